From an optimization exercise on the open Yosys and OpenROAD flow, aimed at small area; shortcuts taken in it are not production practice.
Function was checked by simulation only, so behaviour that the tests miss may differ from the original.
Order is by start time. A run may have started before the one above it ended, and the first run may already hold edits.
Not every run is shown, and edits may drop behaviour that the tests do not exercise.

==> flow/design.v <==
`default_nettype none
`timescale 1ns/1ps
module dffe_nbit_t #( parameter 
		      W=6,      
		      PU=6'b0   
		      ) 
    (
     input  wire         rstb,    
     input  wire         clk,     
     input  wire         ena,     
     input  wire [W-1:0] d,       
     output wire [W-1:0] q,       
     output wire         serOut   
     ); 
    reg [W-1:0] SRa;   
    reg [W-1:0] SRb;   
    reg [W-1:0] SRc;   
    assign q = (SRa & SRb) | (SRa & SRc) | (SRb & SRc);
    assign serOut = |((SRa ^ SRb) | (SRa ^ SRc) | (SRb ^ SRc));
    always @(posedge clk, negedge rstb) begin
	if (!rstb) begin
	    SRa <= PU;
	    SRb <= PU;
	    SRc <= PU;
	end else if (ena) begin
            SRa <= d;
            SRb <= d;
            SRc <= d;
	end else begin
	    SRa <= q;   
	    SRb <= q;   
	    SRc <= q;   
	end
    end
endmodule  
`default_nettype none
`timescale 1ns/1ps
module endeavour 
  (
   input  wire         hardrstb,       
   input  wire         softrstb,       
   input  wire         clk,            
   input  wire [4:0]   chipid_pads,    
   input  wire [19:0]  efuse_chipid,   
   output wire         do_efuse_load,  
   input  wire         serialin,       
   output wire         serialout,      
   output wire         serialout_en,   
   output wire         wstrobe,        
   output wire         rstrobe,        
   output wire         rshift,         
   output wire [7:0]   addr,           
   output wire [31:0]  wdata,          
   input  wire [255:0] rdata           
   );
    wire rstb = softrstb && hardrstb;
    wire [4:0] commid;          
    wire       commid_known;    
    wire [4:0] commid_d;
    reg        do_set_commid;   
    wire       commid_frozen;   
    dffe_nbit_t #(.W(6), .PU(6'b011111)) 
    commid_reg_t   
      ( .rstb(hardrstb), .clk(clk),
	.ena(do_set_commid && !commid_frozen),
	.d({1'b1,commid_d}),
	.q({commid_known,commid}),
	.serOut()   
	);
    reg commid_frozen_ena;   
    reg commid_frozen_d;     
    dffe_nbit_t #(.W(1), .PU(1'b0)) 
    commid_frozen_t   
      ( .rstb(hardrstb), .clk(clk),
	.ena(commid_frozen_ena),
	.d(commid_frozen_d),
	.q(commid_frozen),
	.serOut()   
	);
    reg [4:0] din_sync;
    reg       din;
    always @ (posedge clk or negedge rstb) begin
	if (!rstb) begin
	    din_sync <= 5'b0;
	    din      <= 1'b0;
	end else begin
	    din_sync[0] <= serialin;
	    din_sync[1] <= din_sync[0];
	    din_sync[2] <= din_sync[1];
	    din_sync[3] <= din_sync[2];
	    din_sync[4] <= din_sync[3];
	    din         <= (din_sync[4] && din_sync[2]) || 
			   (din_sync[4] && din_sync[3]) ||
			   (din_sync[3] && din_sync[2]) ;
	end
    end
    reg [63:0] sreg;
    reg sreg_clear, sreg_in, sreg_shift;   
    always @ (posedge clk or negedge rstb) begin
	if (!rstb) begin
	    sreg <= 64'b0;
	end else if (sreg_clear) begin
	    sreg <= 64'b0;
	end else if (sreg_shift) begin
	    sreg <= {sreg[62:0], sreg_in};
	end
    end
    localparam TICKS_QUIESCENT = 256;   
    localparam TICKS_BLIP = 4;      
    localparam TICKS_DIT = 16;      
    localparam TICKS_DMZ = 4;       
    localparam TICKS_DAH = 96;      
    localparam TICKS_QUIET = 96;    
    localparam TICKS_BITGAP = 8;    
    localparam TICKS_NEXTBIT = 64;  
    localparam TICKS_TXDIT = 8;     
    localparam TICKS_TXDAH = 48;    
    localparam TICKS_TXGAP = 16;    
    localparam TICKS_RBITS = 32;    
    localparam BITCOUNT_MAX = 56;
    localparam CMD_RD     = 3'b101;
    localparam CMD_RDNEXT = 3'b100;
    localparam CMD_SETID  = 3'b110;
    localparam CMD_WR     = 3'b111;
    localparam SHORT_REPLY_NBITS = 6'd8;   
    localparam LONG_REPLY_NBITS = 6'd48;   
    localparam WRCMD_NBITS     = 6'd56;    
    localparam RDCMD_NBITS     = 6'd16;    
    localparam RDNEXTCMD_NBITS = 6'd8;     
    wire [2:0]  sreg_cmd     = sreg[55:53];
    wire [4:0]  sreg_id      = sreg[52:48];
    wire [7:0]  sreg_addr    = sreg[47:40];
    wire [31:0] sreg_data    = sreg[39:8];
    wire [7:0]  sreg_crc     = sreg[7:0];
    assign commid_d = sreg[44:40];   
    wire [19:0] sreg_efuseid = sreg[35:16];
    wire [4:0]  sreg_padid   = sreg[12:8];
    wire id_match = commid_known && (sreg_id == commid);
    wire setid_match =
	 (!commid_frozen) &&
	 ((sreg_efuseid==efuse_chipid && sreg_padid==5'b11111) ||
	  (sreg_efuseid==20'hfffff    && sreg_padid==chipid_pads));
    wire efuseload_match = 
         sreg_efuseid==20'hfffff &&
         commid_d==5'b11111 &&
         sreg_padid==5'b11111;
    reg [7:0] rdaddr;
    reg [7:0] rdaddr_d;     
    reg       rdaddr_ena;   
    always @ (posedge clk or negedge rstb) begin
	if (!rstb) begin
	    rdaddr <= 8'b0;
	end else if (rdaddr_ena) begin
	    rdaddr <= rdaddr_d;
	end
    end
    wire [7:0] sreg_calccrc =
	       sreg[55:48] ^ sreg[47:40] ^ sreg[39:32] ^ 
	       sreg[31:24] ^ sreg[23:16] ^ sreg[15: 8];
    wire crcok = (sreg_calccrc == sreg_crc);
    reg        rstrobe_ff, rshift_ff;
    reg        wstrobe_ff, wstrobe_ff1;
    reg        wstrobe_d, rstrobe_d, rshift_d;   
    reg        addr_clear;   
    reg [7:0]  addr_ff;
    reg [31:0] wdata_ff;
    always @ (posedge clk or negedge rstb) begin
	if (!rstb) begin
	    addr_ff  <= 8'b0;
	    wdata_ff <= 32'b0;
	end else if (addr_clear) begin
	    addr_ff  <= 8'b0;
	    wdata_ff <= 32'b0;
	end else if (rstrobe_d) begin
	    addr_ff  <= rdaddr;
	end else if (wstrobe_d) begin
	    addr_ff  <= sreg_addr;
	    wdata_ff <= sreg_data;
	end
    end
    always @ (posedge clk or negedge rstb) begin
	if (!rstb) begin
	    wstrobe_ff  <= 1'b0;
	    wstrobe_ff1 <= 1'b0;
	    rstrobe_ff  <= 1'b0;
	    rshift_ff   <= 1'b0;
	end else begin
	    wstrobe_ff  <= wstrobe_d;
	    wstrobe_ff1 <= wstrobe_ff;
	    rstrobe_ff  <= rstrobe_d;
	    rshift_ff   <= rshift_d;
	end
    end
    assign wstrobe = wstrobe_ff1;   
    assign rstrobe = rstrobe_ff;
    assign rshift  = rshift_ff;
    assign addr    = addr_ff;
    assign wdata   = wdata_ff;
    wire rdat;   
    reg [1:0] rdat_ff;   
    reg [31:0] srin;
    always @ (posedge clk or negedge rstb) begin
	if (!rstb) begin
	    rdat_ff <= 2'b0;
	    srin    <= 32'b0;
	end else if (rshift_ff) begin
	    rdat_ff <= {rdat_ff[0], rdat};
	    srin    <= {srin[30:0], rdat_ff[1]};
	end
    end
    reg [47:0] srout;
    reg [5:0]  srout_bitcount;
    reg [5:0]  srout_bitcount_d;   
    wire [2:0] seqnum;
    reg srout_load, srout_shift, seqnum_inc;   
    always @ (posedge clk or negedge rstb) begin
	if (!rstb) begin
	    srout <= 48'b0;
	    srout_bitcount <= 6'b0;
	end else if (srout_load) begin
	    srout_bitcount <= srout_bitcount_d;
	    srout[47:43] <= commid;
	    srout[42:40] <= seqnum;
	    srout[39:32] <= rdaddr;
	    srout[31:0]  <= srin;   
	end else if (srout_shift) begin
	    srout_bitcount <= (srout_bitcount==6'b0 ? 
			       6'b0 : srout_bitcount - 1'b1);
	    srout <= {srout[46:0], 1'b0};
	end
    end
    dffe_nbit_t #(.W(3), .PU(3'b000))
    seqnum_reg_t   
      ( .rstb(rstb), .clk(clk), .ena(seqnum_inc), 
	.d(seqnum + 1'b1), .q(seqnum), 
	.serOut()   
	);
    reg [5:0] bitcount;
    reg bitcount_clear, bitcount_inc;   
    always @ (posedge clk or negedge rstb) begin
	if (!rstb) begin
	    bitcount <= 6'b0;
	end else if (bitcount_clear) begin
	    bitcount <= 6'b0;
	end else if (bitcount_inc) begin
	    bitcount <= bitcount + 1'b1;
	end
    end
    reg [5:0] bitcountnp;
    reg bitcountnp_ena;   
    always @ (posedge clk or negedge rstb) begin
	if (!rstb) begin
	    bitcountnp <= 6'b0;
	end else if (bitcount_clear) begin
	    bitcountnp <= 6'b0;
	end else if (bitcountnp_ena) begin
	    bitcountnp <= bitcount;
	end
    end
    reg [11:0] ticks;
    reg ticks_clear;   
    always @ (posedge clk or negedge rstb) begin
	if (!rstb) begin
	    ticks <= 12'b0;
	end else if (ticks_clear) begin
	    ticks <= 12'b0;
	end else if (ticks != 12'hfff) begin
	    ticks <= ticks + 1'b1;
	end
    end
    reg do_efuse_load_ff;
    reg do_do_efuse_load;   
    always @ (posedge clk or negedge rstb) begin
        if (!rstb) begin
            do_efuse_load_ff <= 1'b0;
        end else begin
            do_efuse_load_ff <= do_do_efuse_load;
        end
    end
    assign do_efuse_load = do_efuse_load_ff;   
    reg dout_ff, douten_ff;
    reg dout, douten;   
    always @ (posedge clk or negedge rstb) begin
	if (!rstb) begin
	    dout_ff    <= 1'b0;
	    douten_ff <= 1'b0;
	end else begin
	    dout_ff <= dout;
	    douten_ff <= douten;
	end
    end
    assign serialout    = dout_ff;
    assign serialout_en = douten_ff;
    localparam   
      START=7'd0, QUIESCENT=7'd1, WAIT_FIRSTBIT=7'd2, HIGH_BLIP=7'd3,
      HIGH_DIT=7'd4, HIGH_DMZ=7'd5, HIGH_DAH=7'd6, GOT_BIT=7'd7, BITGAP=7'd8,
      WAIT_NEXTBIT=7'd9, REALIGN=7'd10, EOT=7'd11, WRCMD=7'd126,
      SETIDCMD=7'd13, SETIDCMD1=7'd14, RDNEXTCMD=7'd15, RDCMD=7'd16,
      RDCMD1=7'd17, RDCMD2=7'd18, RDCMD3=7'd19, RDCMD4=7'd20, RDCMD5=7'd21,
      RDCMD9=7'd22, REPLY=7'd23, REPLYLOOP=7'd24, SEND_DIT=7'd25,
      SEND_DAH=7'd26, SEND_BITGAP=7'd27, EFUSECMD=7'd28, EOFQUIET=7'd29,
      ERROR=7'd31;
    wire [6:0] fsm;
    reg [6:0] fsm_prev;   
    reg [6:0] fsm_d;   
    dffe_nbit_t #(.W(7), .PU(7'd0))
    fsm_reg_t   
      ( .rstb(rstb), .clk(clk), .ena(1'b1),
        .d(fsm_d), .q(fsm), .serOut());   
    always @ (posedge clk or negedge rstb) begin
	if (!rstb) begin
	    fsm_prev <= START;
	end else begin
	    fsm_prev <= fsm;   
	end
    end
    always @ (*) begin
	fsm_d             = START;
	sreg_clear        = 1'b0;
	sreg_in           = 1'b0;
	sreg_shift        = 1'b0;
	ticks_clear       = 1'b0;
	bitcount_clear    = 1'b0;
	bitcount_inc      = 1'b0;
	bitcountnp_ena    = 1'b0;
	wstrobe_d         = 1'b0;
	rstrobe_d         = 1'b0;
	rshift_d          = 1'b0;
	douten            = 1'b0;
	dout              = 1'b0;
	srout_load        = 1'b0;
	srout_shift       = 1'b0;
	srout_bitcount_d  = 6'b0;
	seqnum_inc        = 1'b0;
	do_set_commid     = 1'b0;
        do_do_efuse_load  = 1'b0;
	rdaddr_ena        = 1'b0;
	rdaddr_d          = 8'b0;
	addr_clear        = 1'b0;
        commid_frozen_ena = 1'b0;
        commid_frozen_d   = 1'b1;
	case (fsm)
	    START:
	      begin
		  sreg_clear = 1'b1;    
		  ticks_clear = 1'b1;   
		  addr_clear = 1'b1;    
		  fsm_d = din ? START : QUIESCENT;
	      end
	    QUIESCENT:
	      begin
		  sreg_clear = 1'b1;
		  ticks_clear = 1'b0;
		  addr_clear = 1'b1;
		  if (din) begin
		      fsm_d = START;
		  end else if (ticks >= TICKS_QUIESCENT) begin
		      fsm_d = WAIT_FIRSTBIT;
		  end else begin
		      fsm_d = QUIESCENT;
		  end
	      end
	    WAIT_FIRSTBIT:
	      begin
		  sreg_clear = 1'b1;
		  ticks_clear = 1'b1;
		  bitcount_clear = 1'b1;
		  addr_clear = 1'b1;
		  fsm_d = din ? HIGH_BLIP : WAIT_FIRSTBIT;
	      end
	    HIGH_BLIP:
	      begin
		  sreg_clear = 1'b0;
		  ticks_clear = 1'b0;
		  if (!din) begin
		      fsm_d = ERROR;
		  end else if (ticks >= TICKS_BLIP) begin
		      ticks_clear = 1'b1;
		      fsm_d = HIGH_DIT;
		  end else begin
		      fsm_d = HIGH_BLIP;
		  end
	      end
	    HIGH_DIT:
	      begin
		  sreg_clear = 1'b0;
		  ticks_clear = 1'b0;
		  if (!din) begin
		      fsm_d = GOT_BIT;
		  end else if (ticks >= TICKS_DIT) begin
		      ticks_clear = 1'b1;
		      fsm_d = HIGH_DMZ;
		  end else begin
		      fsm_d = HIGH_DIT;
		  end
	      end
	    HIGH_DMZ:
	      begin
		  sreg_clear = 1'b0;
		  ticks_clear = 1'b0;
		  if (!din) begin
		      fsm_d = ERROR;
		  end else if (ticks >= TICKS_DMZ) begin
		      ticks_clear = 1'b1;
		      fsm_d = HIGH_DAH;
		  end else begin
		      fsm_d = HIGH_DMZ;
		  end
	      end
	    HIGH_DAH:
	      begin
		  sreg_clear = 1'b0;
		  ticks_clear = 1'b0;
		  if (!din) begin
		      fsm_d = GOT_BIT;
		  end else if (ticks >= TICKS_DAH) begin
		      fsm_d = ERROR;
		  end else begin
		      fsm_d = HIGH_DAH;
		  end
	      end
	    GOT_BIT:
	      begin
		  if ((fsm_prev==HIGH_DAH || fsm_prev==HIGH_DIT) && !din)
		  begin
		      sreg_in = (fsm_prev==HIGH_DAH);
		      sreg_shift = 1'b1;
		      sreg_clear = 1'b0;
		      ticks_clear = 1'b1;
		      bitcount_inc = 1'b1;
		      fsm_d = BITGAP;
		  end else begin
		      fsm_d = ERROR;
		  end
	      end
	    BITGAP:
	      begin
		  if (din) begin
		      fsm_d = ERROR;
		  end else if (ticks >= TICKS_BITGAP) begin
		      ticks_clear = 1'b1;
		      fsm_d = WAIT_NEXTBIT;
		  end else begin
		      fsm_d = BITGAP;
		  end
	      end
	    WAIT_NEXTBIT:
	      begin
		  if (bitcount > BITCOUNT_MAX) begin
		      fsm_d = ERROR;
		  end else if (din) begin
		      ticks_clear = 1'b1;
		      fsm_d = HIGH_BLIP;
		  end else if (ticks >= TICKS_NEXTBIT) begin
		      fsm_d = REALIGN;
		      bitcountnp_ena = 1'b1;
		  end else begin
		      fsm_d = WAIT_NEXTBIT;
		  end
	      end
	    REALIGN:
	      begin
		  if (bitcount >= BITCOUNT_MAX) begin
		      fsm_d = EOT;
		  end else begin
		      bitcount_inc = 1'b1;
		      sreg_in = 1'b0;
		      sreg_shift = 1'b1;
		      fsm_d = REALIGN;
		  end
	      end
	    EOT:
	      begin
                  if (sreg_cmd==CMD_SETID &&
                      bitcountnp==WRCMD_NBITS &&
                      efuseload_match && crcok)
                  begin
		      seqnum_inc = 1'b1;
		      fsm_d = EFUSECMD;
		  end else if (sreg_cmd==CMD_SETID && 
		      bitcountnp==WRCMD_NBITS &&
		      setid_match && crcok)
		  begin
		      seqnum_inc = 1'b1;
		      fsm_d = SETIDCMD;
		  end else if (sreg_cmd==CMD_WR &&
			       bitcountnp==WRCMD_NBITS &&
			       id_match && crcok)
		  begin
		      seqnum_inc = 1'b1;
		      fsm_d = WRCMD;
		  end else if (sreg_cmd==CMD_RD &&
			       bitcountnp==RDCMD_NBITS &&
			       id_match) begin
		      seqnum_inc = 1'b1;
		      fsm_d = RDCMD;
		  end else if (sreg_cmd==CMD_RDNEXT &&
			       bitcountnp==RDNEXTCMD_NBITS &&
			       id_match) begin
		      seqnum_inc = 1'b1;
		      fsm_d = RDNEXTCMD;
		  end else begin
		      fsm_d = ERROR;
		  end
	      end
	    WRCMD:
	      begin
		  if (fsm_prev==EOT) begin
		      wstrobe_d = 1'b1;
		      srout_bitcount_d = SHORT_REPLY_NBITS;
		      srout_load = 1'b1;
		      fsm_d = REPLY;
		  end else begin
		      fsm_d = ERROR;
		  end
	      end
	    SETIDCMD:
	      begin
		  if (sreg[55:48]==8'b11011111 &&
		      sreg[47:45]==3'b111 &&
		      sreg[39:36]==4'b1111 &&
		      sreg[15:13]==3'b111)
		  begin
		      do_set_commid = 1'b1;
                      commid_frozen_d = 1'b1;
                      commid_frozen_ena = 1'b1;
		      fsm_d = SETIDCMD1;
		  end else begin
		      fsm_d = ERROR;
		  end
	      end
	    SETIDCMD1:
	      begin
		  srout_bitcount_d = SHORT_REPLY_NBITS;
		  srout_load = 1'b1;
		  fsm_d = REPLY;
	      end
	    RDNEXTCMD:
	      begin
		  fsm_d = RDCMD1;
		  rdaddr_d = rdaddr + 8'h01;
		  rdaddr_ena = 1'b1;
	      end
	    RDCMD:
	      begin
		  fsm_d = RDCMD1;
		  rdaddr_d = sreg_addr;
		  rdaddr_ena = 1'b1;
	      end
	    RDCMD1:
	      begin
		  fsm_d = RDCMD2;
	      end
	    RDCMD2:
	      begin
		  rstrobe_d = 1'b1;
		  ticks_clear = 1'b1;
		  fsm_d = RDCMD3;
	      end
	    RDCMD3:
	      begin
		  rshift_d = 1'b1;
		  ticks_clear = 1'b1;
		  fsm_d = RDCMD4;
	      end
	    RDCMD4:
	      begin
		  rshift_d = 1'b1;
		  if (ticks < TICKS_RBITS) begin
		      fsm_d = RDCMD4;
		  end else begin
		      fsm_d = RDCMD5;
		  end
	      end
	    RDCMD5:
	      begin
		  fsm_d = RDCMD9;
	      end
	    RDCMD9:
	      begin
		  srout_bitcount_d = LONG_REPLY_NBITS;
		  srout_load = 1'b1;
		  fsm_d = REPLY;
	      end
	    REPLY:
	      begin
		  douten = 1'b1;
		  ticks_clear = 1'b1;
		  fsm_d = SEND_BITGAP;
	      end
	    REPLYLOOP:
	      begin
		  srout_shift = 1'b1;
		  ticks_clear = 1'b1;
		  addr_clear = 1'b1;
		  douten = 1'b1;
		  if (srout_bitcount==6'b0) begin
		      fsm_d = EOFQUIET;
		  end else if (srout[47]) begin
		      fsm_d = SEND_DAH;
		  end else begin
		      fsm_d = SEND_DIT;
		  end
	      end
            EOFQUIET:
              begin
                  douten = 1'b1;
                  dout = 1'b0;
                  if (ticks < TICKS_QUIET) begin
                      fsm_d = EOFQUIET;
                  end else begin
                      ticks_clear = 1'b1;
                      fsm_d = START;
                  end
              end
	    SEND_DIT:
	      begin
		  douten = 1'b1;
		  dout = 1'b1;
		  if (ticks < TICKS_TXDIT) begin
		      fsm_d = SEND_DIT;
		  end else begin
		      ticks_clear = 1'b1;
		      fsm_d = SEND_BITGAP;
		  end
	      end
	    SEND_DAH:
	      begin
		  douten = 1'b1;
		  dout = 1'b1;
		  if (ticks < TICKS_TXDAH) begin
		      fsm_d = SEND_DAH;
		  end else begin
		      ticks_clear = 1'b1;
		      fsm_d = SEND_BITGAP;
		  end
	      end
	    SEND_BITGAP:
	      begin
		  douten = 1'b1;
		  dout = 1'b0;
		  if (ticks < TICKS_TXGAP) begin
		      fsm_d = SEND_BITGAP;
		  end else begin
		      fsm_d = REPLYLOOP;
		  end
	      end
	    EFUSECMD:
	      begin
		  if (sreg[55:48]==8'b11011111 &&
		      sreg[47:40]==8'b11111111 &&
		      sreg[39:36]==4'b1111 &&
		      sreg[15:13]==3'b111)
		  begin
		      do_do_efuse_load = 1'b1;
                      commid_frozen_d = 1'b0;
                      commid_frozen_ena = 1'b1;
		  end
		  fsm_d = ERROR;
	      end
	    ERROR:
	      begin
		  addr_clear = 1'b1;
		  fsm_d = START;
	      end
	    default:
	      begin
		  addr_clear = 1'b1;
		  fsm_d = START;
	      end
	endcase
    end
    wire [7:0]   a = addr_ff; 
    wire [255:0] d = rdata; 
    assign rdat = d[a];
endmodule  
`default_nettype wire
==> flow/run.sh <==
#!/bin/bash
# synth_recipe.tcl (not shown) runs the flow's synth.tcl, then flattens the netlist and writes it again
# the make line also repeats each setting of config.mk as NAME=value (left out here)
make -C /OpenROAD-flow-scripts/flow DESIGN_CONFIG=/design/flow/config.mk WORK_HOME=/design/flow/orfs CLKGATE_MAP_FILE= SYNTH_SCRIPT=/design/flow/synth_recipe.tcl finish
==> flow/config.mk <==
export PLATFORM = sky130hd
export DESIGN_NAME = endeavour
export DESIGN_NICKNAME = endeavour
export VERILOG_FILES = /design/flow/design.v
export SDC_FILE = /design/flow/constraint.sdc
export NUM_CORES = 4
export LEC_CHECK = 0
export CAP_MARGIN = 20
export CORE_MARGIN = 2
export CORE_UTILIZATION = 40
export SLEW_MARGIN = 20
==> flow/constraint.sdc <==
create_clock -name core_clock -period 10.0 [get_ports {clk}]
set_input_delay 2.0000 -clock core_clock [delete_from_list [all_inputs] [get_ports {clk}]]
set_output_delay 2.0000 -clock core_clock [all_outputs]
set_load 0.01 [all_outputs]
==> results.ini, run 1 <==
[run]
cap_violations=0

[clock_tree]
cts_tree=done
ctsHtreeMaxLevel=1
clock_tree.buffer_depth=3
cts.sinks=251
cts_buffers=28
cts_hold_repair.buffers=0
cts_resized=0
ctsRootBufferMaster=sky130_fd_sc_hd__clkbuf_16
clock_latency_ns=0.55
postCtsSetupBuffers=0
clk_pin_slew_worst_paths_ns=0.06

[logic_synthesis]
mappedNetlistArea_um2=14200
ys_seq_elements=251
synth_sequential_area_ratio_pct=44.2
mappedNetlistNets=1687
synth_top_cells_by_area=sky130_fd_sc_hd__dfrtp_1, sky130_fd_sc_hd__mux4_2, sky130_fd_sc_hd__nand2_1
post_synth.cell_area_avg_um2=10.2
synthDominantAreaCellType=sky130_fd_sc_hd__dfrtp_1
syn_inst=1394
synth_warnings=5
synth-edff-count=0
synthDominantCellAreaShare_pct=43.3
postSynth.asyncResetShare_pct=100
netlist-cell-type-count=68
synth_ff_type=sky130_fd_sc_hd__dfrtp_1

[grt]
grt_antenna_before_repair=1
grt_max_degree=80
first_global_vias=12300
grt_pass1_wl_um=70600
grt_use_total_pct=24.4
grt.overflow.total=0

[layout]
layout.cell_area.non_filler_um2=18700
mostFrequentLayoutCell=sky130_fd_sc_hd__clkdlybuf4s50_1
ff_latch_area_um2=6290
multi_input_area_um2=7410
antenna-diode-count=0
area.growth.synth_to_final_pct=31.6
post_layout_nets=1946
nFillCells=3197
highest_count_cells_in_the_layout_ignoring_fill_and_taps=sky130_fd_sc_hd__clkdlybuf4s50_1, sky130_fd_sc_hd__dfrtp_1, sky130_fd_sc_hd__nand2_1, sky130_fd_sc_hd__nor2_1, sky130_fd_sc_hd__a21oi_1
drive_above_1_share_pct=11.0
finalNonFillerCells=2132

[floorplanning]
top_level_pins=331
start_util_pct=40.3
floorplan.core_area_um2=35300
row_count=69
die_area_um2=37100
dieWidth_um=193
die_height_um=193

[place]
placed_cells_incl_taps=2084
dpl_cell_area_um2=17800
buffer_ports.inserted=330
hpwlAfterDp_um=33100
place.gp.congestion=0.910

[worst_setup_path]
critical_path_arrival_ns=4.88
timing.critical_path.from_type=input port
reg2reg_from=fsm_reg_t.SRa[0]
worst_setup_end_kind=async pin
regToRegEndpoint=srout[10]
worst_r2r_path_depth=10
req_time_crit_path_ns=10.55
reg2reg_setup_slack_ns=6.25
critPathMaxFanout=68
criticalPathCategory=in2async

[timing]
slew_headroom_pct=41.2
timing_max_transition_violations_final=0
fin_skew_ns=0.0172
grt_setup_unrepaired=no
post-route-period-util_pct=43.3
finalCriticalPeriod_ns=4.33
setup_viol=0
setup_total_negative_slack_ns=0
final-hold-violation-count=0
worst_slew_pin_slew_ns=0.882
max_freq_mhz=231

[route]
drt_drc_violations_left=0
drt_iter0_drc=618
drt_pre_antenna_iters=5
postRouteAntennaNets=0
routedWlPerCell_um=21.3
avgViaCountPerCell=5.71
drt-total-wl_um=45400
via_total_after_detailed_routing=12200

[outcome]
run_status=timing/DRC/antenna clean

[hold_path]
worst_hold_path_type=reg2reg
hold_path.startpoint=wstrobe_ff
hold_end=wstrobe_ff1
hold_path_depth=0

layout make-up:
cell class              instances  area share (%)
clock inverters                 6           0.214
repair buffers                348            18.4
inverters                      25           0.501
multi-input cells             999            39.6
flip-flops and latches        251            33.6
clock buffers                  42            4.62
well taps                     461            3.08
critical path, cell delays in order:
cell                              delay [ns]
sky130_fd_sc_hd__clkdlybuf4s50_1        0.69
sky130_fd_sc_hd__and2_4                 0.57
sky130_fd_sc_hd__buf_4                  0.71
sky130_fd_sc_hd__buf_4                  0.81
per-stage QoR:
step / hold slack, ns / setup slack (ns) / util [%]
floorplan: 0.331 / 0.104 / -
global placement: 0.333 / 5.05 / 50.4
detailed placement: 0.337 / 4.98 / 50.4
CTS: 0.351 / 5.57 / 53.0
global route: 0.367 / 5.21 / 53.0
finish: 0.350 / 5.67 / 53.0
Yosys cell counts, types with 8 or more instances:
master,count
sky130_fd_sc_hd__o21ai_0,34
sky130_fd_sc_hd__dfrtp_1,246
sky130_fd_sc_hd__xnor3_1,12
sky130_fd_sc_hd__o221ai_1,11
sky130_fd_sc_hd__nand3_1,30
sky130_fd_sc_hd__nor2_2,10
sky130_fd_sc_hd__nand2_1,233
sky130_fd_sc_hd__and3_1,10
sky130_fd_sc_hd__inv_1,24
sky130_fd_sc_hd__mux4_2,51
sky130_fd_sc_hd__a22oi_1,52
sky130_fd_sc_hd__xor2_1,43
sky130_fd_sc_hd__nand2b_1,13
sky130_fd_sc_hd__ha_1,8
sky130_fd_sc_hd__a21oi_1,64
sky130_fd_sc_hd__nor4_1,17
sky130_fd_sc_hd__o22ai_1,8
sky130_fd_sc_hd__mux2i_1,39
sky130_fd_sc_hd__clkbuf_1,102
sky130_fd_sc_hd__nand4_1,23
sky130_fd_sc_hd__nor2_1,66
sky130_fd_sc_hd__mux2_2,40
sky130_fd_sc_hd__xnor2_1,29
sky130_fd_sc_hd__a311oi_1,11
sky130_fd_sc_hd__nor3_1,28
sky130_fd_sc_hd__a22o_1,56
logic make-up after synthesis:
| family | after synthesis | synth area share (%) |
|---|---|---|
| AO/OA/AOI/OAI | 294 | 14.8 |
| XOR/XNOR | 84 | 6.33 |
| adder cells (fa/ha/maj) | 9 | 0.774 |
| buffers and inverters | 144 | 4.00 |
| flip-flops | 251 | 44.2 |
| multiplexers | 130 | 14.0 |
| AND/OR/NAND/NOR | 482 | 15.9 |
layer usage:
layer,GRT usage (%),share of wire [%],vias up
li1,-,-,5624
met1,32.5,44,6129
met2,41.4,48,347
met3,3.51,5.6,77
met4,6.58,2.4,2
met5,0,0.040,-
how the worst max path moves through the flow:
stage / start / end / slack (ns) / depth (start not counted)
final: hardrstb / srout[14] / 5.67 / 4
after global placement: hardrstb / srout[18] / 5.05 / 4
after floorplan: hardrstb / addr_ff[0] / 0.10 / 1
after detailed placement: hardrstb / srout[18] / 4.98 / 4
after CTS: hardrstb / srin[10] / 5.57 / 4
after global routing: hardrstb / srin[17] / 5.21 / 4
state kept, by name, indices dropped and copies added, names as in the netlist, 2 cells and up:
signal            cells
wdata_ff             32
rdat_ff               2
srout                48
din_sync              5
commid_reg_t.SRa      6
fsm_reg_t.SRa         6
addr_ff               8
seqnum_reg_t.SRb      3
ticks                12
sreg                 56
fsm_prev              6
srin                 32
srout_bitcount        6
rdaddr                8
bitcountnp            6
bitcount              6
Power of run 1 is not shown: the default activity estimate is doubtful for this run.
==> run 2, diff against run 1 <==
==> flow/design.v (replaced) <==
`default_nettype none
`timescale 1ns/1ps
module dffe_nbit_t #( parameter 
		      W=6,      
		      PU=6'b0   
		      ) 
    (
     input  wire         rstb,    
     input  wire         clk,     
     input  wire         ena,     
     input  wire [W-1:0] d,       
     output wire [W-1:0] q,       
     output wire         serOut   
     ); 
    reg [W-1:0] SRa;   
    reg [W-1:0] SRb;   
    reg [W-1:0] SRc;   
    assign q = (SRa & SRb) | (SRa & SRc) | (SRb & SRc);
    assign serOut = |((SRa ^ SRb) | (SRa ^ SRc) | (SRb ^ SRc));
    always @(posedge clk, negedge rstb) begin
	if (!rstb) begin
	    SRa <= PU;
	    SRb <= PU;
	    SRc <= PU;
	end else if (ena) begin
            SRa <= d;
            SRb <= d;
            SRc <= d;
	end else begin
	    SRa <= q;   
	    SRb <= q;   
	    SRc <= q;   
	end
    end
endmodule  
`default_nettype none
`timescale 1ns/1ps
module endeavour
  (
   input  wire         hardrstb,
   input  wire         softrstb,
   input  wire         clk,
   input  wire [4:0]   chipid_pads,
   input  wire [19:0]  efuse_chipid,
   output wire         do_efuse_load,
   input  wire         serialin,
   output wire         serialout,
   output wire         serialout_en,
   output wire         wstrobe,
   output wire         rstrobe,
   output wire         rshift,
   output wire [7:0]   addr,
   output wire [31:0]  wdata,
   input  wire [255:0] rdata
   );
    wire rstb = softrstb && hardrstb;
    localparam [4:0]
      START=5'd0, QUIESCENT=5'd1, WAIT_FIRSTBIT=5'd2, HIGH_BLIP=5'd3,
      HIGH_DIT=5'd4, HIGH_DMZ=5'd5, HIGH_DAH=5'd6, GOT_BIT=5'd7,
      BITGAP=5'd8, WAIT_NEXTBIT=5'd9, REALIGN=5'd10, EOT=5'd11,
      WRCMD=5'd12, SETIDCMD=5'd13, SETIDCMD1=5'd14, RDCMD=5'd15,
      RDCMD1=5'd16, RDCMD2=5'd17, RDCMD3=5'd18, RDCMD4=5'd19,
      RDCMD5=5'd20, RDCMD9=5'd21, REPLY=5'd22, REPLYLOOP=5'd23,
      SEND_DIT=5'd24, SEND_DAH=5'd25, SEND_BITGAP=5'd26, EFUSECMD=5'd27,
      EOFQUIET=5'd28, ERROR=5'd29, ERROR_EFL=5'd30;
    reg [4:0] fsm, fsm_d;
    reg [4:0] commid;
    reg       commid_known, commid_frozen;
    reg [4:0] din_sync;
    reg       din;
    always @(posedge clk or negedge rstb) begin
        if (!rstb) begin
            din_sync <= 5'b0;
            din      <= 1'b0;
        end else begin
            din_sync <= {din_sync[3:0], serialin};
            din      <= (din_sync[4] & din_sync[2]) |
                        (din_sync[4] & din_sync[3]) |
                        (din_sync[3] & din_sync[2]);
        end
    end
    wire st_dit   = (fsm == HIGH_DIT);
    wire st_dah   = (fsm == HIGH_DAH);
    wire got      = (st_dit | st_dah) & !din;    
    wire st_real  = (fsm == REALIGN);
    wire st_rd4   = (fsm == RDCMD4);
    wire st_rloop = (fsm == REPLYLOOP);
    reg [8:0] ticks;
    reg       ticks_keep;
    always @(posedge clk) begin
        if (ticks_keep) ticks <= ticks + 1'b1;
        else            ticks <= 9'd0;
    end
    reg  [5:0] bitcount;
    wire bc56 = bitcount[5] & bitcount[4] & bitcount[3];        
    wire bc57 = bc56 & bitcount[0];                             
    always @(posedge clk) begin
        if (fsm == WAIT_FIRSTBIT || fsm == REPLY)
            bitcount <= 6'd0;
        else if (got || st_real || st_rloop)
            bitcount <= bitcount + 1'b1;
    end
    reg [7:0] rdaddr;
    wire rdat = rdata[rdaddr];
    reg  [55:0] sreg;
    wire sreg_shift = got | (st_real & !bc56) | (st_rd4 & !ticks[5]) |
                      st_rloop;
    wire sreg_in = (st_rd4 & rdat) | st_dah;
    always @(posedge clk) begin
        if (sreg_shift) sreg <= {sreg[54:0], sreg_in};
    end
    wire [2:0]  cmd     = sreg[55:53];
    wire [4:0]  id      = sreg[52:48];
    wire [19:0] efuseid = sreg[35:16];
    wire [4:0]  padid   = sreg[12:8];
    wire crcok = ((sreg[55:48] ^ sreg[47:40] ^ sreg[39:32] ^ sreg[31:24] ^
                   sreg[23:16] ^ sreg[15:8] ^ sreg[7:0]) == 8'd0);
    wire id_match = commid_known && (id == commid);
    wire efid_ones = (efuseid == 20'hfffff);
    wire pad_ones  = (padid == 5'b11111);
    wire setid_match = !commid_frozen &&
         ((efuseid == efuse_chipid && pad_ones) ||
          (efid_ones && padid == chipid_pads));
    wire efuseload_match = efid_ones && sreg[44:40] == 5'b11111 && pad_ones;
    wire setid_fixed = sreg[55:45] == 11'b11011111111 &&
                       sreg[39:36] == 4'b1111 && sreg[15:13] == 3'b111;
    wire len56 = (ticks[6:0] == 7'd66);
    wire len16 = (ticks[6:0] == 7'd106);
    wire len8  = (ticks[6:0] == 7'd114);
    wire acc_efuse = cmd == 3'b110 && len56 && efuseload_match && crcok;
    wire acc_setid = cmd == 3'b110 && len56 && setid_match && crcok;
    wire acc_wr    = cmd == 3'b111 && len56 && id_match && crcok;
    wire acc_rd    = cmd[2:1] == 2'b10 && (cmd[0] ? len16 : len8) && id_match;
    reg rlong;
    always @(posedge clk) begin
        if (fsm == EOT) rlong <= !sreg[54];
    end
    reg [2:0] seqnum;
    always @(posedge clk or negedge rstb) begin
        if (!rstb)
            seqnum <= 3'd0;
        else if (fsm == EOT && (acc_efuse | acc_setid | acc_wr | acc_rd))
            seqnum <= seqnum + 1'b1;
    end
    always @(posedge clk or negedge rstb) begin
        if (!rstb)
            rdaddr <= 8'd0;
        else if (fsm == RDCMD)
            rdaddr <= sreg[53] ? sreg[47:40] : rdaddr + 8'd1;
    end
    always @(posedge clk or negedge hardrstb) begin
        if (!hardrstb) begin
            commid        <= 5'b11111;
            commid_known  <= 1'b0;
            commid_frozen <= 1'b0;
        end else if (fsm == SETIDCMD && setid_fixed) begin
            commid        <= sreg[44:40];
            commid_known  <= 1'b1;
            commid_frozen <= 1'b1;
        end else if (fsm == EFUSECMD && setid_fixed && sreg[44:40] == 5'b11111)
        begin
            commid_frozen <= 1'b0;
        end
    end
    reg rd_mode, wr_mode;
    always @(posedge clk or negedge rstb) begin
        if (!rstb) begin
            rd_mode <= 1'b0;
            wr_mode <= 1'b0;
        end else begin
            if (fsm == RDCMD2)   rd_mode <= 1'b1;
            else if (st_rloop)   rd_mode <= 1'b0;
            if (fsm == WRCMD)    wr_mode <= 1'b1;
            else if (st_rloop)   wr_mode <= 1'b0;
        end
    end
    assign addr  = rd_mode ? rdaddr : (wr_mode ? sreg[47:40] : 8'd0);
    assign wdata = wr_mode ? sreg[39:8] : 32'd0;
    assign wstrobe = wr_mode && fsm == SEND_BITGAP && ticks[4:0] == 5'd0;
    assign rstrobe = (fsm == RDCMD3);
    assign rshift  = (fsm == RDCMD4) || (fsm == RDCMD5);
    assign do_efuse_load = (fsm == ERROR_EFL);
    wire [15:0] hdr = {commid, seqnum, rdaddr};
    wire hdr_phase = !bitcount[5] && !bitcount[4];
    wire rbit = hdr_phase ? hdr[~bitcount[3:0]] : sreg[47];
    wire rdone = rlong ? (bitcount[5] & bitcount[4]) : bitcount[3];
    reg dout, douten;
    always @(posedge clk or negedge rstb) begin
        if (!rstb) begin
            dout   <= 1'b0;
            douten <= 1'b0;
        end else begin
            dout   <= (fsm == SEND_DIT) || (fsm == SEND_DAH);
            douten <= (fsm == REPLY) || (fsm == REPLYLOOP) ||
                      (fsm == EOFQUIET) || (fsm == SEND_DIT) ||
                      (fsm == SEND_DAH) || (fsm == SEND_BITGAP);
        end
    end
    assign serialout    = dout;
    assign serialout_en = douten;
    always @(posedge clk or negedge rstb) begin
        if (!rstb) fsm <= START;
        else       fsm <= fsm_d;
    end
    always @(*) begin
        fsm_d = START;
        ticks_keep = 1'b0;
        case (fsm)
          START:         fsm_d = din ? START : QUIESCENT;
          QUIESCENT: begin
              ticks_keep = 1'b1;
              if (din)            fsm_d = START;
              else if (ticks[8])  fsm_d = WAIT_FIRSTBIT;
              else                fsm_d = QUIESCENT;
          end
          WAIT_FIRSTBIT: fsm_d = din ? HIGH_BLIP : WAIT_FIRSTBIT;
          HIGH_BLIP: begin
              ticks_keep = !ticks[2];
              if (!din)           fsm_d = ERROR;
              else if (ticks[2])  fsm_d = HIGH_DIT;
              else                fsm_d = HIGH_BLIP;
          end
          HIGH_DIT: begin
              ticks_keep = !ticks[4];
              if (!din)           fsm_d = GOT_BIT;
              else if (ticks[4])  fsm_d = HIGH_DMZ;
              else                fsm_d = HIGH_DIT;
          end
          HIGH_DMZ: begin
              ticks_keep = !ticks[2];
              if (!din)           fsm_d = ERROR;
              else if (ticks[2])  fsm_d = HIGH_DAH;
              else                fsm_d = HIGH_DMZ;
          end
          HIGH_DAH: begin
              ticks_keep = 1'b1;
              if (!din)                     fsm_d = GOT_BIT;
              else if (ticks[6] & ticks[5]) fsm_d = ERROR;
              else                          fsm_d = HIGH_DAH;
          end
          GOT_BIT:       fsm_d = din ? ERROR : BITGAP;
          BITGAP: begin
              ticks_keep = !ticks[3];
              if (din)            fsm_d = ERROR;
              else if (ticks[3])  fsm_d = WAIT_NEXTBIT;
              else                fsm_d = BITGAP;
          end
          WAIT_NEXTBIT: begin
              ticks_keep = !din;
              if (bc57)           fsm_d = ERROR;
              else if (din)       fsm_d = HIGH_BLIP;
              else if (ticks[6])  fsm_d = REALIGN;
              else                fsm_d = WAIT_NEXTBIT;
          end
          REALIGN: begin
              ticks_keep = 1'b1;
              fsm_d = bc56 ? EOT : REALIGN;
          end
          EOT: begin
              if (acc_efuse)      fsm_d = EFUSECMD;
              else if (acc_setid) fsm_d = SETIDCMD;
              else if (acc_wr)    fsm_d = WRCMD;
              else if (acc_rd)    fsm_d = RDCMD;
              else                fsm_d = ERROR;
          end
          WRCMD:         fsm_d = REPLY;
          SETIDCMD:      fsm_d = setid_fixed ? SETIDCMD1 : ERROR;
          SETIDCMD1:     fsm_d = REPLY;
          RDCMD:         fsm_d = RDCMD1;
          RDCMD1:        fsm_d = RDCMD2;
          RDCMD2:        fsm_d = RDCMD3;
          RDCMD3:        fsm_d = RDCMD4;
          RDCMD4: begin
              ticks_keep = 1'b1;
              fsm_d = ticks[5] ? RDCMD5 : RDCMD4;
          end
          RDCMD5:        fsm_d = RDCMD9;
          RDCMD9:        fsm_d = REPLY;
          REPLY:         fsm_d = SEND_BITGAP;
          REPLYLOOP: begin
              if (rdone)          fsm_d = EOFQUIET;
              else if (rbit)      fsm_d = SEND_DAH;
              else                fsm_d = SEND_DIT;
          end
          EOFQUIET: begin
              ticks_keep = 1'b1;
              fsm_d = (ticks[6] & ticks[5]) ? START : EOFQUIET;
          end
          SEND_DIT: begin
              ticks_keep = !ticks[3];
              fsm_d = ticks[3] ? SEND_BITGAP : SEND_DIT;
          end
          SEND_DAH: begin
              ticks_keep = !(ticks[5] & ticks[4]);
              fsm_d = (ticks[5] & ticks[4]) ? SEND_BITGAP : SEND_DAH;
          end
          SEND_BITGAP: begin
              ticks_keep = 1'b1;
              fsm_d = ticks[4] ? REPLYLOOP : SEND_BITGAP;
          end
          EFUSECMD:
              fsm_d = (setid_fixed && sreg[44:40] == 5'b11111) ?
                      ERROR_EFL : ERROR;
          default:       fsm_d = START;
        endcase
    end
endmodule
`default_nettype wire
==> run 2 against run 1 <==
Effect of this change: clock-buffer cell count shrank 32; global-route usage is 3.3 points higher; synthesized cell count is 43% lower; core utilization grew 6.5 points; via count is 37% lower; sequential share of layout area down 9.9 points; area after synthesis shrank 42%; register-to-register slack better by 0.12 ns; critical endpoint is now wstrobe.
==> results.ini, run 2 <==
[logic_synthesis]
mappedNetlistNets=1079  ; -36%
synth_ff_type=sky130_fd_sc_hd__edfxtp_1
post_synth.cell_area_avg_um2=10.4  ; +2.0%
ys_seq_elements=105  ; -58%
mappedNetlistArea_um2=8200  ; -42%
synthMostInstantiatedCell=sky130_fd_sc_hd__nand2_1
synthDominantAreaCellType=sky130_fd_sc_hd__edfxtp_1
synth_top_cells_by_area=sky130_fd_sc_hd__edfxtp_1, sky130_fd_sc_hd__mux4_2, sky130_fd_sc_hd__dfrtp_1
postSynth.asyncResetShare_pct=31.4  ; -69 points
syn_inst=788  ; -43%
synthTopCellsByCount=sky130_fd_sc_hd__nand2_1, sky130_fd_sc_hd__edfxtp_1, sky130_fd_sc_hd__mux4_2, sky130_fd_sc_hd__nor2_1, sky130_fd_sc_hd__mux2i_1
synth_warnings=1  ; -4
netlist-cell-type-count=66  ; -2.9%
synth_sequential_area_ratio_pct=34.7  ; -9.5 points
synthDominantCellAreaShare_pct=20.9  ; -22 points
synth-edff-count=57  ; +57

[clock_tree]
ctsHtreeMaxLevel=3  ; +2
postCtsSetupBuffers=0  ; unchanged
ctsRootBufferMaster=sky130_fd_sc_hd__clkbuf_16
cts_tree=done
clock_tree.buffer_depth=2  ; -1
cts_resized=0  ; unchanged
clk_pin_slew_worst_paths_ns=0.07  ; about the same
cts_hold_repair.buffers=0  ; unchanged
clock_latency_ns=0.36  ; -0.19 ns
cts.sinks=105  ; -58%
cts_buffers=9  ; -68%

[worst_setup_path]
critPathMaxFanout=21  ; -69%
req_time_crit_path_ns=8.00  ; -2.55 ns
worst_setup_end_kind=output pin
timing.critical_path.from_type=flop
criticalPathCategory=reg2out
critical_path_arrival_ns=2.55  ; -2.33 ns

[route]
avgViaCountPerCell=5.67  ; -0.68%
drt-total-wl_um=30300  ; -33%
drt_pre_antenna_iters=5  ; unchanged
routedWlPerCell_um=22.3  ; +4.6%
drt_iter0_drc=590  ; -4.5%
via_total_after_detailed_routing=7705  ; -37%
drt_drc_violations_left=0  ; unchanged
postRouteAntennaNets=0  ; unchanged

[timing]
worst_slew_pin_slew_ns=1.02  ; +0.135 ns
setup_total_negative_slack_ns=0  ; unchanged
fin_skew_ns=0.0146  ; -0.00259 ns
max_freq_mhz=220  ; -4.9%
setup_viol=0  ; unchanged
final-hold-violation-count=0  ; unchanged
post-route-period-util_pct=45.5  ; +2.2 points
slew_headroom_pct=32.0  ; -9.2 points
grt_setup_unrepaired=no
finalCriticalPeriod_ns=4.55  ; +0.221 ns
timing_max_transition_violations_final=0  ; unchanged

[layout]
max_flop_register=sreg
mostFrequentLayoutCell=sky130_fd_sc_hd__clkdlybuf4s50_1
area.growth.synth_to_final_pct=46.3
post_layout_nets=1372  ; -29%
number_of_flip_flops_in_the_largest_register=56  ; unchanged
highest_count_cells_in_the_layout_ignoring_fill_and_taps=sky130_fd_sc_hd__clkdlybuf4s50_1, sky130_fd_sc_hd__nand2_1, sky130_fd_sc_hd__edfxtp_1, sky130_fd_sc_hd__mux4_2, sky130_fd_sc_hd__nor2_1
drive_above_1_share_pct=8.84  ; -2.2 points
postLayoutCoreUtil_pct=59.5  ; +6.5 points
layout_top_registers=sreg: 56 flops, ticks: 9 flops, rdaddr: 8 flops

[grt]
global_route.peak_usage_layer=met2
grt_pass1_wl_um=45600  ; -35%
groute.layer.met2.usage_pct=44.7  ; +3.4 points
grt_max_degree=57  ; -29%
first_global_vias=7702  ; -37%
groute.layer.met1.usage_pct=36.7  ; +4.2 points
met3_track_utilization_from_global_routing_pct=7.14  ; +3.6 points
grt_antenna_before_repair=6  ; +5
grt.overflow.total=0  ; unchanged
grt_use_total_pct=27.7  ; +3.3 points

[floorplanning]
row_count=52  ; -25%
die_area_um2=21700  ; -42%
die_height_um=147  ; -24%
start_util_pct=40.7  ; +0.37 points
top_level_pins=331  ; unchanged
dieWidth_um=147  ; -24%
floorplan.core_area_um2=20200  ; -43%

[outcome]
run_status=timing/DRC/antenna clean

[place]
hpwlAfterDp_um=23700  ; -28%
place.gp.congestion=0.889  ; -2.3%
buffer_ports.inserted=330  ; unchanged

[run]
cap_violations=0  ; unchanged

[hold_path]
worst_hold_path_type=reg2reg

-- run 2: changes by cell type in the layout (fill, tap and decap cells not counted), moves of 53 or more --
cell,previous run,this run
sky130_fd_sc_hd__a22o_1,56,3
sky130_fd_sc_hd__dfrtp_1,244,26
sky130_fd_sc_hd__edfxtp_1,0,57
sky130_fd_sc_hd__nand2_1,233,61
-- run 2: per-stage QoR --
| step | instances | setup slack (ns) | cell area, µm² | hold WS [ns] |
|---|---|---|---|---|
| floorplan | 788 | 6.26 | 8200 | 0.331 |
| global placement | 1340 | 5.76 | 11700 | 0.334 |
| detailed placement | 1340 | 5.72 | 11700 | 0.335 |
| CTS | 1356 | 5.52 | 12000 | 0.352 |
| global route | 1358 | 5.32 | 12000 | 0.376 |
| finish | 1358 | 5.45 | 12000 | 0.350 |
-- run 2: routing by layer --
metal,routed length (µm),vias up
met5,20,-
met4,700,4
met3,2400,42
met2,14600,335
met1,12500,3736
li1,-,3588
-- run 2: worst paths after layout --
path | from | end | slack [ns] | cells past startpoint
max in group asynchronous | hardrstb | rdaddr[0] | 7.23 | 3
worst min register to register | din_sync[0] | din_sync[1] | 0.35 | 0
worst min-delay path | din_sync[0] | din_sync[1] | 0.35 | 0
min in group asynchronous | hardrstb | commid_known | 1.93 | 1
worst max-delay path | fsm[3] | wstrobe | 5.45 | 3
worst max register to register | rdaddr[0] | sreg[0] | 6.37 | 7
-- run 2: layout make-up --
class                      instances  area [µm²]
fill                            1777        8170
multi-input combinational        611        5060
timing repair buffer             339        3370
sequential                       105        2850
tap                              270         338
clock buffer                      10         250
clock inverter                     6        68.8
inverter                          15        56.3
antenna                            2        5.00
-- run 2: critical path: stages, from the launching register on --
cell	delay, ns
sky130_fd_sc_hd__dfrtp_1	0.76
sky130_fd_sc_hd__nand2b_1	0.28
sky130_fd_sc_hd__nor4_1	0.52
sky130_fd_sc_hd__clkdlybuf4s50_1	0.63
-- run 2: kinds of logic (layout without fill, tap and decap cells) --
family	after synthesis	in the layout	share of synthesized area (%)
fa+ha+maj	7	7	1.04
xor+xnor	79	79	10.8
other cells	0	2	0
compound gates	156	156	12.7
flops	105	105	34.7
simple gates	267	267	16.9
buf+inv	72	370	3.65
mux	102	102	20.2
Power of run 2 is not shown: the default activity estimate is doubtful for this run.
==> run 3, diff against run 2 <==
==> flow/flow/run.sh (new file) <==
#!/bin/bash
set -o pipefail
export BUFFER_PORTS_ARGS="-buffer_cell sky130_fd_sc_hd__buf_1"
bash standard.sh > standard.log 2>&1
==> flow/standard.sh (new file) <==
#!/bin/bash
# synth_recipe.tcl (not shown) runs the flow's synth.tcl, then flattens the netlist and writes it again
# the make line also repeats each setting of config.mk as NAME=value (left out here)
make -C /OpenROAD-flow-scripts/flow DESIGN_CONFIG=/design/flow/config.mk WORK_HOME=/design/flow/orfs CLKGATE_MAP_FILE= SYNTH_SCRIPT=/design/flow/synth_recipe.tcl "${@:-finish}"
removed: flow/run.sh
==> run 3 against run 2 <==
Effect of this change: largest cell class unchanged; die area did not move; first-iteration DRC count rose by 31%; design area decreased by 17%; via count up 0.61%; still clean on timing, DRC and antenna; cell count unchanged.
==> results.ini, run 3 <==
[outcome]
run_status=timing/DRC/antenna clean

[grt]
grt_max_degree=56  ; -1.8%
grt_pass1_wl_um=43000  ; -5.7%
first_global_vias=7343  ; -4.7%
grt_antenna_before_repair=1  ; -5
grt.overflow.total=0  ; unchanged
grt_use_total_pct=26.0  ; -1.7 points

[hold_path]
worst_hold_path_type=reg2reg

[logic_synthesis]
synth_ff_type=sky130_fd_sc_hd__edfxtp_1
synth-edff-count=57  ; unchanged
synth_sequential_area_ratio_pct=34.7  ; unchanged
synthDominantCellAreaShare_pct=20.9  ; unchanged
synthDominantAreaCellType=sky130_fd_sc_hd__edfxtp_1
mappedNetlistNets=1079  ; unchanged
postSynth.asyncResetShare_pct=31.4  ; unchanged
syn_inst=788  ; unchanged
synthMostInstantiatedCell=sky130_fd_sc_hd__nand2_1
post_synth.cell_area_avg_um2=10.4  ; unchanged
synthTopCellsByCount=sky130_fd_sc_hd__nand2_1, sky130_fd_sc_hd__edfxtp_1, sky130_fd_sc_hd__mux4_2, sky130_fd_sc_hd__nor2_1, sky130_fd_sc_hd__mux2i_1
ys_seq_elements=105  ; unchanged
synth_warnings=1  ; unchanged
mappedNetlistArea_um2=8200  ; unchanged
netlist-cell-type-count=66  ; unchanged
synth_top_cells_by_area=sky130_fd_sc_hd__edfxtp_1, sky130_fd_sc_hd__mux4_2, sky130_fd_sc_hd__dfrtp_1

[worst_setup_path]
timing.critical_path.from_type=flop
crit_path_max_incr_delay_ns=0.78  ; +0.02 ns
worst_setup_end_kind=output pin
criticalPathCategory=reg2out
worstPathCellList=nand2b_1, nor4_1, buf_1
critPathMaxFanout=21  ; unchanged
cp_slowest_cell=sky130_fd_sc_hd__dfrtp_1
req_time_crit_path_ns=8.00  ; about the same
critical_path_arrival_ns=2.14  ; -0.41 ns

[floorplanning]
row_count=52  ; unchanged
start_util_pct=40.7  ; unchanged
dieWidth_um=147  ; unchanged
top_level_pins=331  ; unchanged
floorplan.core_area_um2=20200  ; unchanged
die_area_um2=21700  ; unchanged
die_height_um=147  ; unchanged

[timing]
max_freq_mhz=242  ; +9.9%
setup_viol=0  ; unchanged
worst_slew_pin_slew_ns=0.965  ; -0.0522 ns
fin_skew_ns=0.0133  ; -0.00129 ns
slew_headroom_pct=35.5  ; +3.5 points
grt_setup_unrepaired=no
post-route-period-util_pct=41.4  ; -4.1 points
setup_total_negative_slack_ns=0  ; unchanged
timing_max_transition_violations_final=0  ; unchanged
final-hold-violation-count=0  ; unchanged
finalCriticalPeriod_ns=4.14  ; -0.409 ns

[route]
avgViaCountPerCell=5.71  ; +0.61%
drt-total-wl_um=28900  ; -4.5%
routedWlPerCell_um=21.3  ; -4.5%
drt_drc_violations_left=0  ; unchanged
postRouteAntennaNets=0  ; unchanged
drt_iter0_drc=771  ; +31%
drt_pre_antenna_iters=5  ; unchanged
via_total_after_detailed_routing=7752  ; +0.61%

[layout]
post_layout_nets=1373  ; +0.073%
layout_top_registers=sreg: 56 flops, ticks: 9 flops, rdaddr: 8 flops
max_flop_register=sreg
number_of_flip_flops_in_the_largest_register=56  ; unchanged
highest_count_cells_in_the_layout_ignoring_fill_and_taps=sky130_fd_sc_hd__buf_1, sky130_fd_sc_hd__nand2_1, sky130_fd_sc_hd__edfxtp_1, sky130_fd_sc_hd__mux4_2, sky130_fd_sc_hd__nor2_1
area.growth.synth_to_final_pct=21.1
drive_above_1_share_pct=8.83  ; about the same
mostFrequentLayoutCell=sky130_fd_sc_hd__buf_1

[place]
place.gp.congestion=0.913  ; +2.7%
hpwlAfterDp_um=22400  ; -5.4%
buffer_ports.inserted=330  ; unchanged

[clock_tree]
ctsRootBufferMaster=sky130_fd_sc_hd__clkbuf_16
clock_latency_ns=0.36  ; about the same
cts_tree=done
cts_hold_repair.buffers=0  ; unchanged
clk_pin_slew_worst_paths_ns=0.08  ; about the same
cts_buffers=9  ; unchanged
postCtsSetupBuffers=0  ; unchanged
cts_resized=0  ; unchanged
clock_tree.buffer_depth=2  ; unchanged
cts.sinks=105  ; unchanged
ctsHtreeMaxLevel=3  ; unchanged

[run]
cap_violations=0  ; unchanged

-- run 3: cell count changes in the layout (fill, tap and decap cells not counted), sizes merged --
cell and delta:
buf +331, clkdlybuf4s50 -330, clkinvlp +1, diode -1, clkinv -2, bufinv +1
-- run 3: metrics by stage --
step | hold slack (ns) | cells | worst slack (ns) | util (%) | area (µm²)
after floorplan | 0.331 | 788 | 6.26 | - | 8200
after global placement | 0.336 | 1341 | 6.05 | 47.7 | 9620
after detailed placement | 0.352 | 1341 | 6.05 | 47.7 | 9620
after CTS | 0.362 | 1357 | 5.86 | 49.2 | 9930
after global routing | 0.364 | 1358 | 5.74 | 49.2 | 9930
final | 0.361 | 1358 | 5.86 | 49.2 | 9930
-- run 3: worst paths after layout --
kind | endpoint | from | cells past startpoint | slack (ns)
worst max-delay path | wstrobe | fsm[3] | 3 | 5.86
worst min-delay path | din_sync[2] | din_sync[1] | 0 | 0.36
worst max register to register | sreg[0] | rdaddr[0] | 7 | 6.37
worst min register to register | din_sync[2] | din_sync[1] | 0 | 0.36
max in group asynchronous | rdaddr[0] | hardrstb | 3 | 7.52
min in group asynchronous | commid_frozen | hardrstb | 1 | 1.58
-- run 3: worst max-delay path, delay by kind of cell (launching register included) --
family | cells | cell delay, ns
AND/OR/NAND/NOR | 2 | 0.79
flip-flops | 1 | 0.78
buffers and inverters | 1 | 0.21
-- run 3: cells by family (layout without fill, tap and decap cells) --
logic type / count (synthesis) / after routing / share of synthesized area, %
AND/OR/NAND/NOR: 267 / 267 / 16.9
AO/OA/AOI/OAI: 156 / 156 / 12.7
flip-flops: 105 / 105 / 34.7
multiplexers: 102 / 102 / 20.2
XOR/XNOR: 79 / 79 / 10.8
buffers and inverters: 72 / 371 / 3.65
adder cells (fa/ha/maj): 7 / 7 / 1.04
other: 0 / 1 / 0
-- run 3: layout make-up --
type | count | area (µm²)
fillers | 1981 | 10200
multi-input cells | 611 | 5060
flip-flops and latches | 105 | 2850
repair buffers | 340 | 1310
well taps | 270 | 338
clock buffers | 10 | 239
clock inverters | 6 | 72.6
inverters | 15 | 56.3
diodes | 1 | 2.50
-- run 3: per-layer routing --
layer / vias to the layer above / track usage [%] / share of wire [%]
met5: - / 0 / 0
met4: 0 / 7.45 / 2.2
met3: 38 / 3.57 / 6.9
met2: 354 / 41.9 / 48
met1: 3768 / 36.9 / 43
li1: 3592 / - / -
Power of run 3 is not shown: the default activity estimate is doubtful for this run.
==> run 4, diff against run 3 <==
--- a/flow/design.v
+++ b/flow/design.v
@@ -64,7 +64,8 @@
       SEND_DIT=5'd24, SEND_DAH=5'd25, SEND_BITGAP=5'd26, EFUSECMD=5'd27,
       EOFQUIET=5'd28, ERROR=5'd29, ERROR_EFL=5'd30;
     reg [4:0] fsm, fsm_d;
-    reg [4:0] commid;
+    reg [4:0] commid_n;    
+    wire [4:0] commid = ~commid_n;
     reg       commid_known, commid_frozen;
     reg [4:0] din_sync;
     reg       din;
@@ -101,29 +102,63 @@
             bitcount <= bitcount + 1'b1;
     end
     reg [7:0] rdaddr;
-    wire rdat = rdata[rdaddr];
-    reg  [55:0] sreg;
-    wire sreg_shift = got | (st_real & !bc56) | (st_rd4 & !ticks[5]) |
-                      st_rloop;
-    wire sreg_in = (st_rd4 & rdat) | st_dah;
-    always @(posedge clk) begin
-        if (sreg_shift) sreg <= {sreg[54:0], sreg_in};
-    end
-    wire [2:0]  cmd     = sreg[55:53];
-    wire [4:0]  id      = sreg[52:48];
-    wire [19:0] efuseid = sreg[35:16];
-    wire [4:0]  padid   = sreg[12:8];
-    wire crcok = ((sreg[55:48] ^ sreg[47:40] ^ sreg[39:32] ^ sreg[31:24] ^
-                   sreg[23:16] ^ sreg[15:8] ^ sreg[7:0]) == 8'd0);
-    wire id_match = commid_known && (id == commid);
+    wire [7:0]  rsel1 = 8'd1 << rdaddr[2:0];
+    wire [7:0]  rsel2 = 8'd1 << rdaddr[5:3];
+    wire [31:0] rgrp1;
+    wire [3:0]  rgrp2;
+    genvar gi;
+    generate for (gi = 0; gi < 32; gi = gi + 1) begin : RG1
+        assign rgrp1[gi] = |(rdata[gi*8 +: 8] & rsel1);
+    end endgenerate
+    generate for (gi = 0; gi < 4; gi = gi + 1) begin : RG2
+        assign rgrp2[gi] = |(rgrp1[gi*8 +: 8] & rsel2);
+    end endgenerate
+    wire rdat = rgrp2[rdaddr[7:6]];
+    wire word_shift = got | (st_real & !bc56);
+    wire in_bit = st_dah;
+    wire k_lt3  = (bitcount[5:2] == 4'd0) && !(bitcount[1] && bitcount[0]);
+    wire k_ge8  = |bitcount[5:3];
+    wire k_lt48 = !(bitcount[5] && bitcount[4]);
+    wire k_3    = (bitcount == 6'd3);
+    reg [2:0] cmd;
+    always @(posedge clk) begin
+        if (word_shift && k_lt3) cmd <= {cmd[1:0], in_bit};
+    end
+    reg idm, id1;   
+    wire [2:0] idpos = 3'd7 - bitcount[2:0];    
+    wire commid_bit = commid[idpos];
+    always @(posedge clk) begin
+        if (word_shift && !k_lt3 && !k_ge8) begin
+            idm <= (idm || k_3) && (in_bit == commid_bit);
+            id1 <= (id1 || k_3) && in_bit;
+        end
+    end
+    reg  [39:0] sreg;
+    wire hdr_phase = !bitcount[5] && !bitcount[4];
+    wire sreg_shift = (word_shift && k_ge8 && k_lt48) ||
+                      (st_rd4 && !ticks[5]) || (st_rloop && !hdr_phase);
+    wire sreg_in = (st_rd4 & rdat) | in_bit;
+    always @(posedge clk) begin
+        if (sreg_shift) sreg <= {sreg[38:0], sreg_in};
+    end
+    reg [7:0] crcacc;
+    always @(posedge clk) begin
+        if (word_shift)
+            crcacc <= {crcacc[6:0], (crcacc[7] & k_ge8) ^ in_bit};
+    end
+    wire [19:0] efuseid = sreg[27:8];
+    wire [4:0]  padid   = sreg[4:0];
+    wire crcok = (crcacc == 8'd0);
+    wire id_match = commid_known && idm;
     wire efid_ones = (efuseid == 20'hfffff);
     wire pad_ones  = (padid == 5'b11111);
     wire setid_match = !commid_frozen &&
          ((efuseid == efuse_chipid && pad_ones) ||
           (efid_ones && padid == chipid_pads));
-    wire efuseload_match = efid_ones && sreg[44:40] == 5'b11111 && pad_ones;
-    wire setid_fixed = sreg[55:45] == 11'b11011111111 &&
-                       sreg[39:36] == 4'b1111 && sreg[15:13] == 3'b111;
+    wire newid_ones = (sreg[36:32] == 5'b11111);
+    wire efuseload_match = efid_ones && newid_ones && pad_ones;
+    wire setid_fixed = cmd == 3'b110 && id1 && sreg[39:37] == 3'b111 &&
+                       sreg[31:28] == 4'b1111 && sreg[7:5] == 3'b111;
     wire len56 = (ticks[6:0] == 7'd66);
     wire len16 = (ticks[6:0] == 7'd106);
     wire len8  = (ticks[6:0] == 7'd114);
@@ -131,10 +166,7 @@
     wire acc_setid = cmd == 3'b110 && len56 && setid_match && crcok;
     wire acc_wr    = cmd == 3'b111 && len56 && id_match && crcok;
     wire acc_rd    = cmd[2:1] == 2'b10 && (cmd[0] ? len16 : len8) && id_match;
-    reg rlong;
-    always @(posedge clk) begin
-        if (fsm == EOT) rlong <= !sreg[54];
-    end
+    wire rlong = !cmd[1];
     reg [2:0] seqnum;
     always @(posedge clk or negedge rstb) begin
         if (!rstb)
@@ -146,18 +178,18 @@
         if (!rstb)
             rdaddr <= 8'd0;
         else if (fsm == RDCMD)
-            rdaddr <= sreg[53] ? sreg[47:40] : rdaddr + 8'd1;
+            rdaddr <= cmd[0] ? sreg[39:32] : rdaddr + 8'd1;
     end
     always @(posedge clk or negedge hardrstb) begin
         if (!hardrstb) begin
-            commid        <= 5'b11111;
+            commid_n      <= 5'b00000;
             commid_known  <= 1'b0;
             commid_frozen <= 1'b0;
         end else if (fsm == SETIDCMD && setid_fixed) begin
-            commid        <= sreg[44:40];
+            commid_n      <= ~sreg[36:32];
             commid_known  <= 1'b1;
             commid_frozen <= 1'b1;
-        end else if (fsm == EFUSECMD && setid_fixed && sreg[44:40] == 5'b11111)
+        end else if (fsm == EFUSECMD && setid_fixed && newid_ones)
         begin
             commid_frozen <= 1'b0;
         end
@@ -174,15 +206,14 @@
             else if (st_rloop)   wr_mode <= 1'b0;
         end
     end
-    assign addr  = rd_mode ? rdaddr : (wr_mode ? sreg[47:40] : 8'd0);
-    assign wdata = wr_mode ? sreg[39:8] : 32'd0;
+    assign addr  = rd_mode ? rdaddr : (wr_mode ? sreg[39:32] : 8'd0);
+    assign wdata = wr_mode ? sreg[31:0] : 32'd0;
     assign wstrobe = wr_mode && fsm == SEND_BITGAP && ticks[4:0] == 5'd0;
     assign rstrobe = (fsm == RDCMD3);
     assign rshift  = (fsm == RDCMD4) || (fsm == RDCMD5);
     assign do_efuse_load = (fsm == ERROR_EFL);
     wire [15:0] hdr = {commid, seqnum, rdaddr};
-    wire hdr_phase = !bitcount[5] && !bitcount[4];
-    wire rbit = hdr_phase ? hdr[~bitcount[3:0]] : sreg[47];
+    wire rbit = hdr_phase ? hdr[~bitcount[3:0]] : sreg[31];
     wire rdone = rlong ? (bitcount[5] & bitcount[4]) : bitcount[3];
     reg dout, douten;
     always @(posedge clk or negedge rstb) begin
@@ -299,7 +330,7 @@
               fsm_d = ticks[4] ? REPLYLOOP : SEND_BITGAP;
           end
           EFUSECMD:
-              fsm_d = (setid_fixed && sreg[44:40] == 5'b11111) ?
+              fsm_d = (setid_fixed && newid_ones) ?
                       ERROR_EFL : ERROR;
           default:       fsm_d = START;
         endcase
--- a/flow/config.mk
+++ b/flow/config.mk
@@ -7,5 +7,5 @@
 export LEC_CHECK = 0
 export CAP_MARGIN = 20
 export CORE_MARGIN = 2
-export CORE_UTILIZATION = 40
+export CORE_UTILIZATION = 60
 export SLEW_MARGIN = 20
==> run 4 against run 3 <==
Effect of this change: routed wire length down 0.74%; worst hold slack about the same; setup slack worse by 0.31 ns; design area down 10%; clock skew down 0.0038 ns; global-route usage up 17 points; die area down 39%; maximum frequency down 7.0%; still clean; critical endpoint unchanged; core utilization up 25 points.
==> results.ini, run 4 <==
[outcome]
run_status=timing/DRC/antenna clean

[timing]
setup_viol=0  ; unchanged
grt_setup_unrepaired=no
fin_skew_ns=0.00953  ; -0.00377 ns
finalCriticalPeriod_ns=4.45  ; +0.311 ns
slew_headroom_pct=34.9  ; -0.62 points
post-route-period-util_pct=44.5  ; +3.1 points
timing_max_transition_violations_final=0  ; unchanged
worst_slew_pin_slew_ns=0.976  ; +0.0112 ns
hold_ws_ns=0.361  ; -0.0000670 ns
max_freq_mhz=225  ; -7.0%
final-hold-violation-count=0  ; unchanged
setup_total_negative_slack_ns=0  ; unchanged

[logic_synthesis]
mappedNetlistArea_um2=7400  ; -9.8%
post_synth.cell_area_avg_um2=8.87  ; -15%
synth_ff_type=sky130_fd_sc_hd__edfxtp_1
synth_top_cells_by_area=sky130_fd_sc_hd__edfxtp_1, sky130_fd_sc_hd__dfrtp_1, sky130_fd_sc_hd__a222oi_1
netlist-cell-type-count=68  ; +3.0%
postSynth.asyncResetShare_pct=32.7  ; +1.2 points
syn_inst=834  ; +5.8%
synth_sequential_area_ratio_pct=36.7  ; +2.1 points
synthMostInstantiatedCell=sky130_fd_sc_hd__nand2_1
synthTopCellsByCount=sky130_fd_sc_hd__nand2_1, sky130_fd_sc_hd__nor2_1, sky130_fd_sc_hd__edfxtp_1, sky130_fd_sc_hd__a222oi_1, sky130_fd_sc_hd__clkbuf_1
ys_seq_elements=101  ; -3.8%
synthDominantCellAreaShare_pct=21.5  ; +0.65 points
synth-edff-count=53  ; -7.0%
synthDominantAreaCellType=sky130_fd_sc_hd__edfxtp_1
synth_warnings=1  ; unchanged
mappedNetlistNets=1130  ; +4.7%

[layout]
postLayoutCoreUtil_pct=74.4  ; +25 points
highest_count_cells_in_the_layout_ignoring_fill_and_taps=sky130_fd_sc_hd__buf_1, sky130_fd_sc_hd__nand2_1, sky130_fd_sc_hd__nor2_1, sky130_fd_sc_hd__edfxtp_1, sky130_fd_sc_hd__a222oi_1
mostFrequentLayoutCell=sky130_fd_sc_hd__buf_1
number_of_flip_flops_in_the_largest_register=40  ; -29%
finalNonFillerCells=1269  ; -6.6%
max_flop_register=sreg
layout_top_registers=sreg: 40 flops, ticks: 9 flops
area.growth.synth_to_final_pct=20.8
drive_above_1_share_pct=4.64  ; -4.2 points
post_layout_nets=1412  ; +2.8%

[worst_setup_path]
worst_setup_end_kind=output pin
crit_cells=4  ; +1
req_time_crit_path_ns=8.00  ; about the same
cp.buffers_inverters=1  ; unchanged
timing.critical_path.from_type=flop
critical_path_arrival_ns=2.45  ; +0.31 ns
critical-path-top-delay-family=simple AND/OR/NAND/NOR gates
criticalPathCategory=reg2out
critPathMaxFanout=26  ; +24%
cp_slowest_cell=sky130_fd_sc_hd__dfrtp_1
crit_path_max_incr_delay_ns=0.87  ; +0.09 ns
worst_r2r_path_depth=10  ; +3
worstPathCellList=nor2b_1, nand2_1, nor4_1, buf_1

[floorplanning]
dieWidth_um=115  ; -22%
top_level_pins=331  ; unchanged
die_height_um=115  ; -22%
start_util_pct=61.6  ; +21 points
die_area_um2=13200  ; -39%
row_count=40  ; -23%
floorplan.core_area_um2=12000  ; -40%

[route]
drt-total-wl_um=28700  ; -0.74%
postRouteAntennaNets=0  ; unchanged
drt_pre_antenna_iters=9  ; +4
via_total_after_detailed_routing=8538  ; +10%
drt_iter0_drc=1090  ; +41%
routedWlPerCell_um=22.6  ; +6.2%
avgViaCountPerCell=6.73  ; +18%
drt_drc_violations_left=0  ; unchanged

[clock_tree]
cts_hold_repair.buffers=0  ; unchanged
ctsRootBufferMaster=sky130_fd_sc_hd__clkbuf_16
cts_tree=done
postCtsSetupBuffers=0  ; unchanged
clock_tree.buffer_depth=2  ; unchanged
cts.sinks=101  ; -3.8%
clock_latency_ns=0.35  ; about the same
clk_pin_slew_worst_paths_ns=0.07  ; about the same
cts_buffers=9  ; unchanged
ctsHtreeMaxLevel=3  ; unchanged
cts_resized=0  ; unchanged

[place]
buffer_ports.inserted=330  ; unchanged
place.gp.congestion=1.05  ; +15%
hpwlAfterDp_um=21800  ; -2.5%
placed_cells_incl_taps=1252  ; -6.6%

[grt]
grt_max_degree=63  ; +13%
grt_pass1_wl_um=43000  ; about the same
first_global_vias=7966  ; +8.5%
grt_antenna_before_repair=3  ; +2
grt.overflow.total=0  ; unchanged
grt_use_total_pct=43.1  ; +17 points

[hold_path]
hold_path_depth=0  ; unchanged
worst_hold_path_type=reg2reg

[run]
cap_violations=0  ; unchanged

run 4: changes by cell type in the layout (fill, tap and decap cells not counted), moves of 9 or more:
cell / change
sky130_fd_sc_hd__mux2i_1: -23
sky130_fd_sc_hd__mux4_2: -44
sky130_fd_sc_hd__xnor3_1: -14
sky130_fd_sc_hd__xor2_1: -11
sky130_fd_sc_hd__o22ai_1: +9
sky130_fd_sc_hd__a22oi_1: +10
sky130_fd_sc_hd__nor2_1: +19
sky130_fd_sc_hd__nand2_1: +26
sky130_fd_sc_hd__a222oi_1: +49
sky130_fd_sc_hd__a221o_1: +10
sky130_fd_sc_hd__xnor2_1: -13
run 4: metal layers:
layer  vias up  track usage (%)  share of wire [%]
li1       3805                -                  -
met1      3968             53.5                 36
met2       666             71.2                 47
met3        95             12.8                 13
met4         4             16.8                4.3
met5         -                0              0.091
run 4: path summary, 6_finish.rpt:
check | from | to | slack, ns
setup / recovery | fsm[3] | wstrobe | 5.55
hold / removal | din_sync[0] | din_sync[1] | 0.36
setup reg to reg | rdaddr[2] | sreg[0] | 6.43
hold reg to reg | din_sync[0] | din_sync[1] | 0.36
max in group asynchronous | hardrstb | rdaddr[6] | 7.49
min in group asynchronous | hardrstb | commid_frozen | 1.61
run 4: cell families (layout without fill, tap and decap cells):
logic type	Yosys count	in the layout	synth area share, %
buffers and inverters	87	374	5.13
xor gates and xnor gates	41	41	4.86
and+or+nand+nor	314	314	21.0
DFF	101	101	36.7
other	0	1	0
AOI/OAI and AO/OA	246	246	24.7
muxes	33	33	5.57
adders and majority gates	12	12	2.00
run 4: layout make-up:
class | instances | area, µm²
Multi-Input combinational cell | 646 | 4330
Fill cell | 954 | 3080
Sequential cell | 101 | 2720
Timing Repair Buffer | 343 | 1340
Clock buffer | 10 | 239
Tap cell | 147 | 184
Clock inverter | 6 | 67.6
Inverter | 15 | 58.8
Antenna cell | 1 | 2.50
run 4: through the flow:
stage	cell area [µm²]	setup WS, ns
after global routing	8930	5.50
final	8930	5.55
after floorplan	7400	5.34
after CTS	8930	5.67
after detailed placement	8620	5.85
after global placement	8620	5.85
Power of run 4 is not shown: the default activity estimate is doubtful for this run.
==> run 5, diff against run 4 <==
--- a/flow/design.v
+++ b/flow/design.v
@@ -58,11 +58,11 @@
       START=5'd0, QUIESCENT=5'd1, WAIT_FIRSTBIT=5'd2, HIGH_BLIP=5'd3,
       HIGH_DIT=5'd4, HIGH_DMZ=5'd5, HIGH_DAH=5'd6, GOT_BIT=5'd7,
       BITGAP=5'd8, WAIT_NEXTBIT=5'd9, REALIGN=5'd10, EOT=5'd11,
-      WRCMD=5'd12, SETIDCMD=5'd13, SETIDCMD1=5'd14, RDCMD=5'd15,
+      WRCMD=5'd12, SETIDCMD=5'd13, PRE_REPLY=5'd14, RDCMD=5'd15,
       RDCMD1=5'd16, RDCMD2=5'd17, RDCMD3=5'd18, RDCMD4=5'd19,
-      RDCMD5=5'd20, RDCMD9=5'd21, REPLY=5'd22, REPLYLOOP=5'd23,
+      RDCMD5=5'd20, START2=5'd21, REPLY=5'd22, REPLYLOOP=5'd23,
       SEND_DIT=5'd24, SEND_DAH=5'd25, SEND_BITGAP=5'd26, EFUSECMD=5'd27,
-      EOFQUIET=5'd28, ERROR=5'd29, ERROR_EFL=5'd30;
+      EOFQUIET=5'd28, ERROR=5'd29, ERROR_EFL=5'd30, QUIESCENT2=5'd31;
     reg [4:0] fsm, fsm_d;
     reg [4:0] commid_n;    
     wire [4:0] commid = ~commid_n;
@@ -86,11 +86,11 @@
     wire st_real  = (fsm == REALIGN);
     wire st_rd4   = (fsm == RDCMD4);
     wire st_rloop = (fsm == REPLYLOOP);
-    reg [8:0] ticks;
+    reg [7:0] ticks;
     reg       ticks_keep;
     always @(posedge clk) begin
         if (ticks_keep) ticks <= ticks + 1'b1;
-        else            ticks <= 9'd0;
+        else            ticks <= 8'd0;
     end
     reg  [5:0] bitcount;
     wire bc56 = bitcount[5] & bitcount[4] & bitcount[3];        
@@ -159,13 +159,12 @@
     wire efuseload_match = efid_ones && newid_ones && pad_ones;
     wire setid_fixed = cmd == 3'b110 && id1 && sreg[39:37] == 3'b111 &&
                        sreg[31:28] == 4'b1111 && sreg[7:5] == 3'b111;
-    wire len56 = (ticks[6:0] == 7'd66);
-    wire len16 = (ticks[6:0] == 7'd106);
-    wire len8  = (ticks[6:0] == 7'd114);
-    wire acc_efuse = cmd == 3'b110 && len56 && efuseload_match && crcok;
-    wire acc_setid = cmd == 3'b110 && len56 && setid_match && crcok;
-    wire acc_wr    = cmd == 3'b111 && len56 && id_match && crcok;
-    wire acc_rd    = cmd[2:1] == 2'b10 && (cmd[0] ? len16 : len8) && id_match;
+    wire len_ok = ticks[6:0] == {1'b1, !cmd[1], !cmd[1] & !cmd[0],
+                                 !cmd[1] & cmd[0], 3'b010};
+    wire acc_efuse = cmd == 3'b110 && len_ok && efuseload_match && crcok;
+    wire acc_setid = cmd == 3'b110 && len_ok && setid_match && crcok;
+    wire acc_wr    = cmd == 3'b111 && len_ok && id_match && crcok;
+    wire acc_rd    = cmd[2:1] == 2'b10 && len_ok && id_match;
     wire rlong = !cmd[1];
     reg [2:0] seqnum;
     always @(posedge clk or negedge rstb) begin
@@ -215,20 +214,15 @@
     wire [15:0] hdr = {commid, seqnum, rdaddr};
     wire rbit = hdr_phase ? hdr[~bitcount[3:0]] : sreg[31];
     wire rdone = rlong ? (bitcount[5] & bitcount[4]) : bitcount[3];
-    reg dout, douten;
+    reg dout;
     always @(posedge clk or negedge rstb) begin
-        if (!rstb) begin
-            dout   <= 1'b0;
-            douten <= 1'b0;
-        end else begin
-            dout   <= (fsm == SEND_DIT) || (fsm == SEND_DAH);
-            douten <= (fsm == REPLY) || (fsm == REPLYLOOP) ||
-                      (fsm == EOFQUIET) || (fsm == SEND_DIT) ||
-                      (fsm == SEND_DAH) || (fsm == SEND_BITGAP);
-        end
+        if (!rstb) dout <= 1'b0;
+        else       dout <= (fsm == SEND_DIT) || (fsm == SEND_DAH);
     end
     assign serialout    = dout;
-    assign serialout_en = douten;
+    assign serialout_en = (fsm == SEND_BITGAP) || (fsm == REPLYLOOP) ||
+                          (fsm == SEND_DIT) || (fsm == SEND_DAH) ||
+                          (fsm == EOFQUIET) || (fsm == START2);
     always @(posedge clk or negedge rstb) begin
         if (!rstb) fsm <= START;
         else       fsm <= fsm_d;
@@ -237,13 +231,14 @@
         fsm_d = START;
         ticks_keep = 1'b0;
         case (fsm)
-          START:         fsm_d = din ? START : QUIESCENT;
+          START, START2: fsm_d = din ? START : QUIESCENT;
           QUIESCENT: begin
               ticks_keep = 1'b1;
               if (din)            fsm_d = START;
-              else if (ticks[8])  fsm_d = WAIT_FIRSTBIT;
+              else if (&ticks)    fsm_d = QUIESCENT2;
               else                fsm_d = QUIESCENT;
           end
+          QUIESCENT2:    fsm_d = din ? START : WAIT_FIRSTBIT;
           WAIT_FIRSTBIT: fsm_d = din ? HIGH_BLIP : WAIT_FIRSTBIT;
           HIGH_BLIP: begin
               ticks_keep = !ticks[2];
@@ -295,8 +290,8 @@
               else                fsm_d = ERROR;
           end
           WRCMD:         fsm_d = REPLY;
-          SETIDCMD:      fsm_d = setid_fixed ? SETIDCMD1 : ERROR;
-          SETIDCMD1:     fsm_d = REPLY;
+          SETIDCMD:      fsm_d = setid_fixed ? PRE_REPLY : ERROR;
+          PRE_REPLY:     fsm_d = REPLY;
           RDCMD:         fsm_d = RDCMD1;
           RDCMD1:        fsm_d = RDCMD2;
           RDCMD2:        fsm_d = RDCMD3;
@@ -305,8 +300,7 @@
               ticks_keep = 1'b1;
               fsm_d = ticks[5] ? RDCMD5 : RDCMD4;
           end
-          RDCMD5:        fsm_d = RDCMD9;
-          RDCMD9:        fsm_d = REPLY;
+          RDCMD5:        fsm_d = PRE_REPLY;
           REPLY:         fsm_d = SEND_BITGAP;
           REPLYLOOP: begin
               if (rdone)          fsm_d = EOFQUIET;
@@ -315,7 +309,7 @@
           end
           EOFQUIET: begin
               ticks_keep = 1'b1;
-              fsm_d = (ticks[6] & ticks[5]) ? START : EOFQUIET;
+              fsm_d = (ticks[6] & ticks[5]) ? START2 : EOFQUIET;
           end
           SEND_DIT: begin
               ticks_keep = !ticks[3];
@@ -332,7 +326,6 @@
           EFUSECMD:
               fsm_d = (setid_fixed && newid_ones) ?
                       ERROR_EFL : ERROR;
-          default:       fsm_d = START;
         endcase
     end
 endmodule
==> flow/flow/run.sh (replaced) <==
#!/bin/bash
# Layout flow: the standard flow (standard.sh), with two changes:
#  1. synthesis maps the logic with an area-oriented ABC script
#     (flow/area.script) instead of ORFS's speed script; everything else in
#     synthesis, including the flip-flop mapping, is the standard one;
#  2. the port buffers inserted at global placement use the smallest buffer.
# Each tool's output goes to a log file in this folder and to ORFS's logs.
set -euo pipefail
W=$PWD
# synthesis script = synth_recipe.tcl, with the ABC script swapped
{
  echo "proc abc {args} {"
  echo "  set i [lsearch \$args -script]"
  echo "  if {\$i >= 0} { lset args [expr {\$i + 1}] $W/flow/area.script }"
  echo "  yosys abc {*}\$args"
  echo "}"
  cat "$W/synth_recipe.tcl"
} > "$W/area_synth.tcl"
sed "s#SYNTH_SCRIPT=[^ ]*#SYNTH_SCRIPT=$W/area_synth.tcl#" "$W/standard.sh" > "$W/area_standard.sh"
grep -q "SYNTH_SCRIPT=$W/area_synth.tcl" "$W/area_standard.sh"
export BUFFER_PORTS_ARGS="-buffer_cell sky130_fd_sc_hd__buf_1"
bash "$W/area_standard.sh" > "$W/flow.log" 2>&1
==> flow/flow/area.script (new file) <==
&get -n
&st
&dch -f
&nf -a -p -R 100
&st
&dch -f
&nf -a -p -R 100
&st
&dch -f
&nf -a -p -R 100
&put
topo
dnsize -c
--- a/flow/config.mk
+++ b/flow/config.mk
@@ -7,5 +7,6 @@
 export LEC_CHECK = 0
 export CAP_MARGIN = 20
 export CORE_MARGIN = 2
-export CORE_UTILIZATION = 60
+export CORE_UTILIZATION = 50
+export CTS_BUF_LIST = sky130_fd_sc_hd__clkbuf_8
 export SLEW_MARGIN = 20
==> run 5 against run 4 <==
Effect of this change: clock skew is 0.0066 ns higher; non-clock buffer count down 4; still clean; register-to-register slack worse by 0.41 ns; largest cell class unchanged; area after synthesis is 13% lower.
==> results.ini, run 5 <==
[route]
drt-total-wl_um=30000  ; +4.5%
drt_drc_violations_left=0  ; unchanged
via_total_after_detailed_routing=8163  ; -4.4%
drt_pre_antenna_iters=10  ; +1
drt_iter0_drc=1194  ; +9.5%
routedWlPerCell_um=24.6  ; +8.8%
postRouteAntennaNets=0  ; unchanged
avgViaCountPerCell=6.70  ; -0.47%

[logic_synthesis]
synthTopCellsByCount=sky130_fd_sc_hd__a222oi_1, sky130_fd_sc_hd__nand2_1, sky130_fd_sc_hd__edfxtp_1, sky130_fd_sc_hd__nor2_1
postSynth.asyncResetShare_pct=32.3  ; -0.35 points
post_synth.cell_area_avg_um2=9.30  ; +4.9%
synth_top_cells_by_area=sky130_fd_sc_hd__edfxtp_1, sky130_fd_sc_hd__dfrtp_1, sky130_fd_sc_hd__a222oi_1
ys_seq_elements=99  ; -2.0%
syn_inst=691  ; -17%
netlist-cell-type-count=50  ; -26%
synth-edff-count=53  ; unchanged
mappedNetlistNets=987  ; -13%
synthMostInstantiatedCell=sky130_fd_sc_hd__a222oi_1
synthDominantAreaCellType=sky130_fd_sc_hd__edfxtp_1
mappedNetlistArea_um2=6430  ; -13%
synth_sequential_area_ratio_pct=41.6  ; +4.8 points
synth_ff_type=sky130_fd_sc_hd__edfxtp_1
synth_warnings=1  ; unchanged
synthDominantCellAreaShare_pct=24.8  ; +3.2 points

[layout]
area.growth.synth_to_final_pct=27.4
finalNonFillerCells=1219  ; -3.9%
mostFrequentLayoutCell=sky130_fd_sc_hd__buf_1
layout.cell_area.non_filler_um2=8190  ; -8.3%
number_of_flip_flops_in_the_largest_register=40  ; unchanged
highest_count_cells_in_the_layout_ignoring_fill_and_taps=sky130_fd_sc_hd__buf_1, sky130_fd_sc_hd__a222oi_1, sky130_fd_sc_hd__nand2_1, sky130_fd_sc_hd__edfxtp_1, sky130_fd_sc_hd__nor2_1
max_flop_register=sreg
post_layout_nets=1337  ; -5.3%
drive_above_1_share_pct=2.68  ; -2.0 points

[clock_tree]
ctsHtreeMaxLevel=3  ; unchanged
cts_buffers=9  ; unchanged
cts_hold_repair.buffers=0  ; unchanged
clk_pin_slew_worst_paths_ns=0.10  ; +0.03 ns
cts_resized=0  ; unchanged
postCtsSetupBuffers=0  ; unchanged
cts_tree=done
ctsRootBufferMaster=sky130_fd_sc_hd__clkbuf_8
clock_latency_ns=0.39  ; +0.04 ns
cts.sinks=99  ; -2.0%
clock_tree.buffer_depth=2  ; unchanged

[hold_path]
worst_hold_path_type=reg2reg
hold_end=din_sync[1]
hold_path_depth=0  ; unchanged
hold_path.startpoint=din_sync[0]

[grt]
grt_pass1_wl_um=44800  ; +4.2%
grt.overflow.total=0  ; unchanged
grt_antenna_before_repair=2  ; -1
grt_use_total_pct=42.7  ; -0.42 points
first_global_vias=7762  ; -2.6%
grt_max_degree=35  ; -44%

[place]
hpwlAfterDp_um=22800  ; +4.5%
dpl_cell_area_um2=7990  ; -7.4%
placed_cells_incl_taps=1202  ; -4.0%
buffer_ports.inserted=330  ; unchanged
place.gp.congestion=1.01  ; -3.3%

[worst_setup_path]
critical_path_arrival_ns=2.47  ; +0.02 ns
req_time_crit_path_ns=8.00  ; about the same
reg2reg_setup_slack_ns=6.02  ; -0.41 ns
worst_r2r_path_depth=9  ; -1
reg2reg_from=rdaddr[2]
timing.critical_path.from_type=flop
regToRegEndpoint=sreg[0]
critPathMaxFanout=19  ; -27%
worst_setup_end_kind=output pin
criticalPathCategory=reg2out

[timing]
grt_setup_unrepaired=no
post-route-period-util_pct=44.7  ; +0.16 points
slew_headroom_pct=29.3  ; -5.6 points
finalCriticalPeriod_ns=4.47  ; +0.0158 ns
timing_max_transition_violations_final=0  ; unchanged
worst_slew_pin_slew_ns=1.03  ; +0.0577 ns
setup_total_negative_slack_ns=0  ; unchanged
fin_skew_ns=0.0161  ; +0.00658 ns
final-hold-violation-count=0  ; unchanged
setup_viol=0  ; unchanged
max_freq_mhz=224  ; -0.35%

[floorplanning]
dieWidth_um=117  ; +2.1%
floorplan.core_area_um2=12600  ; +4.6%
row_count=41  ; +2.5%
die_area_um2=13800  ; +4.2%
start_util_pct=51.1  ; -10 points
die_height_um=117  ; +2.1%
top_level_pins=331  ; unchanged

[outcome]
run_status=timing/DRC/antenna clean

[run]
cap_violations=0  ; unchanged

run 5: changes by cell type in the layout (fill, tap and decap cells not counted), sizes merged, moves of 10 or more:
cell	previous run	this run
nand3	29	42
a221o	10	0
clkinv	2	26
nor2	65	51
nand2	87	59
o21ai	46	34
xor2	28	11
mux2i	22	3
a31oi	7	17
inv	18	1
a222oi	49	67
run 5: stage by stage:
| stage | hold slack [ns] | setup slack [ns] | util (%) |
|---|---|---|---|
| 2_1_floorplan | 0.331 | 6.29 | - |
| 3_3_place_gp | 0.334 | 5.80 | 63.5 |
| 3_5_place_dp | 0.336 | 5.65 | 63.5 |
| 4_1_cts | 0.356 | 5.58 | 65.2 |
| 5_1_grt | 0.371 | 5.38 | 65.2 |
| 6_report | 0.354 | 5.53 | 65.2 |
run 5: cells by family after synthesis:
logic type / count (synthesis) / synth area share, %
compound gates: 243 / 28.0
fa+ha+maj: 12 / 2.30
buf+inv: 24 / 1.40
simple gates: 278 / 21.8
mux: 6 / 0.993
flops: 99 / 41.6
xor+xnor: 29 / 3.95
run 5: area by class of cell:
type / count / area, µm²
diodes: 1 / 2.50
inverters: 24 / 90.1
clock buffers: 11 / 151
clock inverters: 5 / 53.8
well taps: 172 / 215
multi-input cells: 568 / 3700
fillers: 1109 / 4380
repair buffers: 339 / 1310
flip-flops and latches: 99 / 2670
run 5: metal layers:
metal / vias to the layer above / part of all wire (%) / wire length, µm / track usage (%)
met5: - / 0.017 / 5 / 0
met4: 2 / 5.6 / 1670 / 22.8
met3: 110 / 12 / 3730 / 11.1
met2: 709 / 45 / 13500 / 67.0
met1: 3787 / 37 / 11100 / 54.0
li1: 3555 / - / - / -
run 5: worst max-delay path by stage:
stage          depth (start not counted)              from        end  slack [ns]
2_1_floorplan                         10  efuse_chipid[11]  seqnum[1]        6.29
3_3_place_gp                           7         rdata[59]    sreg[0]        5.80
3_5_place_dp                           7         rdata[59]    sreg[0]        5.65
4_1_cts                                5            fsm[3]    wstrobe        5.58
5_1_grt                                5            fsm[4]     rshift        5.38
6_report                               5            fsm[4]     rshift        5.53
run 5: worst max-delay path, cell delays in order, from the launching register on:
cell                       delay [ns]
sky130_fd_sc_hd__dfrtp_1         0.76
sky130_fd_sc_hd__clkinv_1        0.30
sky130_fd_sc_hd__nor3_1          0.37
sky130_fd_sc_hd__nand2_1         0.26
sky130_fd_sc_hd__o21ai_0         0.20
sky130_fd_sc_hd__buf_1           0.19
Power of run 5 is not shown: the default activity estimate is doubtful for this run.
==> run 6, diff against run 5 <==
--- a/flow/config.mk
+++ b/flow/config.mk
@@ -8,5 +8,4 @@
 export CAP_MARGIN = 20
 export CORE_MARGIN = 2
 export CORE_UTILIZATION = 50
-export CTS_BUF_LIST = sky130_fd_sc_hd__clkbuf_8
 export SLEW_MARGIN = 20
==> run 6 against run 5 <==
Effect of this change: still clean; synthesized cell count stayed put; clock skew fell by 0.0053 ns; clock-buffer cell count increased by 1; critical endpoint unchanged; highest routed layer unchanged.
==> results.ini, run 6 <==
[clock_tree]
ctsHtreeMaxLevel=3  ; unchanged
clk_pin_slew_worst_paths_ns=0.07  ; -0.03 ns
cts_buffers=9  ; unchanged
postCtsSetupBuffers=0  ; unchanged
clock_latency_ns=0.36  ; -0.03 ns
cts_hold_repair.buffers=0  ; unchanged
cts_resized=0  ; unchanged
clock_tree.buffer_depth=2  ; unchanged
cts_tree=done
cts.sinks=99  ; unchanged
ctsRootBufferMaster=sky130_fd_sc_hd__clkbuf_16

[timing]
setup_total_negative_slack_ns=0  ; unchanged
final-hold-violation-count=0  ; unchanged
worst_slew_pin_slew_ns=1.04  ; +0.00218 ns
slew_headroom_pct=30.5  ; +1.3 points
timing_max_transition_violations_final=0  ; unchanged
grt_setup_unrepaired=no
post-route-period-util_pct=44.2  ; -0.50 points
max_freq_mhz=226  ; +1.1%
fin_skew_ns=0.0108  ; -0.00530 ns
finalCriticalPeriod_ns=4.42  ; -0.0497 ns
setup_viol=0  ; unchanged

[grt]
grt_antenna_before_repair=2  ; unchanged
grt.overflow.total=0  ; unchanged
grt_max_degree=35  ; unchanged
grt_use_total_pct=42.6  ; -0.089 points
grt_pass1_wl_um=44700  ; -0.14%
first_global_vias=7767  ; +0.064%

[floorplanning]
row_count=41  ; unchanged
start_util_pct=51.1  ; unchanged
dieWidth_um=117  ; unchanged
floorplan.core_area_um2=12600  ; unchanged
die_area_um2=13800  ; unchanged
top_level_pins=331  ; unchanged
die_height_um=117  ; unchanged

[worst_setup_path]
req_time_crit_path_ns=8.00  ; about the same
critPathMaxFanout=19  ; unchanged
critical-path-top-delay-family=flip-flops
worstPathCellList=clkinv_1, nor3_1, nand2_1, o21ai_0, buf_1
cp.buffers_inverters=2  ; unchanged
timing.critical_path.from_type=flop
critical_path_arrival_ns=2.42  ; -0.05 ns
worst_setup_end_kind=output pin
criticalPathCategory=reg2out
crit_path_max_incr_delay_ns=0.75  ; about the same
crit_cells=5  ; unchanged
cp_slowest_cell=sky130_fd_sc_hd__dfrtp_1
worst_r2r_path_depth=9  ; unchanged

[logic_synthesis]
synth_warnings=1  ; unchanged
mappedNetlistArea_um2=6430  ; unchanged
synth_top_cells_by_area=sky130_fd_sc_hd__edfxtp_1, sky130_fd_sc_hd__dfrtp_1, sky130_fd_sc_hd__a222oi_1
synth_xor_xnor_area_share_pct=3.95  ; unchanged
synth_compound_area_share_pct=28.0  ; unchanged
netlist-cell-type-count=50  ; unchanged
post_synth_and_or_nand_nor_area_fraction_pct=21.8  ; unchanged
synthMostInstantiatedCell=sky130_fd_sc_hd__a222oi_1
synthTopCellsByCount=sky130_fd_sc_hd__a222oi_1, sky130_fd_sc_hd__nand2_1, sky130_fd_sc_hd__edfxtp_1, sky130_fd_sc_hd__nor2_1
post_synth_mux_area_share_pct=0.993  ; unchanged
syn_inst=691  ; unchanged
postSynth.asyncResetShare_pct=32.3  ; unchanged
ys_seq_elements=99  ; unchanged
synth-edff-count=53  ; unchanged
mappedNetlistNets=987  ; unchanged
synth_ff_type=sky130_fd_sc_hd__edfxtp_1
largest_family_of_logic_cells_by_synthesized_area=compound AO/OA/AOI/OAI gates
synthDominantAreaCellType=sky130_fd_sc_hd__edfxtp_1
synthDominantCellAreaShare_pct=24.8  ; unchanged
post_synth.cell_area_avg_um2=9.30  ; unchanged
synth_area_in_adders_pct=2.30  ; unchanged
synth_sequential_area_ratio_pct=41.6  ; unchanged

[hold_path]
worst_hold_path_type=reg2reg
hold_path_depth=0  ; unchanged

[layout]
mostFrequentLayoutCell=sky130_fd_sc_hd__buf_1
number_of_flip_flops_in_the_largest_register=40  ; unchanged
highest_count_cells_in_the_layout_ignoring_fill_and_taps=sky130_fd_sc_hd__buf_1, sky130_fd_sc_hd__a222oi_1, sky130_fd_sc_hd__nand2_1, sky130_fd_sc_hd__edfxtp_1, sky130_fd_sc_hd__nor2_1
post_layout_nets=1337  ; unchanged
antenna-diode-count=0  ; -1
max_flop_register=sreg
area.growth.synth_to_final_pct=29.0
drive_above_1_share_pct=2.68  ; unchanged

[run]
cap_violations=0  ; unchanged

[route]
drt_iter0_drc=1332  ; +12%
routedWlPerCell_um=24.7  ; +0.35%
drt_drc_violations_left=0  ; unchanged
avgViaCountPerCell=6.74  ; +0.60%
postRouteAntennaNets=0  ; unchanged
drt-total-wl_um=30100  ; +0.27%
via_total_after_detailed_routing=8205  ; +0.51%
drt_pre_antenna_iters=9  ; -1

[place]
hpwlAfterDp_um=22800  ; unchanged
buffer_ports.inserted=330  ; unchanged
place.gp.congestion=1.01  ; unchanged

[outcome]
run_status=timing/DRC/antenna clean

run 6: cell counts after synthesis:
Identical to the previous run, type by type.
run 6: metal layers:
layer	vias up	GRT usage [%]	routed length (µm)
li1	3562	-	-
met1	3826	54.0	11200
met2	694	67.4	13500
met3	119	10.2	3640
met4	4	22.9	1690
met5	-	0	27
run 6: path summary, 6_finish.rpt:
kind | startpoint | to | slack (ns)
min in group asynchronous | hardrstb | commid_frozen | 1.60
worst min register to register | din_sync[0] | din_sync[1] | 0.35
worst max-delay path | fsm[4] | rshift | 5.58
max in group asynchronous | hardrstb | rdaddr[4] | 7.48
worst max register to register | rdaddr[2] | sreg[0] | 6.08
worst min-delay path | din_sync[0] | din_sync[1] | 0.35
run 6: kinds of logic after synthesis:
logic type               count (synthesis)
multiplexers                             6
XOR/XNOR                                29
adder cells (fa/ha/maj)                 12
buffers and inverters                   24
flip-flops                              99
AO/OA/AOI/OAI                          243
AND/OR/NAND/NOR                        278
run 6: per-stage QoR:
stage / instance area [µm²] / std cells / hold WS (ns) / worst slack [ns] / utilization, %
6_report: 8290 / 1218 / 0.349 / 5.58 / 66.0
5_1_grt: 8290 / 1218 / 0.364 / 5.44 / 66.0
4_1_cts: 8290 / 1218 / 0.350 / 5.64 / 66.0
3_5_place_dp: 7990 / 1202 / 0.336 / 5.65 / 63.5
3_3_place_gp: 7990 / 1202 / 0.334 / 5.80 / 63.5
2_1_floorplan: 6430 / 691 / 0.331 / 6.29 / -
run 6: cell type report:
class                   instances  area [µm²]
flip-flops and latches         99        2670
inverters                      24        90.1
well taps                     172         215
fillers                      1093        4280
clock buffers                  12         256
multi-input cells             568        3700
repair buffers                339        1310
clock inverters                 4        50.0
Power of run 6 is not shown: the default activity estimate is doubtful for this run.
==> run 7, diff against run 6 <==
--- a/flow/design.v
+++ b/flow/design.v
@@ -193,18 +193,11 @@
             commid_frozen <= 1'b0;
         end
     end
-    reg rd_mode, wr_mode;
-    always @(posedge clk or negedge rstb) begin
-        if (!rstb) begin
-            rd_mode <= 1'b0;
-            wr_mode <= 1'b0;
-        end else begin
-            if (fsm == RDCMD2)   rd_mode <= 1'b1;
-            else if (st_rloop)   rd_mode <= 1'b0;
-            if (fsm == WRCMD)    wr_mode <= 1'b1;
-            else if (st_rloop)   wr_mode <= 1'b0;
-        end
-    end
+    wire rfirst  = (fsm == REPLY) ||
+                   ((fsm == SEND_BITGAP || fsm == REPLYLOOP) && bitcount == 6'd0);
+    wire rd_mode = (fsm == RDCMD3) || (fsm == RDCMD4) || (fsm == RDCMD5) ||
+                   ((fsm == PRE_REPLY || rfirst) && rlong);
+    wire wr_mode = rfirst && !rlong && cmd[0];
     assign addr  = rd_mode ? rdaddr : (wr_mode ? sreg[39:32] : 8'd0);
     assign wdata = wr_mode ? sreg[31:0] : 32'd0;
     assign wstrobe = wr_mode && fsm == SEND_BITGAP && ticks[4:0] == 5'd0;
==> flow/flow/area.script (replaced) <==
&get -n
&st
&dc2
&dch -f
&nf -a -p -R 100
&st
&dc2
&dch -f
&nf -a -p -R 100
&st
&dc2
&dch -f
&nf -a -p -R 100
&put
topo
dnsize -c
--- a/flow/config.mk
+++ b/flow/config.mk
@@ -8,4 +8,5 @@
 export CAP_MARGIN = 20
 export CORE_MARGIN = 2
 export CORE_UTILIZATION = 50
+export CTS_BUF_LIST = sky130_fd_sc_hd__clkbuf_8
 export SLEW_MARGIN = 20
==> run 7 against run 6 <==
Effect of this change: still clean; routed wire length decreased by 8.1%; die area decreased by 0.47%; setup slack got worse by 1.3 ns; non-clock buffer count increased by 1; clock-buffer cell count decreased by 3; clock skew increased by 0.0099 ns; worst hold slack improved by 0.017 ns; flip-flop and latch count decreased by 2; critical path depth increased by 5; cell count decreased by 0.25%; global-route usage decreased by 2.6 points; critical endpoint is now addr[3].
==> results.ini, run 7 <==
[grt]
grt_use_total_pct=40.0  ; -2.6 points
grt_pass1_wl_um=40300  ; -9.9%
first_global_vias=7338  ; -5.5%
grt_max_degree=42  ; +20%
grt.overflow.total=0  ; unchanged
grt_antenna_before_repair=4  ; +2

[timing]
hold_ws_ns=0.366  ; +0.0172 ns
fin_skew_ns=0.0207  ; +0.00990 ns
final-hold-violation-count=0  ; unchanged
grt_setup_unrepaired=no
finalCriticalPeriod_ns=5.67  ; +1.25 ns
timing_max_transition_violations_final=0  ; unchanged
post-route-period-util_pct=56.7  ; +13 points
setup_viol=0  ; unchanged
setup_total_negative_slack_ns=0  ; unchanged
slew_headroom_pct=27.1  ; -3.5 points
max_freq_mhz=176  ; -22%
worst_slew_pin_slew_ns=1.08  ; +0.0479 ns

[logic_synthesis]
netlist-cell-type-count=49  ; -2.0%
synth_compound_area_share_pct=27.2  ; -0.78 points
synth_top_cells_by_area=sky130_fd_sc_hd__edfxtp_1, sky130_fd_sc_hd__dfrtp_1, sky130_fd_sc_hd__a222oi_1
mappedNetlistArea_um2=6400  ; -0.49%
post_synth.cell_area_avg_um2=9.33  ; +0.24%
post_synth_and_or_nand_nor_area_fraction_pct=22.6  ; +0.75 points
synth_xor_xnor_area_share_pct=4.38  ; +0.43 points
synth_ff_type=sky130_fd_sc_hd__edfxtp_1
ys_seq_elements=97  ; -2.0%
post_synth_mux_area_share_pct=1.13  ; +0.14 points
syn_inst=686  ; -0.72%
synthTopCellsByCount=sky130_fd_sc_hd__a222oi_1, sky130_fd_sc_hd__nor2_1, sky130_fd_sc_hd__edfxtp_1, sky130_fd_sc_hd__nand2_1, sky130_fd_sc_hd__nand3_1
synth-edff-count=53  ; unchanged
synth_sequential_area_ratio_pct=41.0  ; -0.58 points
synthDominantAreaCellType=sky130_fd_sc_hd__edfxtp_1
synthMostInstantiatedCell=sky130_fd_sc_hd__a222oi_1
synthDominantCellAreaShare_pct=24.9  ; +0.12 points
postSynth.asyncResetShare_pct=30.9  ; -1.4 points
synth_area_in_adders_pct=2.50  ; +0.21 points
synth_warnings=1  ; unchanged
mappedNetlistNets=983  ; -0.41%
largest_family_of_logic_cells_by_synthesized_area=compound AO/OA/AOI/OAI gates

[worst_setup_path]
critPathMaxFanout=8  ; -11
reg2reg_from=rdaddr[0]
worst_setup_end_kind=output pin
criticalPathCategory=reg2out
timing.critical_path.from_type=flop
critical_path_arrival_ns=3.67  ; +1.25 ns
startpoint=fsm[2]
req_time_crit_path_ns=8.00  ; about the same

[floorplanning]
die_height_um=117  ; -0.23%
floorplan.core_area_um2=12600  ; unchanged
start_util_pct=50.9  ; -0.25 points
dieWidth_um=117  ; -0.23%
top_level_pins=331  ; unchanged
die_area_um2=13700  ; -0.47%
row_count=41  ; unchanged

[route]
postRouteAntennaNets=0  ; unchanged
drt-total-wl_um=27600  ; -8.1%
via_total_after_detailed_routing=7845  ; -4.4%
drt_drc_violations_left=0  ; unchanged
routedWlPerCell_um=22.7  ; -7.9%
drt_iter0_drc=1076  ; -19%
avgViaCountPerCell=6.46  ; -4.2%
drt_pre_antenna_iters=10  ; +1

[clock_tree]
cts.sinks=97  ; -2.0%
ctsRootBufferMaster=sky130_fd_sc_hd__clkbuf_8
cts_tree=done
postCtsSetupBuffers=0  ; unchanged
cts_hold_repair.buffers=0  ; unchanged
ctsHtreeMaxLevel=3  ; unchanged
cts_resized=0  ; unchanged
clock_latency_ns=0.38  ; +0.02 ns
cts_buffers=9  ; unchanged
clk_pin_slew_worst_paths_ns=0.11  ; +0.04 ns
clock_tree.buffer_depth=2  ; unchanged

[place]
hpwlAfterDp_um=21400  ; -6.2%
buffer_ports.inserted=330  ; unchanged
placed_cells_incl_taps=1198  ; -0.33%
place.gp.congestion=0.993  ; -2.1%
dpl_cell_area_um2=7940  ; -0.63%

[layout]
nFillCells=1134  ; +3.8%
finalNonFillerCells=1215  ; -0.25%
number_of_flip_flops_in_the_largest_register=40  ; unchanged
mostFrequentLayoutCell=sky130_fd_sc_hd__buf_1
post_layout_nets=1334  ; -0.22%
max_flop_register=sreg
area.growth.synth_to_final_pct=27.2
highest_count_cells_in_the_layout_ignoring_fill_and_taps=sky130_fd_sc_hd__buf_1, sky130_fd_sc_hd__a222oi_1, sky130_fd_sc_hd__nor2_1, sky130_fd_sc_hd__edfxtp_1, sky130_fd_sc_hd__nand2_1
layout.cell_area.non_filler_um2=8140  ; -1.9%
drive_above_1_share_pct=2.88  ; +0.20 points

[hold_path]
hold_path.startpoint=din_sync[0]
worst_hold_path_type=reg2reg

[run]
cap_violations=0  ; unchanged

[outcome]
run_status=timing/DRC/antenna clean

[run 7: cell types whose count changed after synthesis, moves of 4 or more]
cell	before	now
sky130_fd_sc_hd__nor4_1	10	14
sky130_fd_sc_hd__o22ai_1	14	5
sky130_fd_sc_hd__a311oi_1	0	4
sky130_fd_sc_hd__a21oi_1	42	34
sky130_fd_sc_hd__xnor2_1	18	13
sky130_fd_sc_hd__nor2_1	51	63
sky130_fd_sc_hd__xor2_1	11	19
sky130_fd_sc_hd__nand2_1	59	52
sky130_fd_sc_hd__a22o_1	2	8
sky130_fd_sc_hd__a221oi_1	6	2
[run 7: cell families (layout without fill, tap and decap cells)]
kind of cell,after synthesis,count (layout)
adders and majority gates,13,13
AOI/OAI and AO/OA,230,230
xor gates and xnor gates,32,32
buffers and inverters,21,377
DFF,97,97
muxes,7,7
and+or+nand+nor,286,286
other,0,1
[run 7: layout make-up]
class | count | area [µm²] | area share [%]
Antenna cell | 1 | 2.50 | 0.0308
Tap cell | 172 | 215 | 2.65
Multi-Input combinational cell | 568 | 3710 | 45.6
Timing Repair Buffer | 340 | 1310 | 16.1
Inverter | 21 | 78.8 | 0.969
Sequential cell | 97 | 2620 | 32.2
Clock buffer | 9 | 124 | 1.52
Clock inverter | 7 | 72.6 | 0.892
[run 7: per-stage QoR]
stage	utilization [%]	setup WS (ns)
finish	64.7	4.33
global route	64.7	4.01
CTS	64.7	4.12
detailed placement	63.1	4.55
global placement	63.1	4.61
floorplan	-	5.32
[run 7: path summary, 6_finish.rpt]
path                            cells past startpoint  slack, ns          end
worst max-delay path                               10       4.33      addr[3]
worst min-delay path                                0       0.37  din_sync[1]
worst max register to register                     11       6.18      sreg[0]
worst min register to register                      0       0.37  din_sync[1]
max in group asynchronous                           3       7.33    rdaddr[6]
min in group asynchronous                           2       1.53         dout
[run 7: routing by layer]
layer / up-vias / GRT usage, % / part of all wire, %
met5: - / 0 / 0.098
met4: 4 / 18.5 / 5.0
met3: 89 / 7.88 / 11
met2: 561 / 67.2 / 47
met1: 3648 / 49.9 / 37
li1: 3543 / - / -
[run 7: critical path: stages, from the launching register on]
cell	delay [ns]
sky130_fd_sc_hd__dfrtp_1	0.48
sky130_fd_sc_hd__clkinv_1	0.14
sky130_fd_sc_hd__nor2_1	0.46
sky130_fd_sc_hd__nand2_1	0.29
sky130_fd_sc_hd__nor2_1	0.32
sky130_fd_sc_hd__nor2_1	0.11
sky130_fd_sc_hd__o22ai_1	0.18
sky130_fd_sc_hd__a21oi_1	0.07
sky130_fd_sc_hd__o21ai_1	0.81
sky130_fd_sc_hd__a22o_1	0.28
sky130_fd_sc_hd__buf_1	0.16
Power of run 7 is not shown: the default activity estimate is doubtful for this run.
==> run 8, diff against run 7 <==
--- a/flow/flow/run.sh
+++ b/flow/flow/run.sh
@@ -3,7 +3,8 @@
 #  1. synthesis maps the logic with an area-oriented ABC script
 #     (flow/area.script) instead of ORFS's speed script; everything else in
 #     synthesis, including the flip-flop mapping, is the standard one;
-#  2. the port buffers inserted at global placement use the smallest buffer.
+#  2. the port buffers inserted at global placement use the smallest buffer;
+#  3. clock tree synthesis inserts no dummy (balancing) loads.
 # Each tool's output goes to a log file in this folder and to ORFS's logs.
 set -euo pipefail
 W=$PWD
@@ -19,4 +20,5 @@
 sed "s#SYNTH_SCRIPT=[^ ]*#SYNTH_SCRIPT=$W/area_synth.tcl#" "$W/standard.sh" > "$W/area_standard.sh"
 grep -q "SYNTH_SCRIPT=$W/area_synth.tcl" "$W/area_standard.sh"
 export BUFFER_PORTS_ARGS="-buffer_cell sky130_fd_sc_hd__buf_1"
+export CTS_ARGS="-sink_clustering_enable -repair_clock_nets -dont_use_dummy_load -buf_list sky130_fd_sc_hd__clkbuf_8"
 bash "$W/area_standard.sh" > "$W/flow.log" 2>&1
--- a/flow/config.mk
+++ b/flow/config.mk
@@ -8,5 +8,4 @@
 export CAP_MARGIN = 20
 export CORE_MARGIN = 2
 export CORE_UTILIZATION = 50
-export CTS_BUF_LIST = sky130_fd_sc_hd__clkbuf_8
 export SLEW_MARGIN = 20
==> run 8 against run 7 <==
Effect of this change: sequential share of layout area is 0.29 points higher; non-clock buffer count stayed put; synthesized cell count stayed put; first-iteration DRC count is 5.6% lower.
==> results.ini, run 8 <==
[worst_setup_path]
critical_path_arrival_ns=3.71  ; +0.04 ns
timing.critical_path.from_type=flop
crit_path_max_incr_delay_ns=0.83  ; +0.02 ns
reg2reg_from=rdaddr[0]
reg2reg_setup_slack_ns=6.08  ; -0.10 ns
req_time_crit_path_ns=8.00  ; about the same
criticalPathCategory=reg2out
worstPathCellList=clkinv_1, nor2_1, nand2_1, nor2_1, nor2_1, o22ai_1, a21oi_1, o21ai_1, a22o_1, buf_1
cp_slowest_cell=sky130_fd_sc_hd__o21ai_1
crit_top_cell=sky130_fd_sc_hd__nor2_1
critPathMaxFanout=8  ; unchanged
worst_r2r_path_depth=11  ; unchanged
regToRegEndpoint=sreg[0]
worst_setup_end_kind=output pin

[clock_tree]
cts_resized=0  ; unchanged
cts_hold_repair.buffers=0  ; unchanged
clk_pin_slew_worst_paths_ns=0.10  ; about the same
cts_tree=done
postCtsSetupBuffers=0  ; unchanged
cts.sinks=97  ; unchanged
ctsRootBufferMaster=sky130_fd_sc_hd__clkbuf_8
ctsHtreeMaxLevel=3  ; unchanged
cts_buffers=9  ; unchanged
clock_latency_ns=0.37  ; about the same
clock_tree.buffer_depth=2  ; unchanged

[floorplanning]
die_height_um=117  ; unchanged
start_util_pct=50.9  ; unchanged
dieWidth_um=117  ; unchanged
row_count=41  ; unchanged
top_level_pins=331  ; unchanged
floorplan.core_area_um2=12600  ; unchanged
die_area_um2=13700  ; unchanged

[timing]
worst_slew_pin_slew_ns=1.07  ; -0.0178 ns
final-hold-violation-count=0  ; unchanged
fin_skew_ns=0.0252  ; +0.00444 ns
setup_total_negative_slack_ns=0  ; unchanged
setup_viol=0  ; unchanged
slew_headroom_pct=28.2  ; +1.2 points
post-route-period-util_pct=57.1  ; +0.40 points
max_freq_mhz=175  ; -0.70%
finalCriticalPeriod_ns=5.71  ; +0.0397 ns
grt_setup_unrepaired=no
timing_max_transition_violations_final=0  ; unchanged

[logic_synthesis]
netlist-cell-type-count=49  ; unchanged
synth_sequential_area_ratio_pct=41.0  ; unchanged
synthDominantCellAreaShare_pct=24.9  ; unchanged
mappedNetlistNets=983  ; unchanged
synth-edff-count=53  ; unchanged
syn_inst=686  ; unchanged
postSynth.asyncResetShare_pct=30.9  ; unchanged
ys_seq_elements=97  ; unchanged
synthMostInstantiatedCell=sky130_fd_sc_hd__a222oi_1
mappedNetlistArea_um2=6400  ; unchanged
synthDominantAreaCellType=sky130_fd_sc_hd__edfxtp_1
synth_warnings=1  ; unchanged
synthTopCellsByCount=sky130_fd_sc_hd__a222oi_1, sky130_fd_sc_hd__nor2_1, sky130_fd_sc_hd__edfxtp_1, sky130_fd_sc_hd__nand2_1, sky130_fd_sc_hd__nand3_1
synth_top_cells_by_area=sky130_fd_sc_hd__edfxtp_1, sky130_fd_sc_hd__dfrtp_1, sky130_fd_sc_hd__a222oi_1
post_synth.cell_area_avg_um2=9.33  ; unchanged
synth_ff_type=sky130_fd_sc_hd__edfxtp_1

[grt]
first_global_vias=7317  ; -0.29%
grt_use_total_pct=40.0  ; about the same
grt_antenna_before_repair=2  ; -2
grt.overflow.total=0  ; unchanged
grt_max_degree=42  ; unchanged
grt_pass1_wl_um=40300  ; about the same

[layout]
multi_input_area_um2=3710  ; unchanged
max_flop_register=sreg
postLayoutCoreUtil_pct=64.2  ; -0.58 points
ff_latch_area_um2=2620  ; unchanged
highest_count_cells_in_the_layout_ignoring_fill_and_taps=sky130_fd_sc_hd__buf_1, sky130_fd_sc_hd__a222oi_1, sky130_fd_sc_hd__nor2_1, sky130_fd_sc_hd__edfxtp_1, sky130_fd_sc_hd__nand2_1
post_layout_nets=1334  ; unchanged
area.growth.synth_to_final_pct=26.0
nFillCells=1146  ; +1.1%
drive_above_1_share_pct=2.32  ; -0.56 points
mostFrequentLayoutCell=sky130_fd_sc_hd__buf_1
number_of_flip_flops_in_the_largest_register=40  ; unchanged

[route]
avgViaCountPerCell=6.48  ; +0.43%
drt_pre_antenna_iters=10  ; unchanged
via_total_after_detailed_routing=7833  ; -0.15%
routedWlPerCell_um=22.8  ; +0.42%
postRouteAntennaNets=0  ; unchanged
drt_drc_violations_left=0  ; unchanged
drt_iter0_drc=1016  ; -5.6%
drt-total-wl_um=27600  ; -0.16%

[outcome]
run_status=timing/DRC/antenna clean

[place]
place.gp.congestion=0.993  ; unchanged
buffer_ports.inserted=330  ; unchanged
hpwlAfterDp_um=21400  ; unchanged

[hold_path]
hold_path_depth=0  ; unchanged
hold_end=din_sync[2]
worst_hold_path_type=reg2reg
hold_path.startpoint=din_sync[1]

[run]
cap_violations=0  ; unchanged

## run 8: cell counts after synthesis
Identical to the previous run, type by type.
## run 8: metrics by stage
| stage | hold slack (ns) | cells | instance area (µm²) | setup WS, ns |
|---|---|---|---|---|
| global route | 0.382 | 1208 | 8060 | 4.03 |
| detailed placement | 0.342 | 1198 | 7940 | 4.55 |
| global placement | 0.335 | 1198 | 7940 | 4.61 |
| CTS | 0.375 | 1207 | 8060 | 4.14 |
| floorplan | 0.331 | 686 | 6400 | 5.32 |
| finish | 0.375 | 1208 | 8060 | 4.29 |
## run 8: kinds of logic (layout without fill, tap and decap cells)
kind of cell / Yosys count / count (layout) / synth area share (%)
AOI/OAI and AO/OA: 230 / 230 / 27.2
buffers and inverters: 21 / 370 / 1.23
and+or+nand+nor: 286 / 286 / 22.6
muxes: 7 / 7 / 1.13
other: 0 / 1 / 0
adders and majority gates: 13 / 13 / 2.50
xor gates and xnor gates: 32 / 32 / 4.38
DFF: 97 / 97 / 41.0
## run 8: final cells by class
class | count | share of cell area, %
inverter | 21 | 0.978
tap | 172 | 2.67
antenna | 1 | 0.0310
clock buffer | 9 | 1.54
multi-input combinational | 568 | 46.0
sequential | 97 | 32.5
timing repair buffer | 340 | 16.3
## run 8: how the worst max path moves through the flow
stage	startpoint	end	slack, ns	depth (start not counted)
2_1_floorplan	fsm[2]	wstrobe	5.32	8
3_3_place_gp	fsm[2]	wstrobe	4.61	9
3_5_place_dp	fsm[2]	wstrobe	4.55	9
4_1_cts	fsm[2]	wstrobe	4.14	9
5_1_grt	fsm[2]	addr[1]	4.03	10
6_report	fsm[2]	addr[6]	4.29	10
## run 8: worst max-delay path: cells and delay by family (launching register included)
kind                   cells  cell delay (ns)
and+or+nand+nor            4             1.21
DFF                        1             0.47
buffers and inverters      2             0.30
AOI/OAI and AO/OA          4             1.36
## run 8: metal layers
metal | vias to the layer above | global-route usage [%] | wire length (µm)
li1 | 3532 | - | -
met1 | 3643 | 50.9 | 10400
met2 | 569 | 67.6 | 13100
met3 | 87 | 6.69 | 2790
met4 | 2 | 17.4 | 1240
met5 | - | 0 | 19
Power of run 8 is not shown: the default activity estimate is doubtful for this run.
==> run 9, diff against run 8 <==
--- a/flow/flow/run.sh
+++ b/flow/flow/run.sh
@@ -1,5 +1,5 @@
 #!/bin/bash
-# Layout flow: the standard flow (standard.sh), with two changes:
+# Layout flow: the standard flow (standard.sh), with three changes:
 #  1. synthesis maps the logic with an area-oriented ABC script
 #     (flow/area.script) instead of ORFS's speed script; everything else in
 #     synthesis, including the flip-flop mapping, is the standard one;
==> run 9 against run 8 <==
Effect of this change: global-route usage is the same; setup slack unchanged; still clean; non-clock buffer count did not move; cell count unchanged; routed wire length unchanged; synthesized cell count did not move; clock skew stayed put; flip-flop and latch count did not move; worst hold slack is the same; core utilization stayed put; highest routed layer unchanged; critical endpoint unchanged.
==> results.ini, run 9 <==
[route]
drt-total-wl_um=27600  ; unchanged
drt_pre_antenna_iters=10  ; unchanged
routedWlPerCell_um=22.8  ; unchanged
avgViaCountPerCell=6.48  ; unchanged
postRouteAntennaNets=0  ; unchanged
via_total_after_detailed_routing=7833  ; unchanged
drt_drc_violations_left=0  ; unchanged
drt_iter0_drc=1016  ; unchanged

[grt]
grt_antenna_before_repair=2  ; unchanged
grt_max_degree=42  ; unchanged
grt_use_total_pct=40.0  ; unchanged
first_global_vias=7317  ; unchanged
grt_pass1_wl_um=40300  ; unchanged
grt.overflow.total=0  ; unchanged

[worst_setup_path]
reg2reg_setup_slack_ns=6.08  ; about the same
critical_path_arrival_ns=3.71  ; about the same
criticalPathCategory=reg2out
regToRegEndpoint=sreg[0]
req_time_crit_path_ns=8.00  ; about the same
critPathMaxFanout=8  ; unchanged
reg2reg_from=rdaddr[0]
worst_r2r_path_depth=11  ; unchanged
worst_setup_end_kind=output pin
timing.critical_path.from_type=flop

[floorplanning]
dieWidth_um=117  ; unchanged
die_area_um2=13700  ; unchanged
top_level_pins=331  ; unchanged
die_height_um=117  ; unchanged
start_util_pct=50.9  ; unchanged
floorplan.core_area_um2=12600  ; unchanged
row_count=41  ; unchanged

[hold_path]
hold_path.startpoint=din_sync[1]
hold_end=din_sync[2]
worst_hold_path_type=reg2reg
hold_path_depth=0  ; unchanged

[place]
hpwlAfterDp_um=21400  ; unchanged
buffer_ports.inserted=330  ; unchanged
place.gp.congestion=0.993  ; unchanged
dpl_cell_area_um2=7940  ; unchanged
placed_cells_incl_taps=1198  ; unchanged

[layout]
layout.cell_area.non_filler_um2=8060  ; unchanged
finalNonFillerCells=1208  ; unchanged
drive_above_1_share_pct=2.32  ; unchanged
mostFrequentLayoutCell=sky130_fd_sc_hd__buf_1
highest_count_cells_in_the_layout_ignoring_fill_and_taps=sky130_fd_sc_hd__buf_1, sky130_fd_sc_hd__a222oi_1, sky130_fd_sc_hd__nor2_1, sky130_fd_sc_hd__edfxtp_1, sky130_fd_sc_hd__nand2_1
max_flop_register=sreg
number_of_flip_flops_in_the_largest_register=40  ; unchanged
area.growth.synth_to_final_pct=26.0  ; unchanged
post_layout_nets=1334  ; unchanged

[logic_synthesis]
mappedNetlistArea_um2=6400  ; unchanged
ys_seq_elements=97  ; unchanged
synthMostInstantiatedCell=sky130_fd_sc_hd__a222oi_1
synth_sequential_area_ratio_pct=41.0  ; unchanged
synthDominantCellAreaShare_pct=24.9  ; unchanged
post_synth.cell_area_avg_um2=9.33  ; unchanged
postSynth.asyncResetShare_pct=30.9  ; unchanged
synth_top_cells_by_area=sky130_fd_sc_hd__edfxtp_1, sky130_fd_sc_hd__dfrtp_1, sky130_fd_sc_hd__a222oi_1
synth_warnings=1  ; unchanged
mappedNetlistNets=983  ; unchanged
synth-edff-count=53  ; unchanged
netlist-cell-type-count=49  ; unchanged
syn_inst=686  ; unchanged
synthTopCellsByCount=sky130_fd_sc_hd__a222oi_1, sky130_fd_sc_hd__nor2_1, sky130_fd_sc_hd__edfxtp_1, sky130_fd_sc_hd__nand2_1, sky130_fd_sc_hd__nand3_1
synthDominantAreaCellType=sky130_fd_sc_hd__edfxtp_1
synth_ff_type=sky130_fd_sc_hd__edfxtp_1

[clock_tree]
clock_tree.buffer_depth=2  ; unchanged
cts_tree=done
postCtsSetupBuffers=0  ; unchanged
clock_latency_ns=0.37  ; about the same
ctsRootBufferMaster=sky130_fd_sc_hd__clkbuf_8
cts_buffers=9  ; unchanged
cts_resized=0  ; unchanged
cts_hold_repair.buffers=0  ; unchanged
clk_pin_slew_worst_paths_ns=0.10  ; about the same
ctsHtreeMaxLevel=3  ; unchanged
cts.sinks=97  ; unchanged

[timing]
post-route-period-util_pct=57.1  ; unchanged
slew_headroom_pct=28.2  ; unchanged
fin_skew_ns=0.0252  ; unchanged
setup_total_negative_slack_ns=0  ; unchanged
worst_slew_pin_slew_ns=1.07  ; unchanged
setup_viol=0  ; unchanged
finalCriticalPeriod_ns=5.71  ; unchanged
grt_setup_unrepaired=no
max_freq_mhz=175  ; unchanged
final-hold-violation-count=0  ; unchanged
timing_max_transition_violations_final=0  ; unchanged

[outcome]
run_status=timing/DRC/antenna clean

[run]
cap_violations=0  ; unchanged

==> run 9: cell type report <==
| class | count | area [µm²] |
|---|---|---|
| fill | 1146 | 4510 |
| multi-input combinational | 568 | 3710 |
| sequential | 97 | 2620 |
| timing repair buffer | 340 | 1310 |
| tap | 172 | 215 |
| clock buffer | 9 | 124 |
| inverter | 21 | 78.8 |
| antenna | 1 | 2.50 |
==> run 9: kinds of logic (layout without fill, tap and decap cells) <==
| family | after synthesis | count (layout) | share of synthesized area (%) |
|---|---|---|---|
| buf+inv | 21 | 370 | 1.23 |
| flops | 97 | 97 | 41.0 |
| fa+ha+maj | 13 | 13 | 2.50 |
| other cells | 0 | 1 | 0 |
| compound gates | 230 | 230 | 27.2 |
| mux | 7 | 7 | 1.13 |
| xor+xnor | 32 | 32 | 4.38 |
| simple gates | 286 | 286 | 22.6 |
==> run 9: worst max-delay path, stage by stage (launching register included) <==
cell and delay, ns:
sky130_fd_sc_hd__dfrtp_1 0.47, sky130_fd_sc_hd__clkinv_1 0.14, sky130_fd_sc_hd__nor2_1 0.47, sky130_fd_sc_hd__nand2_1 0.29, sky130_fd_sc_hd__nor2_1 0.33, sky130_fd_sc_hd__nor2_1 0.12
sky130_fd_sc_hd__o22ai_1 0.18, sky130_fd_sc_hd__a21oi_1 0.07, sky130_fd_sc_hd__o21ai_1 0.83, sky130_fd_sc_hd__a22o_1 0.28, sky130_fd_sc_hd__buf_1 0.16
==> run 9: through the flow <==
step / setup WS (ns) / utilization [%] / hold WS [ns]
after detailed placement: 4.55 / 63.1 / 0.342
after floorplan: 5.32 / - / 0.331
final: 4.29 / 64.2 / 0.375
after global placement: 4.61 / 63.1 / 0.335
after global routing: 4.03 / 64.2 / 0.382
after CTS: 4.14 / 64.1 / 0.375
==> run 9: routing by layer <==
metal  up-vias  GRT usage, %  share of wire, %
met5         -             0             0.069
met4         2          17.4               4.5
met3        87          6.69                10
met2       569          67.6                48
met1      3643          50.9                38
li1       3532             -                 -
==> run 9: how the worst max path moves through the flow <==
stage	slack, ns	start	end
final	4.29	fsm[2]	addr[6]
after CTS	4.14	fsm[2]	wstrobe
after floorplan	5.32	fsm[2]	wstrobe
after global routing	4.03	fsm[2]	addr[1]
after detailed placement	4.55	fsm[2]	wstrobe
after global placement	4.61	fsm[2]	wstrobe
Power of run 9 is not shown: the default activity estimate is doubtful for this run.
==> run 10, diff against run 9 <==
--- a/flow/config.mk
+++ b/flow/config.mk
@@ -5,7 +5,7 @@
 export SDC_FILE = /design/flow/constraint.sdc
 export NUM_CORES = 4
 export LEC_CHECK = 0
-export CAP_MARGIN = 20
+export CAP_MARGIN = 0
 export CORE_MARGIN = 2
 export CORE_UTILIZATION = 50
-export SLEW_MARGIN = 20
+export SLEW_MARGIN = 0
==> run 10 against run 9 <==
Effect of this change: still clean; first-iteration DRC count increased by 3.8%; sequential share of layout area about the same; clock-buffer cell count unchanged; area after synthesis unchanged; global-route usage unchanged; critical path depth decreased by 1; design area about the same; critical endpoint is now wstrobe; highest routed layer unchanged.
==> results.ini, run 10 <==
[route]
avgViaCountPerCell=6.53  ; +0.77%
postRouteAntennaNets=0  ; unchanged
drt_iter0_drc=1055  ; +3.8%
drt_drc_violations_left=0  ; unchanged
routedWlPerCell_um=22.8  ; about the same
drt_pre_antenna_iters=12  ; +2
drt-total-wl_um=27600  ; about the same
via_total_after_detailed_routing=7900  ; +0.86%

[grt]
first_global_vias=7317  ; unchanged
grt_antenna_before_repair=2  ; unchanged
grt_use_total_pct=40.0  ; unchanged
grt_pass1_wl_um=40300  ; unchanged
grt.overflow.total=0  ; unchanged
grt_max_degree=42  ; unchanged

[clock_tree]
cts_hold_repair.buffers=0  ; unchanged
cts_tree=done
cts_buffers=9  ; unchanged
ctsRootBufferMaster=sky130_fd_sc_hd__clkbuf_8
cts.sinks=97  ; unchanged
clock_latency_ns=0.37  ; about the same
clk_pin_slew_worst_paths_ns=0.10  ; about the same
ctsHtreeMaxLevel=3  ; unchanged
postCtsSetupBuffers=0  ; unchanged
cts_resized=0  ; unchanged
clock_tree.buffer_depth=2  ; unchanged

[logic_synthesis]
mappedNetlistArea_um2=6400  ; unchanged
mappedNetlistNets=983  ; unchanged
synth-edff-count=53  ; unchanged
synth_sequential_area_ratio_pct=41.0  ; unchanged
synthMostInstantiatedCell=sky130_fd_sc_hd__a222oi_1
ys_seq_elements=97  ; unchanged
synthTopCellsByCount=sky130_fd_sc_hd__a222oi_1, sky130_fd_sc_hd__nor2_1, sky130_fd_sc_hd__edfxtp_1, sky130_fd_sc_hd__nand2_1, sky130_fd_sc_hd__nand3_1
syn_inst=686  ; unchanged
synth_warnings=1  ; unchanged
netlist-cell-type-count=49  ; unchanged
synthDominantCellAreaShare_pct=24.9  ; unchanged
postSynth.asyncResetShare_pct=30.9  ; unchanged
synth_top_cells_by_area=sky130_fd_sc_hd__edfxtp_1, sky130_fd_sc_hd__dfrtp_1, sky130_fd_sc_hd__a222oi_1
synthDominantAreaCellType=sky130_fd_sc_hd__edfxtp_1
post_synth.cell_area_avg_um2=9.33  ; unchanged
synth_ff_type=sky130_fd_sc_hd__edfxtp_1

[worst_setup_path]
timing.critical_path.from_type=flop
crit_top_cell=sky130_fd_sc_hd__nor2_1
critPathMaxFanout=41  ; +33
critical_path_arrival_ns=3.92  ; +0.21 ns
worstPathCellList=clkinv_1, nor2_1, nand2_1, nor2_1, nor2_1, o22ai_1, and3_1, nor4bb_1, buf_1
req_time_crit_path_ns=8.00  ; about the same
crit_path_max_incr_delay_ns=1.01  ; +0.18 ns
cp.buffers_inverters=2  ; unchanged
reg2reg_setup_slack_ns=6.10  ; +0.02 ns
critical-path-top-delay-family=simple AND/OR/NAND/NOR gates
worst_setup_end_kind=output pin
cp_slowest_cell=sky130_fd_sc_hd__and3_1
criticalPathCategory=reg2out

[floorplanning]
die_height_um=117  ; unchanged
die_area_um2=13700  ; unchanged
start_util_pct=50.9  ; unchanged
floorplan.core_area_um2=12600  ; unchanged
dieWidth_um=117  ; unchanged
row_count=41  ; unchanged
top_level_pins=331  ; unchanged

[timing]
max_freq_mhz=169  ; -3.5%
setup_viol=0  ; unchanged
final-hold-violation-count=0  ; unchanged
setup_total_negative_slack_ns=0  ; unchanged
worst_slew_pin_slew_ns=1.24  ; +0.169 ns
slew_headroom_pct=17.6  ; -11 points
finalCriticalPeriod_ns=5.92  ; +0.210 ns
post-route-period-util_pct=59.2  ; +2.1 points
timing_max_transition_violations_final=0  ; unchanged
grt_setup_unrepaired=no
fin_skew_ns=0.0254  ; +0.000204 ns

[place]
buffer_ports.inserted=330  ; unchanged
hpwlAfterDp_um=21400  ; unchanged
place.gp.congestion=0.993  ; unchanged

[hold_path]
worst_hold_path_type=reg2reg

[layout]
post_layout_nets=1334  ; unchanged
max_flop_register=sreg
number_of_flip_flops_in_the_largest_register=40  ; unchanged
highest_count_cells_in_the_layout_ignoring_fill_and_taps=sky130_fd_sc_hd__buf_1, sky130_fd_sc_hd__a222oi_1, sky130_fd_sc_hd__nor2_1, sky130_fd_sc_hd__edfxtp_1, sky130_fd_sc_hd__nand2_1
nFillCells=1142  ; -0.35%
mostFrequentLayoutCell=sky130_fd_sc_hd__buf_1
drive_above_1_share_pct=2.22  ; -0.097 points
area.growth.synth_to_final_pct=26.1  ; about the same

[outcome]
run_status=timing/DRC/antenna clean

[run]
cap_violations=0  ; unchanged

## run 10: cell type report
class	count	area [µm²]	area share, %
sequential	97	2620	32.5
multi-input combinational	568	3700	45.9
timing repair buffer	340	1310	16.3
tap	172	215	2.67
antenna	2	5.00	0.0621
inverter	21	78.8	0.978
clock buffer	9	124	1.54
## run 10: per-stage QoR
| step | hold slack, ns | std cells | util (%) | worst slack [ns] | instance area, µm² |
|---|---|---|---|---|---|
| final | 0.375 | 1209 | 64.2 | 4.08 | 8060 |
| after global routing | 0.382 | 1208 | 64.1 | 3.58 | 8060 |
| after CTS | 0.375 | 1207 | 64.1 | 4.14 | 8060 |
| after detailed placement | 0.342 | 1198 | 63.1 | 4.55 | 7940 |
| after global placement | 0.335 | 1198 | 63.1 | 4.61 | 7940 |
| after floorplan | 0.331 | 686 | - | 5.32 | 6400 |
## run 10: kinds of logic after synthesis
family,after synthesis,synth area share (%)
simple gates,286,22.6
buf+inv,21,1.23
flops,97,41.0
xor+xnor,32,4.38
mux,7,1.13
compound gates,230,27.2
fa+ha+maj,13,2.50
## run 10: final timing paths
| kind | from | endpoint | depth (start not counted) |
|---|---|---|---|
| max in group asynchronous | hardrstb | rdaddr[6] | 3 |
| worst max register to register | rdaddr[0] | sreg[0] | 11 |
| worst max-delay path | fsm[2] | wstrobe | 9 |
| worst min register to register | din_sync[1] | din_sync[2] | 0 |
| worst min-delay path | din_sync[1] | din_sync[2] | 0 |
| min in group asynchronous | softrstb | dout | 2 |
## run 10: per-layer routing
layer  GRT usage (%)  vias up  wire (µm)
met5               0        -         13
met4            17.4        2       1290
met3            6.69       92       3300
met2            67.6      625      13000
met1            50.9     3648       9950
li1                -     3533          -
Power of run 10 is not shown: the default activity estimate is doubtful for this run.
==> run 11, diff against run 10 <==
--- a/flow/design.v
+++ b/flow/design.v
@@ -133,13 +133,14 @@
             id1 <= (id1 || k_3) && in_bit;
         end
     end
-    reg  [39:0] sreg;
+    reg  [39:0] sreg_n;    
+    wire [39:0] sreg = ~sreg_n;
     wire hdr_phase = !bitcount[5] && !bitcount[4];
     wire sreg_shift = (word_shift && k_ge8 && k_lt48) ||
                       (st_rd4 && !ticks[5]) || (st_rloop && !hdr_phase);
     wire sreg_in = (st_rd4 & rdat) | in_bit;
     always @(posedge clk) begin
-        if (sreg_shift) sreg <= {sreg[38:0], sreg_in};
+        if (sreg_shift) sreg_n <= {sreg_n[38:0], !sreg_in};
     end
     reg [7:0] crcacc;
     always @(posedge clk) begin
==> flow/flow/run.sh (replaced) <==
#!/bin/bash
# Layout flow: the standard flow (standard.sh), with three changes:
#  1. synthesis maps the logic with area-oriented ABC scripts
#     (flow/abc_*.script, via flow/abc_multi.tcl: each script is tried and
#     the smallest mapping is kept) instead of ORFS's speed script;
#     everything else in synthesis, including the flip-flop mapping, is the
#     standard one;
#  2. the port buffers inserted at global placement use the smallest buffer;
#  3. clock tree synthesis inserts no dummy (balancing) loads.
# Each tool's output goes to a log file in this folder and to ORFS's logs.
set -euo pipefail
W=$PWD
export ABC_SCRIPTS="$(ls "$W"/flow/abc_*.script | tr '\n' ' ')"
# synthesis script = synth_recipe.tcl, with yosys's abc command replaced
cat "$W/flow/abc_multi.tcl" "$W/synth_recipe.tcl" > "$W/area_synth.tcl"
sed "s#SYNTH_SCRIPT=[^ ]*#SYNTH_SCRIPT=$W/area_synth.tcl#" "$W/standard.sh" > "$W/area_standard.sh"
grep -q "SYNTH_SCRIPT=$W/area_synth.tcl" "$W/area_standard.sh"
export BUFFER_PORTS_ARGS="-buffer_cell sky130_fd_sc_hd__buf_1"
export CTS_ARGS="-sink_clustering_enable -repair_clock_nets -dont_use_dummy_load -buf_list sky130_fd_sc_hd__clkbuf_8"
bash "$W/area_standard.sh" > "$W/flow.log" 2>&1
==> flow/flow/abc_multi.tcl (new file) <==
# Replaces yosys's abc command: maps the logic once with each ABC script in
# ABC_SCRIPTS and keeps the mapping with the smallest cell area.
proc abc {args} {
  set lib ""
  set i [lsearch $args -liberty]
  if {$i >= 0} { set lib [lindex $args [expr {$i + 1}]] }
  set si [lsearch $args -script]
  yosys design -save abc_pre
  set best_area 1e18
  set best_script ""
  foreach s $::env(ABC_SCRIPTS) {
    yosys design -load abc_pre
    set a $args
    lset a [expr {$si + 1}] $s
    yosys abc {*}$a
    set f $::env(OBJECTS_DIR)/abc_area.txt
    yosys tee -q -o $f stat -liberty $lib
    set fh [open $f r]; set txt [read $fh]; close $fh
    regexp {Chip area for module[^:]*: ([0-9.]+)} $txt -> area
    puts "ABC script $s: area $area"
    if {$area < $best_area} {
      set best_area $area
      set best_script $s
      yosys design -save abc_best
    }
  }
  puts "ABC: keeping the mapping of $best_script (area $best_area)"
  yosys design -load abc_best
}
==> flow/flow/abc_s7.script (new file) <==
&get -n
&st
&dch -f
&nf -a -R 50
&st
&dch -f
&nf -a -R 50
&st
&dch -f
&nf -a -R 50
&put
topo
dnsize -c
==> flow/flow/abc_t1.script (new file) <==
&get -n
&st
&dch -f
&nf -a -p -R 100
&st
&dch -f
&nf -a -p -R 100
&st
&dch -f
&nf -a -p -R 100
&put
topo
dnsize -c
==> flow/flow/abc_u2.script (new file) <==
&get -n
&st
&dc2
&dch -f
&nf -a -p -R 100
&st
&dc2
&dch -f
&nf -a -p -R 100
&st
&dc2
&dch -f
&nf -a -p -R 100
&put
topo
dnsize -c
==> flow/flow/abc_u4.script (new file) <==
&get -n
&st
&dc2
&dch -f
&nf -a -p -R 100
&st
&dc2
&dch -f
&nf -a -p -R 100
&st
&dc2
&dch -f
&nf -a -p -R 100
&st
&dc2
&dch -f
&nf -a -p -R 100
&st
&dc2
&dch -f
&nf -a -p -R 100
&put
topo
dnsize -c
==> flow/flow/abc_u6.script (new file) <==
&get -n
&st
&dc2
&dc2
&dch -f
&nf -a -p -R 100
&st
&dc2
&dc2
&dch -f
&nf -a -p -R 100
&st
&dc2
&dc2
&dch -f
&nf -a -p -R 100
&put
topo
dnsize -c
--- a/flow/config.mk
+++ b/flow/config.mk
@@ -5,7 +5,7 @@
 export SDC_FILE = /design/flow/constraint.sdc
 export NUM_CORES = 4
 export LEC_CHECK = 0
-export CAP_MARGIN = 0
+export CAP_MARGIN = 20
 export CORE_MARGIN = 2
 export CORE_UTILIZATION = 50
-export SLEW_MARGIN = 0
+export SLEW_MARGIN = 20
removed: flow/flow/area.script
==> run 11 against run 10 <==
Effect of this change: flip-flop and latch count unchanged; design area down 0.36%; area after synthesis down 1.2%; via count up 3.5%; synthesized cell count down 1.3%; routed wire length up 8.4%; die area down 1.2%; register-to-register slack about the same; clock skew up 0.0029 ns.
==> results.ini, run 11 <==
[timing]
fin_skew_ns=0.0283  ; +0.00293 ns
setup_total_negative_slack_ns=0  ; unchanged
grt_setup_unrepaired=no
worst_slew_pin_slew_ns=1.12  ; -0.112 ns
timing_max_transition_violations_final=0  ; unchanged
slew_headroom_pct=24.3  ; +6.7 points
setup_viol=0  ; unchanged
max_freq_mhz=185  ; +9.8%
post-route-period-util_pct=53.9  ; -5.3 points
final-hold-violation-count=0  ; unchanged
finalCriticalPeriod_ns=5.39  ; -0.527 ns

[layout]
highest_count_cells_in_the_layout_ignoring_fill_and_taps=sky130_fd_sc_hd__buf_1, sky130_fd_sc_hd__nor2_1, sky130_fd_sc_hd__a222oi_1, sky130_fd_sc_hd__edfxtp_1, sky130_fd_sc_hd__nand2_1
max_flop_register=sreg_n
drive_above_1_share_pct=2.82  ; +0.60 points
post_layout_nets=1328  ; -0.45%
mostFrequentLayoutCell=sky130_fd_sc_hd__buf_1
number_of_flip_flops_in_the_largest_register=40  ; unchanged
area.growth.synth_to_final_pct=27.1

[route]
via_total_after_detailed_routing=8178  ; +3.5%
drt_pre_antenna_iters=11  ; -1
drt_drc_violations_left=0  ; unchanged
routedWlPerCell_um=24.8  ; +8.6%
drt_iter0_drc=1542  ; +46%
postRouteAntennaNets=0  ; unchanged
drt-total-wl_um=29900  ; +8.4%
avgViaCountPerCell=6.78  ; +3.7%

[logic_synthesis]
ys_seq_elements=97  ; unchanged
mappedNetlistNets=974  ; -0.92%
post_synth.cell_area_avg_um2=9.34  ; +0.12%
mappedNetlistArea_um2=6320  ; -1.2%
postSynth.asyncResetShare_pct=30.9  ; unchanged
synth_ff_type=sky130_fd_sc_hd__edfxtp_1
synthDominantCellAreaShare_pct=25.2  ; +0.30 points
syn_inst=677  ; -1.3%
synthDominantAreaCellType=sky130_fd_sc_hd__edfxtp_1
synth_top_cells_by_area=sky130_fd_sc_hd__edfxtp_1, sky130_fd_sc_hd__dfrtp_1, sky130_fd_sc_hd__a222oi_1
synthMostInstantiatedCell=sky130_fd_sc_hd__nor2_1
synth_sequential_area_ratio_pct=41.5  ; +0.49 points
netlist-cell-type-count=50  ; +2.0%
synthTopCellsByCount=sky130_fd_sc_hd__nor2_1, sky130_fd_sc_hd__a222oi_1, sky130_fd_sc_hd__edfxtp_1, sky130_fd_sc_hd__nand2_1, sky130_fd_sc_hd__a22oi_1
synth-edff-count=53  ; unchanged
synth_warnings=1  ; unchanged

[grt]
grt.overflow.total=0  ; unchanged
grt_use_total_pct=42.2  ; +2.2 points
groute.layer.met2.usage_pct=64.8  ; -2.8 points
grt_max_degree=41  ; -2.4%
grt_pass1_wl_um=41600  ; +3.3%
first_global_vias=7073  ; -3.3%
groute.layer.met1.usage_pct=56.6  ; +5.7 points
met3_track_utilization_from_global_routing_pct=13.2  ; +6.5 points
global_route.peak_usage_layer=met2
grt_antenna_before_repair=6  ; +4

[worst_setup_path]
critPathMaxFanout=16  ; -61%
cp_slowest_cell=sky130_fd_sc_hd__o21ai_0
cp.buffers_inverters=1  ; -1
worstPathCellList=nand2b_1, nor2_1, nand2_1, nand2_1, nand3_1, o21ai_0, nor2_1, o21ai_0, nand2_1, o21ai_0, buf_1
req_time_crit_path_ns=8.00  ; about the same
crit_path_max_incr_delay_ns=0.87  ; -0.14 ns
critical_path_arrival_ns=3.39  ; -0.53 ns
worst_setup_end_kind=output pin
critical-path-top-delay-family=simple AND/OR/NAND/NOR gates
criticalPathCategory=reg2out
timing.critical_path.from_type=flop

[floorplanning]
die_height_um=116  ; -0.58%
die_area_um2=13600  ; -1.2%
floorplan.core_area_um2=12500  ; -0.82%
start_util_pct=50.7  ; -0.19 points
top_level_pins=331  ; unchanged
row_count=41  ; unchanged
dieWidth_um=116  ; -0.58%

[clock_tree]
cts_buffers=9  ; unchanged
clock_latency_ns=0.38  ; about the same
clk_pin_slew_worst_paths_ns=0.08  ; -0.02 ns
postCtsSetupBuffers=0  ; unchanged
ctsRootBufferMaster=sky130_fd_sc_hd__clkbuf_8
cts_resized=0  ; unchanged
ctsHtreeMaxLevel=3  ; unchanged
cts.sinks=97  ; unchanged
cts_hold_repair.buffers=0  ; unchanged
clock_tree.buffer_depth=2  ; unchanged
cts_tree=done

[place]
hpwlAfterDp_um=23400  ; +9.7%
place.gp.congestion=1.03  ; +3.6%
buffer_ports.inserted=330  ; unchanged

[outcome]
run_status=timing/DRC/antenna clean

[hold_path]
worst_hold_path_type=reg2reg

[run]
cap_violations=0  ; unchanged

run 11: cell count changes after synthesis, moves of 5 or more:
cell,previous run,this run
sky130_fd_sc_hd__and2_0,39,9
sky130_fd_sc_hd__nand4_1,16,7
sky130_fd_sc_hd__a31oi_1,19,26
sky130_fd_sc_hd__nor2_1,63,103
sky130_fd_sc_hd__clkinv_1,21,14
sky130_fd_sc_hd__o21ai_0,31,25
sky130_fd_sc_hd__nor4_1,14,21
sky130_fd_sc_hd__a22o_1,8,0
sky130_fd_sc_hd__nand3_1,41,28
sky130_fd_sc_hd__o22ai_1,5,0
run 11: path summary, 6_finish.rpt:
path / startpoint / endpoint / slack (ns) / depth (start not counted)
max in group asynchronous: hardrstb / rdaddr[6] / 7.53 / 3
min in group asynchronous: hardrstb / commid_known / 1.59 / 1
worst max-delay path: fsm[0] / addr[1] / 4.61 / 11
worst max register to register: rdaddr[0] / sreg_n[0] / 6.11 / 11
worst min register to register: din_sync[0] / din_sync[1] / 0.37 / 0
worst min-delay path: din_sync[0] / din_sync[1] / 0.37 / 0
run 11: cell families (layout without fill, tap and decap cells):
| kind of cell | count (synthesis) | after routing | synth area share [%] |
|---|---|---|---|
| AND/OR/NAND/NOR | 286 | 286 | 21.6 |
| AO/OA/AOI/OAI | 225 | 225 | 27.0 |
| flip-flops | 97 | 97 | 41.5 |
| XOR/XNOR | 31 | 31 | 4.30 |
| buffers and inverters | 14 | 366 | 0.831 |
| adder cells (fa/ha/maj) | 13 | 13 | 2.53 |
| multiplexers | 11 | 11 | 2.24 |
| other | 0 | 6 | 0 |
run 11: metal layers:
metal  vias up  share of wire (%)
met4         2                3.5
li1       3502                  -
met2       678                 45
met1      3885                 37
met5         -               0.27
met3       111                 14
run 11: area by class of cell:
type,instances,area (µm²)
Tap cell,172,215
Sequential cell,97,2620
Multi-Input combinational cell,566,3670
Inverter,14,52.6
Timing Repair Buffer,343,1340
Antenna cell,6,15.0
Clock buffer,9,124
Fill cell,1174,4430
run 11: metrics by stage:
| step | cell area, µm² | worst slack, ns | utilization, % | cells | hold slack [ns] |
|---|---|---|---|---|---|
| 6_report | 8040 | 4.61 | 64.5 | 1207 | 0.368 |
| 5_1_grt | 8030 | 4.50 | 64.4 | 1205 | 0.371 |
| 3_3_place_gp | 7900 | 5.28 | 63.3 | 1192 | 0.348 |
| 4_1_cts | 8020 | 4.80 | 64.3 | 1201 | 0.368 |
| 2_1_floorplan | 6320 | 5.45 | - | 677 | 0.331 |
| 3_5_place_dp | 7900 | 5.21 | 63.3 | 1192 | 0.337 |
Power of run 11 is not shown: the default activity estimate is doubtful for this run.
==> run 12, diff against run 11 <==
--- a/flow/design.v
+++ b/flow/design.v
@@ -58,10 +58,10 @@
       START=5'd0, QUIESCENT=5'd1, WAIT_FIRSTBIT=5'd2, HIGH_BLIP=5'd3,
       HIGH_DIT=5'd4, HIGH_DMZ=5'd5, HIGH_DAH=5'd6, GOT_BIT=5'd7,
       BITGAP=5'd8, WAIT_NEXTBIT=5'd9, REALIGN=5'd10, EOT=5'd11,
-      WRCMD=5'd12, SETIDCMD=5'd13, PRE_REPLY=5'd14, RDCMD=5'd15,
+      CMDX=5'd12, QUIESCENT_B=5'd13, PRE_REPLY=5'd14, RDCMD=5'd15,
       RDCMD1=5'd16, RDCMD2=5'd17, RDCMD3=5'd18, RDCMD4=5'd19,
       RDCMD5=5'd20, START2=5'd21, REPLY=5'd22, REPLYLOOP=5'd23,
-      SEND_DIT=5'd24, SEND_DAH=5'd25, SEND_BITGAP=5'd26, EFUSECMD=5'd27,
+      SEND_DIT=5'd24, SEND_DAH=5'd25, SEND_BITGAP=5'd26,
       EOFQUIET=5'd28, ERROR=5'd29, ERROR_EFL=5'd30, QUIESCENT2=5'd31;
     reg [4:0] fsm, fsm_d;
     reg [4:0] commid_n;    
@@ -86,11 +86,11 @@
     wire st_real  = (fsm == REALIGN);
     wire st_rd4   = (fsm == RDCMD4);
     wire st_rloop = (fsm == REPLYLOOP);
-    reg [7:0] ticks;
+    reg [6:0] ticks;
     reg       ticks_keep;
     always @(posedge clk) begin
         if (ticks_keep) ticks <= ticks + 1'b1;
-        else            ticks <= 8'd0;
+        else            ticks <= 7'd0;
     end
     reg  [5:0] bitcount;
     wire bc56 = bitcount[5] & bitcount[4] & bitcount[3];        
@@ -185,11 +185,12 @@
             commid_n      <= 5'b00000;
             commid_known  <= 1'b0;
             commid_frozen <= 1'b0;
-        end else if (fsm == SETIDCMD && setid_fixed) begin
+        end else if (fsm == CMDX && !cmd[0] && setid_fixed && !efuseload_match)
+        begin
             commid_n      <= ~sreg[36:32];
             commid_known  <= 1'b1;
             commid_frozen <= 1'b1;
-        end else if (fsm == EFUSECMD && setid_fixed && newid_ones)
+        end else if (fsm == CMDX && !cmd[0] && setid_fixed && efuseload_match)
         begin
             commid_frozen <= 1'b0;
         end
@@ -229,9 +230,15 @@
           QUIESCENT: begin
               ticks_keep = 1'b1;
               if (din)            fsm_d = START;
-              else if (&ticks)    fsm_d = QUIESCENT2;
+              else if (&ticks)    fsm_d = QUIESCENT_B;
               else                fsm_d = QUIESCENT;
           end
+          QUIESCENT_B: begin
+              ticks_keep = 1'b1;
+              if (din)            fsm_d = START;
+              else if (&ticks)    fsm_d = QUIESCENT2;
+              else                fsm_d = QUIESCENT_B;
+          end
           QUIESCENT2:    fsm_d = din ? START : WAIT_FIRSTBIT;
           WAIT_FIRSTBIT: fsm_d = din ? HIGH_BLIP : WAIT_FIRSTBIT;
           HIGH_BLIP: begin
@@ -277,14 +284,15 @@
               fsm_d = bc56 ? EOT : REALIGN;
           end
           EOT: begin
-              if (acc_efuse)      fsm_d = EFUSECMD;
-              else if (acc_setid) fsm_d = SETIDCMD;
-              else if (acc_wr)    fsm_d = WRCMD;
+              if (acc_efuse || acc_setid || acc_wr) fsm_d = CMDX;
               else if (acc_rd)    fsm_d = RDCMD;
               else                fsm_d = ERROR;
           end
-          WRCMD:         fsm_d = REPLY;
-          SETIDCMD:      fsm_d = setid_fixed ? PRE_REPLY : ERROR;
+          CMDX:
+              if (cmd[0])             fsm_d = REPLY;
+              else if (!setid_fixed)  fsm_d = ERROR;
+              else if (efuseload_match) fsm_d = ERROR_EFL;
+              else                    fsm_d = PRE_REPLY;
           PRE_REPLY:     fsm_d = REPLY;
           RDCMD:         fsm_d = RDCMD1;
           RDCMD1:        fsm_d = RDCMD2;
@@ -317,9 +325,6 @@
               ticks_keep = 1'b1;
               fsm_d = ticks[4] ? REPLYLOOP : SEND_BITGAP;
           end
-          EFUSECMD:
-              fsm_d = (setid_fixed && newid_ones) ?
-                      ERROR_EFL : ERROR;
         endcase
     end
 endmodule
==> run 12 against run 11 <==
Effect of this change: area after synthesis fell by 1.1%; sequential share of layout area rose by 0.082 points; clock skew rose by 0.00084 ns; largest cell class unchanged; design area fell by 1.0%; die area fell by 1.1%; synthesized cell count fell by 0.15%.
==> results.ini, run 12 <==
[logic_synthesis]
synth_ff_type=sky130_fd_sc_hd__edfxtp_1
postSynth.asyncResetShare_pct=31.3  ; +0.32 points
synthDominantCellAreaShare_pct=25.5  ; +0.28 points
ys_seq_elements=96  ; -1.0%
post_synth.cell_area_avg_um2=9.25  ; -0.96%
synth-edff-count=53  ; unchanged
syn_inst=676  ; -0.15%
synthDominantAreaCellType=sky130_fd_sc_hd__edfxtp_1
synthMostInstantiatedCell=sky130_fd_sc_hd__nor2_1
mappedNetlistArea_um2=6250  ; -1.1%
synthTopCellsByCount=sky130_fd_sc_hd__nor2_1, sky130_fd_sc_hd__a222oi_1, sky130_fd_sc_hd__nand2_1, sky130_fd_sc_hd__edfxtp_1, sky130_fd_sc_hd__nand3_1
mappedNetlistNets=973  ; -0.10%
synth_top_cells_by_area=sky130_fd_sc_hd__edfxtp_1, sky130_fd_sc_hd__dfrtp_1, sky130_fd_sc_hd__a222oi_1
netlist-cell-type-count=48  ; -4.0%
synth_warnings=1  ; unchanged
synth_sequential_area_ratio_pct=41.6  ; +0.14 points

[layout]
multi_input_area_um2=3620  ; -1.4%
layout_top_registers=sreg_n: 40 flops, crcacc: 8 flops, rdaddr: 8 flops
area.growth.synth_to_final_pct=27.2  ; about the same
ff_latch_area_um2=2600  ; -0.76%
number_of_flip_flops_in_the_largest_register=40  ; unchanged
mostFrequentLayoutCell=sky130_fd_sc_hd__buf_1
nFillCells=1106  ; -5.8%
max_flop_register=sreg_n
post_layout_nets=1326  ; -0.15%
drive_above_1_share_pct=2.63  ; -0.19 points
highest_count_cells_in_the_layout_ignoring_fill_and_taps=sky130_fd_sc_hd__buf_1, sky130_fd_sc_hd__nor2_1, sky130_fd_sc_hd__a222oi_1, sky130_fd_sc_hd__nand2_1, sky130_fd_sc_hd__edfxtp_1

[floorplanning]
die_area_um2=13400  ; -1.1%
floorplan.core_area_um2=12100  ; -2.8%
die_height_um=116  ; -0.54%
dieWidth_um=116  ; -0.54%
row_count=40  ; -2.4%
top_level_pins=331  ; unchanged
start_util_pct=51.6  ; +0.90 points

[timing]
setup_total_negative_slack_ns=0  ; unchanged
max_freq_mhz=193  ; +3.8%
slew_headroom_pct=30.9  ; +6.6 points
grt_setup_unrepaired=no
worst_slew_pin_slew_ns=1.03  ; -0.0894 ns
final-hold-violation-count=0  ; unchanged
fin_skew_ns=0.0291  ; +0.000842 ns
finalCriticalPeriod_ns=5.19  ; -0.199 ns
setup_viol=0  ; unchanged
post-route-period-util_pct=51.9  ; -2.0 points
timing_max_transition_violations_final=0  ; unchanged

[worst_setup_path]
timing.critical_path.from_type=flop
critPathMaxFanout=34  ; +18
critical_path_arrival_ns=3.19  ; -0.20 ns
regToRegEndpoint=sreg_n[0]
criticalPathCategory=reg2out
reg2reg_setup_slack_ns=6.32  ; +0.21 ns
req_time_crit_path_ns=8.00  ; about the same
reg2reg_from=rdaddr[1]
worst_r2r_path_depth=10  ; -1
worst_setup_end_kind=output pin

[outcome]
run_status=timing/DRC/antenna clean

[clock_tree]
cts.sinks=96  ; -1.0%
ctsHtreeMaxLevel=3  ; unchanged
clock_latency_ns=0.38  ; about the same
cts_resized=0  ; unchanged
cts_tree=done
postCtsSetupBuffers=0  ; unchanged
cts_buffers=9  ; unchanged
clk_pin_slew_worst_paths_ns=0.07  ; about the same
ctsRootBufferMaster=sky130_fd_sc_hd__clkbuf_8
clock_tree.buffer_depth=2  ; unchanged
cts_hold_repair.buffers=0  ; unchanged

[route]
drt-total-wl_um=29500  ; -1.2%
via_total_after_detailed_routing=8168  ; -0.12%
routedWlPerCell_um=24.6  ; -0.56%
postRouteAntennaNets=0  ; unchanged
avgViaCountPerCell=6.81  ; +0.54%
drt_iter0_drc=1186  ; -23%
drt_drc_violations_left=0  ; unchanged
drt_pre_antenna_iters=12  ; +1

[place]
place.gp.congestion=1.08  ; +4.6%
hpwlAfterDp_um=22600  ; -3.4%
buffer_ports.inserted=330  ; unchanged

[grt]
grt_max_degree=35  ; -15%
grt_use_total_pct=43.5  ; +1.3 points
grt_antenna_before_repair=5  ; -1
grt.overflow.total=0  ; unchanged
first_global_vias=7588  ; +7.3%
grt_pass1_wl_um=42700  ; +2.7%

[hold_path]
worst_hold_path_type=reg2reg
hold_path.startpoint=din_sync[0]
hold_end=din_sync[1]
hold_path_depth=0  ; unchanged

[run]
cap_violations=0  ; unchanged

[run 12: cell count changes after synthesis, moves of 4 or more]
cell / previous run / this run
sky130_fd_sc_hd__o2111ai_1: 4 / 0
sky130_fd_sc_hd__nor2_1: 103 / 90
sky130_fd_sc_hd__a21oi_1: 34 / 40
sky130_fd_sc_hd__nor4_1: 21 / 17
sky130_fd_sc_hd__o22ai_1: 0 / 4
sky130_fd_sc_hd__a31oi_1: 26 / 22
sky130_fd_sc_hd__and2_0: 9 / 4
sky130_fd_sc_hd__xnor2_1: 16 / 10
sky130_fd_sc_hd__nand3_1: 28 / 42
sky130_fd_sc_hd__nand4_1: 7 / 15
sky130_fd_sc_hd__nor3_1: 18 / 23
[run 12: cells by family after synthesis]
| kind of cell | Yosys count | share of synthesized area (%) |
|---|---|---|
| and+or+nand+nor | 293 | 22.6 |
| AOI/OAI and AO/OA | 222 | 26.4 |
| DFF | 96 | 41.6 |
| xor gates and xnor gates | 22 | 3.08 |
| buffers and inverters | 16 | 0.961 |
| muxes | 14 | 2.76 |
| adders and majority gates | 13 | 2.56 |
[run 12: layout make-up]
class,count,share of cell area [%]
Clock buffer,9,1.56
Antenna cell,4,0.126
Timing Repair Buffer,342,16.7
Inverter,16,0.755
Multi-Input combinational cell,564,45.5
Tap cell,168,2.64
Sequential cell,96,32.7
[run 12: how the worst max path moves through the flow]
stage	from	end	depth (start not counted)
4_1_cts	fsm[2]	wstrobe	9
6_report	fsm[2]	wstrobe	9
2_1_floorplan	fsm[2]	wstrobe	7
5_1_grt	fsm[2]	wstrobe	9
3_3_place_gp	fsm[0]	wstrobe	9
3_5_place_dp	fsm[2]	wstrobe	9
[run 12: per-layer routing]
| layer | vias to the layer above | wire (µm) | track usage [%] |
|---|---|---|---|
| li1 | 3493 | - | - |
| met1 | 3828 | 10100 | 49.8 |
| met2 | 706 | 13300 | 68.5 |
| met3 | 139 | 4190 | 17.7 |
| met4 | 2 | 1950 | 26.3 |
| met5 | - | 11 | 0 |
[run 12: per-stage QoR]
stage / util (%) / worst slack, ns / cell area, µm² / cells / hold slack [ns]
floorplan: - / 5.33 / 6250 / 676 / 0.331
detailed placement: 64.6 / 5.22 / 7820 / 1186 / 0.339
global placement: 64.6 / 5.23 / 7820 / 1186 / 0.332
finish: 65.7 / 4.81 / 7950 / 1199 / 0.352
CTS: 65.6 / 4.81 / 7940 / 1195 / 0.355
global route: 65.6 / 4.51 / 7950 / 1197 / 0.355
[run 12: critical path, stage by stage (launching register included)]
cell and delay (ns):
sky130_fd_sc_hd__dfrtp_1 0.50, sky130_fd_sc_hd__nor2b_1 0.57, sky130_fd_sc_hd__nand3_1 0.25, sky130_fd_sc_hd__nor2_1 0.15, sky130_fd_sc_hd__a21oi_1 0.05, sky130_fd_sc_hd__a21oi_1 0.16
sky130_fd_sc_hd__nand3_1 0.31, sky130_fd_sc_hd__buf_4 0.37, sky130_fd_sc_hd__nor4_1 0.26, sky130_fd_sc_hd__buf_1 0.20
Power of run 12 is not shown: the default activity estimate is doubtful for this run.
==> run 13, diff against run 12 <==
--- a/flow/config.mk
+++ b/flow/config.mk
@@ -7,5 +7,5 @@
 export LEC_CHECK = 0
 export CAP_MARGIN = 20
 export CORE_MARGIN = 2
-export CORE_UTILIZATION = 50
+export CORE_UTILIZATION = 55
 export SLEW_MARGIN = 20
==> run 13 against run 12 <==
Effect of this change: register-to-register slack gained 0.22 ns; design area decreased by 0.47%; critical path depth decreased by 1; clock-buffer cell count is the same; first-iteration DRC count grew 21%; via count rose by 1.5%; worst hold slack worse by 0.0051 ns; area after synthesis unchanged; synthesized cell count stayed put; maximum frequency up 3.5%; setup slack better by 0.18 ns; critical path type unchanged.
==> results.ini, run 13 <==
[logic_synthesis]
post_synth.cell_area_avg_um2=9.25  ; unchanged
synth_ff_type=sky130_fd_sc_hd__edfxtp_1
ys_seq_elements=96  ; unchanged
synth_warnings=1  ; unchanged
synthDominantCellAreaShare_pct=25.5  ; unchanged
synthDominantAreaCellType=sky130_fd_sc_hd__edfxtp_1
synth_sequential_area_ratio_pct=41.6  ; unchanged
synthTopCellsByCount=sky130_fd_sc_hd__nor2_1, sky130_fd_sc_hd__a222oi_1, sky130_fd_sc_hd__nand2_1, sky130_fd_sc_hd__edfxtp_1, sky130_fd_sc_hd__nand3_1
synth_top_cells_by_area=sky130_fd_sc_hd__edfxtp_1, sky130_fd_sc_hd__dfrtp_1, sky130_fd_sc_hd__a222oi_1
mappedNetlistArea_um2=6250  ; unchanged
postSynth.asyncResetShare_pct=31.3  ; unchanged
syn_inst=676  ; unchanged
synthMostInstantiatedCell=sky130_fd_sc_hd__nor2_1
netlist-cell-type-count=48  ; unchanged
synth-edff-count=53  ; unchanged
mappedNetlistNets=973  ; unchanged

[timing]
max_freq_mhz=199  ; +3.5%
worst_slew_pin_slew_ns=1.01  ; -0.0206 ns
fin_skew_ns=0.0302  ; +0.00104 ns
setup_viol=0  ; unchanged
grt_setup_unrepaired=no
setup_total_negative_slack_ns=0  ; unchanged
post-route-period-util_pct=50.2  ; -1.8 points
final-hold-violation-count=0  ; unchanged
timing_max_transition_violations_final=0  ; unchanged
slew_headroom_pct=32.3  ; +1.4 points
finalCriticalPeriod_ns=5.02  ; -0.176 ns

[run]
cap_violations=0  ; unchanged

[grt]
grt_max_degree=41  ; +17%
grt_pass1_wl_um=44700  ; +4.7%
first_global_vias=8005  ; +5.5%
grt_use_total_pct=47.8  ; +4.2 points
grt_antenna_before_repair=8  ; +3
grt.overflow.total=0  ; unchanged

[layout]
post_layout_nets=1324  ; -0.15%
area.growth.synth_to_final_pct=26.6
max_flop_register=sreg_n
layout_top_registers=sreg_n: 40 flops, crcacc: 8 flops, rdaddr: 8 flops
highest_count_cells_in_the_layout_ignoring_fill_and_taps=sky130_fd_sc_hd__buf_1, sky130_fd_sc_hd__nor2_1, sky130_fd_sc_hd__a222oi_1, sky130_fd_sc_hd__nand2_1, sky130_fd_sc_hd__edfxtp_1
mostFrequentLayoutCell=sky130_fd_sc_hd__buf_1
postLayoutCoreUtil_pct=72.1  ; +6.4 points
drive_above_1_share_pct=2.44  ; -0.19 points
number_of_flip_flops_in_the_largest_register=40  ; unchanged

[worst_setup_path]
critical_path_arrival_ns=3.02  ; -0.17 ns
worst_setup_end_kind=output pin
req_time_crit_path_ns=8.00  ; about the same
worst_r2r_path_depth=11  ; +1
criticalPathCategory=reg2out
critPathMaxFanout=16  ; -53%
reg2reg_setup_slack_ns=6.54  ; +0.22 ns
reg2reg_from=rdaddr[0]
regToRegEndpoint=sreg_n[0]
timing.critical_path.from_type=flop

[floorplanning]
start_util_pct=56.9  ; +5.3 points
dieWidth_um=111  ; -4.5%
die_height_um=111  ; -4.5%
die_area_um2=12200  ; -8.8%
top_level_pins=331  ; unchanged
row_count=38  ; -5.0%
floorplan.core_area_um2=11000  ; -9.3%

[route]
drt_pre_antenna_iters=10  ; -2
drt-total-wl_um=30100  ; +1.9%
avgViaCountPerCell=7.06  ; +3.7%
via_total_after_detailed_routing=8292  ; +1.5%
routedWlPerCell_um=25.7  ; +4.1%
drt_drc_violations_left=0  ; unchanged
drt_iter0_drc=1433  ; +21%
postRouteAntennaNets=0  ; unchanged

[clock_tree]
ctsRootBufferMaster=sky130_fd_sc_hd__clkbuf_8
cts.sinks=96  ; unchanged
cts_tree=done
cts_hold_repair.buffers=0  ; unchanged
cts_buffers=9  ; unchanged
postCtsSetupBuffers=0  ; unchanged
clock_tree.buffer_depth=2  ; unchanged
clock_latency_ns=0.39  ; about the same
clk_pin_slew_worst_paths_ns=0.07  ; about the same
ctsHtreeMaxLevel=3  ; unchanged
cts_resized=0  ; unchanged

[place]
hpwlAfterDp_um=22700  ; +0.23%
place.gp.congestion=1.14  ; +5.9%
buffer_ports.inserted=330  ; unchanged

[outcome]
run_status=timing/DRC/antenna clean

[hold_path]
hold_path_depth=0  ; unchanged
hold_path.startpoint=din_sync[1]
worst_hold_path_type=reg2reg
hold_end=din_sync[2]

## run 13: cell counts after synthesis
No cell type changed its count.
## run 13: cell type report
type,instances,area [µm²]
fillers,878,3070
repair buffers,340,1310
flip-flops and latches,96,2600
clock buffers,9,124
well taps,140,175
multi-input cells,564,3620
inverters,16,60.1
diodes,9,22.5
## run 13: layer usage
metal	up-vias	GRT usage [%]	routed length, µm
li1	3503	-	-
met1	3745	53.7	9750
met2	844	74.0	13500
met3	200	17.7	4290
met4	0	35.6	2620
met5	-	0	0
## run 13: critical path, cell delays in order, from the launching register on
cell	delay [ns]
sky130_fd_sc_hd__dfrtp_1	0.57
sky130_fd_sc_hd__clkinv_1	0.16
sky130_fd_sc_hd__nand2_1	0.18
sky130_fd_sc_hd__nor2_1	0.39
sky130_fd_sc_hd__nand2_1	0.16
sky130_fd_sc_hd__a21oi_1	0.23
sky130_fd_sc_hd__nand3_1	0.15
sky130_fd_sc_hd__nor4_1	0.60
sky130_fd_sc_hd__buf_1	0.22
## run 13: worst max path at each step
stage	start	end	slack, ns	depth (start not counted)
3_3_place_gp	fsm[0]	wstrobe	5.58	8
4_1_cts	fsm[0]	addr[0]	5.15	10
2_1_floorplan	fsm[2]	wstrobe	5.33	7
6_report	fsm[0]	wstrobe	4.98	8
3_5_place_dp	fsm[0]	addr[0]	5.53	10
5_1_grt	fsm[2]	wstrobe	4.77	8
## run 13: stage by stage
stage	cells	hold slack (ns)	instance area [µm²]	worst slack, ns
after CTS	1165	0.349	7890	5.15
after global routing	1173	0.357	7910	4.77
after global placement	1156	0.336	7770	5.58
after detailed placement	1156	0.339	7770	5.53
after floorplan	676	0.331	6250	5.33
final	1174	0.347	7920	4.98
## run 13: kinds of logic after synthesis
logic type               Yosys count  share of synthesized area (%)
buffers and inverters             16                          0.961
XOR/XNOR                          22                           3.08
adder cells (fa/ha/maj)           13                           2.56
multiplexers                      14                           2.76
AO/OA/AOI/OAI                    222                           26.4
flip-flops                        96                           41.6
AND/OR/NAND/NOR                  293                           22.6
Power of run 13 is not shown: the default activity estimate is doubtful for this run.
==> run 14, diff against run 13 <==
--- a/flow/config.mk
+++ b/flow/config.mk
@@ -7,5 +7,5 @@
 export LEC_CHECK = 0
 export CAP_MARGIN = 20
 export CORE_MARGIN = 2
-export CORE_UTILIZATION = 55
+export CORE_UTILIZATION = 58
 export SLEW_MARGIN = 20
==> run 14 against run 13 <==
Effect of this change: non-clock buffer count grew 2; clock-buffer cell count stayed put; cell count decreased by 0.43%; synthesized cell count is the same; design area is 0.16% higher; area after synthesis is the same; clock skew grew 0.0028 ns.
==> results.ini, run 14 <==
[logic_synthesis]
synthMostInstantiatedCell=sky130_fd_sc_hd__nor2_1
synthDominantAreaCellType=sky130_fd_sc_hd__edfxtp_1
synthTopCellsByCount=sky130_fd_sc_hd__nor2_1, sky130_fd_sc_hd__a222oi_1, sky130_fd_sc_hd__nand2_1, sky130_fd_sc_hd__edfxtp_1, sky130_fd_sc_hd__nand3_1
mappedNetlistNets=973  ; unchanged
mappedNetlistArea_um2=6250  ; unchanged
synth_top_cells_by_area=sky130_fd_sc_hd__edfxtp_1, sky130_fd_sc_hd__dfrtp_1, sky130_fd_sc_hd__a222oi_1
synth_warnings=1  ; unchanged
syn_inst=676  ; unchanged
synth_sequential_area_ratio_pct=41.6  ; unchanged
netlist-cell-type-count=48  ; unchanged
synth_ff_type=sky130_fd_sc_hd__edfxtp_1
ys_seq_elements=96  ; unchanged
synth-edff-count=53  ; unchanged
post_synth.cell_area_avg_um2=9.25  ; unchanged
postSynth.asyncResetShare_pct=31.3  ; unchanged
synthDominantCellAreaShare_pct=25.5  ; unchanged

[timing]
finalCriticalPeriod_ns=5.22  ; +0.200 ns
final-hold-violation-count=0  ; unchanged
slew_headroom_pct=34.0  ; +1.8 points
worst_slew_pin_slew_ns=0.989  ; -0.0244 ns
timing_max_transition_violations_final=0  ; unchanged
grt_setup_unrepaired=no
setup_viol=0  ; unchanged
post-route-period-util_pct=52.2  ; +2.0 points
setup_total_negative_slack_ns=0  ; unchanged
max_freq_mhz=192  ; -3.8%
fin_skew_ns=0.0330  ; +0.00283 ns

[worst_setup_path]
critPathMaxFanout=34  ; +18
timing.critical_path.from_type=flop
worst_setup_end_kind=output pin
cp_slowest_cell=sky130_fd_sc_hd__dfrtp_1
worstPathCellList=clkinv_1, nand2_1, nor2_1, nand2_1, a21oi_1, nand3_1, buf_4, nor4_1, buf_1
crit_path_max_incr_delay_ns=0.55  ; -0.05 ns
req_time_crit_path_ns=8.00  ; about the same
crit_top_cell=sky130_fd_sc_hd__nand2_1
criticalPathCategory=reg2out
critical_path_arrival_ns=3.22  ; +0.20 ns

[grt]
grt_use_total_pct=50.3  ; +2.6 points
grt_antenna_before_repair=8  ; unchanged
grt_max_degree=41  ; unchanged
first_global_vias=7679  ; -4.1%
grt.overflow.total=0  ; unchanged
grt_pass1_wl_um=42800  ; -4.3%

[route]
via_total_after_detailed_routing=8283  ; -0.11%
drt_pre_antenna_iters=13  ; +3
postRouteAntennaNets=0  ; unchanged
drt_drc_violations_left=0  ; unchanged
drt_iter0_drc=1660  ; +16%
drt-total-wl_um=29400  ; -2.5%
routedWlPerCell_um=25.1  ; -2.1%
avgViaCountPerCell=7.09  ; +0.32%

[outcome]
run_status=timing/DRC/antenna clean

[floorplanning]
die_area_um2=11600  ; -5.0%
dieWidth_um=108  ; -2.5%
start_util_pct=60.0  ; +3.1 points
row_count=37  ; -2.6%
floorplan.core_area_um2=10400  ; -5.2%
top_level_pins=331  ; unchanged
die_height_um=108  ; -2.5%

[place]
hpwlAfterDp_um=22100  ; -2.8%
buffer_ports.inserted=330  ; unchanged
place.gp.congestion=1.11  ; -2.9%

[clock_tree]
cts_hold_repair.buffers=0  ; unchanged
ctsRootBufferMaster=sky130_fd_sc_hd__clkbuf_8
clk_pin_slew_worst_paths_ns=0.08  ; about the same
cts_tree=done
clock_tree.buffer_depth=2  ; unchanged
clock_latency_ns=0.38  ; about the same
cts.sinks=96  ; unchanged
cts_buffers=9  ; unchanged
cts_resized=0  ; unchanged
postCtsSetupBuffers=0  ; unchanged
ctsHtreeMaxLevel=3  ; unchanged

[layout]
area.growth.synth_to_final_pct=26.8
post_layout_nets=1326  ; +0.15%
nFillCells=770  ; -12%
highest_count_cells_in_the_layout_ignoring_fill_and_taps=sky130_fd_sc_hd__buf_1, sky130_fd_sc_hd__nor2_1, sky130_fd_sc_hd__a222oi_1, sky130_fd_sc_hd__nand2_1, sky130_fd_sc_hd__edfxtp_1
max_flop_register=sreg_n
number_of_flip_flops_in_the_largest_register=40  ; unchanged
drive_above_1_share_pct=2.63  ; +0.19 points
postLayoutCoreUtil_pct=76.1  ; +4.0 points
layout_top_registers=sreg_n: 40 flops, crcacc: 8 flops, rdaddr: 8 flops
mostFrequentLayoutCell=sky130_fd_sc_hd__buf_1

[run]
cap_violations=0  ; unchanged

[hold_path]
worst_hold_path_type=reg2reg

[run 14: final timing paths]
check	slack, ns	depth (start not counted)	startpoint	end
worst min register to register	0.35	0	din_sync[0]	din_sync[1]
worst min-delay path	0.35	0	din_sync[0]	din_sync[1]
worst max-delay path	4.78	9	fsm[0]	wstrobe
min in group asynchronous	1.61	1	hardrstb	commid_frozen
worst max register to register	6.19	11	rdaddr[0]	sreg_n[0]
max in group asynchronous	7.47	3	hardrstb	din_sync[3]
[run 14: final cells by class]
type                    count  area, µm²  area share [%]
well taps                 136        170            2.15
clock buffers               9        124            1.56
repair buffers            342       1330            16.8
inverters                  16       60.1           0.757
flip-flops and latches     96       2600            32.8
diodes                      6       15.0           0.189
multi-input cells         564       3630            45.8
[run 14: per-stage QoR]
| stage | worst slack [ns] | hold slack, ns | area [µm²] | instances |
|---|---|---|---|---|
| 2_1_floorplan | 5.33 | 0.331 | 6250 | 676 |
| 3_3_place_gp | 5.26 | 0.331 | 7790 | 1154 |
| 3_5_place_dp | 5.24 | 0.347 | 7790 | 1154 |
| 4_1_cts | 4.85 | 0.354 | 7910 | 1163 |
| 5_1_grt | 4.45 | 0.375 | 7930 | 1169 |
| 6_report | 4.78 | 0.352 | 7930 | 1169 |
[run 14: critical path, delay by kind of cell, from the launching register on]
kind                   cells  cell delay, ns
AND/OR/NAND/NOR            5            1.34
buffers and inverters      3            0.72
flip-flops                 1            0.55
AO/OA/AOI/OAI              1            0.24
[run 14: logic make-up after synthesis]
logic type	Yosys count	share of synthesized area, %
simple gates	293	22.6
flops	96	41.6
mux	14	2.76
buf+inv	16	0.961
xor+xnor	22	3.08
fa+ha+maj	13	2.56
compound gates	222	26.4
[run 14: metal layers]
layer | up-vias | GRT usage [%] | routed length, µm
li1 | 3502 | - | -
met1 | 3740 | 57.2 | 9430
met2 | 830 | 76.8 | 12900
met3 | 211 | 20.2 | 4250
met4 | 0 | 35.8 | 2740
met5 | - | 0 | 0
Power of run 14 is not shown: the default activity estimate is doubtful for this run.

re-timing with driven ports:
The flow's constraints put no driver on any port. The routed layouts listed below were extracted and timed again, unchanged, in two steps.
Step 1 (the two cells are an assumption about what drives the block):
set clk [get_ports {clk}]
set_driving_cell -lib_cell sky130_fd_sc_hd__clkbuf_16 $clk
set_driving_cell -lib_cell sky130_fd_sc_hd__buf_2 [delete_from_list [all_inputs] $clk]
Step 2 moves the port delays by t, midway between the first and last clock arrival at a register: inputs arrive t later, outputs are due t later. That takes back most of the time a late clock gives input paths.
a / b / c = ideal ports / drivers / drivers and shift; a / b = the first two.
run | t (ns) | slack for setup (ns) | latest minus earliest clock arrival (ns)
run 1 | 0.589 | 5.672 / 5.666 / 5.077 | 0.018 / 0.018
run 2 | 0.393 | 5.451 / 5.410 / 5.698 | 0.016 / 0.015
run 3 | 0.396 | 5.859 / 5.817 / 6.028 | 0.013 / 0.013
run 4 | 0.387 | 5.548 / 5.510 / 5.768 | 0.009 / 0.010
run 5 | 0.420 | 5.532 / 5.499 / 5.462 | 0.016 / 0.016
run 6 | 0.397 | 5.582 / 5.537 / 5.463 | 0.011 / 0.011
run 7 | 0.406 | 4.329 / 4.293 / 4.699 | 0.023 / 0.022
run 8 | 0.397 | 4.289 / 4.255 / 4.652 | 0.026 / 0.026
run 9 | 0.397 | 4.289 / 4.255 / 4.652 | 0.026 / 0.026
run 10 | 0.393 | 4.080 / 4.045 / 4.438 | 0.026 / 0.026
run 11 | 0.405 | 4.607 / 4.570 / 4.975 | 0.029 / 0.028
run 12 | 0.400 | 4.805 / 4.769 / 5.169 | 0.029 / 0.029
run 13 | 0.413 | 4.981 / 4.945 / 5.358 | 0.031 / 0.030
run 14 | 0.398 | 4.781 / 4.744 / 5.142 | 0.034 / 0.034
After both steps every run listed still meets setup and hold. For run 1, which loses most, drivers alone change the setup slack by -0.006 ns; drivers and shift together by -0.595 ns. Setup slack includes reset recovery checks.
